Source: an optimization exercise on an open RTL-to-GDS flow (aim: small area). Production flows keep margins and buffers that such runs may drop. RTL that was checked went through simulation tests only; none was proved equivalent to the original. Runs are listed by start time; runs that overlapped did not see each other's results, and the first one shown may already differ from the original design. The series may have gaps, and a smaller design here may also do less where the tests do not look. Function not checked in runs 1, 3 to 5, 15 and 16: the RTL went through the layout flow alone. Power and IR drop assume default switching activity.

$ cat flow/config.mk
export PLATFORM = sky130hd
export DESIGN_NAME = rv32ic_core
export DESIGN_NICKNAME = rv32ic_core
export VERILOG_FILES = /design/flow/design.v
export SDC_FILE = /design/flow/constraint.sdc
export NUM_CORES = 4
export LEC_CHECK = 0
export CAP_MARGIN = 20
export CORE_MARGIN = 2
export CORE_UTILIZATION = 35
export PLACE_DENSITY = 0.55
export SLEW_MARGIN = 20
$ cat flow/design.v
module regFile(  
    input clk, rst,
    input rfwr,	
    input [4:0] rfrd, rfrs1, rfrs2,
    input [31:0] rfD,
    output [31:0] rfRS1, rfRS2
	,input simdone
);
    reg[31:0] RF[31:0];
    assign rfRS1 = RF[rfrs1];
	assign rfRS2 = RF[rfrs2];
	integer i;
	always @(posedge clk or posedge rst)
        if(rst) begin
			for(i=0; i<32; i=i+1)
				RF[i] <= 0;
		end
		else begin 
            if(rfwr) begin
                RF[rfrd] <= rfD;
            end
        end
endmodule
`timescale 1ns/1ns
module top_kit(
		input clk, rst,
		output[31:0] bdi, baddr,
		output bwr,
		output[1:0] bsz,
		input[31:0] bdo,
		input brdy,
		output[4:0] rfrd, rfrs1, rfrs2,
		output rfwr,
		output[31:0] rfD,
		input[31:0] rfRS1, rfRS2,
		input [15:0] INT  
	    );
	wire IRQ;
	wire [3:0] IRQnum;
	wire [15:0] IRQen;
	wire[2:0] extFunc3;
	IntCtrl INTCU(
			.clk(clk), .rst(rst),
			.INT(INT), .IRQen(IRQen),
			.IRQ(IRQ), .IRQnum(IRQnum)
		     );
	rv32_CPU_v2 CPU(
			.clk(clk),
			.rst(rst),
			.bdi(bdi), .bdo(bdo), .baddr(baddr), .bsz(bsz), .bwr(bwr),
			.rfwr(rfwr), .rfrd(rfrd), .rfrs1(rfrs1), .rfrs2(rfrs2), .rfD(rfD), .rfRS1(rfRS1), .rfRS2(rfRS2),
			.brdy(brdy),
			.IRQ(IRQ), .IRQnum(IRQnum), .IRQen(IRQen)
		       );
endmodule
module IntCtrl( 
	input clk, rst,
	input[15:0] INT, IRQen,
	output IRQ,
	output reg [3:0] IRQnum
);
	wire [15:0] IRQenINT = (INT & IRQen);
	assign IRQ = | IRQenINT;
	integer i;
	always @(*) begin
		IRQnum = 4'd0;
		for(i=1; i<16; i=i+1)
			if(IRQenINT[i] == 1'b1) IRQnum = i;
	end
endmodule
module rv32Counters(
	input clk, cyc, rst,
	output reg [31:0] Cycle, Timer, Instret, UIE, 
	output reg [3:0] UCause,
	input[31:0] wdata,
	input[4:0] uimm,
	input[3:0] IRQnum,
	input ld_cycle, ld_timer, ld_uie, inc_ret, 
	input c_cycle, c_timer, c_uie,
	output gie, tie, eie,
	output tif
);
	always @ (posedge clk or posedge rst)
		if(rst) Timer <= 32'd0;
		else if(ld_timer && cyc) Timer <= wdata;
		else if (c_timer && cyc) Timer <= Timer & {27'h7ffffff, ~uimm};
		else if(Timer!=32'b0) Timer <= Timer - 32'b1;
	always @ (posedge clk or posedge rst)
		if(rst) Cycle <= 32'd0;
		else if(ld_cycle && cyc) Cycle <= wdata;
		else if (c_cycle && cyc) Cycle <= Cycle & {27'h7ffffff, ~uimm};
		else Cycle <= Cycle + 32'b1;
	always @ (posedge clk or posedge rst)
		if(rst) Instret <= 32'd0;
		else if (inc_ret) Instret <= Instret + 32'b1;
	always @ (posedge clk or posedge rst)
		if(rst) UIE <= 32'd0;  
		else if(ld_uie && cyc) UIE <= wdata;
		else if (c_uie && cyc) UIE <= UIE & {27'h7ffffff, ~uimm};
	always @ (posedge clk or posedge rst)
		if(rst) UCause <= 32'd0;
		else UCause <= IRQnum;
	assign {eie, tie, gie} = UIE[2:0];
	assign tif = (Timer == 32'b1);
endmodule
module rv32dec(
	input[31:0] IR,
	output cu_br_inst,
	cu_jal_inst,
	cu_jalr_inst,
	cu_alu_i_inst,
	cu_alu_r_inst,
	cu_load_inst,
	cu_store_inst,
	cu_lui_inst,
	cu_auipc_inst,
	cu_custom_inst,
	cu_system_inst
);
	assign cu_br_inst = (IR[6:2]==5'b11_000);
	assign cu_jal_inst = (IR[6:2]==5'b11_011);
	assign cu_jalr_inst = (IR[6:2]==5'b11_001);
	assign cu_alu_i_inst = (IR[6:2]==5'b00_100);
	assign cu_alu_r_inst = (IR[6:2]==5'b01_100);
	assign cu_load_inst = (IR[6:2]==5'b00_000);
	assign cu_store_inst = (IR[6:2]==5'b01_000);
	assign cu_lui_inst = (IR[6:2]==5'b01_101);
	assign cu_auipc_inst = (IR[6:2]==5'b00_101);
	assign cu_custom_inst = (IR[6:2]==5'b10_001);
	assign cu_system_inst = (IR[6:2]==5'b11_100);
endmodule
module rv32PCUnit(
	input clk, rst,
	input hold,cyc,
	input s0, s1, s2, s3, s4, reliable, ld_epc,sel_epc,
	input compressed,
    input cu_rst_state,
    output [31:0] PC_w,
	output reg [31:0] PC,
	input[31:0] PC1, I1, alu_r,
	input[4:0] vec
);
	reg[31:0] ePC;
	wire[31:0] pc_adder, nPC;
	wire[31:0] int_vec = {25'd0,vec,2'd0};
	assign pc_adder = (s2? I1 : (compressed? 32'd2 : 32'd4)) + (s2? PC1 : PC);
	assign nPC = s1 ? alu_r : pc_adder;
    assign PC_w = cu_rst_state? 32'd0 : s4 & reliable ? ePC : (s0?  int_vec : nPC);
	always@(posedge clk or posedge rst)
		if(rst)
			PC <= 32'b0;
		else if(cyc)
				if(~hold)
					PC <= PC_w;
	always@(posedge clk or posedge rst)
		if(rst) ePC <= 32'b0;
			else if(ld_epc)
				ePC <= (sel_epc | ~reliable) ? nPC : PC;  
endmodule
module rv32i_alu(
	input [31:0]    a, b,
	input [4:0]     shamt,
	output [31:0]   r,
	output          cf, zf, vf, sf,
	input [4:0]     opcode,
	input [2:0]     func3,
	input [6:0]     func7
);
	wire I = (opcode == 5'b00_100);
	wire R = (opcode == 5'b01_100);
	wire IorR =  I || R;
	wire instr_logic = ((IorR==1'b1) && ((func3==3'b100) || (func3==3'b111) || (func3==3'b110)));
	wire instr_shift = ((IorR==1'b1) && ((func3==3'b001) || (func3==3'b101) ));
	wire instr_slt = ((IorR==1'b1) && (func3==3'b010));
	wire instr_sltu = ((IorR==1'b1) && (func3==3'b011));
	wire instr_store = (opcode == 5'b01_000);
	wire instr_load = (opcode == 5'b00_000);
	wire instr_add = R & (func3 == 3'b000) & (~func7[5]);
	wire instr_sub = R & (func3 == 3'b000) & (func7[5]);
	wire instr_addi = I & (func3 == 3'b000);
	wire instr_lui = (opcode == 5'b01_101);
	wire instr_auipc = (opcode == 5'b00_101);
	wire instr_branch = (opcode == 5'b11_000);
	wire [31:0] add_sub, op_b;
	wire sub = (instr_branch | instr_sub | instr_slt | instr_sltu);
	assign op_b = ({32{sub}} ^ b) ;
	assign {cf, add_sub} = a + op_b + {31'b0,sub};
	wire[31:0] and_or_xor;
	assign and_or_xor = (IorR & (func3==3'b111)) ? (a & b) :
					 ((IorR & (func3==3'b110))) ? (a | b) : (a ^ b);
	wire[31:0] shift;
	wire[4:0] sha = (opcode==5'b00_100) ? shamt : b[4:0];
	assign shift = func3[2]? (func7[5]? $signed($signed(a) >>> sha) : (a >> sha) ):
						  (a << sha);
	wire[31:0] slt;
	assign slt = (instr_slt) ? {31'b0,(sf != vf)} : {31'b0,(~cf)} ;
	assign r =  (instr_slt | instr_sltu) ? slt :
				(instr_logic) ?     and_or_xor :
				(instr_shift) ?          shift : add_sub;
	assign zf = (add_sub == 32'b0);
	assign sf = (add_sub[31]);
	assign vf = (a[31] ^ op_b[31] ^ add_sub[31] ^ cf);
endmodule
module rv32i_branch_unit (
	input cf, zf, vf, sf,
	input[2:0] func3,
	output reg taken
);
	always @ * begin
		taken = 1'b0;
		(* full_case *)
		(* parallel_case *)
		case(func3)
			3'b000: taken = zf;           
			3'b001: taken = ~zf;          
			3'b100: taken = (sf != vf);   
			3'b101: taken = (sf == vf);   
			3'b110: taken = (~cf);       
			3'b111: taken = (cf);        
			default: taken = 1'b0;
		endcase
	end
endmodule
module rv32i_imm_gen (
input [31:0] inst,
output reg [31:0] imm
);
always @(*) begin
	case (inst[6:2])
		5'b00_100   : 	imm = { {21{inst[31]}}, inst[30:25], inst[24:21], inst[20] };
		5'b01_000     :     imm = { {21{inst[31]}}, inst[30:25], inst[11:8], inst[7] };
		5'b01_101       :     imm = { inst[31], inst[30:20], inst[19:12], 12'b0 };
		5'b00_101     :     imm = { inst[31], inst[30:20], inst[19:12], 12'b0 };
		5'b11_011       : 	imm = { {12{inst[31]}}, inst[19:12], inst[20], inst[30:25], inst[24:21], 1'b0 };
		5'b11_001      : 	imm = { {21{inst[31]}}, inst[30:25], inst[24:21], inst[20] };
		5'b11_000    : 	imm = { {20{inst[31]}}, inst[7], inst[30:25], inst[11:8], 1'b0};
		default           : 	imm = { {21{inst[31]}}, inst[30:25], inst[24:21], inst[20] };  
	endcase  
end
endmodule
module rv32i_extender (
	input [1:0] bsel,
	input [31:0] di,
	output reg [31:0] dout,
	input [1:0] sz,
	input utype
);
reg [31:0] disi;
always @ (*) begin
    (* full_case *)
        (* parallel_case *)
        case (bsel)
            2'b00: disi = di;
            2'b01: disi = di >> 8;
            2'b10: disi = di >> 16;
            2'b11: disi = di >> 24;
        endcase
end
always @ * begin
	if(utype)  
		case(sz)
			2'b00: dout = {{24{1'b0}},disi[7:0]};
			2'b01: dout = {{16{1'b0}},disi[15:0]};
			default: dout = disi;
		endcase
	else
		case(sz)
			2'b00: dout = {{24{disi[7]}},disi[7:0]};
			2'b01: dout = {{16{disi[15]}},disi[15:0]};
			default: dout = disi;
		endcase
end
endmodule
module rv32CU(
	input clk, rst,
	input[31:0] IR,
	input cf, zf, sf, vf,
	input tov,
	input gie, tie, eie, IRQ,
	output reg [31:0] IR1, IR2,
	output cu_wfi_hold,
	input cu_brdy,
	output cu_hold,
	output reg cyc,
	output cu_rf_wr,
	output cu_r1_ld,
	output cu_r2_ld,
	output cu_r1_src,
	output cu_r2_src,
    output cu_memrd,
    output reg cu_rst_state,
	output[4:0] cu_rf_rs1, cu_rf_rs2, cu_rf_rd_1, cu_rf_rd_2,  
	output cu_pc_s0, cu_pc_s1, cu_pc_s2, cu_pc_s3, cu_pc_s4, cu_pc_reliable,
	output cu_alu_a_src, cu_alu_b_src,
	output cu_resmux_s0, cu_resmux_s1, cu_resmux_s2,
	output cu_csr_rd_s0, 
	output [1:0] cu_csr_rd_s1, cu_csr_rd_s2,
	output cu_int_ecall, cu_int_ebreak,
	output cu_ld_cycle, cu_ld_time, cu_ld_uie,
	output cu_c_cycle, cu_c_time, cu_c_uie,
	output cu_ld_epc, cu_sel_epc,
	output reg TMRIF,
	output intf,
	output cu_mwr,
	output cu_r_s,
	output cu_ret 
);
reg VF, ZF, SF, CF;
reg ISRMode;
wire  cu_br_inst,
cu_jal_inst,
cu_jalr_inst,
cu_alu_i_inst,
cu_alu_r_inst,
cu_load_inst,
cu_store_inst,
cu_lui_inst,
cu_auipc_inst,
cu_custom,
cu_system_inst;
wire  cu_br_inst_1,
cu_jal_inst_1,
cu_jalr_inst_1,
cu_alu_i_inst_1,
cu_alu_r_inst_1,
cu_load_inst_1,
cu_store_inst_1,
cu_lui_inst_1,
cu_auipc_inst_1,
cu_custom_1,
cu_system_inst_1;
wire  cu_br_inst_2,
cu_jal_inst_2,
cu_jalr_inst_2,
cu_alu_i_inst_2,
cu_alu_r_inst_2,
cu_load_inst_2,
cu_store_inst_2,
cu_lui_inst_2,
cu_auipc_inst_2,
cu_custom_2,
cu_system_inst_2;
assign cu_mwr =  (~cyc & (cu_store_inst_1));
assign cu_r_s = cu_custom_1;
wire cu_br_taken;
wire[2:0] func3_1 = IR1[14:12];
assign intf = ~ISRMode & ( (cu_pc_reliable&(cu_int_ecall|cu_int_ebreak)) | (IRQ & eie) | (TMRIF & tie)) & gie;
assign cu_sel_epc = cu_int_ecall | cu_int_ebreak;
always @ (posedge clk or posedge rst)
	if(rst) TMRIF <= 1'b0;
	else if(tov) TMRIF <= 1'b1;
	else if(cu_ld_time & cyc) TMRIF <= 1'b0;
always @ (posedge clk or posedge rst)
	if(rst) ISRMode <= 0;
	else if(intf & cyc) ISRMode <= 1;
	else if(cu_pc_s4) ISRMode <= 0;
always @ (posedge clk or posedge rst)
	if(rst) 
        cyc <= 1'b1;
	else if (~cu_hold) 
		cyc <= ~ cyc;
rv32dec IDEC0(
	.IR(IR),
	.cu_br_inst(cu_br_inst),
	.cu_jal_inst(cu_jal_inst),
	.cu_jalr_inst(cu_jalr_inst),
	.cu_alu_i_inst(cu_alu_i_inst),
	.cu_alu_r_inst(cu_alu_r_inst),
	.cu_load_inst(cu_load_inst),
	.cu_store_inst(cu_store_inst),
	.cu_lui_inst(cu_lui_inst),
	.cu_auipc_inst(cu_auipc_inst),
	.cu_custom_inst(cu_custom),
	.cu_system_inst(cu_system_inst)
);
wire cu_wfi_1;
rv32dec IDEC1(
	.IR(IR1),
	.cu_br_inst(cu_br_inst_1),
	.cu_jal_inst(cu_jal_inst_1),
	.cu_jalr_inst(cu_jalr_inst_1),
	.cu_alu_i_inst(cu_alu_i_inst_1),
	.cu_alu_r_inst(cu_alu_r_inst_1),
	.cu_load_inst(cu_load_inst_1),
	.cu_store_inst(cu_store_inst_1),
	.cu_lui_inst(cu_lui_inst_1),
	.cu_auipc_inst(cu_auipc_inst_1),
	.cu_custom_inst(cu_custom_1),
	.cu_system_inst(cu_system_inst_1)
);
rv32dec IDEC2(
	.IR(IR2),
	.cu_br_inst(cu_br_inst_2),
	.cu_jal_inst(cu_jal_inst_2),
	.cu_jalr_inst(cu_jalr_inst_2),
	.cu_alu_i_inst(cu_alu_i_inst_2),
	.cu_alu_r_inst(cu_alu_r_inst_2),
	.cu_load_inst(cu_load_inst_2),
	.cu_store_inst(cu_store_inst_2),
	.cu_lui_inst(cu_lui_inst_2),
	.cu_auipc_inst(cu_auipc_inst_2),
	.cu_custom_inst(cu_custom_2),
	.cu_system_inst(cu_system_inst_2)
);
rv32i_branch_unit BR(
	.cf(CF), .zf(ZF), .vf(VF), .sf(SF),
	.func3(func3_1),
	.taken(cu_br_taken)
	);
wire cu_j_inst_1 = cu_jal_inst_1 | cu_jalr_inst_1;
wire cu_ctrl_inst_1 = cu_br_inst_1 | cu_j_inst_1;
wire cu_alu_inst = cu_alu_r_inst | cu_alu_i_inst;
wire cu_alu_inst_1 = cu_alu_r_inst_1 | cu_alu_i_inst_1;
wire cu_alu_inst_2 = cu_alu_r_inst_2 | cu_alu_i_inst_2;
always @ (posedge clk or posedge rst)
	if(rst)
		IR1 <= 32'h13;
	else if(cyc) begin
		if(~cu_pc_reliable | intf) IR1 <= 32'h13;
		else if(~cu_hold) IR1 <= IR;
	end
always @ (posedge clk or posedge rst)
	if(rst)
		IR2 <= 32'h13;
	else
		if(cyc) IR2 <= IR1;
always @ (posedge clk)
	if(~cyc & (cu_alu_inst_1 | cu_br_inst_1)) begin
		CF <= cf;
		ZF <= zf;
		VF <= vf;
		SF <= sf;
	end
assign cu_rf_rd_1 = IR1[11:7];
assign cu_rf_rd_2 = IR2[11:7];
assign cu_rf_rs1 = IR[19:15];
assign cu_rf_rs2 = IR[24:20];
assign cu_pc_s0 = intf;
assign cu_pc_s1 = cu_jalr_inst_1;
assign cu_pc_s2 = (cu_br_inst_1 & cu_br_taken) | (cu_jal_inst_1) ;
assign cu_pc_s3 = (cu_br_inst_1 & ~cu_br_taken) ;
assign cu_pc_s4 = (IR==32'h00200073);
assign cu_pc_reliable = ~(cu_pc_s1 | cu_pc_s2);
assign cu_ret = (IR2 != 32'h13 & ~cyc); 
assign cu_wfi_hold = (~intf) & (cu_wfi_1);
	assign cu_hold = cu_wfi_hold | ~cu_brdy;
assign cu_rf_wr = (~cyc) &
			   (cu_rf_rd_2 != 5'b0) &
			   (cu_alu_inst_2 | cu_jal_inst_2 | cu_jalr_inst_2 | cu_lui_inst_2 | cu_load_inst_2 | cu_auipc_inst_2  | cu_system_inst_2);
assign cu_r1_ld = cyc & (cu_alu_inst | cu_br_inst | cu_load_inst | cu_store_inst | cu_jalr_inst | cu_custom | cu_system_inst);
assign cu_r1_src = (cu_rf_rd_1==cu_rf_rs1) & (cu_alu_inst_1 | cu_load_inst_1 | cu_lui_inst_1 | cu_auipc_inst_1 | cu_custom_1 | cu_system_inst_1) & (cu_rf_rs1 != 5'b0);  
assign cu_r2_ld = cyc & (cu_alu_inst | cu_br_inst | cu_store_inst | cu_custom);
assign cu_r2_src = (cu_rf_rd_1 == cu_rf_rs2) & (cu_alu_inst_1 | cu_load_inst_1 | cu_lui_inst_1 | cu_auipc_inst_1 | cu_custom_1 | cu_system_inst_1) & (cu_rf_rs2 != 5'b0);
assign cu_alu_a_src = cu_auipc_inst_1;
assign cu_alu_b_src = (cu_alu_i_inst_1 | cu_load_inst_1 | cu_store_inst_1 | cu_jalr_inst_1 | cu_auipc_inst_1 | cu_lui_inst_1);
assign cu_memrd = cu_load_inst_1 | cu_store_inst_1;
always@(posedge clk or posedge rst)
	if(rst)
		cu_rst_state <= 1'b1;
    else
        cu_rst_state <= 1'b0;
assign cu_resmux_s0 = cu_load_inst_1;
assign cu_resmux_s1 = cu_lui_inst_1;
assign cu_resmux_s2 = cu_j_inst_1;
assign cu_csr_rd_s0 = cu_system_inst_1;
assign cu_csr_rd_s1 = IR1[21:20];  
assign cu_csr_rd_s2 = {IR1[26], IR1[22]};
assign cu_int_ecall = (IR==32'h00000073);
assign cu_int_ebreak = (IR==32'h00100073);
assign cu_wfi_1 = (IR1==32'h10500073);
assign cu_ld_cycle = cu_system_inst_1 & (IR1[14:12]==3'b001) & (IR1[31:20]==12'hc00);
assign cu_c_cycle = cu_system_inst_1 & (IR1[14:12]==3'b111) & (IR1[31:20]==12'hc00);
assign cu_ld_time = cu_system_inst_1 & (IR1[14:12]==3'b001) & (IR1[31:20]==12'hc01);
assign cu_c_time = cu_system_inst_1 & (IR1[14:12]==3'b111) & (IR1[31:20]==12'hc01);
assign cu_ld_uie = cu_system_inst_1 & (IR1[14:12]==3'b001) & (IR1[31:20]==12'h004);
assign cu_c_uie = cu_system_inst_1 & (IR1[14:12]==3'b111) & (IR1[31:20]==12'h004);
assign cu_ld_epc = (intf & cyc & ~cu_hold);
endmodule
module rv32_CPU_v2 (
	clk, rst,
	bdi, bdo, baddr, bsz, bwr,
	rfwr, rfrd, rfrs1, rfrs2, rfD, rfRS1, rfRS2,
	brdy,
	IRQ, IRQnum, IRQen
);
input clk, rst;
output[31:0] bdi, baddr;
output bwr;
output[1:0] bsz;
input[31:0] bdo;
output[4:0] rfrd, rfrs1, rfrs2;
output rfwr;
output[31:0] rfD;
input[31:0] rfRS1, rfRS2;
input brdy;
input IRQ;
input[3:0] IRQnum;
output[15:0] IRQen;
wire cyc;
wire[31:0] ext_bdo;
wire cu_csr_rd_s0;
wire[1:0] cu_csr_rd_s1, cu_csr_rd_s2;
wire cu_int_ecall, cu_int_ebreak;
wire cu_ld_cycle, cu_ld_time, cu_ld_uie, cu_ret; 
wire cu_c_cycle, cu_c_time, cu_c_uie;
reg[31:0] IR, R1, R2, PC1, I1; 
reg[31:0] R, RES;
wire[31:0] IR1, IR2;
wire[4:0] rf_rs1, rf_rs2;
wire[4:0] rf_rd;
wire[31:0] IMM;
wire[4:0] rf_rd_2;
wire[31:0] RS1, RS2;
wire rf_wr;
assign RS1 = (rf_rs1==5'b0) ? 32'b0 : rfRS1;
assign RS2 = (rf_rs2==5'b0) ? 32'b0 : rfRS2;
assign rfwr = rf_wr;
assign rfrs1 = rf_rs1;
assign rfrs2 = rf_rs2;
assign rfrd = rf_rd_2;
assign rfD = RES;
wire cu_pc_s0, cu_pc_s1, cu_pc_s2, cu_pc_s3, cu_pc_s4, cu_pc_reliable;
wire cu_ld_epc, cu_sel_epc;
wire[31:0] PC, PC_w;
wire[31:0] Cycle, Timer, Instret, UIE;
wire [3:0] UCause; 
wire tov;
wire gie, tie, eie;
wire intf, TMRIF;
wire[4:0] vec = IRQ ? {1'b1,IRQnum} : TMRIF ? 5'd12 : cu_int_ebreak ? 5'd8 : 5'd4;
wire [31:0]  cntr = cu_csr_rd_s1[1]? (cu_csr_rd_s2[1]? {28'd0, UCause} : Instret ): (cu_csr_rd_s2[0]? UIE : (cu_csr_rd_s1[0]? Timer : Cycle)); 
assign IRQen = UIE[18:3];
wire[4:0] rf_rs_1;
rv32Counters CNTR (
	.clk(clk),
	.cyc(cyc),
	.rst(rst),
	.Cycle(Cycle),
	.Timer(Timer),
	.Instret(Instret),
	.UIE(UIE),
	.UCause(UCause),
	.wdata(R1),
	.uimm(rf_rs_1),
	.IRQnum(IRQnum),
	.ld_cycle(cu_ld_cycle), .ld_timer(cu_ld_time), .ld_uie(cu_ld_uie), .inc_ret(cu_ret), 
	.c_cycle(cu_c_cycle), .c_timer(cu_c_time), .c_uie(cu_c_uie),
	.gie(gie), .tie(tie), .eie(eie),
	.tif(tov)
	);
assign  rf_rs1 = IR[19:15];
assign  rf_rs2 = IR[24:20];
assign  rf_rd = IR[11:7];
rv32i_imm_gen IMMGen(
 	.inst(IR),
	.imm(IMM)
	);
wire [31:0] d16ic_32;
wire compressed;
D16Inst d16ic (.Inst(bdo[15:0]), .Instout(d16ic_32), .Is16inst(compressed));
wire hold;
always @ (posedge clk or posedge rst)
	if(rst)
		IR <= 32'h13;
	else
		if(~cyc)
            IR <= hold? 32'h13 : (compressed? d16ic_32 : bdo);
always @ (posedge clk or posedge rst)
	if (rst)
		I1 <= 32'b0;
	else if(cyc) 
		if(~hold) I1 <= IMM;
always @ (posedge clk or posedge rst)
	if(rst)
	   	PC1 <= 32'b0;
	else if(cyc & ~hold)
            PC1 <= PC;
wire cu_r1_ld, cu_r2_ld;
wire cu_r1_src, cu_r2_src;
wire[31:0] RESMux;
always @ (posedge clk or posedge rst)
	if (rst)
		R1 <= 32'b0;
	else if(cu_r1_ld & ~hold)
		if(cu_r1_src)
			R1 <= RESMux;
		else
			R1 <= RS1;
always @ (posedge clk or posedge rst)
	if (rst)
		R2 <= 32'b0;
	else if(cu_r2_ld & ~hold)
		if(cu_r2_src)
			R2 <= RESMux;
		else
			R2 <= RS2;
wire[31:0] alu_r, alu_a, alu_b;
wire alu_cf, alu_zf, alu_vf, alu_sf;
wire[4:0] rf_rd_1 = IR1[11:7];
assign rf_rs_1 = IR1[19:15];
wire cu_alu_a_src, cu_alu_b_src;
assign alu_a = (cu_alu_a_src) ? PC1 : R1 ;  
assign alu_b = (cu_alu_b_src) ? I1 : R2;
rv32i_alu ALU (
	.a(alu_a), .b(alu_b),
	.shamt(IR1[24:20]),
	.r(alu_r),
	.cf(alu_cf), .zf(alu_zf), .vf(alu_vf), .sf(alu_sf),
	.opcode(IR1[6:2]),
	.func3(IR1[14:12]),
	.func7(IR1[31:25])
	);
	always @ (posedge clk or posedge rst)
		if(rst)
			R <= 32'b0;
		else if(~cyc)
			R <= alu_r;
wire cu_resmux_s0, cu_resmux_s1, cu_resmux_s2;
assign  RESMux =  
				   (cu_resmux_s0) ? ext_bdo :
				   (cu_resmux_s1) ? I1 :
				   (cu_resmux_s2) ? PC :
				   (cu_csr_rd_s0) ? cntr : R;
always @ (posedge clk or posedge rst)
	if(rst)
		RES <= 32'b0;
	else begin
		if(cyc) RES <= RESMux;
	end
wire[2:0] func3_1 = IR1[14:12];
wire cu_mwr, cu_memrd;
assign bwr = cu_mwr;
wire compressed_n = IR[0]&IR[1];
assign baddr =  cyc? PC_w : (cu_memrd? alu_r : 32'h40404040);
assign bsz = (cyc) ? 2'b10 : func3_1[1:0];
wire [1:0] bsel = baddr[1:0];
assign bdi = (bsel == 2'b01)? {R2[23:0],  8'd0}:
			 (bsel == 2'b10)? {R2[15:0], 16'd0}:			  	
			 (bsel == 2'b11)? {R2[7:0],  24'd0}: R2;			  	
rv32i_extender EXT (
	.bsel(R[1:0]),
	.di(bdo), .dout(ext_bdo), .sz(func3_1[1:0]), .utype(func3_1[2]) );
assign rf_rd_2 = IR2[11:7];
wire wfi_hold;
wire cu_rst_state;
rv32PCUnit PCU(
	.clk(clk), .rst(rst),
	.hold(hold),.cyc(cyc),
	.s0(cu_pc_s0), .s1(cu_pc_s1), .s2(cu_pc_s2), .s3(cu_pc_s3), .s4(cu_pc_s4), .reliable(cu_pc_reliable),
	.PC(PC),
    .PC_w(PC_w),
	.compressed(~(IR[0]&IR[1])),
    .cu_rst_state(cu_rst_state),
	.PC1(PC1), .I1(I1), .alu_r(alu_r),
	.vec(vec),
	.ld_epc(cu_ld_epc),
	.sel_epc(cu_sel_epc)
);
wire cu_r_s;
	rv32CU CTRL(
		.clk(clk), .rst(rst),
		.IR(IR),
		.cf(alu_cf), .zf(alu_zf), .sf(alu_sf), .vf(alu_vf),
		.tov(tov),
		.gie(gie), .tie(tie), .eie(eie), .IRQ(IRQ),
		.IR1(IR1), .IR2(IR2),
		.cu_wfi_hold(wfi_hold),
		.cu_brdy(brdy),
		.cu_hold(hold),
		.cyc(cyc),
		.cu_rf_wr(rf_wr),
		.cu_r1_ld(cu_r1_ld),
		.cu_r2_ld(cu_r2_ld),
		.cu_r1_src(cu_r1_src),
		.cu_r2_src(cu_r2_src),
		.cu_memrd(cu_memrd),
        .cu_rst_state(cu_rst_state),
		.cu_pc_s0(cu_pc_s0),.cu_pc_s1(cu_pc_s1), .cu_pc_s2(cu_pc_s2), .cu_pc_s3(cu_pc_s3),.cu_pc_s4(cu_pc_s4),.cu_pc_reliable(cu_pc_reliable),
		.cu_alu_a_src(cu_alu_a_src), .cu_alu_b_src(cu_alu_b_src),
		.cu_resmux_s0(cu_resmux_s0), .cu_resmux_s1(cu_resmux_s1), .cu_resmux_s2(cu_resmux_s2),
		.cu_csr_rd_s0(cu_csr_rd_s0), .cu_csr_rd_s1(cu_csr_rd_s1), .cu_csr_rd_s2(cu_csr_rd_s2),
		.cu_int_ecall(cu_int_ecall), .cu_int_ebreak(cu_int_ebreak),
		.cu_ld_cycle(cu_ld_cycle), .cu_ld_time(cu_ld_time), .cu_ld_uie(cu_ld_uie),
		.cu_c_cycle(cu_c_cycle), .cu_c_time(cu_c_time), .cu_c_uie(cu_c_uie),
		.cu_ld_epc(cu_ld_epc), .cu_sel_epc(cu_sel_epc),
		.TMRIF(TMRIF),
		.intf(intf),
		.cu_mwr(cu_mwr),
		.cu_r_s(cu_r_s),
		.cu_ret(cu_ret) 
	);
endmodule
module D16Inst(Inst,Instout, Is16inst);
input[15:0] Inst;                            
output reg[31:0] Instout;                    
output Is16inst;                             
assign Is16inst = !Inst[1] | !Inst[0];      
wire [1:0] op = Inst[1:0];
wire [2:0] fun3 = Inst[15:13];
wire [1:0] fun2 = Inst[11:10];
wire [1:0] fun = Inst[6:5];
wire [4:0] Brs1 = Inst[11:7];
wire [4:0] Brs2 = Inst[6:2];
always @(Inst) begin
    Instout = 32'b0;
    case(op)
        2'b00:begin                  
            case(fun3)
                3'b000:begin              
                    Instout = {2'b00,Inst[12:11],Inst[10:7],Inst[5],Inst[6],2'b00,5'b00010,3'b000,2'b01,Inst[4:2],7'b0010001};
                end
                3'b010:begin              
                    Instout = {5'd0,Inst[5],Inst[12:10],Inst[6],2'b00,2'b01,Inst[9:7],3'b010,2'b01,Inst[4:2],7'b0000001};
                end
                3'b110:begin          
                    Instout = {5'd0,Inst[5],Inst[12],2'b01,Inst[4:2],2'b01,Inst[9:7],3'b010,Inst[11:10],Inst[6],2'b00,7'b0100001};
                end
                	default:
	Instout = 32'b0;
            endcase
        end
        2'b01:begin                  
            case(fun3)
                3'b000:begin             
                    Instout = {{6{Inst[12]}},Inst[12],Inst[6:2],Inst[11:7],3'b000,Inst[11:7],7'b0010001};
                end
                3'b001:begin          
                    Instout = {Inst[12],Inst[8],Inst[10:9],Inst[6],Inst[7],Inst[2],Inst[11],Inst[5:3],Inst[12],{8{Inst[12]}},5'b00001,7'b1101101};
                end
                3'b010:begin             
                    Instout = {{6{Inst[12]}},Inst[12],Inst[6:2],5'b00000,3'b000,Inst[11:7],7'b0010001};
                end
                3'b011:begin             
                    case(Brs1)
                    5'b00010: begin      
                        Instout = {{3{Inst[12]}},Inst[12],Inst[6],Inst[5],Inst[4:3],Inst[2],3'd0,Brs1,3'b000,Brs1,7'b0010001};
                    end
                    default: begin       
                        Instout = {{14{Inst[12]}},Inst[12],Inst[6:2],Brs1,7'b0110101};
                    end
                    endcase
                end
                3'b100:begin          
                    case(fun2)
                    2'b00:begin      
                        Instout = {7'b0000000,Inst[6:2],2'b01,Inst[9:7],3'b101,2'b01,Inst[9:7],7'b0010001};
                    end  
                    2'b01:begin      
                        Instout = {7'b0100000,Inst[6:2],2'b01,Inst[9:7],3'b101,2'b01,Inst[9:7],7'b0010001};
                    end
                    2'b10:begin      
                        Instout = {{6{Inst[12]}},Inst[12],Inst[6:2],2'b01,Inst[9:7],3'b111,2'b01,Inst[9:7],7'b0010001};
                    end
                    2'b11:
                        if(!Inst[12])begin
                            case(fun)
                                2'b00: begin     
                                    Instout = {7'b0000000,2'b01, Inst[4:2],2'b01,Inst[9:7],3'b111,2'b01,Inst[9:7],7'b0110001};
                                end
                                2'b01: begin     
                                    Instout = {7'b0000000,2'b01, Inst[4:2],2'b01,Inst[9:7],3'b110,2'b01,Inst[9:7],7'b0110001};
                                end
                                2'b10: begin     
                                    Instout = {7'b0000000,2'b01, Inst[4:2],2'b01,Inst[9:7],3'b100,2'b01,Inst[9:7],7'b0110001};
                                end
                                2'b11: begin     
                                    Instout = {7'b0100000,2'b01, Inst[4:2],2'b01,Inst[9:7],3'b000,2'b01,Inst[9:7],7'b0110001};
                                end
                            endcase
                        end
                    endcase
                end
                3'b101:begin          
                    Instout = {Inst[12],Inst[8],Inst[10:9],Inst[6],Inst[7],Inst[2],Inst[11],Inst[5:3],Inst[12],{8{Inst[12]}},5'b00000,7'b1101101};
                end
                3'b110:begin          
                    Instout = {Inst[12],{2{Inst[12]}},Inst[12],Inst[6:5],Inst[2],5'b00000,2'b01,Inst[9:7],3'b000,Inst[11:10],Inst[4:3],Inst[12],7'b1100001};
                end
                3'b111:begin          
                    Instout = {Inst[12],{2{Inst[12]}},Inst[12],Inst[6:5],Inst[2],5'b00000,2'b01,Inst[9:7],3'b001,Inst[11:10],Inst[4:3],Inst[12],7'b1100001};
                end
            endcase
        end
        2'b10:begin                  
            case(fun3)
                3'b000:begin             
                    Instout = {7'b0000000,Inst[6:2],Inst[11:7],3'b001,Inst[11:7],7'b0010001};
                end
                3'b010:begin             
                    Instout = {4'd0,Inst[3:2],Inst[12],Inst[6:4],2'b00,5'b00010,3'b010,Inst[11:7],7'b0000001};
                end
                3'b100:begin             
                    case(Inst[12])
                        1'b0: begin
                            if(!Brs2) begin              
                                Instout = {12'd0,Brs1,3'b000,5'b00000,7'b1100101};
                            end
                            else begin                   
                                Instout = {7'b0000000,Brs2,5'b00000,3'b000,Brs1,7'b0110001};
                            end
                        end
                        1'b1: begin
                            if(!Brs2&&!Brs1) begin       
                                Instout = {12'd1,5'd0,3'b000,5'd0,7'b1110001};
                            end
                            else if(!Brs2) begin         
                                Instout = {12'd0,Brs1,3'b000,5'b00001,7'b1100101};
                            end
                            else begin                   
                                Instout = {7'b0000000,Brs2,Brs1,3'b000,Brs1,7'b0110001};
                            end
                        end
                    endcase
                end
                3'b110:begin          
                    Instout = {4'd0,Inst[8:7],Inst[12],Inst[6:2],5'b00010,3'b010,Inst[11:9],2'b00,7'b0100001};
                end
	default:
	Instout = 32'b0;
            endcase
        end
	default:
	Instout = 32'b0;
    endcase
end
endmodule
module rv32ic_core(
	input         clk,
	input         rst,
	output [31:0] bdi,
	output [31:0] baddr,
	output        bwr,
	output [1:0]  bsz,
	input  [31:0] bdo,
	input         brdy,
	input  [15:0] INT
);
	wire [4:0]  rfrd, rfrs1, rfrs2;
	wire        rfwr;
	wire [31:0] rfD, rfRS1, rfRS2;
	top_kit KIT(
		.clk(clk), .rst(rst),
		.bdi(bdi), .baddr(baddr), .bwr(bwr), .bsz(bsz),
		.bdo(bdo), .brdy(brdy),
		.rfrd(rfrd), .rfrs1(rfrs1), .rfrs2(rfrs2), .rfwr(rfwr),
		.rfD(rfD), .rfRS1(rfRS1), .rfRS2(rfRS2),
		.INT(INT)
	);
	regFile RF(
		.clk(clk), .rst(rst),
		.rfwr(rfwr), .rfrd(rfrd), .rfrs1(rfrs1), .rfrs2(rfrs2),
		.rfD(rfD), .rfRS1(rfRS1), .rfRS2(rfRS2),
		.simdone(1'b0)
	);
endmodule
$ cat flow/constraint.sdc
create_clock -name core_clock -period 15.0 [get_ports {clk}]
set_input_delay 3.0000 -clock core_clock [delete_from_list [all_inputs] [get_ports {clk}]]
set_output_delay 3.0000 -clock core_clock [all_outputs]
set_load 0.01 [all_outputs]
$ cat flow/run.sh
#!/bin/bash
# synth_recipe.tcl (not shown) runs the flow's synth.tcl, then flattens the netlist and writes it again
# the make line also repeats each setting of config.mk as NAME=value (left out here)
make -C /OpenROAD-flow-scripts/flow DESIGN_CONFIG=/design/flow/config.mk WORK_HOME=/design/flow/orfs CLKGATE_MAP_FILE= SYNTH_SCRIPT=/design/flow/synth_recipe.tcl finish
==> flow_metrics.tcl, run 1 <==
set metrics [dict create \
    synthArstFlopShare 0.997 \
    dp_hpwl_mm 297 \
    overflow 0 \
    yosysWarnings 11 \
    worst_pin_slew_ps 1360 \
    slew_violations 0 \
    synth_cell_type_count 122 \
    pin_count 118 \
    crit_slowest_cell "dfrtp_1" \
    vias 84000 \
    max_freq_mhz 90.7 \
    layout_common_cells "1463 x dfrtp_1, 1136 x mux2_2, 697 x nand2_1" \
    clock_latency_ps 870 \
    totalWireLength_mm 470 \
    cts_made_buffers 162 \
    worstPathRequired_ps 12000 \
    cts_tree "built" \
    relSlewSlack 0.0910 \
    drc_errors 0 \
    ys_seq_area_frac 0.423 \
    place_congestion 1.04 \
    cts_buffer_depth 3 \
    crit_type "flip-flop to output port" \
    skew_ps 67.0 \
    grt_pass1_vias 79300 \
    wire_per_inst_um 39.0 \
    fp.dieH_um 505 \
    cts_resized 0 \
    p_leak_uw 0.0433 \
    min_period_ps 11030 \
    synth_compound_area_frac 0.225 \
    synth-xor-area-share 0.0130 \
    p_per_area_nw_per_um2 251 \
    dieArea_um2 255000 \
    core-area_um2 249000 \
    drv_cap 0 \
    ys.flop_type "dfrtp_1" \
    hold_path.class "flip-flop to flip-flop" \
    ir_drop_v 0.000224 \
    cts_setup_buffers 0 \
    synthesis.area_um2 87900 \
    r2r-start "KIT.CPU.CTRL.IR1[4]$_DFFE_PP1P_" \
    grt_pass1_wl_mm 645 \
    final_cell_area_um2 98900 \
    io_buffers 117 \
    first_iter_violations 13300 \
    vias_per_cell 6.97 \
    critical_path.startpoint_type "flip-flop" \
    grt_max_degree 169 \
    critPathCaptureType "output port" \
    synth_top_family_by_area "compound AO/OA/AOI/OAI gates" \
    antenna_found_initial 42 \
    crit_start "KIT.CPU.CTRL.IR1[5]$_DFFE_PP0P_" \
    syn2layout_area_growth_pct 12.5 \
    initial_core_util 0.353 \
    rows 183 \
    ant_nets 0 \
    hold_viol 0 \
    drive_gt1_frac 0.220 \
    num-fill-cells 24500 \
    fp.dieW_um 505 \
    cts_hold_buf 0 \
    setup_viol 0 \
    worstHoldStart "KIT.CPU.R[28]$_DFFE_PP0N_" \
    path_cells "nand3b_1 > nor3_1 > o31ai_1 > o21ai_4 > buf_4 > mux2_2 > ha_1 > a211o_1 > o211ai_1 > a211oi_1 > o211ai_1 > a31oi_1 > a41oi_1 > o31ai_1 > xor2_1 > nor2_1 > a211o_1 > a32oi_1 > clkdlybuf4s50_1" \
    fin_nets 8764 \
    synthCells 8819 \
    clockRootBuffer "clkbuf_16" \
    cp_max_fo 65 \
    path_buf_inv 2 \
    setup_tns_ps 0 \
    critPathTopFamily "compound AO/OA/AOI/OAI gates" \
    cts.reportedPaths.clkPinSlew_ps 60 \
    rsz0062_at_grt "no" \
    crit_arrival_ps 8030 \
    h-tree-depth 4 \
    post_dp_cell_area_um2 93000 \
    syn_area_per_cell_um2 9.97 \
    track_usage 0.354 \
    first_pass_iters 9 \
    synth_simple_gate_area_frac 0.109 \
    synth-edff-count 4 \
    crit_path_max_incr_delay_ps 690 \
    numClockSinks 1484 \
    status "timing/DRC/antenna clean" \
    yosys.area_share.adder 0.0190 \
    fin_crit_sh 0.735 \
    final_common_cell "dfrtp_1" \
    muxShareOfSynthArea 0.170 \
    synth-seq-cells 1484 \
]
==> power breakdown <==
part,leakage (uW),internal (uW),switching (uW)
registers,0.0199,5020,1830
logic,0.0206,4110,9410
clock network,0.00285,2540,1890
==> worst paths after layout <==
| check | endpoint | slack (ps) | cells past startpoint |
|---|---|---|---|
| worst min-delay path | KIT.CPU.R[28]$_DFFE_PP0N_ | 480 | 2 |
| worst min register to register | KIT.CPU.R[28]$_DFFE_PP0N_ | 480 | 2 |
| worst max-delay path | baddr[30] | 3970 | 19 |
| worst max register to register | KIT.CPU.R[28]$_DFFE_PP0N_ | 7940 | 17 |
| max in group asynchronous | RF.RF[31][30]$_DFFE_PP0P_ | 9690 | 5 |
| min in group asynchronous | KIT.CPU.CNTR.Cycle[8]$_DFFE_PP0P_ | 2870 | 3 |
==> worst reg2reg max path, delay by kind of cell (launching register included) <==
| family | cells | cell delay [ps] |
|---|---|---|
| simple gates | 7 | 2720 |
| compound gates | 7 | 2680 |
| flops | 1 | 740 |
| fa+ha+maj | 1 | 410 |
| buf+inv | 1 | 270 |
| xor+xnor | 1 | 130 |
==> synthesized netlist by cell type (all sizes together), types with 64 or more instances <==
master / instances / area share
buf: 173 / 0.0098
a21oi: 508 / 0.029
o211ai: 99 / 0.0087
inv: 121 / 0.0052
mux2: 1137 / 0.15
a22o: 375 / 0.037
ha: 130 / 0.019
a22oi: 258 / 0.022
nor2: 526 / 0.023
mux2i: 192 / 0.022
dfrtp: 1469 / 0.42
nand3: 168 / 0.0096
clkbuf: 620 / 0.026
nor3: 170 / 0.010
a31oi: 64 / 0.0046
a211oi: 68 / 0.0059
nand4: 161 / 0.011
o21ai: 515 / 0.029
xor2: 66 / 0.0066
a221oi: 403 / 0.040
nand2: 711 / 0.031
==> kinds of logic (layout without fill, tap and decap cells) <==
kind of cell | count (synthesis) | after routing
AO/OA/AOI/OAI | 2763 | 2763
other | 1 | 12
flip-flops | 1484 | 1484
multiplexers | 1336 | 1336
XOR/XNOR | 128 | 128
buffers and inverters | 916 | 811
AND/OR/NAND/NOR | 2059 | 2059
adder cells (fa/ha/maj) | 132 | 132
==> sequential cells by signal, indices dropped and copies added, names as in the netlist, 4 cells and up <==
| name | count |
|---|---|
| KIT.CPU.R2 | 32 |
| KIT.CPU.I1 | 32 |
| KIT.CPU.CNTR.Timer | 32 |
| KIT.CPU.CNTR.UIE | 32 |
| KIT.CPU.CNTR.Cycle | 32 |
| KIT.CPU.IR | 32 |
| KIT.CPU.CNTR.Instret | 32 |
| KIT.CPU.CNTR.UCause | 4 |
| RF.RF | 992 |
| KIT.CPU.R1 | 32 |
| KIT.CPU.R | 32 |
| KIT.CPU.CTRL.IR1 | 32 |
| KIT.CPU.PCU.PC | 32 |
| KIT.CPU.CTRL.IR2 | 32 |
| KIT.CPU.RES | 32 |
| KIT.CPU.PC1 | 32 |
| KIT.CPU.PCU.ePC | 32 |
==> stage by stage <==
step / std cells / hold slack, ps / setup WS, ps / power (uW) / util
global placement: 11700 / 458 / 4580 / 19500 / 0.373
floorplan: 8819 / 442 / -8480 / 13600 / -
finish: 12100 / 481 / 3970 / 24800 / 0.397
CTS: 12000 / 482 / 4120 / 24000 / 0.397
detailed placement: 11700 / 464 / 4540 / 19600 / 0.373
global route: 12000 / 497 / 3630 / 25400 / 0.397
==> area by class of cell <==
cell class | instances | area (um^2) | share of cell area
diodes | 11 | 27.5 | 0.000278
clock buffers | 231 | 4800 | 0.0485
clock inverters | 66 | 1030 | 0.0104
inverters | 123 | 465 | 0.00471
multi-input cells | 6419 | 47900 | 0.484
flip-flops and latches | 1484 | 37200 | 0.376
well taps | 3330 | 4170 | 0.0421
repair buffers | 391 | 3330 | 0.0336
==> metal layers <==
metal | global-route usage | wire length [um]
met3 | 0.132 | 63500
met5 | 0.000938 | 271
met2 | 0.505 | 192000
met1 | 0.445 | 175000
met4 | 0.234 | 39500
==> run 2: changes to the inputs <==
==> flow/design.v (replaced) <==
module regFile(
	input clk, rst,
	input we,
	input [4:0] wa,
	input [31:0] wd,
	input [4:0] ra,
	output reg [31:0] rd
);
	reg [31:0] RF [1:31];
	reg [31:1] V;
	genvar g;
	generate
		for (g = 1; g < 32; g = g + 1) begin : R
			always @(posedge clk)
				if (we && wa == g) RF[g] <= wd;
		end
	endgenerate
	always @(posedge clk or posedge rst)
		if (rst) V <= 31'd0;
		else if (we && wa != 5'd0) V[wa] <= 1'b1;
	integer i;
	always @(*) begin
		rd = 32'd0;
		for (i = 1; i < 32; i = i + 1)
			if (ra == i && V[i]) rd = rd | RF[i];
	end
endmodule
`timescale 1ns/1ns
module IntCtrl( 
	input clk, rst,
	input[15:0] INT, IRQen,
	output IRQ,
	output reg [3:0] IRQnum
);
	wire [15:0] IRQenINT = (INT & IRQen);
	assign IRQ = | IRQenINT;
	integer i;
	always @(*) begin
		IRQnum = 4'd0;
		for(i=1; i<16; i=i+1)
			if(IRQenINT[i] == 1'b1) IRQnum = i;
	end
endmodule
module rv32Counters(
	input clk, cyc, rst,
	output reg [31:0] Cycle, Timer, Instret, UIE, 
	output reg [3:0] UCause,
	input[31:0] wdata,
	input[4:0] uimm,
	input[3:0] IRQnum,
	input ld_cycle, ld_timer, ld_uie, inc_ret, 
	input c_cycle, c_timer, c_uie,
	output gie, tie, eie,
	output tif
);
	always @ (posedge clk or posedge rst)
		if(rst) Timer <= 32'd0;
		else if(ld_timer && cyc) Timer <= wdata;
		else if (c_timer && cyc) Timer <= Timer & {27'h7ffffff, ~uimm};
		else if(Timer!=32'b0) Timer <= Timer - 32'b1;
	always @ (posedge clk or posedge rst)
		if(rst) Cycle <= 32'd0;
		else if(ld_cycle && cyc) Cycle <= wdata;
		else if (c_cycle && cyc) Cycle <= Cycle & {27'h7ffffff, ~uimm};
		else Cycle <= Cycle + 32'b1;
	always @ (posedge clk or posedge rst)
		if(rst) Instret <= 32'd0;
		else if (inc_ret) Instret <= Instret + 32'b1;
	always @ (posedge clk or posedge rst)
		if(rst) UIE <= 32'd0;  
		else if(ld_uie && cyc) UIE <= wdata;
		else if (c_uie && cyc) UIE <= UIE & {27'h7ffffff, ~uimm};
	always @ (posedge clk or posedge rst)
		if(rst) UCause <= 32'd0;
		else UCause <= IRQnum;
	assign {eie, tie, gie} = UIE[2:0];
	assign tif = (Timer == 32'b1);
endmodule
module rv32dec(
	input[31:0] IR,
	output cu_br_inst,
	cu_jal_inst,
	cu_jalr_inst,
	cu_alu_i_inst,
	cu_alu_r_inst,
	cu_load_inst,
	cu_store_inst,
	cu_lui_inst,
	cu_auipc_inst,
	cu_custom_inst,
	cu_system_inst
);
	assign cu_br_inst = (IR[6:2]==5'b11_000);
	assign cu_jal_inst = (IR[6:2]==5'b11_011);
	assign cu_jalr_inst = (IR[6:2]==5'b11_001);
	assign cu_alu_i_inst = (IR[6:2]==5'b00_100);
	assign cu_alu_r_inst = (IR[6:2]==5'b01_100);
	assign cu_load_inst = (IR[6:2]==5'b00_000);
	assign cu_store_inst = (IR[6:2]==5'b01_000);
	assign cu_lui_inst = (IR[6:2]==5'b01_101);
	assign cu_auipc_inst = (IR[6:2]==5'b00_101);
	assign cu_custom_inst = (IR[6:2]==5'b10_001);
	assign cu_system_inst = (IR[6:2]==5'b11_100);
endmodule
module rv32i_alu(
	input [31:0]    a, b,
	input [4:0]     shamt,
	output [31:0]   r,
	output          cf, zf, vf, sf,
	input [4:0]     opcode,
	input [2:0]     func3,
	input [6:0]     func7
);
	wire I = (opcode == 5'b00_100);
	wire R = (opcode == 5'b01_100);
	wire IorR =  I || R;
	wire instr_logic = ((IorR==1'b1) && ((func3==3'b100) || (func3==3'b111) || (func3==3'b110)));
	wire instr_shift = ((IorR==1'b1) && ((func3==3'b001) || (func3==3'b101) ));
	wire instr_slt = ((IorR==1'b1) && (func3==3'b010));
	wire instr_sltu = ((IorR==1'b1) && (func3==3'b011));
	wire instr_store = (opcode == 5'b01_000);
	wire instr_load = (opcode == 5'b00_000);
	wire instr_add = R & (func3 == 3'b000) & (~func7[5]);
	wire instr_sub = R & (func3 == 3'b000) & (func7[5]);
	wire instr_addi = I & (func3 == 3'b000);
	wire instr_lui = (opcode == 5'b01_101);
	wire instr_auipc = (opcode == 5'b00_101);
	wire instr_branch = (opcode == 5'b11_000);
	wire [31:0] add_sub, op_b;
	wire sub = (instr_branch | instr_sub | instr_slt | instr_sltu);
	assign op_b = ({32{sub}} ^ b) ;
	assign {cf, add_sub} = a + op_b + {31'b0,sub};
	wire[31:0] and_or_xor;
	assign and_or_xor = (IorR & (func3==3'b111)) ? (a & b) :
					 ((IorR & (func3==3'b110))) ? (a | b) : (a ^ b);
	wire[31:0] shift;
	wire[4:0] sha = (opcode==5'b00_100) ? shamt : b[4:0];
	assign shift = func3[2]? (func7[5]? $signed($signed(a) >>> sha) : (a >> sha) ):
						  (a << sha);
	wire[31:0] slt;
	assign slt = (instr_slt) ? {31'b0,(sf != vf)} : {31'b0,(~cf)} ;
	assign r =  (instr_slt | instr_sltu) ? slt :
				(instr_logic) ?     and_or_xor :
				(instr_shift) ?          shift : add_sub;
	assign zf = (add_sub == 32'b0);
	assign sf = (add_sub[31]);
	assign vf = (a[31] ^ op_b[31] ^ add_sub[31] ^ cf);
endmodule
module rv32i_branch_unit (
	input cf, zf, vf, sf,
	input[2:0] func3,
	output reg taken
);
	always @ * begin
		taken = 1'b0;
		(* full_case *)
		(* parallel_case *)
		case(func3)
			3'b000: taken = zf;           
			3'b001: taken = ~zf;          
			3'b100: taken = (sf != vf);   
			3'b101: taken = (sf == vf);   
			3'b110: taken = (~cf);       
			3'b111: taken = (cf);        
			default: taken = 1'b0;
		endcase
	end
endmodule
module rv32i_imm_gen (
input [31:0] inst,
output reg [31:0] imm
);
always @(*) begin
	case (inst[6:2])
		5'b00_100   : 	imm = { {21{inst[31]}}, inst[30:25], inst[24:21], inst[20] };
		5'b01_000     :     imm = { {21{inst[31]}}, inst[30:25], inst[11:8], inst[7] };
		5'b01_101       :     imm = { inst[31], inst[30:20], inst[19:12], 12'b0 };
		5'b00_101     :     imm = { inst[31], inst[30:20], inst[19:12], 12'b0 };
		5'b11_011       : 	imm = { {12{inst[31]}}, inst[19:12], inst[20], inst[30:25], inst[24:21], 1'b0 };
		5'b11_001      : 	imm = { {21{inst[31]}}, inst[30:25], inst[24:21], inst[20] };
		5'b11_000    : 	imm = { {20{inst[31]}}, inst[7], inst[30:25], inst[11:8], 1'b0};
		default           : 	imm = { {21{inst[31]}}, inst[30:25], inst[24:21], inst[20] };  
	endcase  
end
endmodule
module rv32i_extender (
	input [1:0] bsel,
	input [31:0] di,
	output reg [31:0] dout,
	input [1:0] sz,
	input utype
);
reg [31:0] disi;
always @ (*) begin
    (* full_case *)
        (* parallel_case *)
        case (bsel)
            2'b00: disi = di;
            2'b01: disi = di >> 8;
            2'b10: disi = di >> 16;
            2'b11: disi = di >> 24;
        endcase
end
always @ * begin
	if(utype)  
		case(sz)
			2'b00: dout = {{24{1'b0}},disi[7:0]};
			2'b01: dout = {{16{1'b0}},disi[15:0]};
			default: dout = disi;
		endcase
	else
		case(sz)
			2'b00: dout = {{24{disi[7]}},disi[7:0]};
			2'b01: dout = {{16{disi[15]}},disi[15:0]};
			default: dout = disi;
		endcase
end
endmodule
module rv32_core (
	input clk, rst,
	output [31:0] bdi, baddr,
	output bwr,
	output [1:0] bsz,
	input [31:0] bdo,
	input brdy,
	input [15:0] INT,
	output rf_we,
	output [4:0] rf_wa,
	output [31:0] rf_wd,
	output [4:0] rf_ra,
	input [31:0] rf_rd
);
reg cyc, cu_rst_state, TMRIF, ISRMode;
reg [31:0] IR, IR1, PC, PC1, R1, R2, ePC;
reg keep2, ir2nn;
wire [15:0] IRQen;
wire IRQ;
wire [3:0] IRQnum;
IntCtrl INTCU(.clk(clk), .rst(rst), .INT(INT), .IRQen(IRQen), .IRQ(IRQ), .IRQnum(IRQnum));
wire br_0, jal_0, jalr_0, alui_0, alur_0, load_0, store_0, lui_0, auipc_0, custom_0, system_0;
wire br_1, jal_1, jalr_1, alui_1, alur_1, load_1, store_1, lui_1, auipc_1, custom_1, system_1;
rv32dec IDEC0(.IR(IR), .cu_br_inst(br_0), .cu_jal_inst(jal_0), .cu_jalr_inst(jalr_0),
	.cu_alu_i_inst(alui_0), .cu_alu_r_inst(alur_0), .cu_load_inst(load_0), .cu_store_inst(store_0),
	.cu_lui_inst(lui_0), .cu_auipc_inst(auipc_0), .cu_custom_inst(custom_0), .cu_system_inst(system_0));
rv32dec IDEC1(.IR(IR1), .cu_br_inst(br_1), .cu_jal_inst(jal_1), .cu_jalr_inst(jalr_1),
	.cu_alu_i_inst(alui_1), .cu_alu_r_inst(alur_1), .cu_load_inst(load_1), .cu_store_inst(store_1),
	.cu_lui_inst(lui_1), .cu_auipc_inst(auipc_1), .cu_custom_inst(custom_1), .cu_system_inst(system_1));
wire alu_0 = alui_0 | alur_0;
wire alu_1 = alui_1 | alur_1;
wire [2:0] func3_1 = IR1[14:12];
wire [4:0] rd_1 = IR1[11:7];
wire [4:0] rs1_0 = IR[19:15];
wire [4:0] rs2_0 = IR[24:20];
wire [4:0] rs2_1 = IR1[24:20];
wire [31:0] I1;
rv32i_imm_gen IMMGen(.inst(IR1), .imm(I1));
wire [31:0] alu_r;
wire alu_cf, alu_zf, alu_vf, alu_sf;
wire [31:0] alu_a = auipc_1 ? PC1 : R1;
wire alu_b_src = alui_1 | load_1 | store_1 | jalr_1 | auipc_1 | lui_1;
wire [31:0] alu_b = alu_b_src ? I1 : R2;
rv32i_alu ALU(.a(alu_a), .b(alu_b), .shamt(IR1[24:20]), .r(alu_r),
	.cf(alu_cf), .zf(alu_zf), .vf(alu_vf), .sf(alu_sf),
	.opcode(IR1[6:2]), .func3(func3_1), .func7(IR1[31:25]));
wire br_taken;
rv32i_branch_unit BR(.cf(alu_cf), .zf(alu_zf), .vf(alu_vf), .sf(alu_sf), .func3(func3_1), .taken(br_taken));
wire [31:0] Cycle, Timer, Instret, UIE;
wire [3:0] UCause;
wire gie, tie, eie, tov;
wire sys_rw = system_1 & (func3_1 == 3'b001);
wire sys_rci = system_1 & (func3_1 == 3'b111);
wire csr_cycle = (IR1[31:20] == 12'hc00);
wire csr_time = (IR1[31:20] == 12'hc01);
wire csr_uie = (IR1[31:20] == 12'h004);
wire cu_ld_time = sys_rw & csr_time;
rv32Counters CNTR(.clk(clk), .cyc(cyc), .rst(rst),
	.Cycle(Cycle), .Timer(Timer), .Instret(Instret), .UIE(UIE), .UCause(UCause),
	.wdata(R1), .uimm(IR1[19:15]), .IRQnum(IRQnum),
	.ld_cycle(sys_rw & csr_cycle), .ld_timer(cu_ld_time), .ld_uie(sys_rw & csr_uie), .inc_ret(ir2nn & ~cyc),
	.c_cycle(sys_rci & csr_cycle), .c_timer(sys_rci & csr_time), .c_uie(sys_rci & csr_uie),
	.gie(gie), .tie(tie), .eie(eie), .tif(tov));
assign IRQen = UIE[18:3];
wire pc_s1 = jalr_1;
wire pc_s2 = (br_1 & br_taken) | jal_1;
wire pc_s4 = (IR == 32'h00200073);
wire reliable = ~(pc_s1 | pc_s2);
wire int_ecall = (IR == 32'h00000073);
wire int_ebreak = (IR == 32'h00100073);
wire intf = ~ISRMode & ((reliable & (int_ecall | int_ebreak)) | (IRQ & eie) | (TMRIF & tie)) & gie;
wire wfi_1 = (IR1 == 32'h10500073);
wire hold = (~intf & wfi_1) | ~brdy;
wire compressed = ~(IR[0] & IR[1]);
wire [4:0] vec = IRQ ? {1'b1, IRQnum} : TMRIF ? 5'd12 : int_ebreak ? 5'd8 : 5'd4;
wire [31:0] pc_adder = (pc_s2 ? I1 : (compressed ? 32'd2 : 32'd4)) + (pc_s2 ? PC1 : PC);
wire [31:0] nPC = pc_s1 ? alu_r : pc_adder;
wire [31:0] PC_w = cu_rst_state ? 32'd0 : (pc_s4 & reliable) ? ePC : (intf ? {25'd0, vec, 2'd0} : nPC);
wire [31:0] ext_bdo;
rv32i_extender EXT(.bsel(alu_r[1:0]), .di(bdo), .dout(ext_bdo), .sz(func3_1[1:0]), .utype(func3_1[2]));
wire [31:0] cntr = IR1[21] ? (IR1[26] ? {28'd0, UCause} : Instret) : (IR1[22] ? UIE : (IR1[20] ? Timer : Cycle));
wire [31:0] RESMux = load_1 ? ext_bdo : lui_1 ? I1 : (jal_1 | jalr_1) ? PC : system_1 ? cntr : alu_r;
wire rfw_cls = alu_1 | jal_1 | jalr_1 | lui_1 | load_1 | auipc_1 | system_1;
assign rf_we = cyc & ~hold & (rd_1 != 5'd0) & rfw_cls;
assign rf_wa = rd_1;
assign rf_wd = RESMux;
assign rf_ra = cyc ? rs1_0 : rs2_1;
wire byp_cls = alu_1 | load_1 | lui_1 | auipc_1 | custom_1 | system_1;
wire r1_src = (rd_1 == rs1_0) & byp_cls & (rs1_0 != 5'd0);
wire r2_src = (rd_1 == rs2_0) & byp_cls & (rs2_0 != 5'd0);
wire r1_ld = alu_0 | br_0 | load_0 | store_0 | jalr_0 | custom_0 | system_0;
wire r2_ld = alu_0 | br_0 | store_0 | custom_0;
wire memrd = load_1 | store_1;
assign baddr = cyc ? PC_w : (memrd ? alu_r : 32'h40404040);
assign bsz = cyc ? 2'b10 : func3_1[1:0];
assign bwr = ~cyc & store_1;
assign bdi = (baddr[1:0] == 2'b01) ? {R2[23:0], 8'd0} :
	     (baddr[1:0] == 2'b10) ? {R2[15:0], 16'd0} :
	     (baddr[1:0] == 2'b11) ? {R2[7:0], 24'd0} : R2;
wire [31:0] d16ic_32;
wire is16;
D16Inst d16ic(.Inst(bdo[15:0]), .Instout(d16ic_32), .Is16inst(is16));
always @(posedge clk or posedge rst)
	if (rst) IR <= 32'h13;
	else if (~cyc) IR <= hold ? 32'h13 : (is16 ? d16ic_32 : bdo);
always @(posedge clk or posedge rst)
	if (rst) IR1 <= 32'h13;
	else if (cyc) begin
		if (~reliable | intf) IR1 <= 32'h13;
		else if (~hold) IR1 <= IR;
	end
always @(posedge clk or posedge rst)
	if (rst) ir2nn <= 1'b0;
	else if (cyc) ir2nn <= (IR1 != 32'h13);
always @(posedge clk or posedge rst)
	if (rst) PC <= 32'd0;
	else if (cyc & ~hold) PC <= PC_w;
always @(posedge clk)
	if (cyc & ~hold) PC1 <= PC;
always @(posedge clk or posedge rst)
	if (rst) ePC <= 32'd0;
	else if (intf & cyc & ~hold) ePC <= ((int_ecall | int_ebreak) | ~reliable) ? nPC : PC;
always @(posedge clk)
	if (cyc & ~hold & r1_ld) R1 <= r1_src ? RESMux : rf_rd;
always @(posedge clk)
	if (cyc) begin
		if (~hold & r2_ld & r2_src) R2 <= RESMux;
	end else if (~keep2) R2 <= rf_rd;
always @(posedge clk)
	if (cyc) keep2 <= ~hold & r2_ld & r2_src;
always @(posedge clk or posedge rst)
	if (rst) cyc <= 1'b1;
	else if (~hold) cyc <= ~cyc;
always @(posedge clk or posedge rst)
	if (rst) cu_rst_state <= 1'b1;
	else cu_rst_state <= 1'b0;
always @(posedge clk or posedge rst)
	if (rst) TMRIF <= 1'b0;
	else if (tov) TMRIF <= 1'b1;
	else if (cu_ld_time & cyc) TMRIF <= 1'b0;
always @(posedge clk or posedge rst)
	if (rst) ISRMode <= 1'b0;
	else if (intf & cyc) ISRMode <= 1'b1;
	else if (pc_s4) ISRMode <= 1'b0;
endmodule
module D16Inst(Inst,Instout, Is16inst);
input[15:0] Inst;                            
output reg[31:0] Instout;                    
output Is16inst;                             
assign Is16inst = !Inst[1] | !Inst[0];      
wire [1:0] op = Inst[1:0];
wire [2:0] fun3 = Inst[15:13];
wire [1:0] fun2 = Inst[11:10];
wire [1:0] fun = Inst[6:5];
wire [4:0] Brs1 = Inst[11:7];
wire [4:0] Brs2 = Inst[6:2];
always @(Inst) begin
    Instout = 32'b0;
    case(op)
        2'b00:begin                  
            case(fun3)
                3'b000:begin              
                    Instout = {2'b00,Inst[12:11],Inst[10:7],Inst[5],Inst[6],2'b00,5'b00010,3'b000,2'b01,Inst[4:2],7'b0010001};
                end
                3'b010:begin              
                    Instout = {5'd0,Inst[5],Inst[12:10],Inst[6],2'b00,2'b01,Inst[9:7],3'b010,2'b01,Inst[4:2],7'b0000001};
                end
                3'b110:begin          
                    Instout = {5'd0,Inst[5],Inst[12],2'b01,Inst[4:2],2'b01,Inst[9:7],3'b010,Inst[11:10],Inst[6],2'b00,7'b0100001};
                end
                	default:
	Instout = 32'b0;
            endcase
        end
        2'b01:begin                  
            case(fun3)
                3'b000:begin             
                    Instout = {{6{Inst[12]}},Inst[12],Inst[6:2],Inst[11:7],3'b000,Inst[11:7],7'b0010001};
                end
                3'b001:begin          
                    Instout = {Inst[12],Inst[8],Inst[10:9],Inst[6],Inst[7],Inst[2],Inst[11],Inst[5:3],Inst[12],{8{Inst[12]}},5'b00001,7'b1101101};
                end
                3'b010:begin             
                    Instout = {{6{Inst[12]}},Inst[12],Inst[6:2],5'b00000,3'b000,Inst[11:7],7'b0010001};
                end
                3'b011:begin             
                    case(Brs1)
                    5'b00010: begin      
                        Instout = {{3{Inst[12]}},Inst[12],Inst[6],Inst[5],Inst[4:3],Inst[2],3'd0,Brs1,3'b000,Brs1,7'b0010001};
                    end
                    default: begin       
                        Instout = {{14{Inst[12]}},Inst[12],Inst[6:2],Brs1,7'b0110101};
                    end
                    endcase
                end
                3'b100:begin          
                    case(fun2)
                    2'b00:begin      
                        Instout = {7'b0000000,Inst[6:2],2'b01,Inst[9:7],3'b101,2'b01,Inst[9:7],7'b0010001};
                    end  
                    2'b01:begin      
                        Instout = {7'b0100000,Inst[6:2],2'b01,Inst[9:7],3'b101,2'b01,Inst[9:7],7'b0010001};
                    end
                    2'b10:begin      
                        Instout = {{6{Inst[12]}},Inst[12],Inst[6:2],2'b01,Inst[9:7],3'b111,2'b01,Inst[9:7],7'b0010001};
                    end
                    2'b11:
                        if(!Inst[12])begin
                            case(fun)
                                2'b00: begin     
                                    Instout = {7'b0000000,2'b01, Inst[4:2],2'b01,Inst[9:7],3'b111,2'b01,Inst[9:7],7'b0110001};
                                end
                                2'b01: begin     
                                    Instout = {7'b0000000,2'b01, Inst[4:2],2'b01,Inst[9:7],3'b110,2'b01,Inst[9:7],7'b0110001};
                                end
                                2'b10: begin     
                                    Instout = {7'b0000000,2'b01, Inst[4:2],2'b01,Inst[9:7],3'b100,2'b01,Inst[9:7],7'b0110001};
                                end
                                2'b11: begin     
                                    Instout = {7'b0100000,2'b01, Inst[4:2],2'b01,Inst[9:7],3'b000,2'b01,Inst[9:7],7'b0110001};
                                end
                            endcase
                        end
                    endcase
                end
                3'b101:begin          
                    Instout = {Inst[12],Inst[8],Inst[10:9],Inst[6],Inst[7],Inst[2],Inst[11],Inst[5:3],Inst[12],{8{Inst[12]}},5'b00000,7'b1101101};
                end
                3'b110:begin          
                    Instout = {Inst[12],{2{Inst[12]}},Inst[12],Inst[6:5],Inst[2],5'b00000,2'b01,Inst[9:7],3'b000,Inst[11:10],Inst[4:3],Inst[12],7'b1100001};
                end
                3'b111:begin          
                    Instout = {Inst[12],{2{Inst[12]}},Inst[12],Inst[6:5],Inst[2],5'b00000,2'b01,Inst[9:7],3'b001,Inst[11:10],Inst[4:3],Inst[12],7'b1100001};
                end
            endcase
        end
        2'b10:begin                  
            case(fun3)
                3'b000:begin             
                    Instout = {7'b0000000,Inst[6:2],Inst[11:7],3'b001,Inst[11:7],7'b0010001};
                end
                3'b010:begin             
                    Instout = {4'd0,Inst[3:2],Inst[12],Inst[6:4],2'b00,5'b00010,3'b010,Inst[11:7],7'b0000001};
                end
                3'b100:begin             
                    case(Inst[12])
                        1'b0: begin
                            if(!Brs2) begin              
                                Instout = {12'd0,Brs1,3'b000,5'b00000,7'b1100101};
                            end
                            else begin                   
                                Instout = {7'b0000000,Brs2,5'b00000,3'b000,Brs1,7'b0110001};
                            end
                        end
                        1'b1: begin
                            if(!Brs2&&!Brs1) begin       
                                Instout = {12'd1,5'd0,3'b000,5'd0,7'b1110001};
                            end
                            else if(!Brs2) begin         
                                Instout = {12'd0,Brs1,3'b000,5'b00001,7'b1100101};
                            end
                            else begin                   
                                Instout = {7'b0000000,Brs2,Brs1,3'b000,Brs1,7'b0110001};
                            end
                        end
                    endcase
                end
                3'b110:begin          
                    Instout = {4'd0,Inst[8:7],Inst[12],Inst[6:2],5'b00010,3'b010,Inst[11:9],2'b00,7'b0100001};
                end
	default:
	Instout = 32'b0;
            endcase
        end
	default:
	Instout = 32'b0;
    endcase
end
endmodule
module rv32ic_core(
	input         clk,
	input         rst,
	output [31:0] bdi,
	output [31:0] baddr,
	output        bwr,
	output [1:0]  bsz,
	input  [31:0] bdo,
	input         brdy,
	input  [15:0] INT
);
	wire        rf_we;
	wire [4:0]  rf_wa, rf_ra;
	wire [31:0] rf_wd, rf_rd;
	rv32_core CPU(
		.clk(clk), .rst(rst),
		.bdi(bdi), .baddr(baddr), .bwr(bwr), .bsz(bsz),
		.bdo(bdo), .brdy(brdy), .INT(INT),
		.rf_we(rf_we), .rf_wa(rf_wa), .rf_wd(rf_wd), .rf_ra(rf_ra), .rf_rd(rf_rd)
	);
	regFile RF(
		.clk(clk), .rst(rst),
		.we(rf_we), .wa(rf_wa), .wd(rf_wd), .ra(rf_ra), .rd(rf_rd)
	);
endmodule
==> flow_metrics.tcl, run 2 <==
set metrics [dict create \
    status "timing/DRC/antenna clean" \
    path_buf_inv 5 \
    first_pass_iters 7 \
    yosys.area_share.adder 0.0255 \
    setup_tns_ps 0 \
    yosys-top-cells-area "edfxtp_1 46%, dfrtp_1 10%, a22oi_1 3.1%" \
    dp_hpwl_mm 226 \
    ant_nets 0 \
    synth_common_cells "1089 x edfxtp_1, 483 x nand2_1, 424 x o21ai_0, 418 x nor2_1, 410 x a21oi_1" \
    num-fill-cells 19400 \
    crit_top_cell "buf_4" \
    cp_max_fo 45 \
    clock_latency_ps 830 \
    fin_ws_ps 387 \
    synth_cell_type_count 106 \
    io_buffers 117 \
    totalWireLength_mm 341 \
    drive_gt1_frac 0.123 \
    synth-seq-cells 1385 \
    crit_slowest_cell "dfstp_4" \
    pin_count 118 \
    layout_common_cells "1089 x edfxtp_1, 483 x nand2_1, 420 x o21ai_0" \
    synthCells 6373 \
    synth-edff-count 1089 \
    synth-xor-area-share 0.0153 \
    synth_top_family_by_area "compound AO/OA/AOI/OAI gates" \
    critical_path.startpoint_type "flip-flop" \
    hold_path.class "flip-flop to flip-flop" \
    grt_max_degree 158 \
    yosysWarnings 9 \
    antenna_found_initial 21 \
    worstPathRequired_ps 12000 \
    relSlewSlack 0.143 \
    initial_core_util 0.352 \
    cts.reportedPaths.clkPinSlew_ps 60 \
    hold_viol 0 \
    crit_path_max_incr_delay_ps 740 \
    post_dp_cell_area_um2 76400 \
    track_usage 0.322 \
    clockRootBuffer "clkbuf_16" \
    rsz0062_at_grt "no" \
    place_ws_ps 697 \
    yosysMostFrequentCell "edfxtp_1" \
    fin_crit_sh 0.974 \
    synthesis.area_um2 71200 \
    final_cell_area_um2 81500 \
    min_period_ps 14610 \
    first_iter_violations 8629 \
    syn_area_per_cell_um2 11.2 \
    cts_buffer_depth 3 \
    ys.flop_type "edfxtp_1" \
    synth_compound_area_frac 0.198 \
    place_congestion 1.05 \
    vias 60300 \
    multiInputGateArea_um2 29300 \
    fin_nets 6624 \
    synthArstFlopShare 0.214 \
    synth_simple_gate_area_frac 0.117 \
    grt_pass1_wl_mm 466 \
    synth_top_cell_area_share 0.460 \
    skew_ps 67.0 \
    critPathCaptureType "output port" \
    cts_made_buffers 152 \
    wire_per_inst_um 36.9 \
    rows 165 \
    grt_pass1_vias 56800 \
    synth_top_cell_by_area "edfxtp_1" \
    regMostFlops "RF.RF" \
    crit_arrival_ps 11610 \
    max_freq_mhz 68.4 \
    h-tree-depth 4 \
    layout.area.seq_um2 40100 \
    utilization 0.403 \
    overflow 0 \
    cts_tree "built" \
    muxShareOfSynthArea 0.0468 \
    fp.dieW_um 455 \
    syn2layout_area_growth_pct 14.6 \
    dieArea_um2 207000 \
    slew_violations 0 \
    setup_viol 0 \
    drc_errors 0 \
    drv_cap 0 \
    worst_pin_slew_ps 1270 \
    vias_per_cell 6.54 \
    largest_register_ffs 992 \
    fp.dieH_um 455 \
    final_common_cell "edfxtp_1" \
    crit_type "flip-flop to output port" \
    numClockSinks 1385 \
    ys_seq_area_frac 0.564 \
    core-area_um2 202000 \
    critPathTopFamily "compound AO/OA/AOI/OAI gates" \
]
## run 2: logic make-up (layout without fill, tap and decap cells)
logic type,Yosys count,in the layout
buf+inv,628,804
flops,1385,1385
xor+xnor,124,124
fa+ha+maj,144,144
simple gates,1731,1731
compound gates,2059,2059
other cells,1,9
mux,301,301
## run 2: final cells by class
cell class | count | area share
Timing Repair Buffer | 386 | 0.0397
Clock inverter | 78 | 0.0103
Multi-Input combinational cell | 4361 | 0.359
Clock buffer | 197 | 0.0503
Tap cell | 2672 | 0.0410
Inverter | 143 | 0.00674
Sequential cell | 1385 | 0.492
Antenna cell | 7 | 0.000215
## run 2: timing repair
action	4_1_cts	5_1_grt
buffers inserted	0	5
pin swaps	0	1
hold buffers	0	0
endpoints found under the setup margin	3	10
resized for setup	5	21
## run 2: worst paths after layout
| kind | startpoint | end | slack, ps | cells after the start |
|---|---|---|---|---|
| min in group asynchronous | rst | CPU.IR[10]$_DFFE_PP0N_ | 2670 | 2 |
| worst max register to register | CPU.IR1[4]$_DFFE_PP1P_ | CPU.ePC[31]$_DFFE_PP0P_ | 4580 | 35 |
| worst min register to register | RF.V[10]$_DFFE_PP0P_ | RF.V[10]$_DFFE_PP0P_ | 450 | 1 |
| worst min-delay path | RF.V[10]$_DFFE_PP0P_ | RF.V[10]$_DFFE_PP0P_ | 450 | 1 |
| worst max-delay path | CPU.IR1[4]$_DFFE_PP1P_ | baddr[30] | 390 | 37 |
| max in group asynchronous | rst | CPU.CNTR.UIE[21]$_DFFE_PP0P_ | 9890 | 4 |
## run 2: worst reg2reg max path: cells and delay by family, from the launching register on
kind	cells	cell delay, ps
and+or+nand+nor	9	2360
xor gates and xnor gates	1	110
DFF	1	740
AOI/OAI and AO/OA	18	5110
buffers and inverters	3	760
adders and majority gates	2	730
muxes	2	490
## run 2: layer usage
metal | GRT usage | up-vias | routed length, um
met3 | 0.0586 | 982 | 30900
met1 | 0.399 | 30700 | 127000
met4 | 0.216 | 18 | 27400
met2 | 0.513 | 3770 | 156000
met5 | 0 | - | 142
li1 | - | 24900 | -
## run 2: stage by stage
step                std cells  hold slack, ps
CTS                      9216             447
global placement         8941             429
global route             9222             458
detailed placement       8941             435
finish                   9229             447
floorplan                6374             420
Power of run 2 is left out: the tool's default activity adds up to more than one toggle a clock period on the data nets, which glitch-free logic cannot reach.
==> run 3: changes to the inputs <==
--- a/flow/design.v
+++ b/flow/design.v
@@ -114,36 +114,35 @@
 	wire I = (opcode == 5'b00_100);
 	wire R = (opcode == 5'b01_100);
-	wire IorR =  I || R;
-	wire instr_logic = ((IorR==1'b1) && ((func3==3'b100) || (func3==3'b111) || (func3==3'b110)));
-	wire instr_shift = ((IorR==1'b1) && ((func3==3'b001) || (func3==3'b101) ));
-	wire instr_slt = ((IorR==1'b1) && (func3==3'b010));
-	wire instr_sltu = ((IorR==1'b1) && (func3==3'b011));
-	wire instr_store = (opcode == 5'b01_000);
-	wire instr_load = (opcode == 5'b00_000);
-	wire instr_add = R & (func3 == 3'b000) & (~func7[5]);
-	wire instr_sub = R & (func3 == 3'b000) & (func7[5]);
-	wire instr_addi = I & (func3 == 3'b000);
-	wire instr_lui = (opcode == 5'b01_101);
-	wire instr_auipc = (opcode == 5'b00_101);
+	wire IorR =  I | R;
+	wire instr_logic = IorR & ((func3==3'b100) | (func3==3'b111) | (func3==3'b110));
+	wire instr_shift = IorR & ((func3==3'b001) | (func3==3'b101));
+	wire instr_slt = IorR & (func3==3'b010);
+	wire instr_sltu = IorR & (func3==3'b011);
+	wire instr_sub = R & (func3 == 3'b000) & func7[5];
 	wire instr_branch = (opcode == 5'b11_000);
-	wire [31:0] add_sub, op_b;
-	wire sub = (instr_branch | instr_sub | instr_slt | instr_sltu);
-	assign op_b = ({32{sub}} ^ b) ;
+	wire sub = instr_branch | instr_sub | instr_slt | instr_sltu;
+	wire [31:0] op_b = {32{sub}} ^ b;
+	wire [31:0] add_sub;
 	assign {cf, add_sub} = a + op_b + {31'b0,sub};
-	wire[31:0] and_or_xor;
-	assign and_or_xor = (IorR & (func3==3'b111)) ? (a & b) :
-					 ((IorR & (func3==3'b110))) ? (a | b) : (a ^ b);
-	wire[31:0] shift;
-	wire[4:0] sha = (opcode==5'b00_100) ? shamt : b[4:0];
-	assign shift = func3[2]? (func7[5]? $signed($signed(a) >>> sha) : (a >> sha) ):
-						  (a << sha);
-	wire[31:0] slt;
-	assign slt = (instr_slt) ? {31'b0,(sf != vf)} : {31'b0,(~cf)} ;
-	assign r =  (instr_slt | instr_sltu) ? slt :
-				(instr_logic) ?     and_or_xor :
-				(instr_shift) ?          shift : add_sub;
+	wire [31:0] and_or_xor = (IorR & (func3==3'b111)) ? (a & b) :
+					 (IorR & (func3==3'b110)) ? (a | b) : (a ^ b);
+	wire [4:0] sha = I ? shamt : b[4:0];
+	wire left = ~func3[2];
+	wire [31:0] ar, sr, srr;
+	genvar k;
+	generate for (k = 0; k < 32; k = k + 1) begin : REV
+		assign ar[k] = a[31-k];
+		assign srr[k] = sr[31-k];
+	end endgenerate
+	wire [31:0] sin = left ? ar : a;
+	wire fill = func3[2] & func7[5] & a[31];
+	wire [63:0] sx = {{32{fill}}, sin} >> sha;
+	assign sr = sx[31:0];
+	wire [31:0] shift = left ? srr : sr;
+	wire [31:0] slt = instr_slt ? {31'b0,(sf != vf)} : {31'b0,(~cf)};
+	assign r = (instr_slt | instr_sltu) ? slt : instr_logic ? and_or_xor : instr_shift ? shift : add_sub;
 	assign zf = (add_sub == 32'b0);
-	assign sf = (add_sub[31]);
-	assign vf = (a[31] ^ op_b[31] ^ add_sub[31] ^ cf);
+	assign sf = add_sub[31];
+	assign vf = a[31] ^ op_b[31] ^ add_sub[31] ^ cf;
 endmodule
 module rv32i_branch_unit (
@@ -232,5 +231,6 @@
 );
 reg cyc, cu_rst_state, TMRIF, ISRMode;
-reg [31:0] IR, IR1, PC, PC1, R1, R2, ePC;
+reg [31:0] IR, IR1, PC, R1, R2, ePC;
+wire [31:0] PC1 = PC - ((IR1[0] & IR1[1]) ? 32'd4 : 32'd2);
 reg keep2, ir2nn;
 wire [15:0] IRQen;
@@ -334,6 +334,4 @@
 	if (rst) PC <= 32'd0;
 	else if (cyc & ~hold) PC <= PC_w;
-always @(posedge clk)
-	if (cyc & ~hold) PC1 <= PC;
 always @(posedge clk or posedge rst)
 	if (rst) ePC <= 32'd0;
--- a/flow/config.mk
+++ b/flow/config.mk
@@ -9,4 +9,5 @@
 export CORE_MARGIN = 2
 export CORE_UTILIZATION = 35
+export CTS_BUF_LIST = sky130_fd_sc_hd__clkbuf_4 sky130_fd_sc_hd__clkbuf_8
 export PLACE_DENSITY = 0.55
 export SLEW_MARGIN = 20
==> flow_metrics.tcl, run 3 <==
set metrics [dict create \
    status "timing/DRC/antenna clean" \
    cts_made_buffers 221 \
    crit_slowest_cell "dfstp_2" \
    synthCells 6412 \
    drc_errors 0 \
    numClockSinks 1353 \
    place_congestion 1.07 \
    first_pass_iters 7 \
    gr-usage-met2 0.499 \
    cts_buffer_depth 3 \
    h-tree-depth 4 \
    largest_register_ffs 992 \
    rows 164 \
    layout_common_cells "1057 x edfxtp_1, 485 x nand2_1, 456 x nor2_1" \
    wire_per_inst_um 34.9 \
    fp.dieW_um 453 \
    max_freq_mhz 68.8 \
    crit_type "flip-flop to output port" \
    path_buf_inv 3 \
    drv_cap 0 \
    utilization 0.401 \
    yosys.area_share.adder 0.0267 \
    vias 59300 \
    drive_gt1_frac 0.144 \
    worstRegToRegCells 38 \
    num-fill-cells 19300 \
    setup_viol 0 \
    min_path_cells 1 \
    crit_arrival_ps 11540 \
    totalWireLength_mm 326 \
    vias_per_cell 6.35 \
    synth_common_cells "1057 x edfxtp_1, 489 x nand2_1, 473 x nor2_1, 432 x a21oi_1, 389 x clkbuf_1" \
    hold_viol 0 \
    synth_compound_area_frac 0.197 \
    grt_pass1_vias 56000 \
    synth-edff-count 1057 \
    place_ws_ps 137 \
    ys_seq_area_frac 0.555 \
    synth-xor-area-share 0.0206 \
    min_to "RF.V[3]$_DFFE_PP0P_" \
    synthesis.area_um2 70600 \
    antenna_found_initial 10 \
    hold_path.class "flip-flop to flip-flop" \
    grt_max_degree 146 \
    regMostFlops "RF.RF" \
    r2r_setup_slack_ps 4620 \
    synth-seq-cells 1353 \
    fin_nets 6707 \
    dp_hpwl_mm 213 \
    syn2layout_area_growth_pct 13.8 \
    critical_path.startpoint_type "flip-flop" \
    core-area_um2 200000 \
    min_period_ps 14540 \
    dieArea_um2 205000 \
    final_common_cell "edfxtp_1" \
    grt_use_met3 0.0525 \
    r2r-start "CPU.IR1[4]$_DFFE_PP1P_" \
    busiest_layer "met2" \
    worst_pin_slew_ps 1300 \
    cts_hold_buf 0 \
    yosysMostFrequentCell "edfxtp_1" \
    ys.flop_type "edfxtp_1" \
    synth_cell_type_count 120 \
    fp.dieH_um 453 \
    synth_top_family_by_area "compound AO/OA/AOI/OAI gates" \
    crit-reg2reg-capture "CPU.ePC[31]$_DFFE_PP0P_" \
    track_usage 0.309 \
    ant_nets 0 \
    synth_top_cell_area_share 0.450 \
    clock_latency_ps 1030 \
    overflow 0 \
    worstPathRequired_ps 12000 \
    first_iter_violations 8097 \
    synthArstFlopShare 0.219 \
    syn_area_per_cell_um2 11.0 \
    yosys-top-cells-area "edfxtp_1 45%, dfrtp_1 10%, a22oi_1 3.1%" \
    critPathTopFamily "compound AO/OA/AOI/OAI gates" \
    synth_top_cell_by_area "edfxtp_1" \
    yosysWarnings 9 \
    slew_violations 0 \
    pin_count 118 \
    clockRootBuffer "clkbuf_8" \
    critPathCaptureType "output port" \
    grt_pass1_wl_mm 448 \
    skew_ps 116 \
    io_buffers 117 \
    fin_crit_sh 0.969 \
    cts.reportedPaths.clkPinSlew_ps 60 \
    initial_core_util 0.353 \
    muxShareOfSynthArea 0.0364 \
    crit_path_max_incr_delay_ps 770 \
    cts_tree "built" \
    relSlewSlack 0.130 \
    synth_simple_gate_area_frac 0.127 \
    use_met1 0.380 \
    worstHoldStart "RF.V[3]$_DFFE_PP0P_" \
    fin_ws_ps 458 \
    cp_max_fo 19 \
]
==> run 3: cell count changes after synthesis, sizes merged, moves of 47 or more <==
cell | previous run | this run
mux2i | 189 | 142
nand3 | 273 | 214
nor2 | 418 | 476
o21ai | 426 | 367
nor3 | 112 | 169
==> run 3: how the worst max path moves through the flow <==
stage,start,end,slack [ps],cells past startpoint
after global placement,CPU.IR1[6]$_DFFE_PP0P_,baddr[30],250,41
final,CPU.IR1[4]$_DFFE_PP1P_,baddr[30],460,40
after detailed placement,CPU.IR1[6]$_DFFE_PP0P_,baddr[30],140,42
after CTS,CPU.IR1[4]$_DFFE_PP1P_,baddr[30],20,41
after floorplan,CPU.IR1[14]$_DFFE_PP0P_,baddr[30],2000,44
after global routing,CPU.IR1[4]$_DFFE_PP1P_,baddr[30],-80,41
==> run 3: kinds of logic after synthesis <==
family / count (synthesis)
mux: 223
xor+xnor: 166
flops: 1353
fa+ha+maj: 149
compound gates: 2009
other cells: 1
buf+inv: 665
simple gates: 1846
==> run 3: cell type report <==
cell class,count,area [um^2],area share
Antenna cell,6,15.0,0.000187
Clock buffer,333,3990,0.0497
Clock inverter,59,523,0.00651
Inverter,164,623,0.00776
Multi-Input combinational cell,4396,29500,0.368
Sequential cell,1353,39200,0.488
Tap cell,2656,3320,0.0414
Timing Repair Buffer,371,3130,0.0390
==> run 3: repair_timing <==
item / CTS / global route
gates cloned: 0 / 1
pin swaps: 1 / 5
resized for setup: 15 / 51
endpoints found under the hold margin: 0 / 0
setup buffers: 1 / 2
setup endpoints to repair: 19 / 19
==> run 3: metrics by stage <==
step / area (um^2) / cells / TNS (ps) / hold slack (ps)
floorplan: 70600 / 6413 / 0 / 423
global placement: 75400 / 8935 / 0 / 453
detailed placement: 75400 / 8936 / 0 / 456
CTS: 80000 / 9329 / 0 / 469
global route: 80300 / 9334 / -121 / 481
finish: 80300 / 9338 / 0 / 467
==> run 3: metal layers <==
| layer | vias to the layer above | routed length (um) |
|---|---|---|
| li1 | 25000 | - |
| met1 | 30100 | 122000 |
| met5 | - | 13 |
| met4 | 2 | 25700 |
| met2 | 3419 | 152000 |
| met3 | 853 | 27100 |
Power of run 3 is left out for the same reason.
==> run 4: changes to the inputs <==
--- a/flow/design.v
+++ b/flow/design.v
@@ -103,4 +103,46 @@
 	assign cu_system_inst = (IR[6:2]==5'b11_100);
 endmodule
+module bk_add32(
+	input [31:0] a, b,
+	input cin,
+	output [31:0] s,
+	output cout, c31,
+	output [31:0] p, g
+);
+	assign p = a ^ b;
+	assign g = a & b;
+	wire [31:0] G [0:9];
+	wire [31:0] P [0:9];
+	assign G[0] = {g[31:1], g[0] | (p[0] & cin)};
+	assign P[0] = p;
+	genvar l, i;
+	generate
+		for (l = 1; l <= 5; l = l + 1) begin : UP
+			for (i = 0; i < 32; i = i + 1) begin : B
+				if (((i + 1) % (1 << l)) == 0) begin : C
+					assign G[l][i] = G[l-1][i] | (P[l-1][i] & G[l-1][i - (1 << (l-1))]);
+					assign P[l][i] = P[l-1][i] & P[l-1][i - (1 << (l-1))];
+				end else begin : T
+					assign G[l][i] = G[l-1][i];
+					assign P[l][i] = P[l-1][i];
+				end
+			end
+		end
+		for (l = 6; l <= 9; l = l + 1) begin : DN
+			for (i = 0; i < 32; i = i + 1) begin : B
+				if (((i + 1) % (2 << (9-l))) == (1 << (9-l)) && i > (1 << (9-l))) begin : C
+					assign G[l][i] = G[l-1][i] | (P[l-1][i] & G[l-1][i - (1 << (9-l))]);
+					assign P[l][i] = P[l-1][i] & P[l-1][i - (1 << (9-l))];
+				end else begin : T
+					assign G[l][i] = G[l-1][i];
+					assign P[l][i] = P[l-1][i];
+				end
+			end
+		end
+	endgenerate
+	assign s = p ^ {G[9][30:0], cin};
+	assign cout = G[9][31];
+	assign c31 = G[9][30];
+endmodule
 module rv32i_alu(
 	input [31:0]    a, b,
@@ -110,5 +152,6 @@
 	input [4:0]     opcode,
 	input [2:0]     func3,
-	input [6:0]     func7
+	input [6:0]     func7,
+	input           br_cmp
 );
 	wire I = (opcode == 5'b00_100);
@@ -121,10 +164,11 @@
 	wire instr_sub = R & (func3 == 3'b000) & func7[5];
 	wire instr_branch = (opcode == 5'b11_000);
-	wire sub = instr_branch | instr_sub | instr_slt | instr_sltu;
+	wire sub = (instr_branch & br_cmp) | instr_sub | instr_slt | instr_sltu;
 	wire [31:0] op_b = {32{sub}} ^ b;
-	wire [31:0] add_sub;
-	assign {cf, add_sub} = a + op_b + {31'b0,sub};
-	wire [31:0] and_or_xor = (IorR & (func3==3'b111)) ? (a & b) :
-					 (IorR & (func3==3'b110)) ? (a | b) : (a ^ b);
+	wire [31:0] add_sub, p, g;
+	wire c31;
+	bk_add32 ADD(.a(a), .b(op_b), .cin(sub), .s(add_sub), .cout(cf), .c31(c31), .p(p), .g(g));
+	wire [31:0] and_or_xor = (IorR & (func3==3'b111)) ? g :
+				 (IorR & (func3==3'b110)) ? (p | g) : p;
 	wire [4:0] sha = I ? shamt : b[4:0];
 	wire left = ~func3[2];
@@ -144,5 +188,5 @@
 	assign zf = (add_sub == 32'b0);
 	assign sf = add_sub[31];
-	assign vf = a[31] ^ op_b[31] ^ add_sub[31] ^ cf;
+	assign vf = c31 ^ cf;
 endmodule
 module rv32i_branch_unit (
@@ -233,5 +277,5 @@
 reg [31:0] IR, IR1, PC, R1, R2, ePC;
 wire [31:0] PC1 = PC - ((IR1[0] & IR1[1]) ? 32'd4 : 32'd2);
-reg keep2, ir2nn;
+reg keep2, ir2nn, taken_r;
 wire [15:0] IRQen;
 wire IRQ;
@@ -257,10 +301,11 @@
 wire [31:0] alu_r;
 wire alu_cf, alu_zf, alu_vf, alu_sf;
-wire [31:0] alu_a = auipc_1 ? PC1 : R1;
-wire alu_b_src = alui_1 | load_1 | store_1 | jalr_1 | auipc_1 | lui_1;
-wire [31:0] alu_b = alu_b_src ? I1 : R2;
+wire tgt_1 = cyc & (br_1 | jal_1);
+wire [31:0] alu_a = (auipc_1 | tgt_1) ? PC1 : R1;
+wire alu_b_src = alui_1 | load_1 | store_1 | jalr_1 | auipc_1 | lui_1 | tgt_1;
+wire [31:0] alu_b = alu_b_src ? I1 : ((cyc | keep2) ? R2 : rf_rd);
 rv32i_alu ALU(.a(alu_a), .b(alu_b), .shamt(IR1[24:20]), .r(alu_r),
 	.cf(alu_cf), .zf(alu_zf), .vf(alu_vf), .sf(alu_sf),
-	.opcode(IR1[6:2]), .func3(func3_1), .func7(IR1[31:25]));
+	.opcode(IR1[6:2]), .func3(func3_1), .func7(IR1[31:25]), .br_cmp(~cyc));
 wire br_taken;
 rv32i_branch_unit BR(.cf(alu_cf), .zf(alu_zf), .vf(alu_vf), .sf(alu_sf), .func3(func3_1), .taken(br_taken));
@@ -282,5 +327,5 @@
 assign IRQen = UIE[18:3];
 wire pc_s1 = jalr_1;
-wire pc_s2 = (br_1 & br_taken) | jal_1;
+wire pc_s2 = (br_1 & taken_r) | jal_1;
 wire pc_s4 = (IR == 32'h00200073);
 wire reliable = ~(pc_s1 | pc_s2);
@@ -292,7 +337,13 @@
 wire compressed = ~(IR[0] & IR[1]);
 wire [4:0] vec = IRQ ? {1'b1, IRQnum} : TMRIF ? 5'd12 : int_ebreak ? 5'd8 : 5'd4;
-wire [31:0] pc_adder = (pc_s2 ? I1 : (compressed ? 32'd2 : 32'd4)) + (pc_s2 ? PC1 : PC);
-wire [31:0] nPC = pc_s1 ? alu_r : pc_adder;
-wire [31:0] PC_w = cu_rst_state ? 32'd0 : (pc_s4 & reliable) ? ePC : (intf ? {25'd0, vec, 2'd0} : nPC);
+wire [31:0] pc_seq = PC + (compressed ? 32'd2 : 32'd4);
+wire [31:0] nPC = (pc_s1 | pc_s2) ? alu_r : pc_seq;
+wire irq_t = (IRQ & eie) | (TMRIF & tie);
+wire intf_r = ~ISRMode & gie & (int_ecall | int_ebreak | irq_t);
+wire intf_n = ~ISRMode & gie & irq_t;
+wire [31:0] int_vec = {25'd0, vec, 2'd0};
+wire [31:0] PC_w = cu_rst_state ? 32'd0 :
+	reliable ? (pc_s4 ? ePC : intf_r ? int_vec : pc_seq) :
+	           (intf_n ? int_vec : alu_r);
 wire [31:0] ext_bdo;
 rv32i_extender EXT(.bsel(alu_r[1:0]), .di(bdo), .dout(ext_bdo), .sz(func3_1[1:0]), .utype(func3_1[2]));
@@ -344,4 +395,6 @@
 	end else if (~keep2) R2 <= rf_rd;
 always @(posedge clk)
+	if (~cyc) taken_r <= br_taken;
+always @(posedge clk)
 	if (cyc) keep2 <= ~hold & r2_ld & r2_src;
 always @(posedge clk or posedge rst)
--- a/flow/config.mk
+++ b/flow/config.mk
@@ -9,5 +9,7 @@
 export CORE_MARGIN = 2
 export CORE_UTILIZATION = 35
-export CTS_BUF_LIST = sky130_fd_sc_hd__clkbuf_4 sky130_fd_sc_hd__clkbuf_8
+export CTS_BUF_LIST = sky130_fd_sc_hd__clkbuf_8 sky130_fd_sc_hd__clkbuf_16
+export CTS_CLUSTER_DIAMETER = 60
+export CTS_CLUSTER_SIZE = 24
 export PLACE_DENSITY = 0.55
 export SLEW_MARGIN = 20
==> flow_metrics.tcl, run 4 <==
set metrics [dict create \
    largest_register_ffs 992 \
    setup_viol 0 \
    synthArstFlopShare 0.219 \
    met2_length_mm 151 \
    antenna_found_initial 14 \
    synth_compound_area_frac 0.203 \
    muxShareOfSynthArea 0.0311 \
    vias 59700 \
    grt_pass1_wl_mm 462 \
    rows 164 \
    layout_common_cells "1058 x edfxtp_1, 536 x nand2_1, 433 x nor2_1" \
    dieArea_um2 204000 \
    cts_tree "built" \
    crit_path_max_incr_delay_ps 1140 \
    pin_count 118 \
    synth-xor-area-share 0.0212 \
    rsz0062_at_grt "no" \
    crit_slowest_cell "dfstp_4" \
    synth_common_cells "1058 x edfxtp_1, 537 x nand2_1, 472 x nor2_1, 380 x o21ai_0, 373 x clkbuf_1" \
    totalWireLength_mm 338 \
    synth_top_cell_by_area "edfxtp_1" \
    crit_top_cell "nand2_1" \
    fin_nets 6473 \
    critical_path.startpoint_type "flip-flop" \
    worstHoldStart "CPU.CNTR.Instret[31]$_DFFE_PP0P_" \
    io_buffers 117 \
    hold_path.class "flip-flop to flip-flop" \
    drv_cap 0 \
    drc_errors 0 \
    place_congestion 1.01 \
    critPathCaptureType "output port" \
    wl_met1_mm 131 \
    crit_arrival_ps 11010 \
    final_cell_area_um2 78600 \
    hold_viol 0 \
    fp.dieW_um 452 \
    synth-edff-count 1058 \
    initial_core_util 0.351 \
    dpl.cell_count 8872 \
    clock_latency_ps 790 \
    cp_max_fo 89 \
    yosys-top-cells-area "edfxtp_1 45%, dfrtp_1 10%, a22oi_1 3.7%" \
    yosys.area_share.adder 0.0205 \
    clockRootBuffer "clkbuf_16" \
    grt_pass1_vias 55600 \
    h-tree-depth 3 \
    min_period_ps 14010 \
    drive_gt1_frac 0.109 \
    yosysWarnings 10 \
    overflow 0 \
    first_pass_iters 6 \
    synth_top_cell_area_share 0.453 \
    ys_seq_area_frac 0.559 \
    worstPathRequired_ps 12000 \
    relSlewSlack 0.142 \
    synth_top_family_by_area "compound AO/OA/AOI/OAI gates" \
    status "timing/DRC/antenna clean" \
    dr.max_layer_used "met5" \
    fp.dieH_um 452 \
    core-area_um2 199000 \
    wl_met3_mm 32.4 \
    final_common_cell "edfxtp_1" \
    dp_hpwl_mm 229 \
    fin_crit_sh 0.934 \
    crit_start "CPU.cyc$_DFFE_PP1P_" \
    cts_buffer_depth 3 \
    synthesis.area_um2 70100 \
    slew_violations 0 \
    cts_made_buffers 99 \
    grt_max_degree 129 \
    track_usage 0.320 \
    worst_pin_slew_ps 1250 \
    r2r-start "CPU.cyc$_DFFE_PP1P_" \
    synth_cell_type_count 112 \
    synthCells 6350 \
    ant_nets 0 \
    synth-seq-cells 1354 \
    syn_area_per_cell_um2 11.0 \
    numClockSinks 1354 \
    skew_ps 92.1 \
    cts_resized 0 \
    first_iter_violations 8941 \
    cts.reportedPaths.clkPinSlew_ps 80 \
    setup_tns_ps 0 \
    syn2layout_area_growth_pct 12.2 \
    crit_type "flip-flop to output port" \
    post_dp_cell_area_um2 75100 \
    vias_per_cell 6.59 \
    yosysMostFrequentCell "edfxtp_1" \
    wire_per_inst_um 37.3 \
    cts_hold_buf 0 \
    layout.cells.non_filler 9059 \
    regMostFlops "RF.RF" \
    max_freq_mhz 71.4 \
    cts_setup_buffers 0 \
    synth_simple_gate_area_frac 0.130 \
    ys.flop_type "edfxtp_1" \
]
==> run 4: changes by cell type in the layout (fill, tap and decap cells not counted), moves of 52 or more <==
cell,change
clkbuf_8,-235
a22oi_1,+52
clkbuf_4,-95
clkbuf_16,+100
ha_1,-56
nand3_1,-60
==> run 4: kinds of logic after synthesis <==
kind of cell | after synthesis
flip-flops | 1354
AND/OR/NAND/NOR | 1855
other | 1
XOR/XNOR | 170
adder cells (fa/ha/maj) | 104
buffers and inverters | 620
multiplexers | 204
AO/OA/AOI/OAI | 2042
==> run 4: area by class of cell <==
cell class / count / area, um^2
fillers: 19400 / 121000
flip-flops and latches: 1354 / 39200
multi-input cells: 4376 / 29200
well taps: 2656 / 3320
repair buffers: 353 / 2980
clock buffers: 103 / 2540
clock inverters: 77 / 896
inverters: 134 / 510
diodes: 6 / 15.0
==> run 4: layer usage <==
layer / up-vias / GRT usage
met4: 8 / 0.183
met3: 739 / 0.0604
li1: 24600 / -
met2: 3837 / 0.495
met1: 30500 / 0.421
met5: - / 0
==> run 4: worst max-delay path: cells and delay by family, from the launching register on <==
| kind | cells | cell delay [ps] |
|---|---|---|
| simple gates | 12 | 3910 |
| compound gates | 10 | 2680 |
| buf+inv | 4 | 1630 |
| flops | 1 | 1140 |
| xor+xnor | 1 | 460 |
| fa+ha+maj | 1 | 270 |
==> run 4: final timing paths <==
kind | endpoint | slack (ps) | cells after the start
worst max-delay path | bdi[7] | 990 | 28
worst min-delay path | CPU.CNTR.Instret[31]$_DFFE_PP0P_ | 470 | 1
worst max register to register | RF.RF[26][31]$_DFFE_PP_ | 3780 | 32
worst min register to register | CPU.CNTR.Instret[31]$_DFFE_PP0P_ | 470 | 1
max in group asynchronous | CPU.IR1[22]$_DFFE_PP0P_ | 9790 | 4
min in group asynchronous | CPU.CNTR.Instret[28]$_DFFE_PP0P_ | 2830 | 2
==> run 4: metrics by stage <==
stage           util  hold WS, ps  setup slack, ps
4_1_cts        0.394          477             1180
2_1_floorplan      -          425             3840
6_report       0.394          473              992
3_3_place_gp   0.377          458             2130
3_5_place_dp   0.377          464             2020
5_1_grt        0.394          481              515
Power of run 4 is left out for the same reason.
==> run 5: changes to the inputs <==
--- a/flow/config.mk
+++ b/flow/config.mk
@@ -9,7 +9,7 @@
 export CORE_MARGIN = 2
 export CORE_UTILIZATION = 35
-export CTS_BUF_LIST = sky130_fd_sc_hd__clkbuf_8 sky130_fd_sc_hd__clkbuf_16
+export CTS_BUF_LIST = sky130_fd_sc_hd__clkbuf_8
 export CTS_CLUSTER_DIAMETER = 60
-export CTS_CLUSTER_SIZE = 24
+export CTS_CLUSTER_SIZE = 16
 export PLACE_DENSITY = 0.55
 export SLEW_MARGIN = 20
==> flow_metrics.tcl, run 5 <==
set metrics [dict create \
    synth-edff-count 1058 \
    place_congestion 1.01 \
    cts_hold_buf 0 \
    crit_top_cell "nand2_1" \
    fp.dieH_um 452 \
    first_pass_iters 7 \
    max_freq_mhz 70.1 \
    path_buf_inv 4 \
    largest_register_ffs 992 \
    cts_made_buffers 114 \
    hold_path.class "flip-flop to flip-flop" \
    syn2layout_area_growth_pct 10.5 \
    synth_top_cell_area_share 0.453 \
    yosys-top-cells-area "edfxtp_1 45%, dfrtp_1 10%, a22oi_1 3.7%" \
    worstHoldStart "CPU.CNTR.Instret[31]$_DFFE_PP0P_" \
    antenna_found_initial 16 \
    critical_path.startpoint_type "flip-flop" \
    synth_top_cell_by_area "edfxtp_1" \
    cts_setup_buffers 0 \
    first_iter_violations 9081 \
    synth_common_cells "1058 x edfxtp_1, 537 x nand2_1, 472 x nor2_1, 380 x o21ai_0, 373 x clkbuf_1" \
    crit_slowest_cell "dfstp_4" \
    cts.reportedPaths.clkPinSlew_ps 90 \
    drive_gt1_frac 0.108 \
    yosysMostFrequentCell "edfxtp_1" \
    core-area_um2 199000 \
    fp.dieW_um 452 \
    regMostFlops "RF.RF" \
    cp_max_fo 89 \
    ys.flop_type "edfxtp_1" \
    fin_nets 6488 \
    io_buffers 117 \
    cp.depth 28 \
    totalWireLength_mm 337 \
    grt_pass1_wl_mm 461 \
    ant_nets 0 \
    cts_tree "built" \
    crit_start "CPU.cyc$_DFFE_PP1P_" \
    worst_pin_slew_ps 1360 \
    final_cell_area_um2 77400 \
    min_period_ps 14260 \
    cts_buffer_depth 3 \
    hold_viol 0 \
    fin_crit_sh 0.951 \
    clockRootBuffer "clkbuf_8" \
    vias 59600 \
    cts_resized 0 \
    crit_type "flip-flop to output port" \
    critPathCaptureType "output port" \
    worstPathRequired_ps 12000 \
    vias_per_cell 6.59 \
    h-tree-depth 3 \
    yosysWarnings 10 \
    grt_max_degree 129 \
    dp_hpwl_mm 229 \
    drv_cap 0 \
    r2r-start "CPU.cyc$_DFFE_PP1P_" \
    syn_area_per_cell_um2 11.0 \
    setup_tns_ps 0 \
    final_common_cell "edfxtp_1" \
    crit_path_max_incr_delay_ps 1150 \
    status "timing/DRC/antenna clean" \
    rsz0062_at_grt "no" \
    utilization 0.388 \
    crit_arrival_ps 11260 \
    setup_viol 0 \
    track_usage 0.320 \
    synth_cell_type_count 112 \
    drc_errors 0 \
    critPathTopFamily "simple AND/OR/NAND/NOR gates" \
    pin_count 118 \
    synthArstFlopShare 0.219 \
    worstRegToRegCells 26 \
    numClockSinks 1354 \
    relSlewSlack 0.0824 \
    synthesis.area_um2 70100 \
    wire_per_inst_um 37.3 \
    skew_ps 99.4 \
    ys_seq_area_frac 0.559 \
    initial_core_util 0.351 \
    slew_violations 0 \
    min_path_cells 1 \
    rows 164 \
    synth-seq-cells 1354 \
    layout_common_cells "1058 x edfxtp_1, 536 x nand2_1, 433 x nor2_1" \
    overflow 0 \
    dieArea_um2 204000 \
    post_dp_cell_area_um2 75100 \
    grt_pass1_vias 55700 \
    clock_latency_ps 980 \
    synthCells 6350 \
]
-- run 5: path summary, 6_finish.rpt --
| kind | endpoint | slack (ps) |
|---|---|---|
| worst max-delay path | bdi[7] | 740 |
| worst min-delay path | CPU.CNTR.Instret[31]$_DFFE_PP0P_ | 480 |
| worst max register to register | RF.RF[10][2]$_DFFE_PP_ | 3300 |
| worst min register to register | CPU.CNTR.Instret[31]$_DFFE_PP0P_ | 480 |
| max in group asynchronous | CPU.IR1[22]$_DFFE_PP0P_ | 9980 |
| min in group asynchronous | CPU.CNTR.Instret[28]$_DFFE_PP0P_ | 2650 |
-- run 5: per-layer routing --
layer | track usage | share of wire | vias to the layer above
met2 | 0.490 | 0.44 | 3896
met4 | 0.191 | 0.072 | 10
met3 | 0.0628 | 0.098 | 809
met5 | 0 | 0.00022 | -
met1 | 0.420 | 0.39 | 30400
li1 | - | - | 24600
-- run 5: layout make-up --
cell class / count / area [um^2]
sequential: 1354 / 39200
fill: 19600 / 122000
clock inverter: 53 / 622
tap: 2656 / 3320
clock buffer: 119 / 1640
inverter: 134 / 510
antenna: 9 / 22.5
multi-input combinational: 4376 / 29200
timing repair buffer: 353 / 2970
-- run 5: kinds of logic (layout without fill, tap and decap cells) --
| family | after synthesis | in the layout | synth area share |
|---|---|---|---|
| xor+xnor | 170 | 170 | 0.0212 |
| compound gates | 2042 | 2042 | 0.203 |
| flops | 1354 | 1354 | 0.559 |
| other cells | 1 | 10 | 0.0000535 |
| simple gates | 1855 | 1855 | 0.130 |
| fa+ha+maj | 104 | 104 | 0.0205 |
| buf+inv | 620 | 659 | 0.0345 |
| mux | 204 | 204 | 0.0311 |
-- run 5: per-stage QoR --
step / hold slack [ps] / setup WS, ps / std cells
after floorplan: 425 / 3840 / 6350
after global placement: 458 / 2130 / 8872
after detailed placement: 464 / 2020 / 8872
after CTS: 481 / 965 / 9044
after global routing: 485 / 304 / 9047
final: 478 / 738 / 9054
-- run 5: worst register-to-register path: stages, from the launching register on --
cell and delay [ps]:
dfstp_4 1150, nor3_1 380, buf_4 270, o221a_2 540, a22oi_1 310, nand2_1 70, or4_1 730, o21ai_2 240
buf_4 390, nand2_1 500, xnor2_1 460, fa_1 280, a21o_1 130, a21oi_1 140, nor2b_1 170, o21a_1 190
o2111a_1 260, nand3_1 100, or3_1 390, a22o_1 320, or4_1 600, a31o_2 230, and2_1 480, nand2_1 940
o211ai_1 180, a22oi_1 600, clkinv_1 1020
Power of run 5 is left out for the same reason.
==> run 6: changes to the inputs <==
--- a/flow/design.v
+++ b/flow/design.v
@@ -5,8 +5,10 @@
 	input [31:0] wd,
 	input [4:0] ra,
-	output reg [31:0] rd
+	output [31:0] rd
 );
 	reg [31:0] RF [1:31];
 	reg [31:1] V;
+	wire [30:0] sel;
+	wire [991:0] d;
 	genvar g;
 	generate
@@ -14,4 +16,6 @@
 			always @(posedge clk)
 				if (we && wa == g) RF[g] <= wd;
+			assign sel[g-1] = (ra == g) & V[g];
+			assign d[(g-1)*32 +: 32] = RF[g];
 		end
 	endgenerate
@@ -19,9 +23,16 @@
 		if (rst) V <= 31'd0;
 		else if (we && wa != 5'd0) V[wa] <= 1'b1;
+	rf_rdmux MUX(.sel(sel), .d(d), .rd(rd));
+endmodule
+module rf_rdmux(
+	input [30:0] sel,
+	input [991:0] d,
+	output reg [31:0] rd
+);
 	integer i;
 	always @(*) begin
 		rd = 32'd0;
-		for (i = 1; i < 32; i = i + 1)
-			if (ra == i && V[i]) rd = rd | RF[i];
+		for (i = 0; i < 31; i = i + 1)
+			rd = rd | ({32{sel[i]}} & d[i*32 +: 32]);
 	end
 endmodule
--- a/flow/config.mk
+++ b/flow/config.mk
@@ -14,2 +14,4 @@
 export PLACE_DENSITY = 0.55
 export SLEW_MARGIN = 20
+export SYNTH_HIERARCHICAL = 1
+export SYNTH_MINIMUM_KEEP_SIZE = 0
==> flow_metrics.tcl, run 6 <==
set metrics [dict create \
    worst_pin_slew_ps 1180 \
    final_common_cell "edfxtp_1" \
    place_congestion 1.01 \
    grt_pass1_vias 50500 \
    antenna_found_initial 32 \
    layout_common_cells "1058 x edfxtp_1, 607 x nand2_1, 459 x a22oi_1" \
    rows 162 \
    cts_hold_buf 0 \
    largest_register_ffs 992 \
    crit_path_max_incr_delay_ps 1030 \
    wire_per_inst_um 33.3 \
    pin_count 118 \
    ant_nets 0 \
    clock_latency_ps 960 \
    numClockSinks 1354 \
    initial_core_util 0.352 \
    cts_made_buffers 109 \
    crit_slowest_cell "dfstp_4" \
    io_buffers 117 \
    totalWireLength_mm 286 \
    fp.dieH_um 447 \
    drc_errors 0 \
    clockRootBuffer "clkbuf_8" \
    syn2layout_area_growth_pct 10.6 \
    regMostFlops "RF.RF" \
    dp_hpwl_mm 201 \
    fin_crit_sh 0.962 \
    track_usage 0.279 \
    vias_per_cell 6.24 \
    synthCells 5852 \
    cp_max_fo 56 \
    skew_ps 85.4 \
    syn_area_per_cell_um2 11.7 \
    slew_violations 0 \
    core-area_um2 195000 \
    min_period_ps 14430 \
    grt_max_degree 84 \
    synthesis.area_um2 68600 \
    status "timing/DRC/antenna clean" \
    max_freq_mhz 69.3 \
    setup_viol 0 \
    yosysWarnings 17 \
    drive_gt1_frac 0.126 \
    fp.dieW_um 447 \
    cts_buffer_depth 3 \
    setup_tns_ps 0 \
    dieArea_um2 200000 \
    crit_type "flip-flop to output port" \
    grt_pass1_wl_mm 399 \
    rsz0062_at_grt "no" \
    critPathCaptureType "output port" \
    hold_path.class "flip-flop to flip-flop" \
    worstRegToRegCells 33 \
    cts_tree "built" \
    first_iter_violations 7683 \
    cts.reportedPaths.clkPinSlew_ps 110 \
    relSlewSlack 0.194 \
    worstPathRequired_ps 12000 \
    vias 53600 \
    fin_nets 6013 \
    min_path_cells 2 \
    first_pass_iters 9 \
    critical_path.startpoint_type "flip-flop" \
    cts_setup_buffers 0 \
    overflow 0 \
    h-tree-depth 3 \
    hold_viol 0 \
    cts_resized 0 \
    crit_arrival_ps 11430 \
    drv_cap 0 \
    crit_top_cell "xnor2_1" \
]
## run 6: per-stage QoR
stage	setup WS (ps)	area (um^2)	instances	hold WS, ps	utilization
floorplan	3740	68600	5852	420	-
global placement	1450	73600	8398	449	0.378
detailed placement	1440	73700	8402	452	0.378
CTS	437	75800	8576	469	0.389
global route	23.6	75900	8583	499	0.389
finish	567	75900	8587	471	0.389
## run 6: per-layer routing
layer	wire [um]	vias to the layer above	global-route usage
met1	113000	27100	0.368
li1	-	22800	-
met4	20700	6	0.168
met2	130000	2960	0.437
met5	40	-	0
met3	22600	609	0.0399
## run 6: final timing paths
kind	startpoint	slack, ps	endpoint
worst max-delay path	CPU.cyc$_DFFE_PP1P_	570	bdi[2]
worst max register to register	CPU.cyc$_DFFE_PP1P_	3400	CPU.R1[22]$_DFFE_PP_
min in group asynchronous	rst	3060	RF.V[28]$_DFFE_PP0P_
max in group asynchronous	rst	10410	CPU.PC[19]$_DFFE_PP0P_
worst min register to register	CPU.IR1[1]$_DFFE_PP1P_	470	CPU.IR1[1]$_DFFE_PP1P_
worst min-delay path	CPU.IR1[1]$_DFFE_PP1P_	470	CPU.IR1[1]$_DFFE_PP1P_
## run 6: cell type report
type | instances | area, um^2
diodes | 9 | 22.5
clock buffers | 113 | 1560
clock inverters | 61 | 526
fillers | 18700 | 119000
inverters | 99 | 382
multi-input cells | 3982 | 27900
flip-flops and latches | 1354 | 39200
well taps | 2624 | 3280
repair buffers | 345 | 3000
## run 6: worst max-delay path: cells and delay by family (launching register included)
| kind | cells | cell delay [ps] |
|---|---|---|
| flops | 1 | 1030 |
| xor+xnor | 4 | 980 |
| mux | 1 | 130 |
| compound gates | 13 | 3560 |
| simple gates | 8 | 2560 |
| buf+inv | 3 | 1410 |
| fa+ha+maj | 2 | 780 |
Power of run 6 is left out for the same reason.
==> run 7: changes to the inputs <==
==> flow/flow/run.sh (new file) <==
#!/bin/bash
# The standard layout, with the port buffers that global placement inserts
# made from the smallest buffer cell instead of the resizer's default pick.
set -euo pipefail
export BUFFER_PORTS_ARGS="-buffer_cell sky130_fd_sc_hd__buf_1"
bash standard.sh > standard.log 2>&1
==> flow/standard.sh (new file) <==
#!/bin/bash
# synth_recipe.tcl (not shown) runs the flow's synth.tcl, then flattens the netlist and writes it again
# the make line also repeats each setting of config.mk as NAME=value (left out here)
make -C /OpenROAD-flow-scripts/flow DESIGN_CONFIG=/design/flow/config.mk WORK_HOME=/design/flow/orfs CLKGATE_MAP_FILE= SYNTH_SCRIPT=/design/flow/synth_recipe.tcl "${@:-finish}"
removed: flow/run.sh
==> flow_metrics.tcl, run 7 <==
set metrics [dict create \
    grt_pass1_wl_mm 392 \
    vias_per_cell 6.21 \
    first_pass_iters 8 \
    crit_arrival_ps 11350 \
    cp_max_fo 37 \
    final_common_cell "edfxtp_1" \
    rsz0062_at_grt "no" \
    crit_start "CPU.IR1[21]$_DFFE_PP0P_" \
    crit-reg2reg-capture "CPU.R2[17]$_DFFE_PP_" \
    clock_latency_ps 930 \
    slew_violations 0 \
    drv_cap 0 \
    worstRegToRegCells 39 \
    syn2layout_area_growth_pct 9.64 \
    grt_use_met3 0.0413 \
    r2r_setup_slack_ps 3410 \
    status "timing/DRC/antenna clean" \
    crit_type "flip-flop to output port" \
    regMostFlops "RF.RF" \
    critPathCaptureType "output port" \
    totalWireLength_mm 282 \
    drc_errors 0 \
    worstHoldStart "CPU.IR1[0]$_DFFE_PP1P_" \
    cts_made_buffers 113 \
    dp_hpwl_mm 196 \
    yosysWarnings 17 \
    grt_max_degree 79 \
    hold_path.class "flip-flop to flip-flop" \
    fin_nets 5994 \
    pin_count 118 \
    crit_path_max_incr_delay_ps 740 \
    syn_area_per_cell_um2 11.7 \
    layout_common_cells "1058 x edfxtp_1, 606 x nand2_1, 459 x a22oi_1" \
    relSlewSlack 0.181 \
    use_met1 0.361 \
    hold_viol 0 \
    drive_gt1_frac 0.126 \
    synthCells 5852 \
    r2r-start "CPU.IR1[21]$_DFFE_PP0P_" \
    crit_top_cell "xnor2_1" \
    vias 53300 \
    max_freq_mhz 69.7 \
    first_iter_violations 7456 \
    post_dp_cell_area_um2 72900 \
    numClockSinks 1354 \
    largest_register_ffs 992 \
    fp.dieH_um 447 \
    fin_crit_sh 0.957 \
    initial_core_util 0.352 \
    min_path_cells 2 \
    worst_pin_slew_ps 1230 \
    cts_buffer_depth 3 \
    place_congestion 1.02 \
    synthesis.area_um2 68600 \
    ant_nets 0 \
    setup_viol 0 \
    grt_pass1_vias 49900 \
    core-area_um2 195000 \
    h-tree-depth 3 \
    final_cell_area_um2 75200 \
    crit_slowest_cell "o21ai_1" \
    busiest_layer "met2" \
    cts_tree "built" \
    cts.reportedPaths.clkPinSlew_ps 110 \
    clockRootBuffer "clkbuf_8" \
    fp.dieW_um 447 \
    antenna_found_initial 30 \
    overflow 0 \
    min_to "CPU.IR1[0]$_DFFE_PP1P_" \
    rows 162 \
    dieArea_um2 200000 \
    min_period_ps 14350 \
    setup_tns_ps 0 \
    critical_path.startpoint_type "flip-flop" \
    wire_per_inst_um 32.9 \
    skew_ps 79.3 \
    track_usage 0.275 \
    io_buffers 117 \
    gr-usage-met2 0.435 \
    worstPathRequired_ps 12000 \
]
## run 7: worst max-delay path: cells and delay by family (launching register included)
family	cells	cell delay, ps
AO/OA/AOI/OAI	13	3690
XOR/XNOR	4	960
adder cells (fa/ha/maj)	3	1040
buffers and inverters	8	2010
flip-flops	1	590
multiplexers	1	130
AND/OR/NAND/NOR	8	2030
## run 7: layout make-up
cell class | instances | area [um^2]
antenna | 11 | 27.5
clock buffer | 114 | 1570
clock inverter | 65 | 603
fill | 18700 | 120000
inverter | 99 | 382
multi-input combinational | 3982 | 27900
sequential | 1354 | 39200
tap | 2624 | 3280
timing repair buffer | 322 | 2290
## run 7: how the worst max path moves through the flow
stage / cells after the start / slack (ps) / end
after floorplan: 39 / 3740 / bdi[30]
after global placement: 37 / 1550 / bdi[3]
after detailed placement: 37 / 1380 / bdi[6]
after CTS: 37 / 380 / bdi[6]
after global routing: 33 / 120 / bdi[4]
final: 37 / 650 / bdi[6]
## run 7: repair_timing
action / CTS / global route
setup buffers: 0 / 0
resized for setup: 0 / 1
setup endpoints to repair: 0 / 8
hold buffers: 0 / 0
## run 7: per-layer routing
metal | part of all wire | vias up
li1 | - | 22800
met1 | 0.40 | 27000
met2 | 0.46 | 2882
met3 | 0.078 | 597
met4 | 0.065 | 8
met5 | 0.00020 | -
## run 7: per-stage QoR
step / setup WS (ps) / util / hold slack, ps / std cells
after global placement: 1550 / 0.373 / 450 / 8366
after floorplan: 3740 / - / 420 / 5852
after CTS: 384 / 0.385 / 466 / 8555
final: 650 / 0.386 / 466 / 8571
after global routing: 120 / 0.386 / 482 / 8562
after detailed placement: 1380 / 0.374 / 452 / 8376
Power of run 7 is left out for the same reason.
==> run 8: changes to the inputs <==
--- a/flow/config.mk
+++ b/flow/config.mk
@@ -6,5 +6,5 @@
 export NUM_CORES = 4
 export LEC_CHECK = 0
-export CAP_MARGIN = 20
+export CAP_MARGIN = 5
 export CORE_MARGIN = 2
 export CORE_UTILIZATION = 35
@@ -13,5 +13,5 @@
 export CTS_CLUSTER_SIZE = 16
 export PLACE_DENSITY = 0.55
-export SLEW_MARGIN = 20
+export SLEW_MARGIN = 5
 export SYNTH_HIERARCHICAL = 1
 export SYNTH_MINIMUM_KEEP_SIZE = 0
==> flow_metrics.tcl, run 8 <==
set metrics [dict create \
    drive_gt1_frac 0.123 \
    pin_count 118 \
    io_buffers 117 \
    wl_met3_mm 23.0 \
    fin_crit_sh 0.968 \
    synthesis.area_um2 68600 \
    cts_resized 0 \
    min_period_ps 14510 \
    critical_path.startpoint_type "flip-flop" \
    place_congestion 1.02 \
    crit_type "flip-flop to output port" \
    layout_common_cells "1058 x edfxtp_1, 608 x nand2_1, 459 x a22oi_1" \
    drc_errors 0 \
    crit_slowest_cell "o21ai_0" \
    vias 53300 \
    cts_buffer_depth 3 \
    totalWireLength_mm 281 \
    rows 162 \
    core-area_um2 195000 \
    track_usage 0.274 \
    drv_cap 0 \
    clock_latency_ps 950 \
    vias_per_cell 6.22 \
    met2_length_mm 127 \
    dp_hpwl_mm 195 \
    cts_setup_buffers 0 \
    max_freq_mhz 68.9 \
    final_common_cell "edfxtp_1" \
    hold_path.class "flip-flop to flip-flop" \
    whs_ps 466 \
    cts_made_buffers 114 \
    h-tree-depth 3 \
    grt_max_degree 79 \
    worstPathRequired_ps 12000 \
    utilization 0.385 \
    setup_tns_ps 0 \
    first_iter_violations 7241 \
    crit_arrival_ps 11510 \
    yosysWarnings 17 \
    cp_max_fo 33 \
    syn2layout_area_growth_pct 9.29 \
    cts_tree "built" \
    slew_violations 0 \
    skew_ps 108 \
    critPathCaptureType "output port" \
    overflow 0 \
    crit_path_max_incr_delay_ps 1020 \
    synthCells 5852 \
    clockRootBuffer "clkbuf_8" \
    antenna_found_initial 21 \
    syn_area_per_cell_um2 11.7 \
    initial_core_util 0.352 \
    largest_register_ffs 992 \
    first_pass_iters 9 \
    fp.dieH_um 447 \
    grt_pass1_wl_mm 390 \
    post_dp_cell_area_um2 72600 \
    ant_nets 0 \
    worst_pin_slew_ps 1360 \
    cts_hold_buf 0 \
    rsz0062_at_grt "no" \
    final_cell_area_um2 75000 \
    crit_top_cell "xnor2_1" \
    numClockSinks 1354 \
    fin_nets 5980 \
    grt_pass1_vias 49900 \
    hold_viol 0 \
    wire_per_inst_um 32.8 \
    relSlewSlack 0.0939 \
    regMostFlops "RF.RF" \
    dieArea_um2 200000 \
    status "timing/DRC/antenna clean" \
    fp.dieW_um 447 \
    wl_met1_mm 111 \
    setup_viol 0 \
    dr.max_layer_used "met5" \
    cts.reportedPaths.clkPinSlew_ps 90 \
]
## run 8: layer usage
layer | global-route usage | up-vias
met4 | 0.165 | 12
met1 | 0.357 | 27000
li1 | - | 22800
met5 | 0 | -
met2 | 0.425 | 2909
met3 | 0.0463 | 601
## run 8: per-stage QoR
stage | worst slack [ps] | cells
floorplan | 3740 | 5852
global placement | 1550 | 8366
detailed placement | 1400 | 8366
CTS | 423 | 8559
global route | 126 | 8561
finish | 486 | 8569
## run 8: worst paths after layout
check / start / depth (start not counted) / slack (ps) / end
min in group asynchronous: rst / 3 / 2360 / CPU.ir2nn$_DFFE_PP0P_
worst min-delay path: CPU.IR1[0]$_DFFE_PP1P_ / 2 / 470 / CPU.IR1[0]$_DFFE_PP1P_
max in group asynchronous: rst / 4 / 11000 / CPU.IR1[14]$_DFFE_PP0P_
worst min register to register: CPU.IR1[0]$_DFFE_PP1P_ / 2 / 470 / CPU.IR1[0]$_DFFE_PP1P_
worst max-delay path: CPU.cyc$_DFFE_PP1P_ / 36 / 490 / bdi[6]
worst max register to register: CPU.cyc$_DFFE_PP1P_ / 38 / 3280 / CPU.R1[18]$_DFFE_PP_
## run 8: area by class of cell
class / count / area [um^2]
multi-input combinational: 3982 / 27800
timing repair buffer: 307 / 1920
inverter: 99 / 382
antenna: 10 / 25.0
fill: 18600 / 120000
sequential: 1354 / 39200
clock inverter: 71 / 631
tap: 2624 / 3280
clock buffer: 122 / 1680
## run 8: worst max-delay path, delay by kind of cell (launching register included)
kind                       cells  cell delay, ps
DFF                            1             610
and+or+nand+nor                8            2240
buffers and inverters          7            1500
AOI/OAI and AO/OA             13            4070
adders and majority gates      3            1030
muxes                          1             220
xor gates and xnor gates       4             920
Power of run 8 is left out for the same reason.
==> run 9: changes to the inputs <==
--- a/flow/config.mk
+++ b/flow/config.mk
@@ -6,12 +6,12 @@
 export NUM_CORES = 4
 export LEC_CHECK = 0
-export CAP_MARGIN = 5
+export CAP_MARGIN = 20
 export CORE_MARGIN = 2
-export CORE_UTILIZATION = 35
+export CORE_UTILIZATION = 50
 export CTS_BUF_LIST = sky130_fd_sc_hd__clkbuf_8
 export CTS_CLUSTER_DIAMETER = 60
 export CTS_CLUSTER_SIZE = 16
-export PLACE_DENSITY = 0.55
-export SLEW_MARGIN = 5
+export PLACE_DENSITY = 0.65
+export SLEW_MARGIN = 20
 export SYNTH_HIERARCHICAL = 1
 export SYNTH_MINIMUM_KEEP_SIZE = 0
==> flow_metrics.tcl, run 9 <==
set metrics [dict create \
    slew_violations 0 \
    cts_setup_buffers 0 \
    wire_per_inst_um 34.9 \
    cts_buffer_depth 3 \
    clock_latency_ps 910 \
    rows 135 \
    cts_resized 0 \
    layout.cells.non_filler 7702 \
    first_pass_iters 9 \
    cp_max_fo 65 \
    setup_viol 0 \
    cp-endpoint "bdi[25]" \
    cp.depth 22 \
    overflow 0 \
    cts_tree "built" \
    fp.dieW_um 374 \
    max_freq_mhz 71.3 \
    worstPathRequired_ps 12000 \
    path_buf_inv 3 \
    vias_per_cell 7.01 \
    whs_ps 464 \
    setup_tns_ps 0 \
    rsz0062_at_grt "no" \
    layout.area.seq_um2 39200 \
    totalWireLength_mm 269 \
    h-tree-depth 3 \
    crit_slowest_cell "dfstp_4" \
    critPathTopFamily "compound AO/OA/AOI/OAI gates" \
    worstRegToRegCells 37 \
    track_usage 0.374 \
    min_period_ps 14030 \
    largest_register_ffs 992 \
    final_cell_area_um2 74200 \
    r2r_setup_slack_ps 3670 \
    fin_nets 5975 \
    fp.dieH_um 374 \
    cts.reportedPaths.clkPinSlew_ps 100 \
    initial_core_util 0.505 \
    r2r-start "CPU.cyc$_DFFE_PP1P_" \
    worst_pin_slew_ps 1180 \
    crit_top_cell "mux2i_1" \
    fin_crit_sh 0.935 \
    drc_errors 0 \
    hold_path.class "flip-flop to flip-flop" \
    core-area_um2 136000 \
    synthCells 5852 \
    antenna_found_initial 17 \
    dpl.cell_count 7503 \
    relSlewSlack 0.212 \
    crit_path_max_incr_delay_ps 1080 \
    vias 54000 \
    critPathCaptureType "output port" \
    skew_ps 60.6 \
    cts_made_buffers 113 \
    numClockSinks 1354 \
    dp_hpwl_mm 184 \
    syn_area_per_cell_um2 11.7 \
    grt_pass1_wl_mm 375 \
    regMostFlops "RF.RF" \
    dieArea_um2 140000 \
    grt_max_degree 72 \
    syn2layout_area_growth_pct 8.16 \
    ant_nets 0 \
    crit_arrival_ps 11030 \
    clockRootBuffer "clkbuf_8" \
    drv_cap 0 \
    crit-reg2reg-capture "CPU.R2[16]$_DFFE_PP_" \
    final_common_cell "edfxtp_1" \
    io_buffers 117 \
    grt_pass1_vias 49200 \
    path_cells "o21ai_0 > nor3b_1 > and3_1 > a22oi_1 > nand3_1 > or4_1 > mux2i_1 > o21ai_0 > buf_4 > inv_1 > a21oi_1 > nor2_2 > mux2_2 > mux2i_1 > mux2i_1 > mux2i_1 > o21ai_1 > a21oi_4 > a22o_2 > mux2i_1 > mux2i_1 > buf_1" \
    crit_start "CPU.cyc$_DFFE_PP1P_" \
    drive_gt1_frac 0.121 \
    cts_hold_buf 0 \
    yosysWarnings 17 \
    multiInputGateArea_um2 27900 \
    place_congestion 1.09 \
    layout_common_cells "1058 x edfxtp_1, 606 x nand2_1, 459 x a22oi_1" \
    post_dp_cell_area_um2 71500 \
    num-fill-cells 11600 \
    critical_path.startpoint_type "flip-flop" \
    crit_type "flip-flop to output port" \
    hold_viol 0 \
    pin_count 118 \
    first_iter_violations 8704 \
    status "timing/DRC/antenna clean" \
    synthesis.area_um2 68600 \
]
==> run 9: cell count changes in the layout (fill, tap and decap cells not counted), moves of 3 or more <==
| cell | before | now |
|---|---|---|
| clkinv_1 | 5 | 2 |
| inv_8 | 5 | 9 |
| buf_4 | 204 | 162 |
| clkinv_2 | 4 | 9 |
| clkbuf_8 | 122 | 116 |
| buf_16 | 0 | 15 |
| buf_12 | 0 | 8 |
| buf_1 | 102 | 116 |
| inv_6 | 8 | 5 |
| inv_1 | 121 | 100 |
==> run 9: through the flow <==
stage	setup WS, ps	utilization
after floorplan	3740	-
after global placement	2300	0.525
after detailed placement	2240	0.527
after CTS	1270	0.543
after global routing	303	0.546
final	972	0.546
==> run 9: worst min path at each step <==
stage,from,endpoint,slack [ps],cells past startpoint
after floorplan,RF.V[10]$_DFFE_PP0P_,RF.V[10]$_DFFE_PP0P_,420,1
after global placement,CPU.IR1[1]$_DFFE_PP1P_,CPU.IR1[1]$_DFFE_PP1P_,450,2
after detailed placement,RF.V[10]$_DFFE_PP0P_,RF.V[10]$_DFFE_PP0P_,440,1
after CTS,CPU.IR1[0]$_DFFE_PP1P_,CPU.IR1[0]$_DFFE_PP1P_,460,2
after global routing,RF.V[10]$_DFFE_PP0P_,RF.V[10]$_DFFE_PP0P_,490,1
final,CPU.IR1[0]$_DFFE_PP1P_,CPU.IR1[0]$_DFFE_PP1P_,460,2
==> run 9: metal layers <==
layer / wire length [um] / part of all wire / GRT usage / vias up
li1: - / - / - / 22800
met1: 103000 / 0.38 / 0.510 / 27000
met2: 117000 / 0.44 / 0.555 / 3608
met3: 28700 / 0.11 / 0.0745 / 649
met4: 19900 / 0.074 / 0.221 / 4
met5: 25 / 0.000093 / 0 / -
==> run 9: worst min-delay path: cells and delay by family, from the launching register on <==
family	cells	cell delay [ps]
DFF	1	380
AOI/OAI and AO/OA	1	50
buffers and inverters	1	40
==> run 9: layout make-up <==
type | count | share of cell area
Multi-Input combinational cell | 3982 | 0.375
Sequential cell | 1354 | 0.528
Clock inverter | 55 | 0.00879
Timing Repair Buffer | 303 | 0.0303
Antenna cell | 12 | 0.000405
Inverter | 99 | 0.00514
Clock buffer | 116 | 0.0215
Tap cell | 1781 | 0.0300
Power of run 9 is left out for the same reason.
==> run 10: changes to the inputs <==
==> flow/flow/run.sh (replaced) <==
#!/bin/bash
# The standard layout, with:
#  - port buffers from the smallest buffer cell,
#  - clock tree without dummy loads,
#  - power recovery (downsizing off the critical paths) after global routing.
set -euo pipefail
export BUFFER_PORTS_ARGS="-buffer_cell sky130_fd_sc_hd__buf_1"
export CTS_ARGS="-sink_clustering_enable -repair_clock_nets -sink_clustering_size 16 -sink_clustering_max_diameter 60 -buf_list sky130_fd_sc_hd__clkbuf_8 -dont_use_dummy_load"
export RECOVER_POWER=100
bash standard.sh > standard.log 2>&1
--- a/flow/config.mk
+++ b/flow/config.mk
@@ -6,12 +6,12 @@
 export NUM_CORES = 4
 export LEC_CHECK = 0
-export CAP_MARGIN = 20
+export CAP_MARGIN = 5
 export CORE_MARGIN = 2
-export CORE_UTILIZATION = 50
+export CORE_UTILIZATION = 35
 export CTS_BUF_LIST = sky130_fd_sc_hd__clkbuf_8
 export CTS_CLUSTER_DIAMETER = 60
 export CTS_CLUSTER_SIZE = 16
-export PLACE_DENSITY = 0.65
-export SLEW_MARGIN = 20
+export PLACE_DENSITY = 0.55
+export SLEW_MARGIN = 5
 export SYNTH_HIERARCHICAL = 1
 export SYNTH_MINIMUM_KEEP_SIZE = 0
==> flow_metrics.tcl, run 10 <==
set metrics [dict create \
    largest_register_ffs 992 \
    dp_hpwl_mm 195 \
    drc_errors 0 \
    pin_count 118 \
    num-fill-cells 18800 \
    vias 53100 \
    layout.area.seq_um2 39200 \
    multiInputGateArea_um2 27600 \
    first_iter_violations 7585 \
    cts_buffer_depth 3 \
    utilization 0.378 \
    drive_gt1_frac 0.0955 \
    cts_tree "built" \
    setup_viol 0 \
    cts_hold_buf 0 \
    grt_pass1_wl_mm 390 \
    fp.dieH_um 447 \
    slew_violations 2265 \
    regMostFlops "RF.RF" \
    worst_pin_slew_ps 4230 \
    hold_path.class "flip-flop to flip-flop" \
    rsz0062_at_grt "no" \
    crit_top_cell "xnor2_1" \
    crit_path_max_incr_delay_ps 840 \
    worstHoldStart "CPU.IR1[0]$_DFFE_PP1P_" \
    fin_crit_sh 0.971 \
    cts_resized 0 \
    check.faults "max-capacitance violations, max-slew violations" \
    clockRootBuffer "clkbuf_8" \
    max_freq_mhz 68.7 \
    critPathCaptureType "output port" \
    h-tree-depth 3 \
    drv_cap 62 \
    r2r_setup_slack_ps 570 \
    skew_ps 187 \
    r2r-start "CPU.IR1[21]$_DFFE_PP0P_" \
    totalWireLength_mm 281 \
    crit_type "flip-flop to output port" \
    worstRegToRegCells 39 \
    vias_per_cell 6.26 \
    cts_made_buffers 114 \
    track_usage 0.273 \
    fin_nets 5980 \
    synthCells 5852 \
    grt_max_degree 79 \
    synthesis.area_um2 68600 \
    overflow 0 \
    cp_max_fo 37 \
    min_path_cells 2 \
    min_period_ps 14570 \
    grt_pass1_vias 49700 \
    antenna_found_initial 22 \
    numClockSinks 1354 \
    yosysWarnings 17 \
    final_common_cell "edfxtp_1" \
    cts.reportedPaths.clkPinSlew_ps 90 \
    relSlewSlack -1.82 \
    min_to "CPU.IR1[0]$_DFFE_PP1P_" \
    place_congestion 1.02 \
    initial_core_util 0.352 \
    wire_per_inst_um 33.1 \
    crit-reg2reg-capture "CPU.R1[20]$_DFFE_PP_" \
    status "finished with violations" \
    crit_slowest_cell "and3_1" \
    syn_area_per_cell_um2 11.7 \
    layout_common_cells "1058 x edfxtp_1, 608 x nand2_1, 459 x a22oi_1" \
    worstPathRequired_ps 12000 \
    fp.dieW_um 447 \
    first_pass_iters 9 \
    cts_setup_buffers 0 \
    syn2layout_area_growth_pct 7.33 \
    critical_path.startpoint_type "flip-flop" \
    hold_viol 0 \
    dieArea_um2 200000 \
    setup_tns_ps 0 \
    core-area_um2 195000 \
    crit_arrival_ps 11570 \
    io_buffers 117 \
    rows 162 \
    clock_latency_ps 950 \
    ant_nets 0 \
]
[run 10: changes by cell type in the layout (fill, tap and decap cells not counted), moves of 7 or more]
cell / before / now
clkbuf_1: 0 / 79
buf_4: 162 / 115
nor2_1: 248 / 269
nor2_4: 38 / 18
buf_16: 15 / 0
buf_1: 116 / 102
clkbuf_2: 1 / 11
clkinv_2: 9 / 0
inv_1: 100 / 91
inv_8: 9 / 0
buf_12: 8 / 0
and2_0: 2 / 9
and2_1: 29 / 22
bufinv_16: 7 / 0
[run 10: critical path, delay by kind of cell, from the launching register on]
kind | cells | cell delay [ps]
compound gates | 14 | 3810
mux | 1 | 120
fa+ha+maj | 3 | 1030
flops | 1 | 580
simple gates | 8 | 2660
buf+inv | 7 | 1580
xor+xnor | 4 | 970
[run 10: final cells by class]
type                       instances  area share
antenna                            7    0.000238
timing repair buffer             307      0.0217
multi-input combinational       3982       0.375
inverter                          99     0.00508
tap                             2624      0.0446
sequential                      1354       0.532
clock buffer                     114      0.0213
[run 10: how the worst max path moves through the flow]
| stage | startpoint | to | slack [ps] | depth (start not counted) |
|---|---|---|---|---|
| 6_report | CPU.IR1[21]$_DFFE_PP0P_ | bdi[6] | 430 | 37 |
| 5_1_grt | CPU.IR1[21]$_DFFE_PP0P_ | CPU.R1[20]$_DFFE_PP_ | 40 | 39 |
| 4_1_cts | CPU.IR1[21]$_DFFE_PP0P_ | bdi[6] | 490 | 37 |
| 3_5_place_dp | CPU.IR1[21]$_DFFE_PP0P_ | bdi[6] | 1400 | 37 |
| 3_3_place_gp | CPU.IR1[21]$_DFFE_PP0P_ | bdi[3] | 1550 | 37 |
| 2_1_floorplan | CPU.cyc$_DFFE_PP1P_ | bdi[30] | 3740 | 39 |
[run 10: stage by stage]
| stage | instance area, um^2 | hold WS [ps] | worst slack (ps) | instances |
|---|---|---|---|---|
| 5_1_grt | 73600 | 479 | 43.4 | 8481 |
| 3_5_place_dp | 72600 | 452 | 1400 | 8366 |
| 4_1_cts | 74200 | 463 | 495 | 8480 |
| 3_3_place_gp | 72600 | 450 | 1550 | 8366 |
| 6_report | 73600 | 464 | 435 | 8487 |
| 2_1_floorplan | 68600 | 420 | 3740 | 5852 |
[run 10: metal layers]
layer / routed length, um / share of wire / GRT usage
met5: 82 / 0.00029 / 0
met4: 20100 / 0.072 / 0.165
met3: 22700 / 0.081 / 0.0439
met2: 127000 / 0.45 / 0.427
met1: 111000 / 0.39 / 0.357
Power of run 10 is left out for the same reason.
==> run 11: changes to the inputs <==
==> flow/flow/run.sh (replaced) <==
#!/bin/bash
# The standard layout, with:
#  - port buffers from the smallest buffer cell,
#  - clock tree without dummy loads,
#  - power recovery (downsizing off the critical paths) after global routing,
#    followed by a design repair of the slew and capacitance it broke
#    (flow/post_grt.tcl, run at the end of the global route step).
set -euo pipefail
export BUFFER_PORTS_ARGS="-buffer_cell sky130_fd_sc_hd__buf_1"
export CTS_ARGS="-sink_clustering_enable -repair_clock_nets -sink_clustering_size 16 -sink_clustering_max_diameter 60 -buf_list sky130_fd_sc_hd__clkbuf_8 -dont_use_dummy_load"
export RECOVER_POWER=100
export POST_GLOBAL_ROUTE_TCL="$PWD/flow/post_grt.tcl"
bash standard.sh > standard.log 2>&1
==> flow/flow/post_grt.tcl (new file) <==
# After power recovery at the end of global routing: repair the slew and
# capacitance violations that downsizing left, route the changed nets
# incrementally, and write the route guides again for detailed routing.
estimate_parasitics -global_routing
global_route -start_incremental
repair_design -slew_margin 5 -cap_margin 5
detailed_placement
global_route -end_incremental
estimate_parasitics -global_routing
report_check_types -max_slew -max_capacitance -violators
write_guides $::env(RESULTS_DIR)/route.guide
==> flow_metrics.tcl, run 11 <==
set metrics [dict create \
    vias 53200 \
    cts_tree "built" \
    crit-reg2reg-capture "CPU.R1[29]$_DFFE_PP_" \
    worstPathRequired_ps 12000 \
    final_cell_area_um2 75000 \
    status "timing/DRC/antenna clean" \
    path_buf_inv 7 \
    hold_viol 0 \
    worst_pin_slew_ps 1420 \
    fp.dieW_um 447 \
    fp.dieH_um 447 \
    clockRootBuffer "clkbuf_8" \
    slew_violations 0 \
    cts_resized 0 \
    overflow 0 \
    relSlewSlack 0.0501 \
    pin_count 118 \
    h-tree-depth 3 \
    worstRegToRegCells 40 \
    crit_arrival_ps 11560 \
    min_path_cells 2 \
    cts_buffer_depth 3 \
    antenna_found_initial 22 \
    max_freq_mhz 68.7 \
    num-fill-cells 18600 \
    min_to "CPU.IR1[0]$_DFFE_PP1P_" \
    track_usage 0.273 \
    initial_core_util 0.352 \
    io_buffers 117 \
    crit_path_max_incr_delay_ps 820 \
    first_pass_iters 7 \
    place_congestion 1.02 \
    syn_area_per_cell_um2 11.7 \
    fin_nets 6030 \
    setup_viol 0 \
    cts.reportedPaths.clkPinSlew_ps 90 \
    grt_max_degree 79 \
    utilization 0.385 \
    grt_pass1_wl_mm 390 \
    use_met1 0.357 \
    fin_crit_sh 0.970 \
    crit_type "flip-flop to output port" \
    min_period_ps 14560 \
    cp_max_fo 37 \
    skew_ps 188 \
    crit_top_cell "xnor2_1" \
    first_iter_violations 7214 \
    dieArea_um2 200000 \
    place_ws_ps 1400 \
    grt_pass1_vias 49700 \
    critical_path.startpoint_type "flip-flop" \
    crit_slowest_cell "and3_1" \
    ant_nets 0 \
    core-area_um2 195000 \
    final_common_cell "edfxtp_1" \
    critPathCaptureType "output port" \
    yosysWarnings 17 \
    setup_tns_ps 0 \
    cts_hold_buf 0 \
    rows 162 \
    fin_ws_ps 444 \
    gr-usage-met2 0.427 \
    drc_errors 0 \
    clock_latency_ps 940 \
    post_dp_cell_area_um2 72600 \
    busiest_layer "met2" \
    grt_use_met3 0.0439 \
    drive_gt1_frac 0.113 \
    cts_setup_buffers 0 \
    synthCells 5852 \
    wire_per_inst_um 33.0 \
    drv_cap 0 \
    numClockSinks 1354 \
    largest_register_ffs 992 \
    layout_common_cells "1058 x edfxtp_1, 608 x nand2_1, 459 x a22oi_1" \
    totalWireLength_mm 282 \
    worstHoldStart "CPU.IR1[0]$_DFFE_PP1P_" \
    regMostFlops "RF.RF" \
    r2r_setup_slack_ps 2430 \
    synthesis.area_um2 68600 \
    dp_hpwl_mm 195 \
    cts_made_buffers 114 \
    critPathTopFamily "compound AO/OA/AOI/OAI gates" \
    syn2layout_area_growth_pct 9.30 \
    vias_per_cell 6.23 \
    hold_path.class "flip-flop to flip-flop" \
    r2r-start "CPU.IR1[21]$_DFFE_PP0P_" \
]
run 11: how the worst max path moves through the flow:
stage | endpoint | depth (start not counted) | from | slack (ps)
floorplan | bdi[30] | 39 | CPU.cyc$_DFFE_PP1P_ | 3740
global placement | bdi[3] | 37 | CPU.IR1[21]$_DFFE_PP0P_ | 1550
detailed placement | bdi[6] | 37 | CPU.IR1[21]$_DFFE_PP0P_ | 1400
CTS | bdi[6] | 37 | CPU.IR1[21]$_DFFE_PP0P_ | 490
finish | bdi[6] | 37 | CPU.IR1[21]$_DFFE_PP0P_ | 440
run 11: area by class of cell:
| type | instances | area (um^2) | area share |
|---|---|---|---|
| Sequential cell | 1354 | 39200 | 0.523 |
| Multi-Input combinational cell | 3982 | 27700 | 0.370 |
| Tap cell | 2624 | 3280 | 0.0438 |
| Timing Repair Buffer | 357 | 2810 | 0.0374 |
| Clock buffer | 114 | 1570 | 0.0209 |
| Inverter | 99 | 379 | 0.00506 |
| Antenna cell | 8 | 20.0 | 0.000267 |
run 11: worst reg2reg max path: cells and delay by family (launching register included):
family	cells	cell delay [ps]
multiplexers	2	790
flip-flops	1	590
AO/OA/AOI/OAI	15	4490
XOR/XNOR	4	970
buffers and inverters	8	2100
AND/OR/NAND/NOR	8	2440
adder cells (fa/ha/maj)	3	1030
run 11: routing by layer:
layer / vias to the layer above / routed length [um]
met3: 591 / 22300
li1: 22800 / -
met1: 27000 / 112000
met5: - / 82
met2: 2786 / 127000
met4: 12 / 20100
run 11: metrics by stage:
stage,cells,hold WS [ps]
2_1_floorplan,5852,420
3_3_place_gp,8366,450
3_5_place_dp,8366,452
4_1_cts,8480,463
6_report,8538,464
Power of run 11 is left out for the same reason.
==> run 12: changes to the inputs <==
==> flow/flow/run.sh (replaced) <==
#!/bin/bash
# The standard layout, with:
#  - port buffers from the smallest buffer cell,
#  - clock tree without dummy loads.
set -euo pipefail
export BUFFER_PORTS_ARGS="-buffer_cell sky130_fd_sc_hd__buf_1"
export CTS_ARGS="-sink_clustering_enable -repair_clock_nets -sink_clustering_size 16 -sink_clustering_max_diameter 60 -buf_list sky130_fd_sc_hd__clkbuf_8 -dont_use_dummy_load"
bash standard.sh > standard.log 2>&1
removed: flow/flow/post_grt.tcl
==> flow_metrics.tcl, run 12 <==
set metrics [dict create \
    dp_hpwl_mm 195 \
    antenna_found_initial 22 \
    r2r_setup_slack_ps 3310 \
    min_to "CPU.IR1[0]$_DFFE_PP1P_" \
    skew_ps 187 \
    drv_cap 0 \
    cts_tree "built" \
    vias 53200 \
    cts_buffer_depth 3 \
    cts_hold_buf 0 \
    numClockSinks 1354 \
    whs_ps 464 \
    cp_max_fo 37 \
    r2r-start "CPU.IR1[21]$_DFFE_PP0P_" \
    regMostFlops "RF.RF" \
    synthesis.area_um2 68600 \
    wire_per_inst_um 33.1 \
    relSlewSlack 0.102 \
    cts_made_buffers 114 \
    fin_nets 5980 \
    first_pass_iters 9 \
    max_freq_mhz 69.2 \
    place_ws_ps 1400 \
    grt_pass1_wl_mm 390 \
    core-area_um2 195000 \
    fp.dieW_um 447 \
    layout_common_cells "1058 x edfxtp_1, 608 x nand2_1, 459 x a22oi_1" \
    cts.reportedPaths.clkPinSlew_ps 90 \
    critical_path.startpoint_type "flip-flop" \
    crit_type "flip-flop to output port" \
    drive_gt1_frac 0.116 \
    fp.dieH_um 447 \
    fin_crit_sh 0.964 \
    dieArea_um2 200000 \
    worstPathRequired_ps 12000 \
    overflow 0 \
    fin_ws_ps 543 \
    vias_per_cell 6.27 \
    ant_nets 0 \
    syn_area_per_cell_um2 11.7 \
    first_iter_violations 7463 \
    io_buffers 117 \
    track_usage 0.273 \
    grt_max_degree 79 \
    crit_arrival_ps 11460 \
    place_congestion 1.02 \
    worst_pin_slew_ps 1340 \
    grt_pass1_vias 49700 \
    syn2layout_area_growth_pct 8.19 \
    drc_errors 0 \
    grt_use_met3 0.0439 \
    use_met1 0.357 \
    slew_violations 0 \
    crit_path_max_incr_delay_ps 830 \
    rows 162 \
    gr-usage-met2 0.427 \
    synthCells 5852 \
    initial_core_util 0.352 \
    pin_count 118 \
    hold_viol 0 \
    hold_path.class "flip-flop to flip-flop" \
    worstRegToRegCells 39 \
    final_common_cell "edfxtp_1" \
    setup_viol 0 \
    min_path_cells 2 \
    min_period_ps 14460 \
    num-fill-cells 18700 \
    status "timing/DRC/antenna clean" \
    yosysWarnings 17 \
    setup_tns_ps 0 \
    largest_register_ffs 992 \
    crit-reg2reg-capture "CPU.R1[18]$_DFFE_PP_" \
    cts_setup_buffers 0 \
    crit_slowest_cell "and3_1" \
    crit_top_cell "xnor2_1" \
    worstHoldStart "CPU.IR1[0]$_DFFE_PP1P_" \
    busiest_layer "met2" \
    rsz0062_at_grt "no" \
    h-tree-depth 3 \
    totalWireLength_mm 281 \
    clock_latency_ps 940 \
    critPathCaptureType "output port" \
    clockRootBuffer "clkbuf_8" \
]
## run 12: layer usage
metal	wire length, um	up-vias	part of all wire
met5	83	-	0.00030
met4	19800	12	0.070
met3	22100	598	0.079
met2	127000	2823	0.45
met1	112000	27100	0.40
li1	-	22700	-
## run 12: final cells by class
cell class                 instances  area (um^2)  share of cell area
antenna                            5         12.5            0.000169
clock buffer                     114         1570              0.0211
inverter                          99          382             0.00514
multi-input combinational       3982        27800               0.375
sequential                      1354        39200               0.528
tap                             2624         3280              0.0442
timing repair buffer             307         1920              0.0259
## run 12: worst max-delay path: cells and delay by family, from the launching register on
family,cells,cell delay [ps]
fa+ha+maj,3,1030
mux,1,120
compound gates,14,3770
xor+xnor,4,990
simple gates,8,2590
buf+inv,7,1560
flops,1,570
## run 12: worst max-delay path by stage
stage / endpoint / cells past startpoint / slack (ps) / start
after detailed placement: bdi[6] / 37 / 1400 / CPU.IR1[21]$_DFFE_PP0P_
final: bdi[6] / 37 / 540 / CPU.IR1[21]$_DFFE_PP0P_
after global placement: bdi[3] / 37 / 1550 / CPU.IR1[21]$_DFFE_PP0P_
after CTS: bdi[6] / 37 / 490 / CPU.IR1[21]$_DFFE_PP0P_
after global routing: bdi[6] / 37 / 60 / CPU.IR1[21]$_DFFE_PP0P_
after floorplan: bdi[30] / 39 / 3740 / CPU.cyc$_DFFE_PP1P_
## run 12: through the flow
| stage | std cells | utilization | cell area, um^2 |
|---|---|---|---|
| detailed placement | 8366 | 0.373 | 72600 |
| global placement | 8366 | 0.373 | 72600 |
| finish | 8485 | 0.381 | 74200 |
| floorplan | 5852 | - | 68600 |
| CTS | 8480 | 0.381 | 74200 |
| global route | 8481 | 0.381 | 74200 |
## run 12: what timing repair did
action | 4_1_cts | 5_1_grt
resized for setup | 0 | 1
endpoints found under the hold margin | 0 | 0
endpoints found under the setup margin | 0 | 8
Power of run 12 is left out for the same reason.
==> run 13: changes to the inputs <==
==> flow/flow/run.sh (replaced) <==
#!/bin/bash
# The standard layout, with:
#  - port buffers from the smallest buffer cell,
#  - clock tree without dummy loads.
set -euo pipefail
export BUFFER_PORTS_ARGS="-buffer_cell sky130_fd_sc_hd__buf_1"
export CTS_ARGS="-sink_clustering_enable -repair_clock_nets -sink_clustering_size 20 -sink_clustering_max_diameter 50 -buf_list sky130_fd_sc_hd__clkbuf_8 -dont_use_dummy_load"
bash standard.sh > standard.log 2>&1
==> flow_metrics.tcl, run 13 <==
set metrics [dict create \
    status "timing/DRC/antenna clean" \
    fp.dieH_um 447 \
    fin_nets 6000 \
    h-tree-depth 4 \
    crit_top_cell "xnor2_1" \
    pin_count 118 \
    fp.dieW_um 447 \
    regMostFlops "RF.RF" \
    min_path_cells 2 \
    worst_pin_slew_ps 1320 \
    cts_buffer_depth 3 \
    vias 53300 \
    min_to "CPU.IR1[0]$_DFFE_PP1P_" \
    track_usage 0.274 \
    drv_cap 0 \
    r2r_setup_slack_ps 3400 \
    cts.reportedPaths.clkPinSlew_ps 90 \
    clockRootBuffer "clkbuf_8" \
    hold_path.class "flip-flop to flip-flop" \
    fin_crit_sh 0.961 \
    cts_setup_buffers 0 \
    antenna_found_initial 24 \
    relSlewSlack 0.117 \
    slew_violations 0 \
    min_period_ps 14410 \
    syn_area_per_cell_um2 11.7 \
    place_congestion 1.02 \
    critPathCaptureType "output port" \
    hold_viol 0 \
    drc_errors 0 \
    largest_register_ffs 992 \
    ant_nets 0 \
    initial_core_util 0.352 \
    setup_tns_ps 0 \
    max_freq_mhz 69.4 \
    first_pass_iters 9 \
    cp_max_fo 33 \
    rsz0062_at_grt "no" \
    layout_common_cells "1058 x edfxtp_1, 608 x nand2_1, 459 x a22oi_1" \
    num-fill-cells 18700 \
    final_common_cell "edfxtp_1" \
    cts_made_buffers 134 \
    first_iter_violations 7592 \
    vias_per_cell 6.26 \
    final_cell_area_um2 74500 \
    crit_type "flip-flop to output port" \
    worstPathRequired_ps 12000 \
    drive_gt1_frac 0.120 \
    yosysWarnings 17 \
    numClockSinks 1354 \
    rows 162 \
    post_dp_cell_area_um2 72600 \
    grt_max_degree 79 \
    totalWireLength_mm 281 \
    synthesis.area_um2 68600 \
    grt_pass1_vias 49800 \
    r2r-start "CPU.cyc$_DFFE_PP1P_" \
    wire_per_inst_um 33.1 \
    worstRegToRegCells 37 \
    cts_tree "built" \
    syn2layout_area_growth_pct 8.61 \
    grt_pass1_wl_mm 390 \
    crit-reg2reg-capture "CPU.R1[18]$_DFFE_PP_" \
    dp_hpwl_mm 195 \
    core-area_um2 195000 \
    worstHoldStart "CPU.IR1[0]$_DFFE_PP1P_" \
    crit_path_max_incr_delay_ps 1020 \
    crit_slowest_cell "o21ai_0" \
    critical_path.startpoint_type "flip-flop" \
    skew_ps 162 \
    io_buffers 117 \
    crit_arrival_ps 11410 \
    setup_viol 0 \
    synthCells 5852 \
    dpl.cell_count 8366 \
    layout.cells.non_filler 8509 \
    dieArea_um2 200000 \
    overflow 0 \
    clock_latency_ps 950 \
]
==> run 13: worst max-delay path: cells and delay by family (launching register included) <==
family | cells | cell delay (ps)
multiplexers | 1 | 130
AND/OR/NAND/NOR | 8 | 2570
XOR/XNOR | 4 | 990
buffers and inverters | 6 | 1250
adder cells (fa/ha/maj) | 3 | 1050
AO/OA/AOI/OAI | 13 | 3930
flip-flops | 1 | 610
==> run 13: worst max-delay path by stage <==
| stage | from | end | slack [ps] | cells after the start |
|---|---|---|---|---|
| final | CPU.cyc$_DFFE_PP1P_ | bdi[6] | 590 | 35 |
| after global routing | CPU.IR1[21]$_DFFE_PP0P_ | bdi[6] | 110 | 33 |
| after CTS | CPU.IR1[21]$_DFFE_PP0P_ | bdi[6] | 420 | 37 |
| after detailed placement | CPU.IR1[21]$_DFFE_PP0P_ | bdi[6] | 1400 | 37 |
| after global placement | CPU.IR1[21]$_DFFE_PP0P_ | bdi[3] | 1550 | 37 |
| after floorplan | CPU.cyc$_DFFE_PP1P_ | bdi[30] | 3740 | 39 |
==> run 13: per-layer routing <==
| layer | routed length, um | global-route usage | up-vias |
|---|---|---|---|
| li1 | - | - | 22700 |
| met1 | 111000 | 0.358 | 27000 |
| met2 | 128000 | 0.428 | 2896 |
| met3 | 22500 | 0.0463 | 631 |
| met4 | 19200 | 0.163 | 10 |
| met5 | 70 | 0 | - |
==> run 13: area by class of cell <==
type / count / area (um^2) / share of cell area
multi-input cells: 3982 / 27800 / 0.374
diodes: 9 / 22.5 / 0.000302
inverters: 99 / 382 / 0.00512
flip-flops and latches: 1354 / 39200 / 0.526
clock buffers: 134 / 1840 / 0.0248
well taps: 2624 / 3280 / 0.0441
repair buffers: 307 / 1920 / 0.0258
==> run 13: per-stage QoR <==
stage                     hold WS (ps)  utilization  worst slack (ps)
after CTS                          463        0.382               418
final                              463        0.382               589
after global placement             450        0.373              1550
after floorplan                    420            -              3740
after detailed placement           452        0.373              1400
after global routing               477        0.382               108
==> run 13: repair_timing <==
| action | 4_1_cts | 5_1_grt |
|---|---|---|
| hold buffers | 0 | 0 |
| gates resized for setup | 0 | 2 |
| endpoints found under the setup margin | 0 | 20 |
Power of run 13 is left out for the same reason.
==> run 14: changes to the inputs <==
==> flow/flow/run.sh (replaced) <==
#!/bin/bash
# The standard layout, with:
#  - port buffers from the smallest buffer cell,
#  - clock tree without dummy loads,
#  - after the standard synthesis, the larger plain buffers kept out of
#    the resizer's choice, so that repairs use small buffers.
set -euo pipefail
bash standard.sh synth > standard_synth.log 2>&1
export BUFFER_PORTS_ARGS="-buffer_cell sky130_fd_sc_hd__buf_1"
export CTS_ARGS="-sink_clustering_enable -repair_clock_nets -sink_clustering_size 16 -sink_clustering_max_diameter 60 -buf_list sky130_fd_sc_hd__clkbuf_8 -dont_use_dummy_load"
export DONT_USE_CELLS="sky130_fd_sc_hd__buf_4 sky130_fd_sc_hd__buf_6 sky130_fd_sc_hd__buf_8 sky130_fd_sc_hd__buf_12 sky130_fd_sc_hd__buf_16 sky130_fd_sc_hd__clkbuf_4 sky130_fd_sc_hd__clkbuf_16 sky130_fd_sc_hd__bufbuf_8 sky130_fd_sc_hd__bufbuf_16"
bash standard.sh > standard.log 2>&1
==> flow_metrics.tcl, run 14 <==
set metrics [dict create \
    crit_path_max_incr_delay_ps 830 \
    synthCells 5852 \
    cts_hold_buf 0 \
    regMostFlops "RF.RF" \
    grt_pass1_vias 49700 \
    clockRootBuffer "clkbuf_8" \
    clock_latency_ps 940 \
    post_dp_cell_area_um2 72600 \
    initial_core_util 0.352 \
    synthesis.area_um2 68600 \
    setup_viol 0 \
    crit-reg2reg-capture "CPU.R1[18]$_DFFE_PP_" \
    first_iter_violations 7463 \
    rows 162 \
    worstPathRequired_ps 12000 \
    rsz0062_at_grt "no" \
    track_usage 0.273 \
    overflow 0 \
    layout_common_cells "1058 x edfxtp_1, 608 x nand2_1, 459 x a22oi_1" \
    drc_errors 0 \
    max_freq_mhz 69.2 \
    critPathCaptureType "output port" \
    hold_path.class "flip-flop to flip-flop" \
    hold_viol 0 \
    cts_setup_buffers 0 \
    min_path_cells 2 \
    fp.dieH_um 447 \
    worstRegToRegCells 39 \
    utilization 0.381 \
    num-fill-cells 18700 \
    final_cell_area_um2 74200 \
    crit_top_cell "xnor2_1" \
    syn2layout_area_growth_pct 8.19 \
    drive_gt1_frac 0.116 \
    pin_count 118 \
    yosysWarnings 17 \
    grt_max_degree 79 \
    place_congestion 1.02 \
    totalWireLength_mm 281 \
    setup_tns_ps 0 \
    cts_buffer_depth 3 \
    grt_pass1_wl_mm 390 \
    crit_arrival_ps 11460 \
    fin_crit_sh 0.964 \
    slew_violations 0 \
    vias 53200 \
    syn_area_per_cell_um2 11.7 \
    drv_cap 0 \
    final_common_cell "edfxtp_1" \
    fp.dieW_um 447 \
    dp_hpwl_mm 195 \
    antenna_found_initial 22 \
    whs_ps 464 \
    crit_type "flip-flop to output port" \
    cts_tree "built" \
    vias_per_cell 6.27 \
    numClockSinks 1354 \
    core-area_um2 195000 \
    r2r-start "CPU.IR1[21]$_DFFE_PP0P_" \
    crit_slowest_cell "and3_1" \
    r2r_setup_slack_ps 3310 \
    dieArea_um2 200000 \
    cp_max_fo 37 \
    h-tree-depth 3 \
    worst_pin_slew_ps 1340 \
    min_period_ps 14460 \
    fin_nets 5980 \
    relSlewSlack 0.102 \
    status "timing/DRC/antenna clean" \
    skew_ps 187 \
    cts.reportedPaths.clkPinSlew_ps 90 \
    first_pass_iters 9 \
    cts_made_buffers 114 \
    ant_nets 0 \
    min_to "CPU.IR1[0]$_DFFE_PP1P_" \
    critical_path.startpoint_type "flip-flop" \
    largest_register_ffs 992 \
    wire_per_inst_um 33.1 \
    io_buffers 117 \
    worstHoldStart "CPU.IR1[0]$_DFFE_PP1P_" \
]
==> run 14: critical path: cells and delay by family (launching register included) <==
kind / cells / cell delay (ps)
buffers and inverters: 7 / 1560
xor gates and xnor gates: 4 / 990
DFF: 1 / 570
adders and majority gates: 3 / 1030
and+or+nand+nor: 8 / 2590
AOI/OAI and AO/OA: 14 / 3770
muxes: 1 / 120
==> run 14: worst max-delay path by stage <==
stage	to	slack [ps]	start
3_5_place_dp	bdi[6]	1400	CPU.IR1[21]$_DFFE_PP0P_
4_1_cts	bdi[6]	490	CPU.IR1[21]$_DFFE_PP0P_
6_report	bdi[6]	540	CPU.IR1[21]$_DFFE_PP0P_
3_3_place_gp	bdi[3]	1550	CPU.IR1[21]$_DFFE_PP0P_
2_1_floorplan	bdi[30]	3740	CPU.cyc$_DFFE_PP1P_
5_1_grt	bdi[6]	60	CPU.IR1[21]$_DFFE_PP0P_
==> run 14: stage by stage <==
stage / setup WS [ps] / std cells
after CTS: 495 / 8480
after global placement: 1550 / 8366
final: 543 / 8485
after detailed placement: 1400 / 8366
after global routing: 58.0 / 8481
after floorplan: 3740 / 5852
==> run 14: repair_timing <==
action	CTS	global route
setup endpoints to repair	0	8
resized for setup	0	1
endpoints found under the hold margin	0	0
==> run 14: per-layer routing <==
layer / GRT usage / part of all wire / up-vias
li1: - / - / 22700
met1: 0.357 / 0.40 / 27100
met2: 0.427 / 0.45 / 2823
met3: 0.0439 / 0.079 / 598
met4: 0.165 / 0.070 / 12
met5: 0 / 0.00030 / -
==> run 14: cell type report <==
cell class / instances / area (um^2) / area share
well taps: 2624 / 3280 / 0.0442
flip-flops and latches: 1354 / 39200 / 0.528
repair buffers: 307 / 1920 / 0.0259
multi-input cells: 3982 / 27800 / 0.375
inverters: 99 / 382 / 0.00514
diodes: 5 / 12.5 / 0.000169
clock buffers: 114 / 1570 / 0.0211
Power of run 14 is left out for the same reason.
==> run 15: changes to the inputs <==
--- a/flow/design.v
+++ b/flow/design.v
@@ -28,12 +28,38 @@
 	input [30:0] sel,
 	input [991:0] d,
-	output reg [31:0] rd
+	output [31:0] rd
 );
-	integer i;
-	always @(*) begin
-		rd = 32'd0;
-		for (i = 0; i < 31; i = i + 1)
-			rd = rd | ({32{sel[i]}} & d[i*32 +: 32]);
-	end
+	genvar b, i;
+	generate
+		for (b = 0; b < 32; b = b + 1) begin : BIT
+			wire [30:0] col;
+			for (i = 0; i < 31; i = i + 1) begin : C
+				assign col[i] = d[i*32 + b];
+			end
+			rf_rdbit S(.sel(sel), .d(col), .q(rd[b]));
+		end
+	endgenerate
+endmodule
+module rf_rdbit(
+	input [30:0] sel,
+	input [30:0] d,
+	output q
+);
+	wire [10:0] n;
+	genvar k;
+	generate
+		for (k = 0; k < 10; k = k + 1) begin : G
+			rf_aoi3 A(.s(sel[3*k +: 3]), .d(d[3*k +: 3]), .y(n[k]));
+		end
+	endgenerate
+	assign n[10] = ~(sel[30] & d[30]);
+	assign q = ~(n[0] & n[1] & n[2] & n[3]) | ~(n[4] & n[5] & n[6] & n[7]) | ~(n[8] & n[9] & n[10]);
+endmodule
+module rf_aoi3(
+	input [2:0] s,
+	input [2:0] d,
+	output y
+);
+	assign y = ~((s[0] & d[0]) | (s[1] & d[1]) | (s[2] & d[2]));
 endmodule
 `timescale 1ns/1ns
==> flow/flow/run.sh (replaced) <==
#!/bin/bash
# The standard layout, with:
#  - port buffers from the smallest buffer cell,
#  - clock tree without dummy loads.
set -euo pipefail
export BUFFER_PORTS_ARGS="-buffer_cell sky130_fd_sc_hd__buf_1"
export CTS_ARGS="-sink_clustering_enable -repair_clock_nets -sink_clustering_size 16 -sink_clustering_max_diameter 60 -buf_list sky130_fd_sc_hd__clkbuf_8 -dont_use_dummy_load"
bash standard.sh > standard.log 2>&1
==> flow_metrics.tcl, run 15 <==
set metrics [dict create \
    status "timing/DRC/antenna clean" \
    crit_arrival_ps 11350 \
    syn_area_per_cell_um2 12.1 \
    grt_pass1_vias 49100 \
    rows 160 \
    drive_gt1_frac 0.116 \
    clockRootBuffer "clkbuf_8" \
    syn2layout_area_growth_pct 8.40 \
    cp_max_fo 37 \
    fp.dieW_um 443 \
    worst_pin_slew_ps 1260 \
    final_cell_area_um2 73000 \
    min_to "RF.V[2]$_DFFE_PP0P_" \
    slew_violations 0 \
    r2r-start "CPU.IR1[21]$_DFFE_PP0P_" \
    worstHoldStart "RF.V[2]$_DFFE_PP0P_" \
    totalWireLength_mm 270 \
    dieArea_um2 196000 \
    hold_viol 0 \
    core-area_um2 191000 \
    yosysWarnings 16 \
    multiInputGateArea_um2 26800 \
    num-fill-cells 18400 \
    vias 52100 \
    initial_core_util 0.353 \
    critical_path.startpoint_type "flip-flop" \
    max_freq_mhz 69.7 \
    h-tree-depth 3 \
    setup_tns_ps 0 \
    ant_nets 0 \
    layout.cells.non_filler 8164 \
    fin_crit_sh 0.957 \
    worstRegToRegCells 38 \
    largest_register_ffs 992 \
    worstPathRequired_ps 12000 \
    skew_ps 177 \
    cts_tree "built" \
    cts_buffer_depth 3 \
    crit_slowest_cell "and3_2" \
    dp_hpwl_mm 187 \
    final_common_cell "edfxtp_1" \
    grt_max_degree 82 \
    grt_pass1_wl_mm 379 \
    regMostFlops "RF.RF" \
    fin_nets 5771 \
    layout.area.seq_um2 39200 \
    fp.dieH_um 443 \
    synthesis.area_um2 67300 \
    cts_hold_buf 0 \
    cts_setup_buffers 0 \
    first_iter_violations 8024 \
    crit_type "flip-flop to output port" \
    track_usage 0.267 \
    r2r_setup_slack_ps 3370 \
    io_buffers 117 \
    min_period_ps 14350 \
    clock_latency_ps 960 \
    critPathCaptureType "output port" \
    wire_per_inst_um 33.1 \
    crit_top_cell "xnor2_1" \
    synthCells 5567 \
    first_pass_iters 13 \
    dpl.cell_count 8043 \
    crit-reg2reg-capture "CPU.R1[22]$_DFFE_PP_" \
    setup_viol 0 \
    numClockSinks 1354 \
    drc_errors 0 \
    rsz0062_at_grt "no" \
    cts.reportedPaths.clkPinSlew_ps 90 \
    hold_path.class "flip-flop to flip-flop" \
    cts_made_buffers 115 \
    crit_path_max_incr_delay_ps 870 \
    place_congestion 1.00 \
    min_path_cells 1 \
    utilization 0.383 \
    pin_count 118 \
    relSlewSlack 0.161 \
    drv_cap 0 \
    antenna_found_initial 13 \
    post_dp_cell_area_um2 71400 \
    overflow 0 \
    vias_per_cell 6.38 \
    layout_common_cells "1058 x edfxtp_1, 632 x nand2_1, 337 x a222oi_1" \
]
==> run 15: critical path, delay by kind of cell (launching register included) <==
kind	cells	cell delay [ps]
flops	1	610
buf+inv	8	1890
mux	1	150
fa+ha+maj	3	1060
xor+xnor	4	950
compound gates	14	3320
simple gates	7	2430
==> run 15: per-layer routing <==
metal	up-vias	track usage	part of all wire
met4	2	0.155	0.067
met5	-	0	0.000030
met2	3021	0.415	0.45
met3	521	0.0432	0.088
met1	26300	0.354	0.39
li1	22200	-	-
==> run 15: worst max-delay path by stage <==
stage | from | end | slack, ps | cells after the start
after floorplan | CPU.cyc$_DFFE_PP1P_ | bdi[30] | 3690 | 38
after CTS | CPU.IR1[21]$_DFFE_PP0P_ | bdi[4] | 600 | 37
after detailed placement | CPU.IR1[21]$_DFFE_PP0P_ | bdi[4] | 1630 | 37
after global placement | CPU.IR1[21]$_DFFE_PP0P_ | bdi[5] | 1830 | 37
after global routing | CPU.IR1[21]$_DFFE_PP0P_ | bdi[1] | 260 | 37
final | CPU.IR1[21]$_DFFE_PP0P_ | bdi[4] | 650 | 37
==> run 15: layout make-up <==
type / instances / share of cell area
Inverter: 100 / 0.00528
Timing Repair Buffer: 294 / 0.0247
Clock buffer: 115 / 0.0217
Antenna cell: 6 / 0.000206
Sequential cell: 1354 / 0.537
Multi-Input combinational cell: 3784 / 0.368
Tap cell: 2511 / 0.0431
==> run 15: timing repair <==
action	in CTS	in global routing
endpoints found under the hold margin	0	0
endpoints found under the setup margin	0	8
resized for setup	0	1
==> run 15: stage by stage <==
stage          setup WS [ps]  hold slack (ps)
4_1_cts                  599              457
2_1_floorplan           3690              420
3_3_place_gp            1830              430
5_1_grt                  256              470
3_5_place_dp            1630              437
6_report                 651              456
Power of run 15 is left out for the same reason.
==> run 16: changes to the inputs <==
--- a/flow/design.v
+++ b/flow/design.v
@@ -9,20 +9,37 @@
 	reg [31:0] RF [1:31];
 	reg [31:1] V;
-	wire [30:0] sel;
+	wire [31:1] wen, sel;
 	wire [991:0] d;
+	wire [3:0] wl, rl;
+	wire [7:0] wh, rh;
 	genvar g;
 	generate
+		for (g = 0; g < 4; g = g + 1) begin : L
+			assign wl[g] = we & (wa[1:0] == g);
+			assign rl[g] = (ra[1:0] == g);
+		end
+		for (g = 0; g < 8; g = g + 1) begin : H
+			assign wh[g] = (wa[4:2] == g);
+			assign rh[g] = (ra[4:2] == g);
+		end
 		for (g = 1; g < 32; g = g + 1) begin : R
+			rf_and2 WE(.a(wh[g >> 2]), .b(wl[g & 3]), .y(wen[g]));
+			rf_and3 SE(.a(rh[g >> 2]), .b(rl[g & 3]), .c(V[g]), .y(sel[g]));
 			always @(posedge clk)
-				if (we && wa == g) RF[g] <= wd;
-			assign sel[g-1] = (ra == g) & V[g];
+				if (wen[g]) RF[g] <= wd;
+			always @(posedge clk or posedge rst)
+				if (rst) V[g] <= 1'b0;
+				else if (wen[g]) V[g] <= 1'b1;
 			assign d[(g-1)*32 +: 32] = RF[g];
 		end
 	endgenerate
-	always @(posedge clk or posedge rst)
-		if (rst) V <= 31'd0;
-		else if (we && wa != 5'd0) V[wa] <= 1'b1;
 	rf_rdmux MUX(.sel(sel), .d(d), .rd(rd));
 endmodule
+module rf_and2(input a, b, output y);
+	assign y = a & b;
+endmodule
+module rf_and3(input a, b, c, output y);
+	assign y = a & b & c;
+endmodule
 module rf_rdmux(
 	input [30:0] sel,
@@ -91,23 +108,38 @@
 	output tif
 );
+	wire [31:0] mask = {27'h7ffffff, ~uimm};
+	wire [32:0] cc, tb, ic;
+	assign cc[0] = 1'b1;
+	assign tb[0] = 1'b1;
+	assign ic[0] = inc_ret;
+	wire cy_ld = ld_cycle & cyc, cy_clr = ~cy_ld & c_cycle & cyc, cy_inc = ~cy_ld & ~(c_cycle & cyc);
+	wire tm_ld = ld_timer & cyc, tm_clr = ~tm_ld & c_timer & cyc;
+	wire tm_nz = ~tb[32];
+	wire tm_dec = ~tm_ld & ~(c_timer & cyc) & tm_nz;
+	wire ue_ld = ld_uie & cyc, ue_clr = ~ue_ld & c_uie & cyc, ue_hold = ~ue_ld & ~(c_uie & cyc);
+	wire [31:0] cy_n, tm_n, ue_n;
+	genvar k;
+	generate for (k = 0; k < 32; k = k + 1) begin : B
+		assign cc[k+1] = cc[k] & Cycle[k];
+		assign tb[k+1] = tb[k] & ~Timer[k];
+		assign ic[k+1] = ic[k] & Instret[k];
+		aoi222 CY(.a1(cy_ld), .a2(wdata[k]), .b1(cy_clr), .b2(Cycle[k] & mask[k]), .c1(cy_inc), .c2(Cycle[k] ^ cc[k]), .y(cy_n[k]));
+		aoi222 TM(.a1(tm_ld), .a2(wdata[k]), .b1(tm_clr), .b2(Timer[k] & mask[k]), .c1(tm_dec), .c2(Timer[k] ^ tb[k]), .y(tm_n[k]));
+		aoi222 UE(.a1(ue_ld), .a2(wdata[k]), .b1(ue_clr), .b2(UIE[k] & mask[k]), .c1(ue_hold), .c2(UIE[k]), .y(ue_n[k]));
+	end endgenerate
 	always @ (posedge clk or posedge rst)
 		if(rst) Timer <= 32'd0;
-		else if(ld_timer && cyc) Timer <= wdata;
-		else if (c_timer && cyc) Timer <= Timer & {27'h7ffffff, ~uimm};
-		else if(Timer!=32'b0) Timer <= Timer - 32'b1;
+		else Timer <= ~tm_n;
 	always @ (posedge clk or posedge rst)
 		if(rst) Cycle <= 32'd0;
-		else if(ld_cycle && cyc) Cycle <= wdata;
-		else if (c_cycle && cyc) Cycle <= Cycle & {27'h7ffffff, ~uimm};
-		else Cycle <= Cycle + 32'b1;
+		else Cycle <= ~cy_n;
 	always @ (posedge clk or posedge rst)
 		if(rst) Instret <= 32'd0;
-		else if (inc_ret) Instret <= Instret + 32'b1;
+		else Instret <= Instret ^ ic[31:0];
 	always @ (posedge clk or posedge rst)
-		if(rst) UIE <= 32'd0;  
-		else if(ld_uie && cyc) UIE <= wdata;
-		else if (c_uie && cyc) UIE <= UIE & {27'h7ffffff, ~uimm};
+		if(rst) UIE <= 32'd0;
+		else UIE <= ~ue_n;
 	always @ (posedge clk or posedge rst)
-		if(rst) UCause <= 32'd0;
+		if(rst) UCause <= 4'd0;
 		else UCause <= IRQnum;
 	assign {eie, tie, gie} = UIE[2:0];
@@ -206,6 +238,4 @@
 	wire c31;
 	bk_add32 ADD(.a(a), .b(op_b), .cin(sub), .s(add_sub), .cout(cf), .c31(c31), .p(p), .g(g));
-	wire [31:0] and_or_xor = (IorR & (func3==3'b111)) ? g :
-				 (IorR & (func3==3'b110)) ? (p | g) : p;
 	wire [4:0] sha = I ? shamt : b[4:0];
 	wire left = ~func3[2];
@@ -220,7 +250,22 @@
 	wire [63:0] sx = {{32{fill}}, sin} >> sha;
 	assign sr = sx[31:0];
-	wire [31:0] shift = left ? srr : sr;
-	wire [31:0] slt = instr_slt ? {31'b0,(sf != vf)} : {31'b0,(~cf)};
-	assign r = (instr_slt | instr_sltu) ? slt : instr_logic ? and_or_xor : instr_shift ? shift : add_sub;
+	wire slt_bit = instr_slt ? (sf != vf) : ~cf;
+	wire s_slt = instr_slt | instr_sltu;
+	wire s_p = IorR & ((func3 == 3'b110) | (func3 == 3'b100));
+	wire s_g = IorR & ((func3 == 3'b110) | (func3 == 3'b111));
+	wire s_sl = instr_shift & left;
+	wire s_sr = instr_shift & ~left;
+	wire s_add = ~(s_slt | instr_logic | instr_shift);
+	wire [31:0] rn1, rn2;
+	genvar q;
+	generate for (q = 0; q < 32; q = q + 1) begin : RES
+		aoi222 N1(.a1(s_p), .a2(p[q]), .b1(s_g), .b2(g[q]), .c1(s_sl), .c2(srr[q]), .y(rn1[q]));
+		if (q == 0) begin : B0
+			aoi222 N2(.a1(s_sr), .a2(sr[q]), .b1(s_add), .b2(add_sub[q]), .c1(s_slt), .c2(slt_bit), .y(rn2[q]));
+		end else begin : BN
+			aoi22 N2(.a1(s_sr), .a2(sr[q]), .b1(s_add), .b2(add_sub[q]), .y(rn2[q]));
+		end
+		assign r[q] = ~(rn1[q] & rn2[q]);
+	end endgenerate
 	assign zf = (add_sub == 32'b0);
 	assign sf = add_sub[31];
@@ -267,33 +312,28 @@
 	input [1:0] bsel,
 	input [31:0] di,
-	output reg [31:0] dout,
+	output [31:0] dout,
 	input [1:0] sz,
 	input utype
 );
-reg [31:0] disi;
-always @ (*) begin
-    (* full_case *)
-        (* parallel_case *)
-        case (bsel)
-            2'b00: disi = di;
-            2'b01: disi = di >> 8;
-            2'b10: disi = di >> 16;
-            2'b11: disi = di >> 24;
-        endcase
-end
-always @ * begin
-	if(utype)  
-		case(sz)
-			2'b00: dout = {{24{1'b0}},disi[7:0]};
-			2'b01: dout = {{16{1'b0}},disi[15:0]};
-			default: dout = disi;
-		endcase
-	else
-		case(sz)
-			2'b00: dout = {{24{disi[7]}},disi[7:0]};
-			2'b01: dout = {{16{disi[15]}},disi[15:0]};
-			default: dout = disi;
-		endcase
-end
+wire b0 = (bsel == 2'd0), b1 = (bsel == 2'd1), b2 = (bsel == 2'd2), b3 = (bsel == 2'd3);
+wire [7:0] y0 = di[7:0], y1 = di[15:8], y2 = di[23:16], y3 = di[31:24];
+wire s0 = (b0 & y0[7]) | (b1 & y1[7]) | (b2 & y2[7]) | (b3 & y3[7]);
+wire s1 = (b0 & y1[7]) | (b1 & y2[7]) | (b2 & y3[7]);
+wire fill = ~utype & ((sz == 2'b00) ? s0 : s1);
+wire w8 = (sz != 2'b00);		 
+wire w16 = sz[1];			 
+wire [31:0] n1, n2;
+genvar k;
+generate for (k = 0; k < 8; k = k + 1) begin : B
+	aoi22 A0(.a1(b0), .a2(y0[k]), .b1(b1), .b2(y1[k]), .y(n1[k]));
+	aoi22 B0(.a1(b2), .a2(y2[k]), .b1(b3), .b2(y3[k]), .y(n2[k]));
+	aoi22 A1(.a1(w8 & b0), .a2(y1[k]), .b1(w8 & b1), .b2(y2[k]), .y(n1[8+k]));
+	aoi22 B1(.a1(w8 & b2), .a2(y3[k]), .b1(~w8), .b2(fill), .y(n2[8+k]));
+	aoi222 A2(.a1(w16 & b0), .a2(y2[k]), .b1(w16 & b1), .b2(y3[k]), .c1(~w16), .c2(fill), .y(n1[16+k]));
+	assign n2[16+k] = 1'b1;
+	aoi22 A3(.a1(w16 & b0), .a2(y3[k]), .b1(~w16), .b2(fill), .y(n1[24+k]));
+	assign n2[24+k] = 1'b1;
+end endgenerate
+assign dout = ~(n1 & n2);
 endmodule
 module rv32_core (
@@ -337,9 +377,17 @@
 rv32i_imm_gen IMMGen(.inst(IR1), .imm(I1));
 wire [31:0] alu_r;
+wire memrd = load_1 | store_1;
 wire alu_cf, alu_zf, alu_vf, alu_sf;
 wire tgt_1 = cyc & (br_1 | jal_1);
 wire [31:0] alu_a = (auipc_1 | tgt_1) ? PC1 : R1;
 wire alu_b_src = alui_1 | load_1 | store_1 | jalr_1 | auipc_1 | lui_1 | tgt_1;
-wire [31:0] alu_b = alu_b_src ? I1 : ((cyc | keep2) ? R2 : rf_rd);
+wire ab_r2 = ~alu_b_src & (cyc | keep2);
+wire ab_rf = ~alu_b_src & ~(cyc | keep2);
+wire [31:0] alu_b, ab_n;
+genvar abk;
+generate for (abk = 0; abk < 32; abk = abk + 1) begin : AB
+	aoi222 M(.a1(alu_b_src), .a2(I1[abk]), .b1(ab_r2), .b2(R2[abk]), .c1(ab_rf), .c2(rf_rd[abk]), .y(ab_n[abk]));
+	assign alu_b[abk] = ~ab_n[abk];
+end endgenerate
 rv32i_alu ALU(.a(alu_a), .b(alu_b), .shamt(IR1[24:20]), .r(alu_r),
 	.cf(alu_cf), .zf(alu_zf), .vf(alu_vf), .sf(alu_sf),
@@ -375,16 +423,54 @@
 wire [4:0] vec = IRQ ? {1'b1, IRQnum} : TMRIF ? 5'd12 : int_ebreak ? 5'd8 : 5'd4;
 wire [31:0] pc_seq = PC + (compressed ? 32'd2 : 32'd4);
-wire [31:0] nPC = (pc_s1 | pc_s2) ? alu_r : pc_seq;
+wire ep_ecb = int_ecall | int_ebreak;
+wire ep_en = intf & cyc & ~hold;
+wire [31:0] ep_m1, ep_m2, ePC_d;
+genvar eb;
+generate
+	for (eb = 0; eb < 32; eb = eb + 1) begin : EP
+		aoi22 M1(.a1(ep_en & ~reliable), .a2(alu_r[eb]), .b1(ep_en & reliable & ep_ecb), .b2(pc_seq[eb]), .y(ep_m1[eb]));
+		aoi22 M2(.a1(ep_en & reliable & ~ep_ecb), .a2(PC[eb]), .b1(~ep_en), .b2(ePC[eb]), .y(ep_m2[eb]));
+		assign ePC_d[eb] = ~(ep_m1[eb] & ep_m2[eb]);
+	end
+endgenerate
 wire irq_t = (IRQ & eie) | (TMRIF & tie);
 wire intf_r = ~ISRMode & gie & (int_ecall | int_ebreak | irq_t);
 wire intf_n = ~ISRMode & gie & irq_t;
 wire [31:0] int_vec = {25'd0, vec, 2'd0};
-wire [31:0] PC_w = cu_rst_state ? 32'd0 :
-	reliable ? (pc_s4 ? ePC : intf_r ? int_vec : pc_seq) :
-	           (intf_n ? int_vec : alu_r);
+wire ba_r0 = cyc & ~cu_rst_state;
+wire ba_e = ba_r0 & reliable & pc_s4;
+wire ba_v = ba_r0 & (reliable ? (~pc_s4 & intf_r) : intf_n);
+wire ba_s = ba_r0 & reliable & ~pc_s4 & ~intf_r;
+wire ba_a = cyc ? (ba_r0 & ~reliable & ~intf_n) : memrd;
+wire ba_n = ~cyc & ~memrd;
+wire [31:0] selnone = 32'h40404040;
+wire [31:0] ba_m;
+genvar bb;
+generate
+	for (bb = 0; bb < 32; bb = bb + 1) begin : BA
+		aoi222 M(.a1(ba_e), .a2(ePC[bb]), .b1(ba_s), .b2(pc_seq[bb]), .c1(ba_a), .c2(alu_r[bb]), .y(ba_m[bb]));
+		assign baddr[bb] = ~ba_m[bb] | (ba_v & int_vec[bb]) | (ba_n & selnone[bb]);
+	end
+endgenerate
 wire [31:0] ext_bdo;
 rv32i_extender EXT(.bsel(alu_r[1:0]), .di(bdo), .dout(ext_bdo), .sz(func3_1[1:0]), .utype(func3_1[2]));
-wire [31:0] cntr = IR1[21] ? (IR1[26] ? {28'd0, UCause} : Instret) : (IR1[22] ? UIE : (IR1[20] ? Timer : Cycle));
-wire [31:0] RESMux = load_1 ? ext_bdo : lui_1 ? I1 : (jal_1 | jalr_1) ? PC : system_1 ? cntr : alu_r;
+wire rs_l = load_1, rs_u = lui_1, rs_j = jal_1 | jalr_1, rs_sys = system_1;
+wire rs_a = ~(load_1 | lui_1 | jal_1 | jalr_1 | system_1);
+wire cs_uc = rs_sys & IR1[21] & IR1[26];
+wire cs_ir = rs_sys & IR1[21] & ~IR1[26];
+wire cs_uie = rs_sys & ~IR1[21] & IR1[22];
+wire cs_t = rs_sys & ~IR1[21] & ~IR1[22] & IR1[20];
+wire cs_c = rs_sys & ~IR1[21] & ~IR1[22] & ~IR1[20];
+wire [31:0] ucause32 = {28'd0, UCause};
+wire [31:0] rm_n1, rm_n2, rm_n3, RESMux;
+genvar rb;
+generate
+	for (rb = 0; rb < 32; rb = rb + 1) begin : RM
+		aoi222 N1(.a1(rs_l), .a2(ext_bdo[rb]), .b1(rs_u), .b2(I1[rb]), .c1(rs_j), .c2(PC[rb]), .y(rm_n1[rb]));
+		aoi222 N2(.a1(cs_ir), .a2(Instret[rb]), .b1(cs_uie), .b2(UIE[rb]), .c1(cs_t), .c2(Timer[rb]), .y(rm_n2[rb]));
+		aoi222 N3(.a1(cs_c), .a2(Cycle[rb]), .b1(rs_a), .b2(alu_r[rb]), .c1(cs_uc), .c2(ucause32[rb]), .y(rm_n3[rb]));
+		assign RESMux[rb] = ~(rm_n1[rb] & rm_n2[rb] & rm_n3[rb]);
+	end
+endgenerate
 wire rfw_cls = alu_1 | jal_1 | jalr_1 | lui_1 | load_1 | auipc_1 | system_1;
 assign rf_we = cyc & ~hold & (rd_1 != 5'd0) & rfw_cls;
@@ -397,6 +483,4 @@
 wire r1_ld = alu_0 | br_0 | load_0 | store_0 | jalr_0 | custom_0 | system_0;
 wire r2_ld = alu_0 | br_0 | store_0 | custom_0;
-wire memrd = load_1 | store_1;
-assign baddr = cyc ? PC_w : (memrd ? alu_r : 32'h40404040);
 assign bsz = cyc ? 2'b10 : func3_1[1:0];
 assign bwr = ~cyc & store_1;
@@ -407,13 +491,21 @@
 wire is16;
 D16Inst d16ic(.Inst(bdo[15:0]), .Instout(d16ic_32), .Is16inst(is16));
+wire [31:0] nop32 = 32'h13;
+wire ir_w = ~cyc & ~hold & ~is16, ir_c = ~cyc & ~hold & is16, ir_nop = ~cyc & hold;
+wire i1_nop = cyc & (~reliable | intf);
+wire i1_ir = cyc & ~(~reliable | intf) & ~hold;
+wire i1_keep = ~(i1_nop | i1_ir);
+wire [31:0] ir_n, ir1_n;
+genvar rk;
+generate for (rk = 0; rk < 32; rk = rk + 1) begin : RN
+	aoi222 IRM(.a1(ir_w), .a2(bdo[rk]), .b1(ir_c), .b2(d16ic_32[rk]), .c1(cyc), .c2(IR[rk]), .y(ir_n[rk]));
+	aoi222 I1M(.a1(i1_ir), .a2(IR[rk]), .b1(i1_keep), .b2(IR1[rk]), .c1(i1_nop), .c2(nop32[rk]), .y(ir1_n[rk]));
+end endgenerate
 always @(posedge clk or posedge rst)
 	if (rst) IR <= 32'h13;
-	else if (~cyc) IR <= hold ? 32'h13 : (is16 ? d16ic_32 : bdo);
+	else IR <= ~ir_n | ({32{ir_nop}} & nop32);
 always @(posedge clk or posedge rst)
 	if (rst) IR1 <= 32'h13;
-	else if (cyc) begin
-		if (~reliable | intf) IR1 <= 32'h13;
-		else if (~hold) IR1 <= IR;
-	end
+	else IR1 <= ~ir1_n;
 always @(posedge clk or posedge rst)
 	if (rst) ir2nn <= 1'b0;
@@ -421,14 +513,23 @@
 always @(posedge clk or posedge rst)
 	if (rst) PC <= 32'd0;
-	else if (cyc & ~hold) PC <= PC_w;
+	else if (cyc & ~hold) PC <= baddr;	 
 always @(posedge clk or posedge rst)
 	if (rst) ePC <= 32'd0;
-	else if (intf & cyc & ~hold) ePC <= ((int_ecall | int_ebreak) | ~reliable) ? nPC : PC;
+	else ePC <= ePC_d;
+wire r1_en = cyc & ~hold & r1_ld;
+wire r1_b = r1_en & r1_src, r1_f = r1_en & ~r1_src;
+wire r2_b = cyc & ~hold & r2_ld & r2_src;
+wire r2_f = ~cyc & ~keep2;
+wire r2_k = ~(r2_b | r2_f);
+wire [31:0] r1_n, r2_n;
+genvar qk;
+generate for (qk = 0; qk < 32; qk = qk + 1) begin : RR
+	aoi222 R1M(.a1(r1_b), .a2(RESMux[qk]), .b1(r1_f), .b2(rf_rd[qk]), .c1(~r1_en), .c2(R1[qk]), .y(r1_n[qk]));
+	aoi222 R2M(.a1(r2_b), .a2(RESMux[qk]), .b1(r2_f), .b2(rf_rd[qk]), .c1(r2_k), .c2(R2[qk]), .y(r2_n[qk]));
+end endgenerate
 always @(posedge clk)
-	if (cyc & ~hold & r1_ld) R1 <= r1_src ? RESMux : rf_rd;
+	R1 <= ~r1_n;
 always @(posedge clk)
-	if (cyc) begin
-		if (~hold & r2_ld & r2_src) R2 <= RESMux;
-	end else if (~keep2) R2 <= rf_rd;
+	R2 <= ~r2_n;
 always @(posedge clk)
 	if (~cyc) taken_r <= br_taken;
@@ -584,4 +685,10 @@
 end
 endmodule
+module aoi222(input a1, a2, b1, b2, c1, c2, output y);
+	assign y = ~((a1 & a2) | (b1 & b2) | (c1 & c2));
+endmodule
+module aoi22(input a1, a2, b1, b2, output y);
+	assign y = ~((a1 & a2) | (b1 & b2));
+endmodule
 module rv32ic_core(
 	input         clk,
==> flow_metrics.tcl, run 16 <==
set metrics [dict create \
    status "timing/DRC/antenna clean" \
    final_common_cell "edfxtp_1" \
    core-area_um2 180000 \
    fp.dieH_um 429 \
    initial_core_util 0.351 \
    cts.reportedPaths.clkPinSlew_ps 90 \
    clockRootBuffer "clkbuf_8" \
    whs_ps 467 \
    h-tree-depth 3 \
    vias_per_cell 6.40 \
    rows 156 \
    cts_buffer_depth 3 \
    io_buffers 117 \
    syn2layout_area_growth_pct 9.57 \
    hold_path.class "flip-flop to flip-flop" \
    dp_hpwl_mm 162 \
    crit_slowest_cell "a222oi_1" \
    setup_tns_ps 0 \
    crit_start "CPU.cyc$_DFFE_PP1N_" \
    critPathTopFamily "compound AO/OA/AOI/OAI gates" \
    wire_per_inst_um 32.3 \
    largest_register_ffs 992 \
    final_cell_area_um2 69300 \
    crit_top_cell "a222oi_1" \
    fp.dieW_um 429 \
    synthesis.area_um2 63300 \
    drive_gt1_frac 0.133 \
    drc_errors 0 \
    cts_made_buffers 112 \
    r2r-start "CPU.cyc$_DFFE_PP1N_" \
    layout.area.seq_um2 38500 \
    skew_ps 131 \
    syn_area_per_cell_um2 13.5 \
    vias 47400 \
    dieArea_um2 184000 \
    regMostFlops "RF.RF" \
    worst_pin_slew_ps 1420 \
    critPathCaptureType "output port" \
    crit_arrival_ps 11500 \
    critical_path.startpoint_type "flip-flop" \
    ant_nets 0 \
    numClockSinks 1354 \
    r2r_setup_slack_ps 2340 \
    crit_path_max_incr_delay_ps 850 \
    fin_crit_sh 0.967 \
    setup_viol 0 \
    first_pass_iters 14 \
    hold_viol 0 \
    clock_latency_ps 890 \
    first_iter_violations 10200 \
    num-fill-cells 17100 \
    worstRegToRegCells 39 \
    yosysWarnings 15 \
    cts_hold_buf 0 \
    grt_pass1_wl_mm 338 \
    totalWireLength_mm 240 \
    multiInputGateArea_um2 23000 \
    cts_tree "built" \
    slew_violations 0 \
    grt_max_degree 80 \
    post_dp_cell_area_um2 67700 \
    relSlewSlack 0.0509 \
    track_usage 0.251 \
    rsz0062_at_grt "no" \
    drv_cap 0 \
    fin_nets 5227 \
    cp.depth 34 \
    cp-endpoint "bdi[28]" \
    max_freq_mhz 69.0 \
    place_congestion 0.986 \
    cts_setup_buffers 0 \
    grt_pass1_vias 44700 \
    min_path_cells 1 \
    min_period_ps 14500 \
    worstPathRequired_ps 12000 \
    cp_max_fo 33 \
    path_buf_inv 6 \
    crit-reg2reg-capture "CPU.R2[19]$_DFF_P_" \
    crit_type "flip-flop to output port" \
    layout_common_cells "994 x edfxtp_1, 748 x a222oi_1, 414 x inv_1" \
    antenna_found_initial 21 \
    synthCells 4700 \
    pin_count 118 \
    overflow 0 \
]
-- run 16: area by class of cell --
type,count,area share
Antenna cell,17,0.000614
Multi-Input combinational cell,2865,0.332
Inverter,419,0.0228
Sequential cell,1354,0.556
Tap cell,2370,0.0428
Timing Repair Buffer,276,0.0236
Clock buffer,112,0.0222
-- run 16: timing repair --
action | 4_1_cts | 5_1_grt
resized for setup | 0 | 1
setup endpoints to repair | 0 | 8
endpoints found under the hold margin | 0 | 0
-- run 16: through the flow --
| stage | instances | utilization | worst slack [ps] |
|---|---|---|---|
| floorplan | 4759 | - | 2240 |
| global placement | 7284 | 0.376 | 1380 |
| detailed placement | 7284 | 0.376 | 1290 |
| CTS | 7396 | 0.385 | 300 |
| global route | 7410 | 0.385 | 1.40 |
| finish | 7413 | 0.385 | 500 |
-- run 16: metal layers --
layer	vias to the layer above	share of wire	global-route usage
met2	2709	0.46	0.393
met5	-	0	0
li1	20100	-	-
met4	0	0.066	0.149
met3	444	0.089	0.0371
met1	24200	0.39	0.331
-- run 16: worst min path at each step --
stage                     slack (ps)            startpoint                    to
final                            470  RF.V[25]$_DFFE_PP0P_  RF.V[25]$_DFFE_PP0P_
after global routing             480  RF.V[25]$_DFFE_PP0P_  RF.V[25]$_DFFE_PP0P_
after floorplan                  430  RF.V[10]$_DFFE_PP0P_  RF.V[10]$_DFFE_PP0P_
after detailed placement         440  RF.V[10]$_DFFE_PP0P_  RF.V[10]$_DFFE_PP0P_
after global placement           440   RF.V[1]$_DFFE_PP0P_   RF.V[1]$_DFFE_PP0P_
after CTS                        470  RF.V[25]$_DFFE_PP0P_  RF.V[25]$_DFFE_PP0P_
Power of run 16 is not shown: the default activity estimate is doubtful for this run.
==> run 17: changes to the inputs <==
--- a/flow/design.v
+++ b/flow/design.v
@@ -424,12 +424,10 @@
 wire [31:0] pc_seq = PC + (compressed ? 32'd2 : 32'd4);
 wire ep_ecb = int_ecall | int_ebreak;
-wire ep_en = intf & cyc & ~hold;
-wire [31:0] ep_m1, ep_m2, ePC_d;
+wire [31:0] ep_m, ePC_d;
 genvar eb;
 generate
 	for (eb = 0; eb < 32; eb = eb + 1) begin : EP
-		aoi22 M1(.a1(ep_en & ~reliable), .a2(alu_r[eb]), .b1(ep_en & reliable & ep_ecb), .b2(pc_seq[eb]), .y(ep_m1[eb]));
-		aoi22 M2(.a1(ep_en & reliable & ~ep_ecb), .a2(PC[eb]), .b1(~ep_en), .b2(ePC[eb]), .y(ep_m2[eb]));
-		assign ePC_d[eb] = ~(ep_m1[eb] & ep_m2[eb]);
+		aoi222 M(.a1(~reliable), .a2(alu_r[eb]), .b1(reliable & ep_ecb), .b2(pc_seq[eb]), .c1(reliable & ~ep_ecb), .c2(PC[eb]), .y(ep_m[eb]));
+		assign ePC_d[eb] = ~ep_m[eb];
 	end
 endgenerate
@@ -491,21 +489,13 @@
 wire is16;
 D16Inst d16ic(.Inst(bdo[15:0]), .Instout(d16ic_32), .Is16inst(is16));
-wire [31:0] nop32 = 32'h13;
-wire ir_w = ~cyc & ~hold & ~is16, ir_c = ~cyc & ~hold & is16, ir_nop = ~cyc & hold;
-wire i1_nop = cyc & (~reliable | intf);
-wire i1_ir = cyc & ~(~reliable | intf) & ~hold;
-wire i1_keep = ~(i1_nop | i1_ir);
-wire [31:0] ir_n, ir1_n;
-genvar rk;
-generate for (rk = 0; rk < 32; rk = rk + 1) begin : RN
-	aoi222 IRM(.a1(ir_w), .a2(bdo[rk]), .b1(ir_c), .b2(d16ic_32[rk]), .c1(cyc), .c2(IR[rk]), .y(ir_n[rk]));
-	aoi222 I1M(.a1(i1_ir), .a2(IR[rk]), .b1(i1_keep), .b2(IR1[rk]), .c1(i1_nop), .c2(nop32[rk]), .y(ir1_n[rk]));
-end endgenerate
 always @(posedge clk or posedge rst)
 	if (rst) IR <= 32'h13;
-	else IR <= ~ir_n | ({32{ir_nop}} & nop32);
+	else if (~cyc) IR <= hold ? 32'h13 : (is16 ? d16ic_32 : bdo);
 always @(posedge clk or posedge rst)
 	if (rst) IR1 <= 32'h13;
-	else IR1 <= ~ir1_n;
+	else if (cyc) begin
+		if (~reliable | intf) IR1 <= 32'h13;
+		else if (~hold) IR1 <= IR;
+	end
 always @(posedge clk or posedge rst)
 	if (rst) ir2nn <= 1'b0;
@@ -516,20 +506,11 @@
 always @(posedge clk or posedge rst)
 	if (rst) ePC <= 32'd0;
-	else ePC <= ePC_d;
-wire r1_en = cyc & ~hold & r1_ld;
-wire r1_b = r1_en & r1_src, r1_f = r1_en & ~r1_src;
-wire r2_b = cyc & ~hold & r2_ld & r2_src;
-wire r2_f = ~cyc & ~keep2;
-wire r2_k = ~(r2_b | r2_f);
-wire [31:0] r1_n, r2_n;
-genvar qk;
-generate for (qk = 0; qk < 32; qk = qk + 1) begin : RR
-	aoi222 R1M(.a1(r1_b), .a2(RESMux[qk]), .b1(r1_f), .b2(rf_rd[qk]), .c1(~r1_en), .c2(R1[qk]), .y(r1_n[qk]));
-	aoi222 R2M(.a1(r2_b), .a2(RESMux[qk]), .b1(r2_f), .b2(rf_rd[qk]), .c1(r2_k), .c2(R2[qk]), .y(r2_n[qk]));
-end endgenerate
+	else if (intf & cyc & ~hold) ePC <= ePC_d;
 always @(posedge clk)
-	R1 <= ~r1_n;
+	if (cyc & ~hold & r1_ld) R1 <= r1_src ? RESMux : rf_rd;
 always @(posedge clk)
-	R2 <= ~r2_n;
+	if (cyc) begin
+		if (~hold & r2_ld & r2_src) R2 <= RESMux;
+	end else if (~keep2) R2 <= rf_rd;
 always @(posedge clk)
 	if (~cyc) taken_r <= br_taken;
==> flow_metrics.tcl, run 17 <==
set metrics [dict create \
    skew_ps 132 \
    cts_buffer_depth 3 \
    fp.dieW_um 430 \
    hold_viol 0 \
    numClockSinks 1354 \
    finalPower_uw 13800 \
    status "timing/DRC/antenna clean" \
    clock_latency_ps 900 \
    min_period_ps 14500 \
    final_cell_area_um2 68900 \
    final_common_cell "edfxtp_1" \
    syn2layout_area_growth_pct 8.62 \
    initial_core_util 0.352 \
    setup_viol 0 \
    cp_max_fo 52 \
    worst_pin_slew_ps 1220 \
    core-area_um2 180000 \
    cts_resized 0 \
    p_clk_frac 0.132 \
    vias 46300 \
    crit_slowest_cell "dfstp_4" \
    drc_errors 0 \
    ant_nets 0 \
    hold_path.class "flip-flop to flip-flop" \
    p_leak_uw 0.0257 \
    rows 156 \
    slew_violations 0 \
    totalWireLength_mm 234 \
    setup_tns_ps 0 \
    track_usage 0.245 \
    cts_tree "built" \
    swShare 0.445 \
    whs_ps 470 \
    grt_pass1_vias 43900 \
    drive_gt1_frac 0.109 \
    first_pass_iters 15 \
    wire_per_inst_um 31.9 \
    cts_setup_buffers 0 \
    h-tree-depth 3 \
    regMostFlops "RF.RF" \
    crit_path_max_incr_delay_ps 940 \
    pwr-share-comb 0.436 \
    yosysWarnings 15 \
    pin_count 118 \
    synthesis.area_um2 63400 \
    p_per_area_nw_per_um2 201 \
    p_int_uw 7680 \
    rsz0062_at_grt "no" \
    cts_made_buffers 109 \
    r2r_setup_slack_ps 2240 \
    post_dp_cell_area_um2 67400 \
    critical_path.startpoint_type "flip-flop" \
    place_congestion 1.02 \
    crit_arrival_ps 11500 \
    worstPathRequired_ps 12000 \
    num-fill-cells 17300 \
    drv_cap 0 \
    io_buffers 117 \
    vias_per_cell 6.29 \
    crit_type "flip-flop to output port" \
    cts_hold_buf 0 \
    fp.dieH_um 430 \
    ir_drop_v 0.000118 \
    switchingPower_uw 6160 \
    fin_crit_sh 0.967 \
    max_freq_mhz 69.0 \
    cts.reportedPaths.clkPinSlew_ps 100 \
    fin_nets 5179 \
    overflow 0 \
    largest_register_ffs 992 \
    critPathCaptureType "output port" \
    first_iter_violations 8177 \
    relSlewSlack 0.186 \
    antenna_found_initial 4 \
    clockRootBuffer "clkbuf_8" \
    dp_hpwl_mm 166 \
    layout_common_cells "1058 x edfxtp_1, 653 x a222oi_1, 390 x nand2_1" \
    syn_area_per_cell_um2 13.3 \
    synthCells 4756 \
    grt_max_degree 77 \
    grt_pass1_wl_mm 332 \
    dieArea_um2 185000 \
    pwr-share-seq 0.432 \
]
[run 17: metal layers]
| layer | up-vias | track usage | routed length [um] |
|---|---|---|---|
| li1 | 19900 | - | - |
| met1 | 23700 | 0.330 | 95400 |
| met2 | 2219 | 0.384 | 107000 |
| met3 | 410 | 0.0383 | 17800 |
| met4 | 0 | 0.126 | 13900 |
| met5 | - | 0 | 0 |
[run 17: through the flow]
step	utilization	setup WS (ps)	instances
final	0.382	501	7355
after global routing	0.382	5.82	7352
after CTS	0.382	323	7348
after detailed placement	0.374	1320	7239
after global placement	0.374	1470	7239
after floorplan	-	2250	4784
[run 17: cell type report]
type,count,area [um^2],area share
Antenna cell,7,17.5,0.000254
Inverter,333,1260,0.0183
Tap cell,2370,2970,0.0430
Sequential cell,1354,39200,0.569
Timing Repair Buffer,244,1390,0.0202
Clock buffer,109,1500,0.0218
Multi-Input combinational cell,2938,22600,0.328
[run 17: worst max-delay path: cells and delay by family (launching register included)]
family,cells,cell delay (ps)
AND/OR/NAND/NOR,9,1550
XOR/XNOR,4,810
adder cells (fa/ha/maj),3,1020
buffers and inverters,9,2080
AO/OA/AOI/OAI,13,4190
flip-flops,1,940
[run 17: path summary, 6_finish.rpt]
| kind | startpoint | to | cells past startpoint |
|---|---|---|---|
| worst max-delay path | CPU.cyc$_DFFE_PP1P_ | bdi[16] | 38 |
| worst min-delay path | RF.V[14]$_DFFE_PP0P_ | RF.V[14]$_DFFE_PP0P_ | 1 |
| worst max register to register | CPU.cyc$_DFFE_PP1P_ | RF.RF[17][19]$_DFFE_PP_ | 38 |
| worst min register to register | RF.V[14]$_DFFE_PP0P_ | RF.V[14]$_DFFE_PP0P_ | 1 |
| max in group asynchronous | rst | CPU.CNTR.Cycle[12]$_DFF_PP0_ | 3 |
| min in group asynchronous | rst | CPU.CNTR.Instret[0]$_DFF_PP0_ | 2 |
[run 17: power groups by stage]
| stage | clock (uW) | combinational, uW | sequential [uW] |
|---|---|---|---|
| floorplan | 0 | 3350 | 5730 |
| global placement | 0 | 5790 | 6050 |
| finish | 1830 | 6030 | 5980 |
| detailed placement | 0 | 5860 | 6050 |
| CTS | 1850 | 5870 | 5970 |
| global route | 1980 | 6350 | 6000 |
==> run 18: changes to the inputs <==
--- a/flow/design.v
+++ b/flow/design.v
@@ -489,7 +489,14 @@
 wire is16;
 D16Inst d16ic(.Inst(bdo[15:0]), .Instout(d16ic_32), .Is16inst(is16));
+wire [31:0] nop32i = 32'h13;
+wire ir_w = ~cyc & ~hold & ~is16, ir_c = ~cyc & ~hold & is16, ir_nop = ~cyc & hold;
+wire [31:0] ir_n;
+genvar ik;
+generate for (ik = 0; ik < 32; ik = ik + 1) begin : IN
+	aoi222 IRM(.a1(ir_w), .a2(bdo[ik]), .b1(ir_c), .b2(d16ic_32[ik]), .c1(cyc), .c2(IR[ik]), .y(ir_n[ik]));
+end endgenerate
 always @(posedge clk or posedge rst)
 	if (rst) IR <= 32'h13;
-	else if (~cyc) IR <= hold ? 32'h13 : (is16 ? d16ic_32 : bdo);
+	else IR <= ~ir_n | ({32{ir_nop}} & nop32i);
 always @(posedge clk or posedge rst)
 	if (rst) IR1 <= 32'h13;
@@ -507,10 +514,19 @@
 	if (rst) ePC <= 32'd0;
 	else if (intf & cyc & ~hold) ePC <= ePC_d;
+wire r1_en = cyc & ~hold & r1_ld;
+wire r1_b = r1_en & r1_src, r1_f = r1_en & ~r1_src;
+wire r2_b = cyc & ~hold & r2_ld & r2_src;
+wire r2_f = ~cyc & ~keep2;
+wire r2_k = ~(r2_b | r2_f);
+wire [31:0] r1_n, r2_n;
+genvar qk;
+generate for (qk = 0; qk < 32; qk = qk + 1) begin : RR
+	aoi222 R1M(.a1(r1_b), .a2(RESMux[qk]), .b1(r1_f), .b2(rf_rd[qk]), .c1(~r1_en), .c2(R1[qk]), .y(r1_n[qk]));
+	aoi222 R2M(.a1(r2_b), .a2(RESMux[qk]), .b1(r2_f), .b2(rf_rd[qk]), .c1(r2_k), .c2(R2[qk]), .y(r2_n[qk]));
+end endgenerate
 always @(posedge clk)
-	if (cyc & ~hold & r1_ld) R1 <= r1_src ? RESMux : rf_rd;
+	R1 <= ~r1_n;
 always @(posedge clk)
-	if (cyc) begin
-		if (~hold & r2_ld & r2_src) R2 <= RESMux;
-	end else if (~keep2) R2 <= rf_rd;
+	R2 <= ~r2_n;
 always @(posedge clk)
 	if (~cyc) taken_r <= br_taken;
--- a/flow/config.mk
+++ b/flow/config.mk
@@ -6,5 +6,5 @@
 export NUM_CORES = 4
 export LEC_CHECK = 0
-export CAP_MARGIN = 5
+export CAP_MARGIN = 15
 export CORE_MARGIN = 2
 export CORE_UTILIZATION = 35
@@ -13,5 +13,5 @@
 export CTS_CLUSTER_SIZE = 16
 export PLACE_DENSITY = 0.55
-export SLEW_MARGIN = 5
+export SLEW_MARGIN = 15
 export SYNTH_HIERARCHICAL = 1
 export SYNTH_MINIMUM_KEEP_SIZE = 0
==> flow_metrics.tcl, run 18 <==
set metrics [dict create \
    status "timing/DRC/antenna clean" \
    io_buffers 117 \
    wl_met1_mm 98.2 \
    hold_path.class "flip-flop to flip-flop" \
    critPathTopFamily "compound AO/OA/AOI/OAI gates" \
    grt_pass1_vias 44100 \
    fp.dieW_um 427 \
    setup_tns_ps 0 \
    crit_path_max_incr_delay_ps 790 \
    dr.max_layer_used "met5" \
    pin_count 118 \
    crit_type "flip-flop to output port" \
    max_freq_mhz 69.9 \
    initial_core_util 0.351 \
    cp_max_fo 34 \
    first_iter_violations 10100 \
    crit_top_cell "a222oi_1" \
    wl_met3_mm 24.6 \
    numClockSinks 1354 \
    h-tree-depth 3 \
    skew_ps 171 \
    fin_nets 5149 \
    cts_tree "built" \
    rsz0062_at_grt "no" \
    place_congestion 1.01 \
    dieArea_um2 182000 \
    layout_common_cells "994 x edfxtp_1, 748 x a222oi_1, 393 x inv_1" \
    synthCells 4664 \
    grt_pass1_wl_mm 342 \
    vias 47900 \
    crit_slowest_cell "dfstp_2" \
    setup_viol 0 \
    track_usage 0.263 \
    drc_errors 0 \
    clockRootBuffer "clkbuf_8" \
    core-area_um2 178000 \
    crit_arrival_ps 11300 \
    whs_ps 460 \
    cts_buffer_depth 3 \
    worstPathRequired_ps 12000 \
    cts.reportedPaths.clkPinSlew_ps 100 \
    yosysWarnings 15 \
    overflow 0 \
    clock_latency_ps 940 \
    worst_pin_slew_ps 1310 \
    drv_cap 0 \
    path_buf_inv 7 \
    relSlewSlack 0.117 \
    fp.dieH_um 427 \
    drive_gt1_frac 0.115 \
    antenna_found_initial 10 \
    final_common_cell "edfxtp_1" \
    regMostFlops "RF.RF" \
    syn2layout_area_growth_pct 9.47 \
    syn_area_per_cell_um2 13.4 \
    num-fill-cells 17000 \
    first_pass_iters 13 \
    largest_register_ffs 992 \
    totalWireLength_mm 247 \
    vias_per_cell 6.56 \
    hold_viol 0 \
    grt_max_degree 83 \
    critical_path.startpoint_type "flip-flop" \
    dp_hpwl_mm 167 \
    met2_length_mm 109 \
    critPathCaptureType "output port" \
    slew_violations 0 \
    wire_per_inst_um 33.8 \
    min_period_ps 14300 \
    ant_nets 0 \
    synthesis.area_um2 62500 \
    rows 155 \
    cts_made_buffers 114 \
    fin_crit_sh 0.953 \
]
## run 18: layout make-up
class | instances | area (um^2) | share of cell area
inverters | 397 | 1500 | 0.0219
diodes | 8 | 20.0 | 0.000293
flip-flops and latches | 1354 | 38500 | 0.563
well taps | 2355 | 2950 | 0.0431
multi-input cells | 2808 | 22200 | 0.325
clock buffers | 114 | 1570 | 0.0229
repair buffers | 275 | 1630 | 0.0239
## run 18: final timing paths
| check | from | cells past startpoint | end | slack, ps |
|---|---|---|---|---|
| worst max-delay path | CPU.cyc$_DFFE_PP1N_ | 35 | bdi[30] | 700 |
| worst min-delay path | CPU.IR1[1]$_DFFE_PP1P_ | 2 | CPU.IR1[1]$_DFFE_PP1P_ | 460 |
| max in group asynchronous | rst | 3 | CPU.IR1[14]$_DFFE_PP0P_ | 10890 |
| worst min register to register | CPU.IR1[1]$_DFFE_PP1P_ | 2 | CPU.IR1[1]$_DFFE_PP1P_ | 460 |
| worst max register to register | CPU.cyc$_DFFE_PP1N_ | 39 | CPU.R2[23]$_DFF_P_ | 1500 |
| min in group asynchronous | rst | 3 | RF.V[23]$_DFFE_PP0P_ | 2450 |
## run 18: what timing repair did
item,in CTS,in global routing
hold buffers,0,0
endpoints found under the setup margin,0,24
gates resized for setup,0,2
setup buffers,0,1
## run 18: per-layer routing
| layer | GRT usage | vias up |
|---|---|---|
| met4 | 0.136 | 2 |
| met2 | 0.396 | 3065 |
| li1 | - | 19900 |
| met5 | 0 | - |
| met1 | 0.364 | 24400 |
| met3 | 0.0441 | 567 |
## run 18: per-stage QoR
step           setup WS [ps]   util  instance area (um^2)  instances
2_1_floorplan           2310      -                 62600       4692
3_5_place_dp            1420  0.375                 66800       7188
5_1_grt                 73.7  0.384                 68400       7306
3_3_place_gp            1620  0.375                 66800       7187
6_report                 701  0.384                 68400       7311
4_1_cts                  365  0.384                 68400       7302
## run 18: worst min-delay path, delay by kind of cell, from the launching register on
kind                   cells  cell delay, ps
AO/OA/AOI/OAI              1              50
buffers and inverters      1              40
flip-flops                 1             360
Power of run 18 is not shown: the default activity estimate is doubtful for this run.

## what the ideal ports hide
No port has a modelled driver above. Below, the same layouts with a new extraction and two added sets of constraints.
Step 1 (the two cells are an assumption about what drives the block):
set clk [get_ports {clk}]
set_driving_cell -lib_cell sky130_fd_sc_hd__clkbuf_16 $clk
set_driving_cell -lib_cell sky130_fd_sc_hd__buf_2 [delete_from_list [all_inputs] $clk]
Step 2 moves the port delays by t, midway between the first and last clock arrival at a register: inputs arrive t later, outputs are due t later. That takes back most of the time a late clock gives input paths.
a / b / c = ideal / step 1 / step 2; a / b = the first two.
| run | t, ns | setup WS [ns] | worst setup path after step 2 | cell pins on the clock port's net |
|---|---|---|---|---|
| run 1 | 0.928 | 3.971 / 3.885 / 4.504 | input to output | 1 |
| run 2 | 0.875 | 0.387 / 0.308 / 1.184 | register to output | 1 |
| run 3 | 1.052 | 0.458 / 0.381 / 1.433 | register to output | 1 |
| run 4 | 0.822 | 0.992 / 0.913 / 1.735 | register to output | 1 |
| run 5 | 1.012 | 0.738 / 0.660 / 1.673 | register to output | 1 |
| run 6 | 0.991 | 0.567 / 0.491 / 1.482 | register to output | 1 |
| run 7 | 0.968 | 0.650 / 0.575 / 1.543 | register to output | 1 |
| run 8 | 0.974 | 0.486 / 0.412 / 1.386 | register to output | 1 |
| run 9 | 0.962 | 0.972 / 0.890 / 1.852 | register to output | 1 |
| run 10 | 0.929 | 0.435 / 0.360 / 0.567 | register to register | 1 |
| run 11 | 0.924 | 0.444 / 0.369 / 1.293 | register to output | 1 |
| run 12 | 0.925 | 0.543 / 0.468 / 1.394 | register to output | 1 |
| run 13 | 0.949 | 0.589 / 0.512 / 1.461 | register to output | 1 |
| run 14 | 0.925 | 0.543 / 0.468 / 1.394 | register to output | 1 |
| run 15 | 0.953 | 0.651 / 0.566 / 1.519 | register to output | 1 |
| run 16 | 0.896 | 0.500 / 0.429 / 1.325 | register to output | 1 |
| run 17 | 0.907 | 0.501 / 0.428 / 1.335 | register to output | 1 |
| run 18 | 0.932 | 0.701 / 0.622 / 1.500 | register to register | 1 |
